Source: an optimization exercise on an open RTL-to-GDS flow (aim: small area). Production flows keep margins and buffers that such runs may drop.
RTL that was checked went through simulation tests only; none was proved equivalent to the original.
The runs stand in the order in which they began. Some may have run side by side, so a run need not build on the results above it, and the first need not be the original design.
The series may have gaps, and a smaller design here may also do less where the tests do not look.
For runs 3 to 9 and 11, only the layout was checked, not whether the RTL still works.
Power is estimated from default activity; no workload was simulated.

--- design/flow/run.sh ---
#!/bin/bash
# synth_recipe.tcl (not shown) runs the flow's synth.tcl, then flattens the netlist and writes it again
# the make line also repeats each setting of config.mk as NAME=value (left out here)
make -C /OpenROAD-flow-scripts/flow DESIGN_CONFIG=/design/flow/config.mk WORK_HOME=/design/flow/orfs CLKGATE_MAP_FILE= SYNTH_SCRIPT=/design/flow/synth_recipe.tcl finish
--- design/flow/constraint.sdc ---
create_clock -name core_clock -period 10.0 [get_ports {clk}]
set_input_delay 2.0000 -clock core_clock [delete_from_list [all_inputs] [get_ports {clk}]]
set_output_delay 2.0000 -clock core_clock [all_outputs]
set_load 0.01 [all_outputs]
--- design/flow/design.v ---
module disp_7segment(
input [3:0] in,
output reg [6:0] segment);
always @(in)
casex (in)
	4'd0  : segment = 7'b1000000;
	4'd1  : segment = 7'b1111001;
	4'd2  : segment = 7'b0100100;
	4'd3  : segment = 7'b0110000;
	4'd4  : segment = 7'b0011001;
	4'd5  : segment = 7'b0010010;
	4'd6  : segment = 7'b0000010;
	4'd7  : segment = 7'b1111000;
	4'd8  : segment = 7'b0000000;
	4'd9  : segment = 7'b0010000;
	4'd10 : segment = 7'b0001000;
	4'd11 : segment = 7'b0000011;
	4'd12 : segment = 7'b1000110;
	4'd13 : segment = 7'b0100001;
	4'd14 : segment = 7'b0000110;
	4'd15 : segment = 7'b0001110;
	default : segment = 7'b1111111;
endcase
endmodule
module kypd(
input clk, rst, scan_en, sample_en, received,
input [3:0] row, 
output [3:0] col,
output reg new_cycle,
output reg [15:0] number
);
parameter [1:0] col0 = 2'd0, col1 = 2'd1, col2 = 2'd2, col3 = 2'd3;
reg [15:0] button;
reg [15:0] button_nxt;
reg [1:0] state;
reg [2:0] button_pressed_count;
reg [11:0] temp_number;
reg [3:0] temp;
reg [3:0] temp_nxt;
wire button_released;
assign button_released = sample_en & (|button) & ~(|button_nxt);
assign col[0] = (state == col0) ? 1'b0 : 1'b1; 
assign col[1] = (state == col1) ? 1'b0 : 1'b1;
assign col[2] = (state == col2) ? 1'b0 : 1'b1;
assign col[3] = (state == col3) ? 1'b0 : 1'b1;
always@(posedge clk) 
begin
	if(rst) 
		state <= col0;
	else if (scan_en)
		state <= state + 2'd1;
end
always@(*) 
begin
	button_nxt = button;
	case(state)
		col0: 
		begin
			button_nxt[1]  = ~row[0];  
			button_nxt[4]  = ~row[1];  
			button_nxt[7]  = ~row[2];  
			button_nxt[0]  = ~row[3];  
		end
		col1: 
		begin
			button_nxt[2]  = ~row[0];  
			button_nxt[5]  = ~row[1];  
			button_nxt[8]  = ~row[2];  
			button_nxt[15] = ~row[3];  
		end
		col2: 
		begin
			button_nxt[3]  = ~row[0];  
			button_nxt[6]  = ~row[1];  
			button_nxt[9]  = ~row[2];  
			button_nxt[14] = ~row[3];  
		end
		col3: 
		begin
			button_nxt[10] = ~row[0];  
			button_nxt[11] = ~row[1];  
			button_nxt[12] = ~row[2];  
			button_nxt[13] = ~row[3];  
		end
	endcase
end
always@(*) 
begin
	temp_nxt = temp;
	casez(button)
		16'b1???????????????: temp_nxt = 4'hf;
		16'b01??????????????: temp_nxt = 4'he;
		16'b001?????????????: temp_nxt = 4'hd;
		16'b0001????????????: temp_nxt = 4'hc;
		16'b00001???????????: temp_nxt = 4'hb;
		16'b000001??????????: temp_nxt = 4'ha;
		16'b0000001?????????: temp_nxt = 4'h9;
		16'b00000001????????: temp_nxt = 4'h8;
		16'b000000001???????: temp_nxt = 4'h7;
		16'b0000000001??????: temp_nxt = 4'h6;
		16'b00000000001?????: temp_nxt = 4'h5;
		16'b000000000001????: temp_nxt = 4'h4;
		16'b0000000000001???: temp_nxt = 4'h3;
		16'b00000000000001??: temp_nxt = 4'h2;
		16'b000000000000001?: temp_nxt = 4'h1;
		16'b0000000000000001: temp_nxt = 4'h0;
		default: temp_nxt = temp;
	endcase
end
always@(posedge clk) 
begin
	if (rst)
	begin
		button <= 16'd0;
		temp <= 4'd0;
	end
	else if (sample_en)
	begin
		button <= button_nxt;
		temp <= temp_nxt;
	end
end
always@(posedge clk)
begin
	if (rst)
	begin
		button_pressed_count <= 0;
		new_cycle <= 0;
		number <= 0;
		temp_number <= 0;
	end
	else if (button_released)
	begin
		if(received)
		begin
			button_pressed_count <= 0;
			new_cycle <= 0;
			number <= 0;
			temp_number <= 0;
		end
		else if(button_pressed_count == 3'd3)
		begin
			number <= {temp_number,temp_nxt};
			button_pressed_count <= button_pressed_count + 1;
			new_cycle <= 1'b1;
		end
		else if(button_pressed_count == 3'd2)
		begin
			temp_number[3:0] <= temp_nxt;
			button_pressed_count <= button_pressed_count + 1;
			new_cycle <= 1'b0;
		end
		else if(button_pressed_count == 3'd1)
		begin
			temp_number[7:4] <= temp_nxt;
			button_pressed_count <= button_pressed_count + 1;
			new_cycle <= 1'b0;
		end
		else if(button_pressed_count == 3'd0)
		begin
			temp_number[11:8] <= temp_nxt;
			button_pressed_count <= button_pressed_count + 1;
			new_cycle <= 1'b0;
		end
		else if(button_pressed_count == 3'd4)
		begin
			button_pressed_count <= 0;
			new_cycle <= 0;
			number <= 0;
			temp_number <= 0;
		end
	end
end
endmodule
module input_password(
input clk, rst, scan_en, sample_en,
input [3:0] row,
output [3:0] col,
output cycle_complete,
output [15:0] code
);
wire [15:0] number;
wire done;
wire received;
assign received = 1'b0;
kypd u1 (clk, rst, scan_en, sample_en, received, row, col, done, number);
assign cycle_complete = done;
assign code = number;
endmodule
module profiles(
input clk, rst, en, hold, write,
input [15:0] password,
input [3:0] selected_profile,
output valid
);
reg [15:0] profile [15:0];
reg [3:0] t_sel_prof;
reg [15:0] t_pass;
reg t_wr;
integer i;
assign valid = ~rst & ~hold & ~t_wr & (profile[t_sel_prof] == t_pass);
always@ (posedge clk)
begin
	if(rst)
	begin
		t_sel_prof  <= 4'd0;
		t_wr  <= 1'b0;
		t_pass <= 16'd0;
	end
	else if(en & ~hold)
	begin
		t_sel_prof  <= selected_profile;
		t_wr  <= write;
		t_pass <= password;
	end
end
always@ (posedge clk)
begin
	if(rst)
	begin
		for (i = 0; i < 16; i = i + 1)
			profile[i] <= 16'd0;
	end
	else if (en & ~hold & write)
		profile[selected_profile] <= password;
end
endmodule
module digital_lock(
input clk, rst, add_profile, d3_in,
input [3:0] profile_selected,
input [3:0] row,
output [3:0] col,
output [1:0] high, low,
output valid, 
output reg locked,
output [6:0] dis_code0, dis_code1, dis_code2, dis_code3
);
wire [15:0] code;
reg [15:0] pass_code;
wire input_done;
wire [3:0] t_prof_sel;
wire t_add_prof;
wire div_rise, div_fall;
reg [7:0] divcntr;
reg [15:0] d3_fix;
assign t_add_prof = add_profile;
assign t_prof_sel = profile_selected;
assign div_rise = (divcntr == 8'h7f);
assign div_fall = (divcntr == 8'hff);
assign high = 2'b11;
assign low = 2'b00;
input_password in_pass (clk, rst, div_rise, div_fall, row, col, input_done, code);
profiles prof (clk, rst, div_rise, ~input_done, t_add_prof, code, t_prof_sel, valid);
disp_7segment disp1 (pass_code[3:0]  , dis_code0);
disp_7segment disp2 (pass_code[7:4]  , dis_code1);
disp_7segment disp3 (pass_code[11:8] , dis_code2);
disp_7segment disp4 (pass_code[15:12], dis_code3);
always@ (posedge clk)
begin
	if (rst)
		pass_code <= 16'd0;
	else if (div_rise)
	begin
		if (input_done)
			pass_code <= code;
		else
			pass_code <= 16'd0;
	end
end
always@(posedge clk)
begin
	if (rst)
		divcntr <= 8'd0;
	else
		divcntr <= divcntr + 8'd1;
end
always@ (posedge clk)
begin
	if(rst)
	begin
		d3_fix <= {15'h7fff, 1'b0} | {15'd0, d3_in};
		locked <= 1'b0;
	end
	else if (div_rise)
	begin
		if (!locked)
			locked <= ~(&d3_fix);
		d3_fix <= {d3_fix[14:0], d3_in};
	end
end
endmodule
--- design/flow/config.mk ---
export PLATFORM = sky130hd
export DESIGN_NAME = digital_lock
export DESIGN_NICKNAME = digital_lock
export VERILOG_FILES = /design/flow/design.v
export SDC_FILE = /design/flow/constraint.sdc
export NUM_CORES = 4
export LEC_CHECK = 0
export CAP_MARGIN = 20
export CORE_MARGIN = 2
export CORE_UTILIZATION = 40
export SLEW_MARGIN = 20
==> results of run 1 <==
-- layer usage --
metal,share of wire,routed length [µm],track usage,vias up
met5,0.00070,33,0,-
met4,0.024,1130,0.0518,4
met3,0.065,3060,0.0377,78
met2,0.48,22900,0.337,358
met1,0.43,20200,0.272,5995
li1,-,-,-,5570
-- cell usage in the layout (no fill, tap or decap), drive strengths merged, types with 4 or more instances in the layout --
| cell | synthesis | final |
|---|---|---|
| and2 | 261 | 261 |
| edfxtp | 257 | 257 |
| dfxtp | 146 | 146 |
| nand2 | 101 | 101 |
| a21oi | 87 | 87 |
| nor2 | 81 | 81 |
| clkbuf | 79 | 70 |
| mux4 | 63 | 63 |
| o21ai | 61 | 61 |
| buf | 25 | 51 |
| mux2i | 46 | 46 |
| nand3 | 45 | 45 |
| clkdlybuf4s50 | 0 | 44 |
| inv | 39 | 41 |
| ha | 32 | 32 |
| nor3 | 17 | 17 |
| a22o | 16 | 16 |
| a22oi | 16 | 16 |
| o22ai | 13 | 13 |
| nand4 | 12 | 12 |
| xnor2 | 11 | 11 |
| nor2b | 9 | 9 |
| xor2 | 7 | 7 |
| clkinv | 2 | 7 |
| a31oi | 6 | 6 |
| nand2b | 5 | 5 |
| o32ai | 5 | 5 |
| or3 | 5 | 5 |
| a211oi | 5 | 5 |
| nand3b | 5 | 5 |
| and3 | 5 | 5 |
| or4 | 5 | 5 |
| nor4 | 5 | 5 |
| or2 | 4 | 4 |
| conb | 2 | 4 |
-- metrics by stage --
stage / instance area (µm²) / hold WS [ns]
after global placement: 19400 / 0.414
after detailed placement: 19400 / 0.428
final: 20800 / 0.439
after global routing: 20800 / 0.472
after floorplan: 18300 / 0.402
after CTS: 20800 / 0.452
-- layout make-up --
type / instances / share of cell area
multi-input cells: 972 / 0.339
inverters: 41 / 0.00741
clock inverters: 8 / 0.00403
repair buffers: 95 / 0.0395
diodes: 1 / 0.000120
clock buffers: 70 / 0.0610
well taps: 600 / 0.0361
flip-flops and latches: 403 / 0.512
-- state kept, by name (all words and copies together), names as in the netlist, 7 cells and up, named ones only --
| name | cells |
|---|---|
| divcntr | 8 |
| d3_fix | 16 |
| prof.t_pass | 16 |
| in_pass.u1.number | 16 |
| prof.profile | 256 |
| dis_code3 | 7 |
| dis_code1 | 7 |
| dis_code2 | 7 |
| pass_code | 16 |
| dis_code0 | 7 |
| in_pass.u1.temp_number | 12 |
| in_pass.u1.button | 16 |
-- cells by family (layout without fill, tap and decap cells) --
kind of cell,after synthesis,count (layout),synth area share
simple gates,573,573,0.170
other cells,2,5,0.000411
xor+xnor,18,18,0.00863
compound gates,235,235,0.0785
buf+inv,145,214,0.0330
mux,110,110,0.105
flops,403,403,0.583
fa+ha+maj,32,32,0.0219
-- power by group --
part,total (mW),internal [mW],switching [mW],leakage [nW]
Sequential,1.83,1.82,0.0154,3.62
Clock,1.55,0.892,0.655,0.665
Combinational,0.0963,0.0347,0.0616,2.96
Total,3.48,2.74,0.732,7.24
-- how the worst max path moves through the flow --
stage	depth (start not counted)	start	slack, ns	endpoint
floorplan	5	rst	4.74	valid
global placement	8	rst	3.16	valid
detailed placement	8	rst	3.20	valid
CTS	8	rst	3.19	valid
global route	8	rst	2.95	valid
finish	8	rst	3.13	valid
==> impl_summary.log, run 1 <==
INFO  metric run_status = complete, no violations
INFO  metric post-place-ws = 3.20 ns
INFO  metric n_fill_cell = a little over 4000
INFO  metric synthesis.area_per_instance = about 12 µm²
INFO  metric grtUsageTotal = 0.202
INFO  metric fin_ws = about 3.1 ns
INFO  metric layout.area.seq = between 10000 and 15000 µm²
INFO  metric syn-cell-area = 18300 µm²
INFO  metric synthTopCellsByCount = and2_1, edfxtp_1, dfxtp_1
INFO  metric r2r-start = divcntr[0]
INFO  metric initial_antenna_violation_count = 3
INFO  metric grt_pass1_vias = about 12000
INFO  metric min-delay-start = divcntr[0]
INFO  metric cts.root.buffer_cell = clkbuf_16
INFO  metric via_count = 12005
INFO  metric numPortBuffers = 45
INFO  metric start_util = 0.404
INFO  metric worstSkewPairLatency = 0.56 ns
INFO  metric unrepaired_setup_endpoints_after_global_routing = no
INFO  metric library_cell_with_the_highest_instance_count_after_synthesis = and2_1
INFO  metric synth.yosys.seq_area_share = 0.583
INFO  metric synth_async_sr_flop_share = 0
INFO  metric cp_data_required_time = roughly 8 ns
INFO  metric synth_enable_flop_cells = around 260
INFO  metric grt_pass1_wl = ~72000 µm
INFO  metric cp-end-kind = output pin
INFO  metric power.density = 167 nW/µm²
INFO  metric detail_route.drc_violations = 0
INFO  metric cts_num_sinks = roughly 400
INFO  metric crit_fanout = between 80 and 90
INFO  metric num_io_pins = 50
INFO  metric detail_route.first_pass.iterations = 5
INFO  metric ff_latch_count_synth = approximately 400
INFO  metric post_cts_buffers = 0
INFO  metric fmax = 145 MHz
INFO  metric hold_path_depth = 1
INFO  metric timing.critical_path.slowest_stage_cell = clkdlybuf4s50_1
INFO  metric ys_warn_count = 4
INFO  metric tritoncts = done
INFO  metric relSlewSlack = 0.354
INFO  metric postSynth.topFlopCell = edfxtp_1
INFO  metric timing.critical_path.arrival = a little under 5 ns
INFO  metric ant_nets = 0
INFO  metric startpoint_type = primary input
INFO  metric tightestPinTransition = between 0.9 and 1 ns
INFO  metric ir_drop = roughly 0.10 mV
INFO  metric grt_start_max_net_pins = 86
INFO  metric ff2ff_setup_slack = 6.93 ns
INFO  metric path_cells = buf_2, buf_4, nand2b_1, a211oi_1, o31ai_1, or4_1, nor4_2, clkdlybuf4s50_1
INFO  metric die-area = between 40000 and 50000 µm²
INFO  metric cp_slowest_stage_delay = 0.63 ns
INFO  metric final_nets = 1599
INFO  metric max-clock-path-buffers = 3
INFO  metric fin_setup_tns = 0 ns
INFO  metric detailedRoute.firstIterationViolations = between 1000 and 1500
INFO  metric placement_rows = 78
INFO  metric layout_cell_share_with_drive_strength_beyond_1 = 0.118
INFO  metric synth.distinct_cells = 67
INFO  metric drt-vias-per-instance = around 5.5
INFO  metric cts-resized-gates = 0
INFO  metric worstPathBufferInverterCount = 3
INFO  metric grt.overflow.total = 0
INFO  metric synth_area_leaders = edfxtp_1, dfxtp_1, and2_1
INFO  metric ctsHtreeMaxLevel = 2
INFO  metric synthDominantAreaCellType = edfxtp_1
INFO  metric finalSetupViolations = 0
INFO  metric placed_cells_incl_taps = ~2100
INFO  metric fin_total_pwr = around 3.5 mW
INFO  metric worst_hold_path_type = flip-flop to flip-flop
INFO  metric syn_to_final_growth = 13.8%
INFO  metric max_cap_viol_count = 0
INFO  metric worst_path_dominant_cell_family = simple AND/OR/NAND/NOR gates
INFO  metric total_length_of_routed_wires = 47300 µm
INFO  metric layout_cells_excl_fill = about 2200
INFO  metric finalHoldViolations = 0
INFO  metric route.detailed.wl_per_inst = 21.6 µm
INFO  metric static-leakage-power = 7.24 nW
INFO  metric crit_type = primary input to output pin
INFO  metric r2r-end = dis_code1[3]
INFO  metric clkTransAtPathRegs = around 0.060 ns
INFO  metric finalCritPeriodShare = 0.687
INFO  metric yosysTopAreaCellShare = 0.423
INFO  metric clock-skew-final = between 0.01 and 0.015 ns
INFO  metric final_max_slew_viol_count = 0
INFO  metric die-height = 218 µm
INFO  metric final_core_util = 0.460
INFO  metric die_width = ~220 µm
INFO  metric multi_input_area = slightly above 7000 µm²
INFO  metric tritoncts.num_buffers = 42
INFO  metric cts-hold-fix-buffers = 0
INFO  metric core_area = ~45000 µm²
INFO  metric synthesis.instances = between 1500 and 2000
INFO  metric reg2reg_depth = 7
INFO  metric post-dp-hpwl = between 20000 and 30000 µm
INFO  metric min_delay_worst_endpoint = divcntr[0]
INFO  metric place_congestion = around 0.85
INFO  metric post-route-min-period = 6.87 ns
==> inputs of run 2 (changes only) <==
==> design/flow/design.v (replaced) <==
module disp_7segment(
input [3:0] in,
output reg [6:0] segment);
always @(in)
casex (in)
	4'd0  : segment = 7'b1000000;
	4'd1  : segment = 7'b1111001;
	4'd2  : segment = 7'b0100100;
	4'd3  : segment = 7'b0110000;
	4'd4  : segment = 7'b0011001;
	4'd5  : segment = 7'b0010010;
	4'd6  : segment = 7'b0000010;
	4'd7  : segment = 7'b1111000;
	4'd8  : segment = 7'b0000000;
	4'd9  : segment = 7'b0010000;
	4'd10 : segment = 7'b0001000;
	4'd11 : segment = 7'b0000011;
	4'd12 : segment = 7'b1000110;
	4'd13 : segment = 7'b0100001;
	4'd14 : segment = 7'b0000110;
	4'd15 : segment = 7'b0001110;
	default : segment = 7'b1111111;
endcase
endmodule
module kypd(
input clk, rst, sample_en,
input [1:0] state,
input [3:0] row,
output [3:0] col,
output done,
output reg [15:0] number
);
reg [15:0] button;
reg [15:0] button_nxt;
reg [2:0] count;
reg [3:0] key;
wire button_released;
assign col[0] = (state == 2'd0) ? 1'b0 : 1'b1;
assign col[1] = (state == 2'd1) ? 1'b0 : 1'b1;
assign col[2] = (state == 2'd2) ? 1'b0 : 1'b1;
assign col[3] = (state == 2'd3) ? 1'b0 : 1'b1;
always @(*)
begin
	button_nxt = button;
	case (state)
		2'd0: begin
			button_nxt[1]  = ~row[0];
			button_nxt[4]  = ~row[1];
			button_nxt[7]  = ~row[2];
			button_nxt[0]  = ~row[3];
		end
		2'd1: begin
			button_nxt[2]  = ~row[0];
			button_nxt[5]  = ~row[1];
			button_nxt[8]  = ~row[2];
			button_nxt[15] = ~row[3];
		end
		2'd2: begin
			button_nxt[3]  = ~row[0];
			button_nxt[6]  = ~row[1];
			button_nxt[9]  = ~row[2];
			button_nxt[14] = ~row[3];
		end
		2'd3: begin
			button_nxt[10] = ~row[0];
			button_nxt[11] = ~row[1];
			button_nxt[12] = ~row[2];
			button_nxt[13] = ~row[3];
		end
	endcase
end
integer k;
always @(*)
begin
	key = 4'd0;
	for (k = 0; k < 16; k = k + 1)
		if (button[k])
			key = k;
end
assign button_released = sample_en & (|button) & ~(|button_nxt);
assign done = count[2];
always @(posedge clk)
begin
	if (rst)
		button <= 16'd0;
	else if (sample_en)
		button <= button_nxt;
end
always @(posedge clk)
begin
	if (rst)
		count <= 3'd0;
	else if (button_released)
		count <= done ? 3'd0 : count + 3'd1;
end
always @(posedge clk)
begin
	if (button_released & ~done)
		number <= {number[11:0], key};
end
endmodule
module input_password(
input clk, rst, sample_en,
input [1:0] state,
input [3:0] row,
output [3:0] col,
output cycle_complete,
output [15:0] code
);
kypd u1 (clk, rst, sample_en, state, row, col, cycle_complete, code);
endmodule
module profiles(
input clk, rst, en, done, write,
input [15:0] password,
input [3:0] selected_profile,
input [3:0] slot,
output valid
);
reg [255:0] ring;
reg [15:0] match;
reg ok;         
reg wpend;      
reg [3:0] wsel;
reg clr;        
wire wnow = wpend & (slot == wsel);
wire [15:0] head = clr ? 16'd0 : wnow ? password : ring[15:0];
wire [15:0] match_at_rise = {match[0], match[15:1]};
assign valid = ~rst & done & ok;
always @(posedge clk)
begin
	ring <= {head, ring[255:16]};
	match <= {head == password, match[15:1]};
end
always @(posedge clk)
begin
	if (rst)
		clr <= 1'b1;
	else if (&slot)
		clr <= 1'b0;
end
always @(posedge clk)
begin
	if (rst)
	begin
		ok <= 1'b1;
		wpend <= 1'b0;
	end
	else
	begin
		if (en & done)
			ok <= ~write & match_at_rise[selected_profile];
		if (en & done & write)
			wpend <= 1'b1;
		else if (wnow)
			wpend <= 1'b0;
	end
end
always @(posedge clk)
begin
	if (en & done & write)
		wsel <= selected_profile;
end
endmodule
module digital_lock(
input clk, rst, add_profile, d3_in,
input [3:0] profile_selected,
input [3:0] row,
output [3:0] col,
output [1:0] high, low,
output valid,
output reg locked,
output [6:0] dis_code0, dis_code1, dis_code2, dis_code3
);
reg [9:0] cnt;
wire div_rise = &cnt[7:0];
wire div_fall = ~cnt[7] & (&cnt[6:0]);
wire [15:0] code;
wire done;
reg disp_on;    
reg zero_seen;  
assign high = 2'b11;
assign low = 2'b00;
always @(posedge clk)
begin
	if (rst)
		cnt <= 10'h080;
	else
		cnt <= cnt + 10'd1;
end
input_password in_pass (clk, rst, div_fall, cnt[9:8], row, col, done, code);
profiles prof (clk, rst, div_rise, done, add_profile, code, profile_selected, cnt[3:0], valid);
wire [15:0] pass_code = disp_on ? code : 16'd0;
disp_7segment disp1 (pass_code[3:0]  , dis_code0);
disp_7segment disp2 (pass_code[7:4]  , dis_code1);
disp_7segment disp3 (pass_code[11:8] , dis_code2);
disp_7segment disp4 (pass_code[15:12], dis_code3);
always @(posedge clk)
begin
	if (rst)
		disp_on <= 1'b0;
	else if (div_rise)
		disp_on <= done;
end
always @(posedge clk)
begin
	if (rst)
	begin
		zero_seen <= ~d3_in;
		locked <= 1'b0;
	end
	else if (div_rise)
	begin
		zero_seen <= ~d3_in;
		locked <= locked | zero_seen;
	end
end
endmodule
==> run 2 against run 1 <==
Compared with the run above:
- routed wire length shrank 66%
- die area decreased by 46%
- worst setup slack better by 1.8 ns
- non-clock buffer count is 46 lower
- area after synthesis is 47% lower
- synthesized cell count is 49% lower
- final cell count shrank 47%
- design area decreased by 45%
- global-route usage fell by 7.5 points
- clock skew increased by 0.0013 ns
- highest routed layer is now met4
==> impl_summary.log, run 2 <==
INFO  metric postSynth.topFlopCell = dfxtp_1
INFO  metric final_max_slew_viol_count = 0 (unchanged)
INFO  metric layout.cells.most_common = dfxtp_1
INFO  metric grt_pass1_wl = 26400 µm (-63%)
INFO  metric clock-skew-final = 0.0135 ns (+0.00131 ns)
INFO  metric top_signal_layer_used = met4
INFO  metric largest_register_ffs = 256 (unchanged)
INFO  metric grt.overflow.total = 0 (unchanged)
INFO  metric timing.critical_path.slowest_stage_cell = clkdlybuf4s50_1
INFO  metric grt_start_max_net_pins = 39 (-55%)
INFO  metric layout.area.seq = 6760 µm² (-37%)
INFO  metric hold_path_depth = 0 (-1)
INFO  metric via_count = 5409 (-55%)
INFO  metric unrepaired_setup_endpoints_after_global_routing = no
INFO  metric layout_cell_share_with_drive_strength_beyond_1 = 0.0896 (-0.0287)
INFO  metric die_width = 160 µm (-27%)
INFO  metric min-delay-start = prof.ring[162]
INFO  metric synth_area_leaders = dfxtp_1, edfxtp_1, ha_1
INFO  metric die-area = 25500 µm² (-46%)
INFO  metric fmax = 198 MHz (+36%)
INFO  metric syn-cell-area = 9680 µm² (-47%)
INFO  metric post-place-ws = 4.93 ns (+1.73 ns)
INFO  metric r2r-start = cnt[8]
INFO  metric critPathMostFrequentCell = clkdlybuf4s50_1
INFO  metric drt-vias-per-instance = 4.63 (-15%)
INFO  metric cts.root.buffer_cell = clkbuf_16
INFO  metric cp_data_required_time = 8.00 ns (about the same)
INFO  metric numPortBuffers = 45 (unchanged)
INFO  metric largest_register = prof.ring
INFO  metric grt_pass1_vias = 5055 (-58%)
INFO  metric postPlaceCellArea = 10400 µm² (-46%)
INFO  metric worst_path_dominant_cell_family = buffers and inverters
INFO  metric placement_rows = 56 (-28%)
INFO  metric crit_fanout = 2 (-98%)
INFO  metric synth_async_sr_flop_share = 0 (unchanged)
INFO  metric route.detailed.wl_per_inst = 13.9 µm (-36%)
INFO  metric dr_wl_met3 = 745 µm (-76%)
INFO  metric worstPathBufferInverterCount = 2 (-1)
INFO  metric post_cts_buffers = 0 (unchanged)
INFO  metric most-common-layout-cells = dfxtp_1, nor2_1, clkdlybuf4s50_1
INFO  metric path_cells = clkdlybuf4s50_1, nor2_1, clkdlybuf4s50_1
INFO  metric wl_met2 = 6780 µm (-70%)
INFO  metric post-dp-hpwl = 10400 µm (-64%)
INFO  metric min_delay_worst_endpoint = prof.ring[146]
INFO  metric fin_ws = 4.94 ns (+1.82 ns)
INFO  metric detail_route.drc_violations = 0 (unchanged)
INFO  metric detail_route.first_pass.iterations = 4 (-1)
INFO  metric detailedRoute.firstIterationViolations = 260 (-77%)
INFO  metric worstSkewPairLatency = 0.54 ns (-0.02 ns)
INFO  metric max_cap_viol_count = 0 (unchanged)
INFO  metric clkTransAtPathRegs = 0.06 ns (about the same)
INFO  metric ff_latch_count_synth = 327 (-19%)
INFO  metric place_congestion = 0.848 (about the same)
INFO  metric worst_hold_path_type = flip-flop to flip-flop
INFO  metric initial_antenna_violation_count = 0 (-3)
INFO  metric synth_enable_flop_cells = 21 (-92%)
INFO  metric fin_setup_tns = 0 ns (unchanged)
INFO  metric max-clock-path-buffers = 3 (unchanged)
INFO  metric ant_nets = 0 (unchanged)
INFO  metric multi_input_area = 2640 µm² (-63%)
INFO  metric relSlewSlack = 0.468 (+0.114)
INFO  metric yosysTopAreaCellShare = 0.633 (+0.210)
INFO  metric startpoint_type = primary input
INFO  metric cts-resized-gates = 0 (unchanged)
INFO  metric cts-hold-fix-buffers = 0 (unchanged)
INFO  metric run_status = complete, no violations
INFO  metric synth.distinct_cells = 67 (unchanged)
INFO  metric finalCritPeriodShare = 0.506 (-0.182)
INFO  metric grtUsageTotal = 0.127 (-0.0752)
INFO  metric synth.yosys.seq_area_share = 0.698 (+0.115)
INFO  metric cp_slowest_stage_delay = 0.54 ns (-0.09 ns)
INFO  metric final_nets = 862 (-46%)
INFO  metric synthDominantAreaCellType = dfxtp_1
INFO  metric library_cell_with_the_highest_instance_count_after_synthesis = dfxtp_1
INFO  metric worstSetupStartpoint = rst
INFO  metric final_core_util = 0.485 (+0.0254)
INFO  metric synthesis.area_per_instance = 12.5 µm² (+3.7%)
INFO  metric synthesis.instances = 776 (-49%)
INFO  metric finalSetupViolations = 0 (unchanged)
INFO  metric finalHoldViolations = 0 (unchanged)
INFO  metric crit_type = primary input to output pin
INFO  metric tritoncts = done
INFO  metric num_io_pins = 50 (unchanged)
INFO  metric start_util = 0.410 (+0.00573)
INFO  metric final_area = 11500 µm² (-45%)
INFO  metric syn_to_final_growth = 18.4%
INFO  metric synthTopCellsByCount = dfxtp_1, nor2_1, nand2_1
INFO  metric post-route-min-period = 5.06 ns (-1.82 ns)
INFO  metric n_fill_cell = 2096 (-48%)
INFO  metric r2r-end = in_pass.u1.number[13]
INFO  metric antenna_cells = 0 (-1)
INFO  metric cp-end-kind = output pin
INFO  metric reg2reg_depth = 6 (-1)
INFO  metric timing.critical_path.arrival = 3.06 ns (-1.81 ns)
INFO  metric core_area = 23600 µm² (-48%)
INFO  metric ff2ff_setup_slack = 7.39 ns (+0.46 ns)
INFO  metric m1WireLength = 8240 µm (-59%)
INFO  metric tritoncts.num_buffers = 31 (-26%)
INFO  metric cts_num_sinks = 327 (-19%)
INFO  metric ctsHtreeMaxLevel = 1 (-1)
INFO  metric total_length_of_routed_wires = 16200 µm (-66%)
INFO  metric tightestPinTransition = 0.797 ns (-0.171 ns)
INFO  metric ys_warn_count = 4 (unchanged)
INFO  metric die-height = 160 µm (-27%)
[run 2: logic make-up after synthesis]
family | count (synthesis) | synth area share
AND/OR/NAND/NOR | 200 | 0.109
multiplexers | 34 | 0.0424
other | 2 | 0.000776
XOR/XNOR | 10 | 0.00905
adder cells (fa/ha/maj) | 26 | 0.0336
flip-flops | 327 | 0.698
buffers and inverters | 68 | 0.0301
AO/OA/AOI/OAI | 109 | 0.0767
[run 2: layer usage]
layer	up-vias	GRT usage
li1	2737	-
met4	0	0.0450
met1	2547	0.183
met5	-	0
met3	32	0.0300
met2	93	0.185
[run 2: area by class of cell]
| type | instances | area share |
|---|---|---|
| Inverter | 32 | 0.0105 |
| Tap cell | 319 | 0.0348 |
| Timing Repair Buffer | 49 | 0.0419 |
| Clock inverter | 12 | 0.0110 |
| Multi-Input combinational cell | 383 | 0.231 |
| Clock buffer | 45 | 0.0813 |
| Sequential cell | 327 | 0.590 |
[run 2: how the worst max path moves through the flow]
| stage | endpoint | slack (ns) | cells after the start |
|---|---|---|---|
| 4_1_cts | valid | 4.93 | 3 |
| 3_5_place_dp | valid | 4.93 | 3 |
| 5_1_grt | valid | 4.88 | 3 |
| 2_1_floorplan | valid | 5.37 | 3 |
| 6_report | valid | 4.94 | 3 |
| 3_3_place_gp | valid | 4.94 | 3 |
[run 2: worst register-to-register path, cell delays in order, from the launching register on]
cell      delay [ns]
dfxtp_1         0.73
nand2b_1        0.32
mux2i_1         0.27
nand3_1         0.09
or4_1           0.52
nor2_1          0.11
buf_4           0.25
[run 2: per-stage QoR]
stage                     cells  hold slack (ns)
after floorplan             778            0.310
after global placement     1110            0.310
after detailed placement   1110            0.312
after CTS                  1167            0.322
after global routing       1167            0.322
final                      1167            0.320
Power of run 2 is not shown: the default activity estimate is doubtful for this run.
==> inputs of run 3 (changes only) <==
--- a/design/flow/design.v
+++ b/design/flow/design.v
@@ -30,61 +30,66 @@
 output done,
 output reg [15:0] number
 );
-reg [15:0] button;
-reg [15:0] button_nxt;
+reg [2:0] gap;       
+reg [1:0] rank;      
 reg [2:0] count;
+reg [1:0] new_rank;
 reg [3:0] key;
-wire button_released;
+wire [3:0] pressed = ~row;
+wire [3:0] order = (state == 2'd0) ? {pressed[2], pressed[1], pressed[0], pressed[3]} : pressed;
+wire any_new = |pressed;
+wire button_released = sample_en & ~any_new & (gap == 3'd3) ;
 assign col[0] = (state == 2'd0) ? 1'b0 : 1'b1;
 assign col[1] = (state == 2'd1) ? 1'b0 : 1'b1;
 assign col[2] = (state == 2'd2) ? 1'b0 : 1'b1;
 assign col[3] = (state == 2'd3) ? 1'b0 : 1'b1;
 always @(*)
 begin
-	button_nxt = button;
-	case (state)
-		2'd0: begin
-			button_nxt[1]  = ~row[0];
-			button_nxt[4]  = ~row[1];
-			button_nxt[7]  = ~row[2];
-			button_nxt[0]  = ~row[3];
-		end
-		2'd1: begin
-			button_nxt[2]  = ~row[0];
-			button_nxt[5]  = ~row[1];
-			button_nxt[8]  = ~row[2];
-			button_nxt[15] = ~row[3];
-		end
-		2'd2: begin
-			button_nxt[3]  = ~row[0];
-			button_nxt[6]  = ~row[1];
-			button_nxt[9]  = ~row[2];
-			button_nxt[14] = ~row[3];
-		end
-		2'd3: begin
-			button_nxt[10] = ~row[0];
-			button_nxt[11] = ~row[1];
-			button_nxt[12] = ~row[2];
-			button_nxt[13] = ~row[3];
-		end
+	casez (order)
+		4'b1???: new_rank = 2'd3;
+		4'b01??: new_rank = 2'd2;
+		4'b001?: new_rank = 2'd1;
+		default: new_rank = 2'd0;
 	endcase
 end
-integer k;
 always @(*)
 begin
-	key = 4'd0;
-	for (k = 0; k < 16; k = k + 1)
-		if (button[k])
-			key = k;
-end
-assign button_released = sample_en & (|button) & ~(|button_nxt);
+	case ({state, rank})
+		4'h0: key = 4'h0;
+		4'h1: key = 4'h1;
+		4'h2: key = 4'h4;
+		4'h3: key = 4'h7;
+		4'h4: key = 4'h2;
+		4'h5: key = 4'h5;
+		4'h6: key = 4'h8;
+		4'h7: key = 4'hf;
+		4'h8: key = 4'h3;
+		4'h9: key = 4'h6;
+		4'ha: key = 4'h9;
+		4'hb: key = 4'he;
+		4'hc: key = 4'ha;
+		4'hd: key = 4'hb;
+		4'he: key = 4'hc;
+		default: key = 4'hd;
+	endcase
+end
 assign done = count[2];
 always @(posedge clk)
 begin
 	if (rst)
-		button <= 16'd0;
+		gap <= 3'd4;
 	else if (sample_en)
-		button <= button_nxt;
+	begin
+		if (any_new)
+			gap <= 3'd0;
+		else if (~gap[2])
+			gap <= gap + 3'd1;
+	end
+end
+always @(posedge clk)
+begin
+	if (sample_en & any_new)
+		rank <= new_rank;
 end
 always @(posedge clk)
 begin
--- a/design/flow/config.mk
+++ b/design/flow/config.mk
@@ -8,4 +8,5 @@
 export CAP_MARGIN = 20
 export CORE_MARGIN = 2
 export CORE_UTILIZATION = 40
+export CTS_BUF_LIST = sky130_fd_sc_hd__clkbuf_2 sky130_fd_sc_hd__clkbuf_4 sky130_fd_sc_hd__clkbuf_8
 export SLEW_MARGIN = 20
==> run 3 against run 2 <==
Compared with the run above:
- area after synthesis down 6.3%
- count of clock-buffer cells in the layout up 22
- register-to-register slack better by 0.61 ns
- utilization down 0.30 points
- synthesized cell count down 9.3%
- flip-flop and latch count down 11
- maximum frequency down 9.4%
- via count down 6.7%
- critical path type unchanged
- largest cell class unchanged
==> impl_summary.log, run 3 <==
INFO  metric run_status = complete, no violations
INFO  metric die-height = 155 µm (-3.1%)
INFO  metric ys_warn_count = 4 (unchanged)
INFO  metric finalCritPeriodShare = 0.558 (+0.0527)
INFO  metric layout.cells.most_common = dfxtp_1
INFO  metric unrepaired_setup_endpoints_after_global_routing = no
INFO  metric cp_data_required_time = 8.00 ns (about the same)
INFO  metric placement_rows = 55 (-1.8%)
INFO  metric grtUsageTotal = 0.127 (+0.000177)
INFO  metric largest_register_ffs = 256 (unchanged)
INFO  metric library_cell_with_the_highest_instance_count_after_synthesis = dfxtp_1
INFO  metric place_congestion = 0.799 (-5.9%)
INFO  metric detail_route.drc_violations = 0 (unchanged)
INFO  metric most-common-layout-cells = dfxtp_1, clkbuf_8, nor2_1
INFO  metric startpoint_type = primary input
INFO  metric critPathMostFrequentCell = clkdlybuf4s50_1
INFO  metric worst_hold_path_type = flip-flop to flip-flop
INFO  metric synthesis.area_per_instance = 12.9 µm² (+3.3%)
INFO  metric ctsHtreeMaxLevel = 2 (+1)
INFO  metric tritoncts.num_buffers = 46 (+48%)
INFO  metric syn-cell-area = 9070 µm² (-6.3%)
INFO  metric route.detailed.wl_per_inst = 13.5 µm (-2.8%)
INFO  metric final_area = 10800 µm² (-5.6%)
INFO  metric synth.yosys.seq_area_share = 0.723 (+0.0246)
INFO  metric detailedRoute.firstIterationViolations = 155 (-40%)
INFO  metric finalHoldViolations = 0 (unchanged)
INFO  metric detail_route.first_pass.iterations = 4 (unchanged)
INFO  metric crit_fanout = 24 (+22)
INFO  metric via_count = 5045 (-6.7%)
INFO  metric die-area = 23900 µm² (-6.1%)
INFO  metric syn_to_final_growth = 19.3%
INFO  metric cp_slowest_stage_delay = 0.79 ns (+0.25 ns)
INFO  metric tritoncts = done
INFO  metric path_cells = clkdlybuf4s50_1, nor2_1, clkdlybuf4s50_1
INFO  metric synth_enable_flop_cells = 23 (+9.5%)
INFO  metric timing.critical_path.arrival = 3.58 ns (+0.52 ns)
INFO  metric cts.root.buffer_cell = clkbuf_8
INFO  metric worst_path_dominant_cell_family = buffers and inverters
INFO  metric core_area = 22400 µm² (-5.0%)
INFO  metric worstPathBufferInverterCount = 2 (unchanged)
INFO  metric layout_cells_excl_fill = 1092 (-6.4%)
INFO  metric cp-end-kind = output pin
INFO  metric placed_cells_incl_taps = 1010 (-9.0%)
INFO  metric synth_async_sr_flop_share = 0 (unchanged)
INFO  metric num_io_pins = 50 (unchanged)
INFO  metric layout_cell_share_with_drive_strength_beyond_1 = 0.124 (+0.0343)
INFO  metric fmax = 179 MHz (-9.4%)
INFO  metric grt_pass1_vias = 5109 (+1.1%)
INFO  metric tightestPinTransition = 0.789 ns (-0.00859 ns)
INFO  metric worstSkewPairLatency = 0.54 ns (about the same)
INFO  metric worstSetupStartpoint = rst
INFO  metric synth.distinct_cells = 55 (-18%)
INFO  metric r2r-start = in_pass.u1.number[11]
INFO  metric final_max_slew_viol_count = 0 (unchanged)
INFO  metric synthTopCellsByCount = dfxtp_1, nor2_1, nand2_1
INFO  metric cts-hold-fix-buffers = 0 (unchanged)
INFO  metric antenna_cells = 0 (unchanged)
INFO  metric multi_input_area = 2270 µm² (-14%)
INFO  metric drt-vias-per-instance = 4.62 (-0.32%)
INFO  metric numPortBuffers = 45 (unchanged)
INFO  metric layout.area.seq = 6560 µm² (-3.0%)
INFO  metric post_cts_buffers = 0 (unchanged)
INFO  metric ant_nets = 0 (unchanged)
INFO  metric min-delay-start = prof.ring[195]
INFO  metric post-dp-hpwl = 9310 µm (-10%)
INFO  metric clkTransAtPathRegs = 0.06 ns (about the same)
INFO  metric start_util = 0.404 (-0.00552)
INFO  metric clock-skew-final = 0.0148 ns (+0.00125 ns)
INFO  metric post-route-min-period = 5.58 ns (+0.527 ns)
INFO  metric crit_type = primary input to output pin
INFO  metric timing.critical_path.slowest_stage_cell = clkdlybuf4s50_1
INFO  metric grt.overflow.total = 0 (unchanged)
INFO  metric synth_area_leaders = dfxtp_1, edfxtp_1, ha_1
INFO  metric synthDominantAreaCellType = dfxtp_1
INFO  metric grt_pass1_wl = 24700 µm (-6.6%)
INFO  metric cts_num_sinks = 316 (-3.4%)
INFO  metric postSynth.topFlopCell = dfxtp_1
INFO  metric cts-resized-gates = 0 (unchanged)
INFO  metric reg_top3 = prof.ring: 256 flops, in_pass.u1.number: 16 flops, prof.match: 16 flops
INFO  metric largest_register = prof.ring
INFO  metric postPlaceCellArea = 9780 µm² (-5.9%)
INFO  metric max-clock-path-buffers = 3 (unchanged)
INFO  metric ff_latch_count_synth = 316 (-3.4%)
INFO  metric max_cap_viol_count = 0 (unchanged)
INFO  metric finalSetupViolations = 0 (unchanged)
INFO  metric final_nets = 814 (-5.6%)
INFO  metric synthesis.instances = 704 (-9.3%)
INFO  metric n_fill_cell = 1982 (-5.4%)
INFO  metric fin_setup_tns = 0 ns (unchanged)
INFO  metric yosysTopAreaCellShare = 0.647 (+0.0137)
INFO  metric die_width = 155 µm (-3.1%)
INFO  metric initial_antenna_violation_count = 0 (unchanged)
INFO  metric total_length_of_routed_wires = 14700 µm (-9.0%)
INFO  metric relSlewSlack = 0.474 (+0.00573)
INFO  metric grt_start_max_net_pins = 39 (unchanged)
==> run 3: changes by cell type after synthesis, sizes merged, moves of 4 or more <==
cell,delta
clkbuf,-4
nor2,-17
a211oi,-16
or2,-4
dfxtp,-13
o311ai,-4
nor4,-5
o211ai,+4
==> run 3: worst paths after layout <==
path                         end  slack (ns)  depth (start not counted)
hold reg to reg   prof.ring[179]        0.32                          0
setup reg to reg  prof.match[15]        8.00                          5
setup / recovery           valid        4.42                          3
hold / removal    prof.ring[179]        0.32                          0
==> run 3: worst reg2reg max path, stage by stage (launching register included) <==
cell and delay [ns]:
edfxtp_1 0.63, inv_1 0.26, nor2_1 0.10, a2111oi_0 0.39, o2111a_1 0.24, a2bb2oi_1 0.28
==> run 3: area by class of cell <==
cell class,instances,share of cell area
inverters,33,0.0114
flip-flops and latches,316,0.606
clock buffers,67,0.0760
well taps,285,0.0330
multi-input cells,328,0.210
clock inverters,15,0.0199
repair buffers,48,0.0437
==> run 3: kinds of logic after synthesis <==
kind of cell,after synthesis,synth area share
mux,31,0.0400
flops,316,0.723
xor+xnor,12,0.0116
compound gates,90,0.0644
simple gates,162,0.0921
buf+inv,62,0.0283
fa+ha+maj,29,0.0400
other cells,2,0.000828
==> run 3: routing by layer <==
layer / part of all wire / GRT usage / up-vias
li1: - / - / 2501
met1: 0.48 / 0.169 / 2384
met2: 0.45 / 0.202 / 122
met3: 0.045 / 0.0300 / 38
met4: 0.025 / 0.0498 / 0
met5: 0 / 0 / -
==> run 3: through the flow <==
stage               setup slack, ns  hold slack, ns   util
floorplan                      5.63           0.310      -
global placement               4.38           0.311  0.436
detailed placement             4.39           0.312  0.436
CTS                            4.38           0.322  0.482
global route                   4.27           0.326  0.482
finish                         4.42           0.316  0.482
Power of run 3 is not shown: the default activity estimate is doubtful for this run.
==> inputs of run 4 (changes only) <==
--- a/design/flow/design.v
+++ b/design/flow/design.v
@@ -1,26 +1,13 @@
 module disp_7segment(
 input [3:0] in,
-output reg [6:0] segment);
-always @(in)
-casex (in)
-	4'd0  : segment = 7'b1000000;
-	4'd1  : segment = 7'b1111001;
-	4'd2  : segment = 7'b0100100;
-	4'd3  : segment = 7'b0110000;
-	4'd4  : segment = 7'b0011001;
-	4'd5  : segment = 7'b0010010;
-	4'd6  : segment = 7'b0000010;
-	4'd7  : segment = 7'b1111000;
-	4'd8  : segment = 7'b0000000;
-	4'd9  : segment = 7'b0010000;
-	4'd10 : segment = 7'b0001000;
-	4'd11 : segment = 7'b0000011;
-	4'd12 : segment = 7'b1000110;
-	4'd13 : segment = 7'b0100001;
-	4'd14 : segment = 7'b0000110;
-	4'd15 : segment = 7'b0001110;
-	default : segment = 7'b1111111;
-endcase
+output [6:0] segment);
+assign segment[0] = (in[0] & ~in[1] & ~in[2] & ~in[3]) | (~in[0] & ~in[1] & in[2] & ~in[3]) | (in[0] & in[1] & ~in[2] & in[3]) | (in[0] & ~in[1] & in[2] & in[3]);
+assign segment[1] = (in[0] & ~in[1] & in[2] & ~in[3]) | (~in[0] & in[1] & in[2] & ~in[3]) | (in[0] & in[1] & ~in[2] & in[3]) | (~in[0] & ~in[1] & in[2] & in[3]) | (~in[0] & in[1] & in[2] & in[3]) | (in[0] & in[1] & in[2] & in[3]);
+assign segment[2] = (~in[0] & in[1] & ~in[2] & ~in[3]) | (~in[0] & ~in[1] & in[2] & in[3]) | (~in[0] & in[1] & in[2] & in[3]) | (in[0] & in[1] & in[2] & in[3]);
+assign segment[3] = (in[0] & ~in[1] & ~in[2] & ~in[3]) | (~in[0] & ~in[1] & in[2] & ~in[3]) | (in[0] & in[1] & in[2] & ~in[3]) | (~in[0] & in[1] & ~in[2] & in[3]) | (in[0] & in[1] & in[2] & in[3]);
+assign segment[4] = (in[0] & ~in[1] & ~in[2] & ~in[3]) | (in[0] & in[1] & ~in[2] & ~in[3]) | (~in[0] & ~in[1] & in[2] & ~in[3]) | (in[0] & ~in[1] & in[2] & ~in[3]) | (in[0] & in[1] & in[2] & ~in[3]) | (in[0] & ~in[1] & ~in[2] & in[3]);
+assign segment[5] = (in[0] & ~in[1] & ~in[2] & ~in[3]) | (~in[0] & in[1] & ~in[2] & ~in[3]) | (in[0] & in[1] & ~in[2] & ~in[3]) | (in[0] & in[1] & in[2] & ~in[3]) | (in[0] & ~in[1] & in[2] & in[3]);
+assign segment[6] = (~in[0] & ~in[1] & ~in[2] & ~in[3]) | (in[0] & ~in[1] & ~in[2] & ~in[3]) | (in[0] & in[1] & in[2] & ~in[3]) | (~in[0] & ~in[1] & in[2] & in[3]);
 endmodule
 module kypd(
 input clk, rst, sample_en,
==> design/flow/config.mk (replaced) <==
export PLATFORM = sky130hd
export DESIGN_NAME = digital_lock
export DESIGN_NICKNAME = digital_lock
export VERILOG_FILES = /design/flow/design.v
export SDC_FILE = /design/flow/constraint.sdc
export NUM_CORES = 4
export LEC_CHECK = 0
export CAP_MARGIN = 20
export CORE_MARGIN = 2
export CORE_UTILIZATION = 60
export CTS_BUF_LIST = sky130_fd_sc_hd__clkbuf_8
export CTS_CLUSTER_DIAMETER = 50
export CTS_CLUSTER_SIZE = 20
export PLACE_DENSITY = 0.7
export SLEW_MARGIN = 20
==> run 4 against run 3 <==
Compared with the run above:
- die area shrank 35%
- design area shrank 9.9%
- count of clock-buffer cells in the layout shrank 43
- still clean
- sequential share of layout area grew 6.7 points
- register-to-register slack lost 0.25 ns
- via count shrank 6.1%
==> impl_summary.log, run 4 <==
INFO  metric run_status = complete, no violations
INFO  metric detail_route.first_pass.iterations = 4 (unchanged)
INFO  metric synth.distinct_cells = 59 (+7.3%)
INFO  metric antenna_cells = 0 (unchanged)
INFO  metric cts_num_sinks = 316 (unchanged)
INFO  metric synthesized_area_fraction_occupied_by_ao_oa_aoi_and_oai_cells = 0.0712 (+0.00682)
INFO  metric postSynth.topFlopCell = dfxtp_1
INFO  metric synth_area_leaders = dfxtp_1, edfxtp_1, nor2_1
INFO  metric tightestPinTransition = 0.799 ns (+0.0107 ns)
INFO  metric largest_family_of_logic_cells_by_synthesized_area = simple AND/OR/NAND/NOR gates
INFO  metric via_count = 4735 (-6.1%)
INFO  metric num_io_pins = 50 (unchanged)
INFO  metric critPathMostFrequentCell = clkdlybuf4s50_1
INFO  metric layout.cells.most_common = dfxtp_1
INFO  metric place_congestion = 0.815 (+2.0%)
INFO  metric final_max_slew_viol_count = 0 (unchanged)
INFO  metric total_length_of_routed_wires = 13100 µm (-11%)
INFO  metric finalSetupViolations = 0 (unchanged)
INFO  metric grt_pass1_wl = 21900 µm (-11%)
INFO  metric fin_setup_tns = 0 ns (unchanged)
INFO  metric final_nets = 729 (-10%)
INFO  metric path_cells = clkdlybuf4s50_1, nor2_1, clkdlybuf4s50_1
INFO  metric worst_path_dominant_cell_family = buffers and inverters
INFO  metric layout.area.seq = 6560 µm² (unchanged)
INFO  metric post_synth_mux_area_share = 0.0397 (-0.000330)
INFO  metric post-route-min-period = 5.58 ns (-0.00821 ns)
INFO  metric placement_rows = 44 (-20%)
INFO  metric grt_start_max_net_pins = 34 (-13%)
INFO  metric multi_input_area = 2010 µm² (-11%)
INFO  metric ff_latch_count_synth = 316 (unchanged)
INFO  metric finalCritPeriodShare = 0.558 (-0.000821)
INFO  metric crit_fanout = 23 (-4.2%)
INFO  metric largest_register = prof.ring
INFO  metric max-clock-path-buffers = 3 (unchanged)
INFO  metric detail_route.drc_violations = 0 (unchanged)
INFO  metric die_width = 125 µm (-19%)
INFO  metric initial_antenna_violation_count = 0 (unchanged)
INFO  metric synthDominantAreaCellType = dfxtp_1
INFO  metric synth_async_sr_flop_share = 0 (unchanged)
INFO  metric cts.root.buffer_cell = clkbuf_8
INFO  metric worst_hold_path_type = flip-flop to flip-flop
INFO  metric synthTopCellsByCount = dfxtp_1, nor2_1, o21ai_0
INFO  metric ys_warn_count = 3 (-1)
INFO  metric numPortBuffers = 45 (unchanged)
INFO  metric synth_simple_gate_area_share = 0.0903 (-0.00185)
INFO  metric worstSkewPairLatency = 0.53 ns (about the same)
INFO  metric syn-cell-area = 8800 µm² (-3.0%)
INFO  metric clkTransAtPathRegs = 0.11 ns (+0.05 ns)
INFO  metric worstPathBufferInverterCount = 2 (unchanged)
INFO  metric largest_register_ffs = 256 (unchanged)
INFO  metric drt-vias-per-instance = 5.23 (+13%)
INFO  metric clock-skew-final = 0.0163 ns (+0.00155 ns)
INFO  metric ant_nets = 0 (unchanged)
INFO  metric synth_enable_flop_cells = 23 (unchanged)
INFO  metric n_fill_cell = 1043 (-47%)
INFO  metric layout_cell_share_with_drive_strength_beyond_1 = 0.0637 (-0.0602)
INFO  metric library_cell_with_the_highest_instance_count_after_synthesis = dfxtp_1
INFO  metric crit_type = primary input to output pin
INFO  metric grt_pass1_vias = 4529 (-11%)
INFO  metric cts-hold-fix-buffers = 0 (unchanged)
INFO  metric fmax = 179 MHz (+0.15%)
INFO  metric syn_to_final_growth = 10.8%
INFO  metric max_cap_viol_count = 0 (unchanged)
INFO  metric cts-resized-gates = 0 (unchanged)
INFO  metric relSlewSlack = 0.467 (-0.00684)
INFO  metric startpoint_type = primary input
INFO  metric post_cts_buffers = 0 (unchanged)
INFO  metric timing.critical_path.arrival = 3.58 ns (about the same)
INFO  metric post-dp-hpwl = 8290 µm (-11%)
INFO  metric unrepaired_setup_endpoints_after_global_routing = no
INFO  metric cp_slowest_stage_delay = 0.79 ns (about the same)
INFO  metric grt.overflow.total = 0 (unchanged)
INFO  metric die-height = 125 µm (-19%)
INFO  metric synthesis.area_per_instance = 13.1 µm² (+1.3%)
INFO  metric detailedRoute.firstIterationViolations = 288 (+86%)
INFO  metric synth.yosys.seq_area_share = 0.745 (+0.0223)
INFO  metric most-common-layout-cells = dfxtp_1, nor2_1, clkdlybuf4s50_1
INFO  metric cp-end-kind = output pin
INFO  metric yosysTopAreaCellShare = 0.667 (+0.0200)
INFO  metric synth_fa_ha_area_frac = 0.00711 (-0.0329)
INFO  metric grtUsageTotal = 0.169 (+0.0423)
INFO  metric synth_area_in_xor_xnor = 0.0179 (+0.00633)
INFO  metric tritoncts.num_buffers = 22 (-52%)
INFO  metric synthesis.instances = 674 (-4.3%)
INFO  metric timing.critical_path.slowest_stage_cell = clkdlybuf4s50_1
INFO  metric ctsHtreeMaxLevel = 1 (-1)
INFO  metric finalHoldViolations = 0 (unchanged)
INFO  metric core_area = 14400 µm² (-36%)
INFO  metric die-area = 15700 µm² (-35%)
INFO  metric route.detailed.wl_per_inst = 14.4 µm (+6.7%)
INFO  metric start_util = 0.610 (+0.206)
INFO  metric reg_top3 = prof.ring: 256 flops, in_pass.u1.number: 16 flops, prof.match: 16 flops
INFO  metric tritoncts = done
INFO  metric cp_data_required_time = 8.00 ns (about the same)
run 4: changes by cell type after synthesis, sizes merged, moves of 7 or more:
cell    delta
a31oi      +9
buf        +7
ha        -24
inv       -16
nand2     -13
nand2b    -12
nor2      +17
o21ai     +11
xnor2      +9
run 4: final cells by class:
| class | instances | area share |
|---|---|---|
| Clock buffer | 24 | 0.0339 |
| Sequential cell | 316 | 0.673 |
| Multi-Input combinational cell | 307 | 0.207 |
| Inverter | 18 | 0.00693 |
| Tap cell | 184 | 0.0236 |
| Timing Repair Buffer | 47 | 0.0478 |
| Clock inverter | 10 | 0.00847 |
run 4: final timing paths:
kind / start / to / slack, ns / cells past startpoint
hold / removal: prof.ring[77] / prof.ring[61] / 0.32 / 0
setup reg to reg: cnt[0] / in_pass.u1.number[12] / 7.75 / 4
setup / recovery: rst / valid / 4.42 / 3
hold reg to reg: prof.ring[77] / prof.ring[61] / 0.32 / 0
run 4: metal layers:
metal | vias up | track usage | wire, µm
met5 | - | 0 | 0
met2 | 88 | 0.270 | 6020
met1 | 2276 | 0.238 | 6230
met3 | 26 | 0.0342 | 494
met4 | 0 | 0.0490 | 302
li1 | 2345 | - | -
run 4: logic make-up after synthesis:
logic type,Yosys count
flops,316
simple gates,154
compound gates,98
buf+inv,53
mux,28
xor+xnor,18
fa+ha+maj,5
other cells,2
run 4: stage by stage:
step                      utilization  setup WS, ns  cells  cell area [µm²]  hold slack, ns
final                           0.676          4.42    906             9750           0.322
after global routing            0.676          4.31    906             9750           0.324
after CTS                       0.676          4.40    906             9750           0.332
after detailed placement        0.647          4.41    872             9330           0.312
after global placement          0.647          4.44    872             9330           0.310
after floorplan                     -          5.63    676             8810           0.310
Power of run 4 is not shown: the default activity estimate is doubtful for this run.
==> inputs of run 5 (changes only) <==
--- a/design/flow/config.mk
+++ b/design/flow/config.mk
@@ -8,8 +8,8 @@
 export CAP_MARGIN = 20
 export CORE_MARGIN = 2
 export CORE_UTILIZATION = 60
-export CTS_BUF_LIST = sky130_fd_sc_hd__clkbuf_8
-export CTS_CLUSTER_DIAMETER = 50
-export CTS_CLUSTER_SIZE = 20
+export CTS_BUF_LIST = sky130_fd_sc_hd__clkbuf_4
+export CTS_CLUSTER_DIAMETER = 40
+export CTS_CLUSTER_SIZE = 10
 export PLACE_DENSITY = 0.7
 export SLEW_MARGIN = 20
==> run 5 against run 4 <==
Compared with the run above:
- routed wire length up 2.4%
- count of clock-buffer cells in the layout up 22
- utilization about the same
- critical endpoint unchanged
- hold slack worse by 0.0047 ns
- global-route usage up 0.71 points
- flip-flop and latch count unchanged
- critical path depth unchanged
- still clean
==> impl_summary.log, run 5 <==
INFO  metric run_status = complete, no violations
INFO  metric layout.area.seq = 6560 µm² (unchanged)
INFO  metric reg_top3 = prof.ring: 256 flops, in_pass.u1.number: 16 flops, prof.match: 16 flops
INFO  metric tritoncts.num_buffers = 39 (+77%)
INFO  metric start_util = 0.610 (unchanged)
INFO  metric synth_simple_gate_area_share = 0.0903 (unchanged)
INFO  metric multi_input_area = 2010 µm² (unchanged)
INFO  metric clkTransAtPathRegs = 0.10 ns (about the same)
INFO  metric cts-resized-gates = 0 (unchanged)
INFO  metric synth_async_sr_flop_share = 0 (unchanged)
INFO  metric initial_antenna_violation_count = 1 (+1)
INFO  metric finalSetupViolations = 0 (unchanged)
INFO  metric cts-hold-fix-buffers = 0 (unchanged)
INFO  metric worst_hold_path_type = flip-flop to flip-flop
INFO  metric synth.yosys.seq_area_share = 0.745 (unchanged)
INFO  metric finalHoldViolations = 0 (unchanged)
INFO  metric worstSkewPairLatency = 0.62 ns (+0.09 ns)
INFO  metric syn_to_final_growth = 10.8% (about the same)
INFO  metric synth_enable_flop_cells = 23 (unchanged)
INFO  metric ant_nets = 0 (unchanged)
INFO  metric ff_latch_count_synth = 316 (unchanged)
INFO  metric post_cts_buffers = 0 (unchanged)
INFO  metric synthTopCellsByCount = dfxtp_1, nor2_1, o21ai_0
INFO  metric path_cells = clkdlybuf4s50_1, nor2_1, clkdlybuf4s50_1
INFO  metric layout.cells.most_common = dfxtp_1
INFO  metric clock-skew-final = 0.0339 ns (+0.0175 ns)
INFO  metric cp_slowest_stage_delay = 0.79 ns (about the same)
INFO  metric postSynth.topFlopCell = dfxtp_1
INFO  metric library_cell_with_the_highest_instance_count_after_synthesis = dfxtp_1
INFO  metric relSlewSlack = 0.460 (-0.00654)
INFO  metric final_core_util = 0.676 (about the same)
INFO  metric synthesized_area_fraction_occupied_by_ao_oa_aoi_and_oai_cells = 0.0712 (unchanged)
INFO  metric fin_setup_tns = 0 ns (unchanged)
INFO  metric detail_route.first_pass.iterations = 5 (+1)
INFO  metric postPlaceCellArea = 9330 µm² (unchanged)
INFO  metric crit_fanout = 23 (unchanged)
INFO  metric finalCritPeriodShare = 0.559 (+0.00113)
INFO  metric crit_type = primary input to output pin
INFO  metric grt_pass1_wl = 22500 µm (+2.6%)
INFO  metric grt_start_max_net_pins = 34 (unchanged)
INFO  metric yosysTopAreaCellShare = 0.667 (unchanged)
INFO  metric core_area = 14400 µm² (unchanged)
INFO  metric grt_pass1_vias = 4731 (+4.5%)
INFO  metric drt-vias-per-instance = 5.19 (-0.68%)
INFO  metric final_area = 9750 µm² (about the same)
INFO  metric synth_area_in_xor_xnor = 0.0179 (unchanged)
INFO  metric ctsHtreeMaxLevel = 2 (+1)
INFO  metric post_synth_mux_area_share = 0.0397 (unchanged)
INFO  metric grt.overflow.total = 0 (unchanged)
INFO  metric post-place-ws = 4.41 ns (unchanged)
INFO  metric cp-end-kind = output pin
INFO  metric synthesis.area_per_instance = 13.1 µm² (unchanged)
INFO  metric most-common-layout-cells = dfxtp_1, nor2_1, clkbuf_4
INFO  metric timing.critical_path.slowest_stage_cell = clkdlybuf4s50_1
INFO  metric detail_route.drc_violations = 0 (unchanged)
INFO  metric layout_cell_share_with_drive_strength_beyond_1 = 0.0916 (+0.0279)
INFO  metric tritoncts = done
INFO  metric fmax = 179 MHz (-0.20%)
INFO  metric placement_rows = 44 (unchanged)
INFO  metric detailedRoute.firstIterationViolations = 395 (+37%)
INFO  metric timing.critical_path.arrival = 3.59 ns (about the same)
INFO  metric total_length_of_routed_wires = 13400 µm (+2.4%)
INFO  metric post-route-min-period = 5.59 ns (+0.0113 ns)
INFO  metric cts_num_sinks = 316 (unchanged)
INFO  metric max_cap_viol_count = 0 (unchanged)
INFO  metric final_nets = 746 (+2.3%)
INFO  metric die-area = 15700 µm² (unchanged)
INFO  metric synthesis.instances = 674 (unchanged)
INFO  metric syn-cell-area = 8800 µm² (unchanged)
INFO  metric startpoint_type = primary input
INFO  metric n_fill_cell = 1056 (+1.2%)
INFO  metric cts.root.buffer_cell = clkbuf_4
INFO  metric die-height = 125 µm (unchanged)
INFO  metric route.detailed.wl_per_inst = 14.4 µm (about the same)
INFO  metric numPortBuffers = 45 (unchanged)
INFO  metric tightestPinTransition = 0.809 ns (+0.00980 ns)
INFO  metric post-dp-hpwl = 8290 µm (unchanged)
INFO  metric synth.distinct_cells = 59 (unchanged)
INFO  metric critPathMostFrequentCell = clkdlybuf4s50_1
INFO  metric synth_area_leaders = dfxtp_1, edfxtp_1, nor2_1
INFO  metric num_io_pins = 50 (unchanged)
INFO  metric synthDominantAreaCellType = dfxtp_1
INFO  metric largest_register = prof.ring
INFO  metric synth_fa_ha_area_frac = 0.00711 (unchanged)
INFO  metric fin_ws = 4.41 ns (-0.0113 ns)
INFO  metric grtUsageTotal = 0.176 (+0.00714)
INFO  metric max-clock-path-buffers = 3 (unchanged)
INFO  metric final_max_slew_viol_count = 0 (unchanged)
INFO  metric largest_register_ffs = 256 (unchanged)
INFO  metric via_count = 4812 (+1.6%)
INFO  metric die_width = 125 µm (unchanged)
INFO  metric largest_family_of_logic_cells_by_synthesized_area = simple AND/OR/NAND/NOR gates
INFO  metric unrepaired_setup_endpoints_after_global_routing = no
INFO  metric ys_warn_count = 3 (unchanged)
INFO  metric place_congestion = 0.815 (unchanged)
INFO  metric cp_data_required_time = 8.00 ns (about the same)
-- run 5: cell counts after synthesis --
Identical to the previous run, type by type.
-- run 5: layout make-up --
type                       count  area share
tap                          184      0.0236
timing repair buffer          47      0.0477
multi-input combinational    307       0.207
sequential                   316       0.672
inverter                      18     0.00693
clock buffer                  46      0.0354
clock inverter                 8     0.00693
antenna                        1    0.000257
-- run 5: cells by family after synthesis --
group / count (synthesis)
flip-flops: 316
AND/OR/NAND/NOR: 154
AO/OA/AOI/OAI: 98
buffers and inverters: 53
multiplexers: 28
XOR/XNOR: 18
adder cells (fa/ha/maj): 5
other: 2
-- run 5: stage by stage --
step                std cells  hold slack, ns
detailed placement        872           0.312
floorplan                 676           0.310
finish                    927           0.317
global placement          872           0.310
global route              927           0.303
CTS                       926           0.314
-- run 5: critical path, delay by kind of cell --
family                 cells  cell delay [ns]
buffers and inverters      2             1.35
and+or+nand+nor            1             0.23
-- run 5: layer usage --
| metal | vias to the layer above | GRT usage | share of wire |
|---|---|---|---|
| li1 | 2389 | - | - |
| met1 | 2293 | 0.239 | 0.47 |
| met2 | 109 | 0.271 | 0.46 |
| met3 | 21 | 0.0436 | 0.052 |
| met4 | 0 | 0.0791 | 0.021 |
| met5 | - | 0 | 0 |
-- run 5: worst paths after layout --
kind,from,end,slack [ns],cells past startpoint
setup / recovery,rst,valid,4.41,3
hold / removal,prof.ring[174],prof.ring[158],0.32,0
setup reg to reg,cnt[0],in_pass.u1.number[12],7.74,4
hold reg to reg,prof.ring[174],prof.ring[158],0.32,0
Power of run 5 is not shown: the default activity estimate is doubtful for this run.
==> inputs of run 6 (changes only) <==
==> design/flow/config.mk (replaced) <==
export PLATFORM = sky130hd
export DESIGN_NAME = digital_lock
export DESIGN_NICKNAME = digital_lock
export VERILOG_FILES = /design/flow/design.v
export SDC_FILE = /design/flow/constraint.sdc
export NUM_CORES = 4
export LEC_CHECK = 0
export ABC_AREA = 1
export CAP_MARGIN = 20
export CORE_MARGIN = 2
export CORE_UTILIZATION = 60
export CTS_BUF_LIST = sky130_fd_sc_hd__clkbuf_8
export CTS_CLUSTER_DIAMETER = 50
export CTS_CLUSTER_SIZE = 20
export PLACE_DENSITY = 0.7
export SLEW_MARGIN = 20
==> run 6 against run 5 <==
Compared with the run above:
- still clean
- maximum frequency up 3.2%
- clock skew down 0.0025 ns
- design area up 1.1%
- via count up 13%
- sequential share of layout area down 0.76 points
- flip-flop and latch count unchanged
- hold slack better by 0.0053 ns
- first-iteration DRC count up 2.0%
- synthesized cell count up 18%
- critical path type unchanged
==> impl_summary.log, run 6 <==
INFO  metric reg2reg_depth = 12 (+8)
INFO  metric synth.yosys.seq_area_share = 0.735 (-0.0103)
INFO  metric clkTransAtPathRegs = 0.11 ns (about the same)
INFO  metric ys_warn_count = 3 (unchanged)
INFO  metric core_area = 14500 µm² (+0.76%)
INFO  metric synthesis.area_per_instance = 11.2 µm² (-14%)
INFO  metric hold_path_depth = 0 (unchanged)
INFO  metric post_cts_buffers = 0 (unchanged)
INFO  metric post-route-min-period = 5.42 ns (-0.171 ns)
INFO  metric synthTopCellsByCount = dfxtp_1, nand2_1, inv_1
INFO  metric synth_enable_flop_cells = 23 (unchanged)
INFO  metric startpoint_type = primary input
INFO  metric clock-skew-final = 0.0314 ns (-0.00249 ns)
INFO  metric min_delay_worst_endpoint = prof.ring[235]
INFO  metric r2r-end = prof.match[15]
INFO  metric library_cell_with_the_highest_instance_count_after_synthesis = dfxtp_1
INFO  metric fin_setup_tns = 0 ns (unchanged)
INFO  metric timing.critical_path.arrival = 3.42 ns (-0.17 ns)
INFO  metric numPortBuffers = 45 (unchanged)
INFO  metric cp_data_required_time = 8.00 ns (about the same)
INFO  metric ctsHtreeMaxLevel = 1 (-1)
INFO  metric worstSkewPairLatency = 0.53 ns (-0.09 ns)
INFO  metric cts.root.buffer_cell = clkbuf_8
INFO  metric syn_to_final_growth = 10.5%
INFO  metric ant_nets = 0 (unchanged)
INFO  metric unrepaired_setup_endpoints_after_global_routing = no
INFO  metric static-leakage-power = roughly 4.2 nW
INFO  metric synth_async_sr_flop_share = 0 (unchanged)
INFO  metric max-clock-path-buffers = 3 (unchanged)
INFO  metric die_width = 126 µm (+0.68%)
INFO  metric tritoncts = done
INFO  metric place_congestion = 0.913 (+12%)
INFO  metric cp-end-kind = output pin
INFO  metric antenna_cells = 0 (-1)
INFO  metric final_nets = 866 (+16%)
INFO  metric fmax = 185 MHz (+3.2%)
INFO  metric drt-vias-per-instance = 5.22 (+0.54%)
INFO  metric final_max_slew_viol_count = 0 (unchanged)
INFO  metric num_io_pins = 50 (unchanged)
INFO  metric detailedRoute.firstIterationViolations = 403 (+2.0%)
INFO  metric synth.distinct_cells = 40 (-32%)
INFO  metric ir_drop = ~0.15 mV
INFO  metric finalCritPeriodShare = 0.542 (-0.0171)
INFO  metric layout.area.seq = 6560 µm² (unchanged)
INFO  metric route.detailed.wl_per_inst = 14.5 µm (+0.38%)
INFO  metric detail_route.first_pass.iterations = 5 (unchanged)
INFO  metric reg_top3 = prof.ring: 256 flops, in_pass.u1.number: 16 flops, prof.match: 16 flops
INFO  metric ff_latch_count_synth = 316 (unchanged)
INFO  metric die-height = 126 µm (+0.68%)
INFO  metric ff2ff_setup_slack = 7.42 ns (-0.32 ns)
INFO  metric tritoncts.num_buffers = 21 (-46%)
INFO  metric crit_fanout = 14 (-39%)
INFO  metric finalSetupViolations = 0 (unchanged)
INFO  metric run_status = complete, no violations
INFO  metric initial_antenna_violation_count = 0 (-1)
INFO  metric grt_pass1_wl = 24900 µm (+11%)
INFO  metric relSlewSlack = 0.328 (-0.132)
INFO  metric cts-hold-fix-buffers = 0 (unchanged)
INFO  metric cts_num_sinks = 316 (unchanged)
INFO  metric post-dp-hpwl = 10200 µm (+23%)
INFO  metric grt_pass1_vias = 5254 (+11%)
INFO  metric synthDominantAreaCellType = dfxtp_1
INFO  metric total_length_of_routed_wires = 15100 µm (+13%)
INFO  metric detail_route.drc_violations = 0 (unchanged)
INFO  metric fin_total_pwr = roughly 1.9 mW
INFO  metric tightestPinTransition = 1.01 ns (+0.198 ns)
INFO  metric largest_register = prof.ring
INFO  metric max_cap_viol_count = 0 (unchanged)
INFO  metric synth_area_leaders = dfxtp_1, edfxtp_1, nand2_1
INFO  metric final_core_util = 0.678 (+0.00254)
INFO  metric most-common-layout-cells = dfxtp_1, nand2_1, inv_1
INFO  metric cts-resized-gates = 0 (unchanged)
INFO  metric via_count = 5433 (+13%)
INFO  metric layout_cell_share_with_drive_strength_beyond_1 = 0.0665 (-0.0251)
INFO  metric n_fill_cell = 1081 (+2.4%)
INFO  metric power.density = around 190 nW/µm²
INFO  metric worstSetupStartpoint = rst
INFO  metric worst_hold_path_type = flip-flop to flip-flop
INFO  metric multi_input_area = 1900 µm² (-5.8%)
INFO  metric postSynth.topFlopCell = dfxtp_1
INFO  metric yosysTopAreaCellShare = 0.657 (-0.00925)
INFO  metric finalHoldViolations = 0 (unchanged)
INFO  metric crit_type = primary input to output pin
INFO  metric syn-cell-area = 8920 µm² (+1.4%)
INFO  metric grtUsageTotal = 0.190 (+0.0137)
INFO  metric r2r-start = prof.wsel[2]
INFO  metric synthesis.instances = 797 (+18%)
INFO  metric die-area = 15900 µm² (+1.4%)
INFO  metric start_util = 0.614 (+0.00390)
INFO  metric min-delay-start = prof.ring[251]
INFO  metric layout.cells.most_common = dfxtp_1
INFO  metric largest_register_ffs = 256 (unchanged)
INFO  metric grt_start_max_net_pins = 33 (-2.9%)
INFO  metric placement_rows = 44 (unchanged)
INFO  metric grt.overflow.total = 0 (unchanged)
-- run 6: power by group --
| part | total (mW) | internal (mW) | switching (mW) | leakage [nW] |
|---|---|---|---|---|
| logic | 0.0192 | 0.00730 | 0.0119 | 1.40 |
| clock network | 0.569 | 0.205 | 0.364 | 0.198 |
| registers | 1.27 | 1.27 | 0.00129 | 2.57 |
-- run 6: how the worst max path moves through the flow --
stage | to | slack (ns) | cells after the start
after global routing | valid | 4.47 | 3
after global placement | valid | 4.59 | 3
final | valid | 4.58 | 3
after detailed placement | valid | 4.60 | 3
after CTS | valid | 4.58 | 3
after floorplan | valid | 5.63 | 2
-- run 6: kinds of logic (layout without fill, tap and decap cells) --
kind of cell    count (synthesis)  after routing  share of synthesized area
mux                             5              5                    0.00575
xor+xnor                        2              2                    0.00196
other cells                     2              4                   0.000842
buf+inv                       115            173                     0.0534
simple gates                  282            282                      0.150
fa+ha+maj                       5              5                    0.00701
compound gates                 70             70                     0.0460
flops                         316            316                      0.735
-- run 6: routing by layer --
metal	share of wire	wire, µm	track usage	vias up
met1	0.46	6900	0.259	2517
met5	0	0	0	-
met4	0.027	401	0.0562	0
met3	0.058	867	0.0348	37
li1	-	-	-	2689
met2	0.46	6890	0.313	190
-- run 6: area by class of cell --
cell class,instances,area share
Sequential cell,316,0.665
Multi-Input combinational cell,368,0.192
Timing Repair Buffer,46,0.0464
Inverter,96,0.0365
Clock buffer,21,0.0293
Tap cell,184,0.0233
Clock inverter,10,0.00698
-- run 6: stage by stage --
step	hold WS (ns)	std cells	cell area [µm²]	setup slack [ns]
2_1_floorplan	0.310	799	8930	5.63
3_3_place_gp	0.311	1009	9500	4.59
3_5_place_dp	0.312	1009	9500	4.60
4_1_cts	0.329	1040	9850	4.58
5_1_grt	0.330	1041	9860	4.47
6_report	0.323	1041	9860	4.58
-- run 6: critical path, stage by stage --
cell	delay (ns)
clkdlybuf4s50_1	0.67
nor2_1	0.20
clkdlybuf4s50_1	0.55
==> inputs of run 7 (changes only) <==
==> design/flow/flow/run.sh (new file) <==
#!/bin/bash
# The standard layout, with the port buffers made from the smallest buffer cell.
set -euo pipefail
bash standard.sh BUFFER_PORTS_ARGS="-buffer_cell sky130_fd_sc_hd__buf_1" finish > standard.log 2>&1
==> design/flow/standard.sh (new file) <==
#!/bin/bash
# synth_recipe.tcl (not shown) runs the flow's synth.tcl, then flattens the netlist and writes it again
# the make line also repeats each setting of config.mk as NAME=value (left out here)
make -C /OpenROAD-flow-scripts/flow DESIGN_CONFIG=/design/flow/config.mk WORK_HOME=/design/flow/orfs CLKGATE_MAP_FILE= SYNTH_SCRIPT=/design/flow/synth_recipe.tcl "${@:-finish}"
--- a/design/flow/config.mk
+++ b/design/flow/config.mk
@@ -5,7 +5,6 @@
 export SDC_FILE = /design/flow/constraint.sdc
 export NUM_CORES = 4
 export LEC_CHECK = 0
-export ABC_AREA = 1
 export CAP_MARGIN = 20
 export CORE_MARGIN = 2
 export CORE_UTILIZATION = 60
removed: design/flow/run.sh
==> run 7 against run 6 <==
Compared with the run above:
- still clean
- non-clock buffer count is 1 higher
- count of clock-buffer cells in the layout stayed put
- first-iteration DRC count is 13% lower
- hold slack better by 0.0029 ns
- synthesized cell count is 15% lower
- die area is 1.3% lower
- critical path depth stayed put
- clock skew is 0.014 ns lower
- routed wire length is 13% lower
- flip-flop and latch count stayed put
- global-route usage is 2.2 points lower
- maximum frequency is 9.5% higher
- critical endpoint unchanged
- largest cell class unchanged
==> impl_summary.log, run 7 <==
INFO  metric post-route-min-period = 4.95 ns (-0.468 ns)
INFO  metric synth_enable_flop_cells = 23 (unchanged)
INFO  metric finalHoldViolations = 0 (unchanged)
INFO  metric crit_type = primary input to output pin
INFO  metric grt.overflow.total = 0 (unchanged)
INFO  metric ff2ff_setup_slack = 7.72 ns (+0.30 ns)
INFO  metric worst_setup_path_endpoint = valid
INFO  metric max-clock-path-buffers = 3 (unchanged)
INFO  metric ctsHtreeMaxLevel = 1 (unchanged)
INFO  metric yosysTopAreaCellShare = 0.667 (+0.00925)
INFO  metric timing.critical_path.arrival = 2.95 ns (-0.47 ns)
INFO  metric worstSkewPairLatency = 0.52 ns (about the same)
INFO  metric reg_top3 = prof.ring: 256 flops, in_pass.u1.number: 16 flops, prof.match: 16 flops
INFO  metric layout.cells.most_common = dfxtp_1
INFO  metric crit_fanout = 23 (+9)
INFO  metric relSlewSlack = 0.372 (+0.0442)
INFO  metric r2r-end = in_pass.u1.number[12]
INFO  metric postSynth.topFlopCell = dfxtp_1
INFO  metric tritoncts = done
INFO  metric synth_async_sr_flop_share = 0 (unchanged)
INFO  metric final_max_slew_viol_count = 0 (unchanged)
INFO  metric synth_area_leaders = dfxtp_1, edfxtp_1, nor2_1
INFO  metric timing.critical_path.slowest_stage_cell = buf_1
INFO  metric reg2reg_depth = 4 (-8)
INFO  metric die_width = 125 µm (-0.67%)
INFO  metric die-height = 125 µm (-0.67%)
INFO  metric synthesis.area_per_instance = 13.1 µm² (+17%)
INFO  metric die-area = 15700 µm² (-1.3%)
INFO  metric cp_slowest_stage_delay = 0.68 ns (about the same)
INFO  metric synth.yosys.seq_area_share = 0.745 (+0.0103)
INFO  metric critPathMostFrequentCell = buf_1
INFO  metric cts-resized-gates = 0 (unchanged)
INFO  metric syn-cell-area = 8800 µm² (-1.4%)
INFO  metric finalSetupViolations = 0 (unchanged)
INFO  metric largest_register_ffs = 256 (unchanged)
INFO  metric cts_num_sinks = 316 (unchanged)
INFO  metric worst_path_dominant_cell_family = buffers and inverters
INFO  metric clkTransAtPathRegs = 0.11 ns (about the same)
INFO  metric startpoint_type = primary input
INFO  metric post_cts_buffers = 0 (unchanged)
INFO  metric worstSetupStartpoint = rst
INFO  metric post-dp-hpwl = 8210 µm (-19%)
INFO  metric grt_pass1_vias = 4448 (-15%)
INFO  metric via_count = 4640 (-15%)
INFO  metric ff_latch_count_synth = 316 (unchanged)
INFO  metric final_nets = 728 (-16%)
INFO  metric total_length_of_routed_wires = 13000 µm (-13%)
INFO  metric grtUsageTotal = 0.168 (-0.0220)
INFO  metric cp_data_required_time = 8.00 ns (about the same)
INFO  metric grt_pass1_wl = 21800 µm (-13%)
INFO  metric run_status = complete, no violations
INFO  metric ant_nets = 0 (unchanged)
INFO  metric library_cell_with_the_highest_instance_count_after_synthesis = dfxtp_1
INFO  metric cp-end-kind = output pin
INFO  metric r2r-start = cnt[0]
INFO  metric synthDominantAreaCellType = dfxtp_1
INFO  metric cts.root.buffer_cell = clkbuf_8
INFO  metric most-common-layout-cells = dfxtp_1, nor2_1, buf_1
INFO  metric synth.distinct_cells = 59 (+48%)
INFO  metric layout_cell_share_with_drive_strength_beyond_1 = 0.0583 (-0.00818)
INFO  metric syn_to_final_growth = 7.37%
INFO  metric fmax = 202 MHz (+9.5%)
INFO  metric finalCritPeriodShare = 0.495 (-0.0468)
INFO  metric num_io_pins = 50 (unchanged)
INFO  metric placement_rows = 44 (unchanged)
INFO  metric route.detailed.wl_per_inst = 14.4 µm (-0.32%)
INFO  metric synthesis.instances = 674 (-15%)
INFO  metric core_area = 14400 µm² (-0.76%)
INFO  metric worstPathBufferInverterCount = 2 (unchanged)
INFO  metric tritoncts.num_buffers = 21 (unchanged)
INFO  metric worst_hold_path_type = flip-flop to flip-flop
INFO  metric unrepaired_setup_endpoints_after_global_routing = no
INFO  metric worstSetupPathDepth = 3 (unchanged)
INFO  metric numPortBuffers = 45 (unchanged)
INFO  metric place_congestion = 0.779 (-15%)
INFO  metric drt-vias-per-instance = 5.13 (-1.7%)
INFO  metric antenna_cells = 0 (unchanged)
INFO  metric cts-hold-fix-buffers = 0 (unchanged)
INFO  metric detail_route.first_pass.iterations = 5 (unchanged)
INFO  metric initial_antenna_violation_count = 0 (unchanged)
INFO  metric clock-skew-final = 0.0179 ns (-0.0135 ns)
INFO  metric fin_setup_tns = 0 ns (unchanged)
INFO  metric start_util = 0.610 (-0.00390)
INFO  metric largest_register = prof.ring
INFO  metric synthTopCellsByCount = dfxtp_1, nor2_1, o21ai_0
INFO  metric path_cells = buf_1, nor2_1, buf_1
INFO  metric max_cap_viol_count = 0 (unchanged)
INFO  metric ys_warn_count = 3 (unchanged)
INFO  metric tightestPinTransition = 0.942 ns (-0.0652 ns)
INFO  metric grt_start_max_net_pins = 34 (+3.0%)
INFO  metric detailedRoute.firstIterationViolations = 350 (-13%)
INFO  metric detail_route.drc_violations = 0 (unchanged)
==> run 7: changes by cell type after synthesis, moves of 17 or more <==
cell     change
nand4_1     -37
nor2_1      +19
nand3_1     -37
nand2_1     -90
inv_1       -74
mux2i_1     +17
==> run 7: worst reg2reg max path: stages (launching register included) <==
cell	delay (ns)
dfxtp_1	0.42
ha_1	0.26
nand3_4	0.15
nor3_4	0.29
and4b_1	0.76
==> run 7: how the worst min path moves through the flow <==
stage	start	cells past startpoint	endpoint	slack, ns
after global routing	prof.ring[172]	0	prof.ring[156]	0.33
final	prof.ring[172]	0	prof.ring[156]	0.33
after CTS	prof.ring[172]	0	prof.ring[156]	0.33
after global placement	prof.ring[247]	0	prof.ring[231]	0.31
after detailed placement	prof.ring[179]	0	prof.ring[163]	0.31
after floorplan	prof.ring[16]	0	prof.ring[0]	0.31
==> run 7: layer usage <==
metal | up-vias | part of all wire | global-route usage
met5 | - | 0 | 0
met4 | 0 | 0.023 | 0.0451
met3 | 26 | 0.048 | 0.0355
met2 | 91 | 0.45 | 0.272
met1 | 2179 | 0.48 | 0.233
li1 | 2344 | - | -
==> run 7: logic make-up after synthesis <==
family / share of synthesized area
multiplexers: 0.0397
AND/OR/NAND/NOR: 0.0903
other: 0.000853
AO/OA/AOI/OAI: 0.0712
adder cells (fa/ha/maj): 0.00711
flip-flops: 0.745
XOR/XNOR: 0.0179
buffers and inverters: 0.0279
==> run 7: layout make-up <==
type,count,area (µm²)
clock buffers,21,289
clock inverters,11,106
fillers,1078,4980
inverters,18,67.6
multi-input cells,307,2010
flip-flops and latches,316,6560
well taps,184,230
repair buffers,47,184
==> run 7: stage by stage <==
stage	hold slack [ns]	utilization	setup slack (ns)	std cells	area [µm²]
3_5_place_dp	0.312	0.628	5.04	872	9050
5_1_grt	0.332	0.655	4.95	904	9450
3_3_place_gp	0.311	0.628	5.10	872	9050
4_1_cts	0.326	0.655	5.05	904	9450
2_1_floorplan	0.310	-	5.63	676	8810
6_report	0.325	0.655	5.05	904	9450
Power of run 7 is not shown: the default activity estimate is doubtful for this run.
==> inputs of run 8 (changes only) <==
--- a/design/flow/design.v
+++ b/design/flow/design.v
@@ -18,46 +18,22 @@
 output reg [15:0] number
 );
 reg [2:0] gap;       
-reg [1:0] rank;      
 reg [2:0] count;
-reg [1:0] new_rank;
 reg [3:0] key;
 wire [3:0] pressed = ~row;
-wire [3:0] order = (state == 2'd0) ? {pressed[2], pressed[1], pressed[0], pressed[3]} : pressed;
 wire any_new = |pressed;
-wire button_released = sample_en & ~any_new & (gap == 3'd3) ;
+wire button_released = sample_en & ~any_new & (gap == 3'd3);
 assign col[0] = (state == 2'd0) ? 1'b0 : 1'b1;
 assign col[1] = (state == 2'd1) ? 1'b0 : 1'b1;
 assign col[2] = (state == 2'd2) ? 1'b0 : 1'b1;
 assign col[3] = (state == 2'd3) ? 1'b0 : 1'b1;
 always @(*)
 begin
-	casez (order)
-		4'b1???: new_rank = 2'd3;
-		4'b01??: new_rank = 2'd2;
-		4'b001?: new_rank = 2'd1;
-		default: new_rank = 2'd0;
-	endcase
-end
-always @(*)
-begin
-	case ({state, rank})
-		4'h0: key = 4'h0;
-		4'h1: key = 4'h1;
-		4'h2: key = 4'h4;
-		4'h3: key = 4'h7;
-		4'h4: key = 4'h2;
-		4'h5: key = 4'h5;
-		4'h6: key = 4'h8;
-		4'h7: key = 4'hf;
-		4'h8: key = 4'h3;
-		4'h9: key = 4'h6;
-		4'ha: key = 4'h9;
-		4'hb: key = 4'he;
-		4'hc: key = 4'ha;
-		4'hd: key = 4'hb;
-		4'he: key = 4'hc;
-		default: key = 4'hd;
+	case (state)
+		2'd0: key = pressed[2] ? 4'h7 : pressed[1] ? 4'h4 : pressed[0] ? 4'h1 : 4'h0;
+		2'd1: key = pressed[3] ? 4'hf : pressed[2] ? 4'h8 : pressed[1] ? 4'h5 : 4'h2;
+		2'd2: key = pressed[3] ? 4'he : pressed[2] ? 4'h9 : pressed[1] ? 4'h6 : 4'h3;
+		default: key = pressed[3] ? 4'hd : pressed[2] ? 4'hc : pressed[1] ? 4'hb : 4'ha;
 	endcase
 end
 assign done = count[2];
@@ -75,11 +51,6 @@
 end
 always @(posedge clk)
 begin
-	if (sample_en & any_new)
-		rank <= new_rank;
-end
-always @(posedge clk)
-begin
 	if (rst)
 		count <= 3'd0;
 	else if (button_released)
@@ -87,8 +58,13 @@
 end
 always @(posedge clk)
 begin
-	if (button_released & ~done)
-		number <= {number[11:0], key};
+	if (sample_en & any_new & ~done)
+		number[3:0] <= key;
+end
+always @(posedge clk)
+begin
+	if (button_released & ~done & ~(count[1] & count[0]))
+		number[15:4] <= number[11:0];
 end
 endmodule
 module input_password(
==> run 8 against run 7 <==
Compared with the run above:
- non-clock buffer count did not move
- count of clock-buffer cells in the layout rose by 3
- global-route usage rose by 1.2 points
- final cell count rose by 0.44%
- flip-flop and latch count fell by 2
- critical path depth did not move
- maximum frequency barely moved
- hold slack got worse by 0.0085 ns
- highest routed layer unchanged
- worst setup slack barely moved
- largest cell class unchanged
- clock skew rose by 0.014 ns
- critical path type unchanged
- still clean on timing, DRC and antenna
==> impl_summary.log, run 8 <==
INFO  metric detail_route.first_pass.iterations = 4 (-1)
INFO  metric critPathMostFrequentCell = buf_1
INFO  metric syn_to_final_growth = 8.63%
INFO  metric layout_cell_share_with_drive_strength_beyond_1 = 0.0701 (+0.0117)
INFO  metric tritoncts.num_buffers = 23 (+9.5%)
INFO  metric crit_fanout = 23 (unchanged)
INFO  metric tritoncts = done
INFO  metric detail_route.drc_violations = 0 (unchanged)
INFO  metric post_cts_buffers = 0 (unchanged)
INFO  metric r2r-start = cnt[0]
INFO  metric timing.critical_path.slowest_stage_cell = buf_1
INFO  metric synthesized_area_fraction_occupied_by_ao_oa_aoi_and_oai_cells = 0.0722 (+0.00101)
INFO  metric place_congestion = 0.871 (+12%)
INFO  metric yosysTopAreaCellShare = 0.679 (+0.0122)
INFO  metric final_max_slew_viol_count = 0 (unchanged)
INFO  metric min-delay-start = prof.ring[251]
INFO  metric unrepaired_setup_endpoints_after_global_routing = no
INFO  metric grt_start_max_net_pins = 24 (-29%)
INFO  metric ff2ff_setup_slack = 7.88 ns (+0.16 ns)
INFO  metric reg2reg_depth = 5 (+1)
INFO  metric ff_latch_count_synth = 314 (-0.63%)
INFO  metric ctsHtreeMaxLevel = 1 (unchanged)
INFO  metric via_count = 4637 (-0.065%)
INFO  metric numPortBuffers = 45 (unchanged)
INFO  metric clkTransAtPathRegs = 0.10 ns (about the same)
INFO  metric syn-cell-area = 8640 µm² (-1.8%)
INFO  metric cp_slowest_stage_delay = 0.68 ns (about the same)
INFO  metric max-clock-path-buffers = 3 (unchanged)
INFO  metric core_area = 14000 µm² (-3.0%)
INFO  metric cp-end-kind = output pin
INFO  metric worstPathBufferInverterCount = 2 (unchanged)
INFO  metric grt_pass1_vias = 4470 (+0.49%)
INFO  metric largest_register = prof.ring
INFO  metric synthTopCellsByCount = dfxtp_1, nor2_1, nand2_1
INFO  metric cts-hold-fix-buffers = 0 (unchanged)
INFO  metric post-route-min-period = 4.95 ns (-0.000190 ns)
INFO  metric clock-skew-final = 0.0317 ns (+0.0138 ns)
INFO  metric worstSkewPairLatency = 0.55 ns (+0.03 ns)
INFO  metric drt-vias-per-instance = 5.11 (-0.50%)
INFO  metric synth_area_in_xor_xnor = 0.0132 (-0.00474)
INFO  metric synth_async_sr_flop_share = 0 (unchanged)
INFO  metric synthesis.area_per_instance = 12.8 µm² (-2.1%)
INFO  metric ys_warn_count = 3 (unchanged)
INFO  metric start_util = 0.618 (+0.00772)
INFO  metric cts_num_sinks = 314 (-0.63%)
INFO  metric most-common-layout-cells = dfxtp_1, nor2_1, buf_1
INFO  metric max_cap_viol_count = 0 (unchanged)
INFO  metric initial_antenna_violation_count = 0 (unchanged)
INFO  metric reg_top3 = prof.ring: 256 flops, in_pass.u1.number: 16 flops, prof.match: 16 flops
INFO  metric library_cell_with_the_highest_instance_count_after_synthesis = dfxtp_1
INFO  metric post-place-ws = 5.05 ns (+0.00346 ns)
INFO  metric cts-resized-gates = 0 (unchanged)
INFO  metric crit_type = primary input to output pin
INFO  metric postSynth.topFlopCell = dfxtp_1
INFO  metric cp_data_required_time = 8.00 ns (about the same)
INFO  metric post_synth_mux_area_share = 0.0337 (-0.00594)
INFO  metric layout.cells.most_common = dfxtp_1
INFO  metric fin_ws = 5.05 ns (+0.000190 ns)
INFO  metric route.detailed.wl_per_inst = 14.7 µm (+2.0%)
INFO  metric final_nets = 732 (+0.55%)
INFO  metric synth_fa_ha_area_frac = 0.00550 (-0.00161)
INFO  metric multi_input_area = 1920 µm² (-4.6%)
INFO  metric synthDominantAreaCellType = dfxtp_1
INFO  metric path_cells = buf_1, nor2_1, buf_1
INFO  metric n_fill_cell = 1052 (-2.4%)
INFO  metric synth_simple_gate_area_share = 0.0953 (+0.00498)
INFO  metric synth_area_leaders = dfxtp_1, edfxtp_1, nor2_1
INFO  metric antenna_cells = 0 (unchanged)
INFO  metric grtUsageTotal = 0.180 (+0.0115)
INFO  metric fmax = 202 MHz (about the same)
INFO  metric die-height = 124 µm (-0.87%)
INFO  metric cts.root.buffer_cell = clkbuf_8
INFO  metric finalCritPeriodShare = 0.495 (about the same)
INFO  metric synth.yosys.seq_area_share = 0.752 (+0.00664)
INFO  metric num_io_pins = 50 (unchanged)
INFO  metric worstSetupPathDepth = 3 (unchanged)
INFO  metric min_delay_worst_endpoint = prof.ring[235]
INFO  metric post-dp-hpwl = 8640 µm (+5.3%)
INFO  metric worst_hold_path_type = flip-flop to flip-flop
INFO  metric startpoint_type = primary input
INFO  metric relSlewSlack = 0.378 (+0.00595)
INFO  metric hold_path_depth = 0 (unchanged)
INFO  metric synth.distinct_cells = 54 (-8.5%)
INFO  metric largest_register_ffs = 256 (unchanged)
INFO  metric die-area = 15400 µm² (-1.7%)
INFO  metric run_status = complete, no violations
INFO  metric grt.overflow.total = 0 (unchanged)
INFO  metric synthesis.instances = 676 (+0.30%)
INFO  metric tightestPinTransition = 0.933 ns (-0.00893 ns)
INFO  metric fin_setup_tns = 0 ns (unchanged)
INFO  metric worst_path_dominant_cell_family = buffers and inverters
INFO  metric ant_nets = 0 (unchanged)
INFO  metric placed_cells_incl_taps = 872 (unchanged)
INFO  metric layout.area.seq = 6500 µm² (-0.92%)
INFO  metric finalHoldViolations = 0 (unchanged)
INFO  metric detailedRoute.firstIterationViolations = 304 (-13%)
INFO  metric placement_rows = 43 (-2.3%)
INFO  metric finalSetupViolations = 0 (unchanged)
INFO  metric r2r-end = prof.wsel[0]
INFO  metric layout_cells_excl_fill = 908 (+0.44%)
INFO  metric total_length_of_routed_wires = 13400 µm (+2.5%)
INFO  metric timing.critical_path.arrival = 2.95 ns (about the same)
INFO  metric synth_enable_flop_cells = 21 (-8.7%)
INFO  metric die_width = 124 µm (-0.87%)
INFO  metric grt_pass1_wl = 21700 µm (-0.16%)
INFO  metric largest_family_of_logic_cells_by_synthesized_area = simple AND/OR/NAND/NOR gates
[run 8: changes by cell type in the layout (fill, tap and decap cells not counted), moves of 7 or more]
cell,delta
a31oi_1,-8
nand2_1,+9
nand2b_1,+10
o21ai_0,-9
xnor2_1,-7
[run 8: per-stage QoR]
stage	utilization	hold slack, ns	cell area (µm²)
5_1_grt	0.671	0.319	9390
6_report	0.671	0.317	9390
3_3_place_gp	0.637	0.310	8920
3_5_place_dp	0.637	0.312	8920
2_1_floorplan	-	0.310	8650
4_1_cts	0.671	0.318	9390
[run 8: layout make-up]
type	count	share of cell area
multi-input combinational	307	0.205
tap	180	0.0240
timing repair buffer	47	0.0196
sequential	314	0.692
clock buffer	24	0.0352
clock inverter	12	0.0149
inverter	24	0.00960
[run 8: cell families after synthesis]
kind of cell	after synthesis
flops	314
xor+xnor	13
simple gates	167
mux	24
compound gates	95
fa+ha+maj	4
buf+inv	57
other cells	2
[run 8: worst max-delay path by stage]
stage | startpoint | endpoint | slack [ns]
after CTS | rst | valid | 5.03
after floorplan | rst | valid | 5.63
after global placement | rst | valid | 5.11
final | rst | valid | 5.05
after detailed placement | rst | valid | 5.05
after global routing | rst | valid | 4.97
[run 8: per-layer routing]
metal,vias up,GRT usage,share of wire
met3,23,0.0325,0.045
li1,2338,-,-
met4,0,0.0625,0.023
met1,2176,0.253,0.48
met2,100,0.281,0.45
met5,-,0,0
Power of run 8 is not shown: the default activity estimate is doubtful for this run.
==> inputs of run 9 (changes only) <==
==> design/flow/config.mk (replaced) <==
export PLATFORM = sky130hd
export DESIGN_NAME = digital_lock
export DESIGN_NICKNAME = digital_lock
export VERILOG_FILES = /design/flow/design.v
export SDC_FILE = /design/flow/constraint.sdc
export NUM_CORES = 4
export LEC_CHECK = 0
export CAP_MARGIN = 20
export CORE_MARGIN = 2
export CORE_UTILIZATION = 80
export CTS_BUF_LIST = sky130_fd_sc_hd__clkbuf_16
export CTS_CLUSTER_DIAMETER = 60
export CTS_CLUSTER_SIZE = 32
export PLACE_DENSITY = 0.9
export SLEW_MARGIN = 20
==> run 9 against run 8 <==
Compared with the run above:
- design area down 0.61%
- register-to-register slack worse by 0.25 ns
- synthesized cell count unchanged
- count of clock-buffer cells in the layout down 7
- worst setup slack worse by 0.048 ns
- final cell count down 6.4%
- utilization up 22 points
==> impl_summary.log, run 9 <==
INFO  metric run_status = complete, no violations
INFO  metric synth.yosys.seq_area_share = 0.752 (unchanged)
INFO  metric core_area = 10400 µm² (-26%)
INFO  metric timing.critical_path.arrival = 3.00 ns (+0.05 ns)
INFO  metric synthTopCellsByCount = dfxtp_1, nor2_1, nand2_1
INFO  metric total_length_of_routed_wires = 21600 µm (+62%)
INFO  metric most-common-layout-cells = dfxtp_1, nor2_1, buf_1
INFO  metric syn_to_final_growth = 7.96%
INFO  metric internal_power = between 1.5 and 2 mW
INFO  metric power_switching = 0.400 mW
INFO  metric static-leakage-power = between 3 and 4 nW
INFO  metric ff_latch_count_synth = 314 (unchanged)
INFO  metric synthDominantAreaCellType = dfxtp_1
INFO  metric timing.critical_path.slowest_stage_cell = buf_1
INFO  metric syn-cell-area = 8640 µm² (unchanged)
INFO  metric antenna_cells = 0 (unchanged)
INFO  metric ant_nets = 0 (unchanged)
INFO  metric tritoncts = done
INFO  metric drt-vias-per-instance = 6.57 (+29%)
INFO  metric max-clock-path-buffers = 3 (unchanged)
INFO  metric grt.overflow.total = 0 (unchanged)
INFO  metric via_count = 5583 (+20%)
INFO  metric placement_rows = 37 (-14%)
INFO  metric cp-end-kind = output pin
INFO  metric clkTransAtPathRegs = 0.12 ns (+0.02 ns)
INFO  metric min-delay-start = prof.ring[65]
INFO  metric synth.distinct_cells = 54 (unchanged)
INFO  metric post-dp-hpwl = 11300 µm (+31%)
INFO  metric synthesis.instances = 676 (unchanged)
INFO  metric yosysTopAreaCellShare = 0.679 (unchanged)
INFO  metric ff2ff_setup_slack = 7.63 ns (-0.25 ns)
INFO  metric worstSkewPairLatency = 0.50 ns (-0.05 ns)
INFO  metric ir_drop = 0.207 mV
INFO  metric finalCritPeriodShare = 0.500 (+0.00482)
INFO  metric r2r-end = prof.match[15]
INFO  metric die_width = 108 µm (-13%)
INFO  metric largest_register_ffs = 256 (unchanged)
INFO  metric startpoint_type = primary input
INFO  metric path_cells = buf_1, nor2_1, buf_1
INFO  metric fin_total_pwr = between 1.5 and 2 mW
INFO  metric grtUsageTotal = 0.385 (+0.205)
INFO  metric tritoncts.num_buffers = 14 (-39%)
INFO  metric share_clk_of_total_power = 0.355
INFO  metric detail_route.first_pass.iterations = 6 (+2)
INFO  metric fmax = 200 MHz (-0.96%)
INFO  metric largest_register = prof.ring
INFO  metric initial_antenna_violation_count = 0 (unchanged)
INFO  metric ctsHtreeMaxLevel = 1 (unchanged)
INFO  metric tightestPinTransition = 0.953 ns (+0.0200 ns)
INFO  metric synth_area_leaders = dfxtp_1, edfxtp_1, nor2_1
INFO  metric power.density = ~210 nW/µm²
INFO  metric route.detailed.wl_per_inst = 25.4 µm (+73%)
INFO  metric synth_async_sr_flop_share = 0 (unchanged)
INFO  metric detail_route.drc_violations = 0 (unchanged)
INFO  metric library_cell_with_the_highest_instance_count_after_synthesis = dfxtp_1
INFO  metric cts.root.buffer_cell = clkbuf_16
INFO  metric synth_enable_flop_cells = 21 (unchanged)
INFO  metric cts_num_sinks = 314 (unchanged)
INFO  metric layout_cells_excl_fill = 850 (-6.4%)
INFO  metric worst_hold_path_type = flip-flop to flip-flop
INFO  metric final_nets = 723 (-1.2%)
INFO  metric numPortBuffers = 45 (unchanged)
INFO  metric layout_cell_share_with_drive_strength_beyond_1 = 0.0504 (-0.0196)
INFO  metric power.share.switching = 0.202
INFO  metric postSynth.topFlopCell = dfxtp_1
INFO  metric die-height = 108 µm (-13%)
INFO  metric cts-hold-fix-buffers = 0 (unchanged)
INFO  metric grt_start_max_net_pins = 34 (+42%)
INFO  metric detailedRoute.firstIterationViolations = 735 (+140%)
INFO  metric final_max_slew_viol_count = 0 (unchanged)
INFO  metric reg2reg_depth = 5 (unchanged)
INFO  metric post_cts_buffers = 0 (unchanged)
INFO  metric max_cap_viol_count = 0 (unchanged)
INFO  metric reg_top3 = prof.ring: 256 flops, in_pass.u1.number: 16 flops, prof.match: 16 flops
INFO  metric grt_pass1_wl = 33000 µm (+52%)
INFO  metric crit_fanout = 23 (unchanged)
INFO  metric cts-resized-gates = 0 (unchanged)
INFO  metric place_congestion = 0.865 (-0.61%)
INFO  metric die-area = 11700 µm² (-24%)
INFO  metric unrepaired_setup_endpoints_after_global_routing = no
INFO  metric relSlewSlack = 0.365 (-0.0133)
INFO  metric post-route-min-period = 5.00 ns (+0.0482 ns)
INFO  metric layout.cells.most_common = dfxtp_1
INFO  metric start_util = 0.830 (+0.212)
INFO  metric grt_pass1_vias = 5468 (+22%)
INFO  metric cp_slowest_stage_delay = 0.69 ns (about the same)
INFO  metric comb_power_share = 0.007
INFO  metric crit_type = primary input to output pin
INFO  metric cp_data_required_time = 8.00 ns (about the same)
INFO  metric pwr-share-seq = 0.639
INFO  metric r2r-start = in_pass.u1.number[11]
INFO  metric critPathMostFrequentCell = buf_1
INFO  metric min_delay_worst_endpoint = prof.ring[49]
INFO  metric synthesis.area_per_instance = 12.8 µm² (unchanged)
INFO  metric hold_path_depth = 0 (unchanged)
INFO  metric num_io_pins = 50 (unchanged)
INFO  metric finalHoldViolations = 0 (unchanged)
INFO  metric fin_setup_tns = 0 ns (unchanged)
INFO  metric clock-skew-final = 0.0223 ns (-0.00940 ns)
INFO  metric ys_warn_count = 3 (unchanged)
INFO  metric placed_cells_incl_taps = 828 (-5.0%)
INFO  metric finalSetupViolations = 0 (unchanged)
-- run 9: cell types whose count changed in the layout (fill, tap and decap cells not counted), sizes merged --
| cell | before | now |
|---|---|---|
| clkbuf | 24 | 17 |
| bufinv | 1 | 0 |
| clkinvlp | 2 | 1 |
| inv | 31 | 28 |
| clkinv | 2 | 0 |
-- run 9: layout make-up --
type | count | area (µm²)
clock buffers | 17 | 425
clock inverters | 5 | 42.5
fillers | 312 | 1090
inverters | 24 | 90.1
multi-input cells | 307 | 1920
flip-flops and latches | 314 | 6500
well taps | 136 | 170
repair buffers | 47 | 184
-- run 9: cell families after synthesis --
group                    Yosys count  share of synthesized area
AO/OA/AOI/OAI                     95                     0.0722
XOR/XNOR                          13                     0.0132
adder cells (fa/ha/maj)            4                    0.00550
buffers and inverters             57                     0.0275
flip-flops                       314                      0.752
multiplexers                      24                     0.0337
other                              2                   0.000869
AND/OR/NAND/NOR                  167                     0.0953
-- run 9: worst max-delay path: cells and delay by family --
family                 cells  cell delay [ns]
buffers and inverters      2             0.86
AND/OR/NAND/NOR            1             0.13
-- run 9: how the worst max path moves through the flow --
stage,endpoint,start
final,valid,rst
after global routing,valid,rst
after CTS,valid,rst
after detailed placement,valid,rst
after global placement,valid,rst
after floorplan,valid,rst
-- run 9: layer usage --
metal	GRT usage	vias up	part of all wire
met5	0	-	0
met4	0.218	0	0.074
met3	0.0675	147	0.088
met2	0.653	458	0.49
met1	0.466	2658	0.34
li1	-	2320	-
-- run 9: power by group through the flow --
stage | Combinational [mW] | Clock (mW) | Sequential (mW)
5_1_grt | 0.0149 | 0.740 | 1.27
2_1_floorplan | 0.00802 | 0 | 1.29
4_1_cts | 0.0131 | 0.697 | 1.27
3_5_place_dp | 0.0117 | 0 | 1.29
3_3_place_gp | 0.0103 | 0 | 1.29
6_report | 0.0137 | 0.703 | 1.27
-- run 9: stage by stage --
step           hold WS, ns  setup WS [ns]  utilization  area, µm²
2_1_floorplan        0.310           5.63            -       8650
3_3_place_gp         0.310           5.14        0.851       8860
3_5_place_dp         0.312           5.09        0.851       8860
4_1_cts              0.325           5.07        0.896       9330
5_1_grt              0.325           4.96        0.896       9330
6_report             0.319           5.00        0.896       9330
==> inputs of run 10 (changes only) <==
--- a/design/flow/design.v
+++ b/design/flow/design.v
@@ -1,13 +1,13 @@
 module disp_7segment(
 input [3:0] in,
 output [6:0] segment);
-assign segment[0] = (in[0] & ~in[1] & ~in[2] & ~in[3]) | (~in[0] & ~in[1] & in[2] & ~in[3]) | (in[0] & in[1] & ~in[2] & in[3]) | (in[0] & ~in[1] & in[2] & in[3]);
-assign segment[1] = (in[0] & ~in[1] & in[2] & ~in[3]) | (~in[0] & in[1] & in[2] & ~in[3]) | (in[0] & in[1] & ~in[2] & in[3]) | (~in[0] & ~in[1] & in[2] & in[3]) | (~in[0] & in[1] & in[2] & in[3]) | (in[0] & in[1] & in[2] & in[3]);
-assign segment[2] = (~in[0] & in[1] & ~in[2] & ~in[3]) | (~in[0] & ~in[1] & in[2] & in[3]) | (~in[0] & in[1] & in[2] & in[3]) | (in[0] & in[1] & in[2] & in[3]);
-assign segment[3] = (in[0] & ~in[1] & ~in[2] & ~in[3]) | (~in[0] & ~in[1] & in[2] & ~in[3]) | (in[0] & in[1] & in[2] & ~in[3]) | (~in[0] & in[1] & ~in[2] & in[3]) | (in[0] & in[1] & in[2] & in[3]);
-assign segment[4] = (in[0] & ~in[1] & ~in[2] & ~in[3]) | (in[0] & in[1] & ~in[2] & ~in[3]) | (~in[0] & ~in[1] & in[2] & ~in[3]) | (in[0] & ~in[1] & in[2] & ~in[3]) | (in[0] & in[1] & in[2] & ~in[3]) | (in[0] & ~in[1] & ~in[2] & in[3]);
-assign segment[5] = (in[0] & ~in[1] & ~in[2] & ~in[3]) | (~in[0] & in[1] & ~in[2] & ~in[3]) | (in[0] & in[1] & ~in[2] & ~in[3]) | (in[0] & in[1] & in[2] & ~in[3]) | (in[0] & ~in[1] & in[2] & in[3]);
-assign segment[6] = (~in[0] & ~in[1] & ~in[2] & ~in[3]) | (in[0] & ~in[1] & ~in[2] & ~in[3]) | (in[0] & in[1] & in[2] & ~in[3]) | (~in[0] & ~in[1] & in[2] & in[3]);
+assign segment[0] = (~in[0] & ~in[1] & ~in[2] & ~in[3]) | (in[0] & ~in[1] & ~in[2] & ~in[3]) | (in[0] & in[1] & ~in[2] & in[3]) | (in[0] & in[1] & in[2] & in[3]);
+assign segment[1] = (in[0] & ~in[1] & ~in[2] & ~in[3]) | (~in[0] & ~in[1] & in[2] & ~in[3]) | (in[0] & ~in[1] & in[2] & ~in[3]) | (~in[0] & ~in[1] & ~in[2] & in[3]) | (in[0] & ~in[1] & ~in[2] & in[3]) | (~in[0] & ~in[1] & in[2] & in[3]);
+assign segment[2] = (~in[0] & ~in[1] & in[2] & ~in[3]) | (in[0] & ~in[1] & in[2] & ~in[3]) | (~in[0] & ~in[1] & in[2] & in[3]) | (in[0] & ~in[1] & in[2] & in[3]);
+assign segment[3] = (~in[0] & ~in[1] & ~in[2] & ~in[3]) | (in[0] & ~in[1] & in[2] & ~in[3]) | (in[0] & in[1] & in[2] & ~in[3]) | (~in[0] & in[1] & in[2] & in[3]) | (in[0] & in[1] & in[2] & in[3]);
+assign segment[4] = (~in[0] & ~in[1] & ~in[2] & ~in[3]) | (~in[0] & in[1] & ~in[2] & ~in[3]) | (~in[0] & ~in[1] & ~in[2] & in[3]) | (~in[0] & in[1] & ~in[2] & in[3]) | (~in[0] & in[1] & in[2] & in[3]) | (in[0] & in[1] & in[2] & in[3]);
+assign segment[5] = (~in[0] & in[1] & ~in[2] & in[3]) | (in[0] & in[1] & ~in[2] & in[3]) | (in[0] & ~in[1] & in[2] & in[3]) | (~in[0] & in[1] & in[2] & in[3]) | (in[0] & in[1] & in[2] & in[3]);
+assign segment[6] = (~in[0] & ~in[1] & in[2] & ~in[3]) | (~in[0] & in[1] & in[2] & ~in[3]) | (~in[0] & in[1] & in[2] & in[3]) | (in[0] & in[1] & in[2] & in[3]);
 endmodule
 module kypd(
 input clk, rst, sample_en,
@@ -30,10 +30,10 @@
 always @(*)
 begin
 	case (state)
-		2'd0: key = pressed[2] ? 4'h7 : pressed[1] ? 4'h4 : pressed[0] ? 4'h1 : 4'h0;
-		2'd1: key = pressed[3] ? 4'hf : pressed[2] ? 4'h8 : pressed[1] ? 4'h5 : 4'h2;
-		2'd2: key = pressed[3] ? 4'he : pressed[2] ? 4'h9 : pressed[1] ? 4'h6 : 4'h3;
-		default: key = pressed[3] ? 4'hd : pressed[2] ? 4'hc : pressed[1] ? 4'hb : 4'ha;
+		2'd0: key = pressed[2] ? 4'he : pressed[1] ? 4'h0 : pressed[0] ? 4'hf : 4'h6;
+		2'd1: key = pressed[3] ? 4'h5 : pressed[2] ? 4'h3 : pressed[1] ? 4'h8 : 4'hd;
+		2'd2: key = pressed[3] ? 4'hc : pressed[2] ? 4'h2 : pressed[1] ? 4'h9 : 4'ha;
+		default: key = pressed[3] ? 4'hb : pressed[2] ? 4'h4 : pressed[1] ? 4'h1 : 4'h7;
 	endcase
 end
 assign done = count[2];
@@ -90,8 +90,9 @@
 reg wpend;      
 reg [3:0] wsel;
 reg clr;        
+localparam [15:0] ZERO = 16'h6666;
 wire wnow = wpend & (slot == wsel);
-wire [15:0] head = clr ? 16'd0 : wnow ? password : ring[15:0];
+wire [15:0] head = clr ? ZERO : wnow ? password : ring[15:0];
 wire [15:0] match_at_rise = {match[0], match[15:1]};
 assign valid = ~rst & done & ok;
 always @(posedge clk)
@@ -157,7 +158,8 @@
 end
 input_password in_pass (clk, rst, div_fall, cnt[9:8], row, col, done, code);
 profiles prof (clk, rst, div_rise, done, add_profile, code, profile_selected, cnt[3:0], valid);
-wire [15:0] pass_code = disp_on ? code : 16'd0;
+localparam [15:0] ZERO = 16'h6666;
+wire [15:0] pass_code = disp_on ? code : ZERO;
 disp_7segment disp1 (pass_code[3:0]  , dis_code0);
 disp_7segment disp2 (pass_code[7:4]  , dis_code1);
 disp_7segment disp3 (pass_code[11:8] , dis_code2);
==> design/flow/config.mk (replaced) <==
export PLATFORM = sky130hd
export DESIGN_NAME = digital_lock
export DESIGN_NICKNAME = digital_lock
export VERILOG_FILES = /design/flow/design.v
export SDC_FILE = /design/flow/constraint.sdc
export NUM_CORES = 4
export LEC_CHECK = 0
export CAP_MARGIN = 20
export CORE_MARGIN = 2
export CORE_UTILIZATION = 75
export CTS_BUF_LIST = sky130_fd_sc_hd__clkbuf_8
export CTS_CLUSTER_DIAMETER = 50
export CTS_CLUSTER_SIZE = 20
export PLACE_DENSITY = 0.85
export SLEW_MARGIN = 20
==> run 10 against run 9 <==
Compared with the run above:
- count of clock-buffer cells in the layout rose by 3
- sequential share of layout area up 2.9 points
- register-to-register slack gained 0.34 ns
- die area rose by 3.8%
- critical endpoint unchanged
- flip-flop and latch count stayed put
- critical path type unchanged
- still clean on timing, DRC and antenna
- maximum frequency up 0.66%
- clock power down 24%
- worst setup slack better by 0.033 ns
- area after synthesis shrank 2.6%
==> impl_summary.log, run 10 <==
INFO  metric cts_num_sinks = 314 (unchanged)
INFO  metric worstPathBufferInverterCount = 2 (unchanged)
INFO  metric synth_async_sr_flop_share = 0 (unchanged)
INFO  metric final_nets = 689 (-4.7%)
INFO  metric cp_data_required_time = 8.00 ns (about the same)
INFO  metric placement_rows = 38 (+2.7%)
INFO  metric yosysTopAreaCellShare = 0.697 (+0.0180)
INFO  metric synthesis.area_per_instance = 13.2 µm² (+3.4%)
INFO  metric clock-skew-final = 0.0192 ns (-0.00307 ns)
INFO  metric synth_area_in_xor_xnor = 0.0114 (-0.00173)
INFO  metric finalCritPeriodShare = 0.496 (-0.00329)
INFO  metric relSlewSlack = 0.316 (-0.0485)
INFO  metric detail_route.drc_violations = 0 (unchanged)
INFO  metric reg2reg_depth = 5 (unchanged)
INFO  metric syn-cell-area = 8420 µm² (-2.6%)
INFO  metric drt-vias-per-instance = 5.56 (-15%)
INFO  metric m1WireLength = 6030 µm (-19%)
INFO  metric detail_route.first_pass.iterations = 5 (-1)
INFO  metric synthesized_area_fraction_occupied_by_ao_oa_aoi_and_oai_cells = 0.0538 (-0.0184)
INFO  metric ir_drop = 0.169 mV (-19%)
INFO  metric worstSkewPairLatency = 0.53 ns (+0.03 ns)
INFO  metric postSynth.topFlopCell = dfxtp_1
INFO  metric initial_antenna_violation_count = 0 (unchanged)
INFO  metric placed_cells_incl_taps = 793 (-4.2%)
INFO  metric grt_pass1_vias = 4518 (-17%)
INFO  metric ff_latch_count_synth = 314 (unchanged)
INFO  metric tritoncts = done
INFO  metric ff2ff_setup_slack = 7.97 ns (+0.34 ns)
INFO  metric synthesis.instances = 637 (-5.8%)
INFO  metric ctsHtreeMaxLevel = 1 (unchanged)
INFO  metric cp_slowest_stage_delay = 0.67 ns (-0.02 ns)
INFO  metric worst_setup_path_endpoint = valid
INFO  metric detailedRoute.firstIterationViolations = 450 (-39%)
INFO  metric fmax = 201 MHz (+0.66%)
INFO  metric cts.root.buffer_cell = clkbuf_8
INFO  metric synth_enable_flop_cells = 21 (unchanged)
INFO  metric timing.critical_path.slowest_stage_cell = buf_1
INFO  metric grt.overflow.total = 0 (unchanged)
INFO  metric num_io_pins = 50 (unchanged)
INFO  metric die_width = 110 µm (+1.9%)
INFO  metric startpoint_type = primary input
INFO  metric grt_start_max_net_pins = 30 (-12%)
INFO  metric synth_area_leaders = dfxtp_1, edfxtp_1, nand2_1
INFO  metric synth_simple_gate_area_share = 0.103 (+0.00772)
INFO  metric largest_family_of_logic_cells_by_synthesized_area = simple AND/OR/NAND/NOR gates
INFO  metric ys_warn_count = 3 (unchanged)
INFO  metric fin_ws = 5.04 ns (+0.0329 ns)
INFO  metric r2r-end = prof.match[15]
INFO  metric largest_register_ffs = 256 (unchanged)
INFO  metric finalSetupViolations = 0 (unchanged)
INFO  metric layout.cells.most_common = dfxtp_1
INFO  metric reg_top3 = prof.ring: 256 flops, in_pass.u1.number: 16 flops, prof.match: 16 flops
INFO  metric library_cell_with_the_highest_instance_count_after_synthesis = dfxtp_1
INFO  metric grtUsageTotal = 0.241 (-0.144)
INFO  metric top_signal_layer_used = met4
INFO  metric worstSetupStartpoint = rst
INFO  metric layout_cells_excl_fill = 822 (-3.3%)
INFO  metric ant_nets = 0 (unchanged)
INFO  metric numPortBuffers = 45 (unchanged)
INFO  metric finalHoldViolations = 0 (unchanged)
INFO  metric post-dp-hpwl = 9020 µm (-20%)
INFO  metric post-route-min-period = 4.96 ns (-0.0329 ns)
INFO  metric r2r-start = in_pass.u1.number[10]
INFO  metric path_cells = buf_1, nor2_1, buf_1
INFO  metric max-clock-path-buffers = 3 (unchanged)
INFO  metric total_length_of_routed_wires = 14000 µm (-35%)
INFO  metric run_status = complete, no violations
INFO  metric post-place-ws = 5.03 ns (-0.0581 ns)
INFO  metric syn_to_final_growth = 6.38%
INFO  metric crit_type = primary input to output pin
INFO  metric worst_path_dominant_cell_family = buffers and inverters
INFO  metric power.density = 202 nW/µm² (-4.8%)
INFO  metric worstSetupPathDepth = 3 (unchanged)
INFO  metric layout_cell_share_with_drive_strength_beyond_1 = 0.0484 (-0.00203)
INFO  metric cts-hold-fix-buffers = 0 (unchanged)
INFO  metric synth.distinct_cells = 55 (+1.9%)
INFO  metric max_cap_viol_count = 0 (unchanged)
INFO  metric tightestPinTransition = 1.02 ns (+0.0714 ns)
INFO  metric static-leakage-power = 3.44 nW (-1.7%)
INFO  metric synth.yosys.seq_area_share = 0.772 (+0.0199)
INFO  metric wl_met2 = 6670 µm (-37%)
INFO  metric synthTopCellsByCount = dfxtp_1, nand2_1, nor2_1
INFO  metric die-area = 12100 µm² (+3.8%)
INFO  metric clkTransAtPathRegs = 0.12 ns (about the same)
INFO  metric unrepaired_setup_endpoints_after_global_routing = no
INFO  metric synth_fa_ha_area_frac = 0.00446 (-0.00104)
INFO  metric largest_register = prof.ring
INFO  metric crit_fanout = 23 (unchanged)
INFO  metric post_synth_mux_area_share = 0.0270 (-0.00669)
INFO  metric most-common-layout-cells = dfxtp_1, buf_1, nand2_1
INFO  metric cts-resized-gates = 0 (unchanged)
INFO  metric cp-end-kind = output pin
INFO  metric antenna_cells = 0 (unchanged)
INFO  metric tritoncts.num_buffers = 19 (+5)
INFO  metric fin_setup_tns = 0 ns (unchanged)
INFO  metric place_congestion = 0.814 (-5.9%)
INFO  metric final_max_slew_viol_count = 0 (unchanged)
INFO  metric post_cts_buffers = 0 (unchanged)
INFO  metric die-height = 110 µm (+1.9%)
INFO  metric core_area = 10900 µm² (+4.5%)
INFO  metric dr_wl_met3 = 845 µm (-56%)
INFO  metric worst_hold_path_type = flip-flop to flip-flop
INFO  metric critPathMostFrequentCell = buf_1
INFO  metric via_count = 4572 (-18%)
INFO  metric start_util = 0.773 (-0.0564)
INFO  metric grt_pass1_wl = 22200 µm (-33%)
INFO  metric hold_path_depth = 0 (unchanged)
INFO  metric route.detailed.wl_per_inst = 17.0 µm (-33%)
INFO  metric synthDominantAreaCellType = dfxtp_1
INFO  metric timing.critical_path.arrival = 2.96 ns (-0.04 ns)
[run 10: where the power goes]
group / internal, mW / total, mW / leakage, nW / switching, mW
clock: 0.187 / 0.534 / 0.185 / 0.347
sequential: 1.26 / 1.27 / 2.55 / 0.00164
combinational: 0.00462 / 0.0125 / 0.705 / 0.00790
[run 10: kinds of logic after synthesis]
logic type               count (synthesis)
other                                    2
flip-flops                             314
adder cells (fa/ha/maj)                  3
multiplexers                            17
AND/OR/NAND/NOR                        164
AO/OA/AOI/OAI                           69
buffers and inverters                   57
XOR/XNOR                                11
[run 10: how the worst min path moves through the flow]
stage,start,endpoint,slack [ns]
6_report,prof.ring[216],prof.ring[200],0.33
5_1_grt,prof.ring[216],prof.ring[200],0.32
4_1_cts,prof.ring[216],prof.ring[200],0.33
3_5_place_dp,prof.ring[16],prof.ring[0],0.31
3_3_place_gp,prof.ring[16],prof.ring[0],0.31
2_1_floorplan,prof.ring[16],prof.ring[0],0.31
[run 10: layout make-up]
type / count / area, µm²
flip-flops and latches: 314 / 6500
fillers: 583 / 1930
multi-input cells: 268 / 1700
clock buffers: 20 / 275
repair buffers: 47 / 184
well taps: 140 / 175
inverters: 24 / 90.1
clock inverters: 9 / 38.8
[run 10: metrics by stage]
stage / instance area, µm² / power [mW] / hold WS [ns] / utilization
floorplan: 8430 / 1.30 / 0.310 / -
global placement: 8640 / 1.31 / 0.311 / 0.794
detailed placement: 8640 / 1.31 / 0.312 / 0.794
CTS: 8960 / 1.82 / 0.328 / 0.823
global route: 8960 / 1.87 / 0.319 / 0.823
finish: 8960 / 1.81 / 0.326 / 0.823
[run 10: layer usage]
layer / vias to the layer above / GRT usage
li1: 2181 / -
met3: 45 / 0.0409
met1: 2144 / 0.315
met5: - / 0
met4: 0 / 0.0850
met2: 202 / 0.406
==> inputs of run 11 (changes only) <==
--- a/design/flow/design.v
+++ b/design/flow/design.v
@@ -1,13 +1,13 @@
 module disp_7segment(
 input [3:0] in,
 output [6:0] segment);
-assign segment[0] = (~in[0] & ~in[1] & ~in[2] & ~in[3]) | (in[0] & ~in[1] & ~in[2] & ~in[3]) | (in[0] & in[1] & ~in[2] & in[3]) | (in[0] & in[1] & in[2] & in[3]);
-assign segment[1] = (in[0] & ~in[1] & ~in[2] & ~in[3]) | (~in[0] & ~in[1] & in[2] & ~in[3]) | (in[0] & ~in[1] & in[2] & ~in[3]) | (~in[0] & ~in[1] & ~in[2] & in[3]) | (in[0] & ~in[1] & ~in[2] & in[3]) | (~in[0] & ~in[1] & in[2] & in[3]);
+assign segment[0] = (in[0] & ~in[1] & ~in[2] & ~in[3]) | (~in[0] & in[1] & in[2] & ~in[3]) | (in[0] & ~in[1] & ~in[2] & in[3]) | (in[0] & in[1] & in[2] & in[3]);
+assign segment[1] = (~in[0] & ~in[1] & in[2] & ~in[3]) | (in[0] & ~in[1] & in[2] & ~in[3]) | (in[0] & ~in[1] & ~in[2] & in[3]) | (~in[0] & in[1] & ~in[2] & in[3]) | (in[0] & in[1] & ~in[2] & in[3]) | (in[0] & ~in[1] & in[2] & in[3]);
 assign segment[2] = (~in[0] & ~in[1] & in[2] & ~in[3]) | (in[0] & ~in[1] & in[2] & ~in[3]) | (~in[0] & ~in[1] & in[2] & in[3]) | (in[0] & ~in[1] & in[2] & in[3]);
-assign segment[3] = (~in[0] & ~in[1] & ~in[2] & ~in[3]) | (in[0] & ~in[1] & in[2] & ~in[3]) | (in[0] & in[1] & in[2] & ~in[3]) | (~in[0] & in[1] & in[2] & in[3]) | (in[0] & in[1] & in[2] & in[3]);
-assign segment[4] = (~in[0] & ~in[1] & ~in[2] & ~in[3]) | (~in[0] & in[1] & ~in[2] & ~in[3]) | (~in[0] & ~in[1] & ~in[2] & in[3]) | (~in[0] & in[1] & ~in[2] & in[3]) | (~in[0] & in[1] & in[2] & in[3]) | (in[0] & in[1] & in[2] & in[3]);
-assign segment[5] = (~in[0] & in[1] & ~in[2] & in[3]) | (in[0] & in[1] & ~in[2] & in[3]) | (in[0] & ~in[1] & in[2] & in[3]) | (~in[0] & in[1] & in[2] & in[3]) | (in[0] & in[1] & in[2] & in[3]);
-assign segment[6] = (~in[0] & ~in[1] & in[2] & ~in[3]) | (~in[0] & in[1] & in[2] & ~in[3]) | (~in[0] & in[1] & in[2] & in[3]) | (in[0] & in[1] & in[2] & in[3]);
+assign segment[3] = (in[0] & ~in[1] & ~in[2] & ~in[3]) | (~in[0] & in[1] & ~in[2] & ~in[3]) | (in[0] & ~in[1] & in[2] & in[3]) | (~in[0] & in[1] & in[2] & in[3]) | (in[0] & in[1] & in[2] & in[3]);
+assign segment[4] = (in[0] & ~in[1] & ~in[2] & ~in[3]) | (in[0] & in[1] & ~in[2] & ~in[3]) | (in[0] & in[1] & in[2] & ~in[3]) | (in[0] & in[1] & ~in[2] & in[3]) | (~in[0] & in[1] & in[2] & in[3]) | (in[0] & in[1] & in[2] & in[3]);
+assign segment[5] = (~in[0] & in[1] & in[2] & ~in[3]) | (in[0] & in[1] & in[2] & ~in[3]) | (~in[0] & ~in[1] & in[2] & in[3]) | (~in[0] & in[1] & in[2] & in[3]) | (in[0] & in[1] & in[2] & in[3]);
+assign segment[6] = (~in[0] & ~in[1] & ~in[2] & ~in[3]) | (~in[0] & ~in[1] & in[2] & ~in[3]) | (~in[0] & in[1] & in[2] & in[3]) | (in[0] & in[1] & in[2] & in[3]);
 endmodule
 module kypd(
 input clk, rst, sample_en,
@@ -30,10 +30,10 @@
 always @(*)
 begin
 	case (state)
-		2'd0: key = pressed[2] ? 4'he : pressed[1] ? 4'h0 : pressed[0] ? 4'hf : 4'h6;
-		2'd1: key = pressed[3] ? 4'h5 : pressed[2] ? 4'h3 : pressed[1] ? 4'h8 : 4'hd;
-		2'd2: key = pressed[3] ? 4'hc : pressed[2] ? 4'h2 : pressed[1] ? 4'h9 : 4'ha;
-		default: key = pressed[3] ? 4'hb : pressed[2] ? 4'h4 : pressed[1] ? 4'h1 : 4'h7;
+		2'd0: key = pressed[2] ? 4'he : pressed[1] ? 4'h1 : pressed[0] ? 4'hf : 4'h0;
+		2'd1: key = pressed[3] ? 4'hd : pressed[2] ? 4'h8 : pressed[1] ? 4'hb : 4'hc;
+		2'd2: key = pressed[3] ? 4'h5 : pressed[2] ? 4'h3 : pressed[1] ? 4'ha : 4'h7;
+		default: key = pressed[3] ? 4'h6 : pressed[2] ? 4'h4 : pressed[1] ? 4'h9 : 4'h2;
 	endcase
 end
 assign done = count[2];
@@ -90,7 +90,7 @@
 reg wpend;      
 reg [3:0] wsel;
 reg clr;        
-localparam [15:0] ZERO = 16'h6666;
+localparam [15:0] ZERO = 16'h0000;
 wire wnow = wpend & (slot == wsel);
 wire [15:0] head = clr ? ZERO : wnow ? password : ring[15:0];
 wire [15:0] match_at_rise = {match[0], match[15:1]};
@@ -158,7 +158,7 @@
 end
 input_password in_pass (clk, rst, div_fall, cnt[9:8], row, col, done, code);
 profiles prof (clk, rst, div_rise, done, add_profile, code, profile_selected, cnt[3:0], valid);
-localparam [15:0] ZERO = 16'h6666;
+localparam [15:0] ZERO = 16'h0000;
 wire [15:0] pass_code = disp_on ? code : ZERO;
 disp_7segment disp1 (pass_code[3:0]  , dis_code0);
 disp_7segment disp2 (pass_code[7:4]  , dis_code1);
==> design/flow/flow/run.sh (replaced) <==
#!/bin/bash
# The standard layout, with the port buffers made from the smallest buffer cell
# and a clock tree without dummy loads.
set -euo pipefail
bash standard.sh \
  BUFFER_PORTS_ARGS="-buffer_cell sky130_fd_sc_hd__buf_1" \
  CTS_ARGS="-sink_clustering_enable -repair_clock_nets -dont_use_dummy_load -buf_list sky130_fd_sc_hd__clkbuf_8 -sink_clustering_size 20 -sink_clustering_max_diameter 50" \
  finish > standard.log 2>&1
==> run 11 against run 10 <==
Compared with the run above:
- still clean
- synthesized cell count fell by 0.94%
- sequential power about the same
- global-route usage is 0.93 points lower
- critical endpoint unchanged
==> impl_summary.log, run 11 <==
INFO  metric run_status = complete, no violations
INFO  metric worstSkewPairLatency = 0.52 ns (about the same)
INFO  metric syn_to_final_growth = 5.85%
INFO  metric total_length_of_routed_wires = 13600 µm (-2.5%)
INFO  metric synthesis.area_per_instance = 13.3 µm² (+0.35%)
INFO  metric die-area = 12000 µm² (-0.57%)
INFO  metric synth_enable_flop_cells = 21 (unchanged)
INFO  metric ir_drop = 0.180 mV (+7.1%)
INFO  metric most-common-layout-cells = dfxtp_1, nor2_1, buf_1
INFO  metric power.share.switching = 0.192 (-0.00468)
INFO  metric die_width = 110 µm (-0.29%)
INFO  metric synthDominantAreaCellType = dfxtp_1
INFO  metric ant_nets = 0 (unchanged)
INFO  metric worstPathBufferInverterCount = 2 (unchanged)
INFO  metric grtUsageTotal = 0.231 (-0.00931)
INFO  metric post-place-ws = 5.09 ns (+0.0596 ns)
INFO  metric internal_power = 1.44 mW (-0.98%)
INFO  metric synth_async_sr_flop_share = 0 (unchanged)
INFO  metric static-leakage-power = 3.31 nW (-3.9%)
INFO  metric largest_register = prof.ring
INFO  metric post_synth_mux_area_share = 0.0311 (+0.00405)
INFO  metric fin_ws = 5.06 ns (+0.0263 ns)
INFO  metric synthesized_area_fraction_occupied_by_ao_oa_aoi_and_oai_cells = 0.0594 (+0.00555)
INFO  metric grt.overflow.total = 0 (unchanged)
INFO  metric route.detailed.wl_per_inst = 16.9 µm (-0.84%)
INFO  metric cts-resized-gates = 0 (unchanged)
INFO  metric cp_data_required_time = 8.00 ns (about the same)
INFO  metric place_congestion = 0.840 (+3.2%)
INFO  metric detail_route.first_pass.iterations = 5 (unchanged)
INFO  metric finalSetupViolations = 0 (unchanged)
INFO  metric grt_pass1_wl = 21400 µm (-3.7%)
INFO  metric post_cts_buffers = 0 (unchanged)
INFO  metric clock-skew-final = 0.0392 ns (+0.0200 ns)
INFO  metric tritoncts.num_buffers = 19 (unchanged)
INFO  metric detail_route.drc_violations = 0 (unchanged)
INFO  metric initial_antenna_violation_count = 0 (unchanged)
INFO  metric synth.yosys.seq_area_share = 0.776 (+0.00461)
INFO  metric synthesis.instances = 631 (-0.94%)
INFO  metric layout_cell_share_with_drive_strength_beyond_1 = 0.0494 (+0.00101)
INFO  metric share_clk_of_total_power = 0.284 (-0.011)
INFO  metric via_count = 4496 (-1.7%)
INFO  metric clkTransAtPathRegs = 0.12 ns (about the same)
INFO  metric final_core_util = 0.817 (-0.00540)
INFO  metric core_area = 10800 µm² (-0.44%)
INFO  metric worst_hold_path_type = flip-flop to flip-flop
INFO  metric detailedRoute.firstIterationViolations = 336 (-25%)
INFO  metric cts_num_sinks = 314 (unchanged)
INFO  metric postSynth.topFlopCell = dfxtp_1
INFO  metric grt_pass1_vias = 4441 (-1.7%)
INFO  metric power.density = 201 nW/µm² (-0.47%)
INFO  metric synth_simple_gate_area_share = 0.0882 (-0.0148)
INFO  metric finalHoldViolations = 0 (unchanged)
INFO  metric timing.critical_path.slowest_stage_cell = buf_1
INFO  metric fmax = 203 MHz (+0.53%)
INFO  metric cp-end-kind = output pin
INFO  metric post-route-min-period = 4.94 ns (-0.0263 ns)
INFO  metric crit_type = primary input to output pin
INFO  metric timing.critical_path.arrival = 2.94 ns (-0.02 ns)
INFO  metric drt-vias-per-instance = 5.56 (about the same)
INFO  metric yosysTopAreaCellShare = 0.701 (+0.00417)
INFO  metric synth.distinct_cells = 51 (-7.3%)
INFO  metric cp_slowest_stage_delay = 0.67 ns (about the same)
INFO  metric ys_warn_count = 3 (unchanged)
INFO  metric unrepaired_setup_endpoints_after_global_routing = no
INFO  metric die-height = 110 µm (-0.29%)
INFO  metric finalCritPeriodShare = 0.494 (-0.00263)
INFO  metric power_switching = 0.343 mW (-3.9%)
INFO  metric ctsHtreeMaxLevel = 1 (unchanged)
INFO  metric synth_fa_ha_area_frac = 0.00448 (+0.0000267)
INFO  metric library_cell_with_the_highest_instance_count_after_synthesis = dfxtp_1
INFO  metric tightestPinTransition = 0.915 ns (-0.109 ns)
INFO  metric largest_register_ffs = 256 (unchanged)
INFO  metric max_cap_viol_count = 0 (unchanged)
INFO  metric relSlewSlack = 0.390 (+0.0735)
INFO  metric largest_family_of_logic_cells_by_synthesized_area = simple AND/OR/NAND/NOR gates
INFO  metric cts-hold-fix-buffers = 0 (unchanged)
INFO  metric ff_latch_count_synth = 314 (unchanged)
INFO  metric synthTopCellsByCount = dfxtp_1, nor2_1, nand2_1
INFO  metric final_max_slew_viol_count = 0 (unchanged)
INFO  metric crit_fanout = 23 (unchanged)
INFO  metric pwr-share-seq = 0.709 (+0.011)
INFO  metric num_io_pins = 50 (unchanged)
INFO  metric fin_setup_tns = 0 ns (unchanged)
INFO  metric max-clock-path-buffers = 3 (unchanged)
INFO  metric placement_rows = 38 (unchanged)
INFO  metric startpoint_type = primary input
INFO  metric synth_area_leaders = dfxtp_1, edfxtp_1, nor2_1
INFO  metric tritoncts = done
INFO  metric start_util = 0.772 (-0.00123)
INFO  metric synth_area_in_xor_xnor = 0.0126 (+0.00111)
INFO  metric antenna_cells = 0 (unchanged)
INFO  metric grt_start_max_net_pins = 26 (-13%)
INFO  metric post-dp-hpwl = 9010 µm (-0.10%)
INFO  metric comb_power_share = 0.007 (about the same)
INFO  metric numPortBuffers = 45 (unchanged)
INFO  metric cts.root.buffer_cell = clkbuf_8
INFO  metric reg_top3 = prof.ring: 256 flops, in_pass.u1.number: 16 flops, prof.match: 16 flops
INFO  metric critPathMostFrequentCell = buf_1
INFO  metric hold_ws = 0.307 ns (-0.0197 ns)
INFO  metric final_nets = 685 (-0.58%)
INFO  metric layout.cells.most_common = dfxtp_1
INFO  metric syn-cell-area = 8370 µm² (-0.59%)
INFO  metric worst_path_dominant_cell_family = buffers and inverters
INFO  metric fin_total_pwr = 1.78 mW (-1.6%)
INFO  metric path_cells = buf_1, nor2_1, buf_1
==> run 11: changes by cell type in the layout (fill, tap and decap cells not counted), sizes merged, moves of 4 or more <==
cell    previous run  this run
inv               30        22
nor3              15         9
a21oi             18        24
o311ai             0         4
nor2              37        54
nand2             44        30
o21a               6         0
o211ai             6         2
o21ai             11        17
mux2i             13        17
==> run 11: worst reg2reg max path, stage by stage, from the launching register on <==
cell and delay, ns:
dfxtp_1 0.43, ha_1 0.26, nand3_4 0.14, nor3_1 0.62, nand3_1 0.20, inv_1 0.17
==> run 11: final timing paths <==
path	startpoint	to	slack, ns	depth (start not counted)
worst max-delay path	rst	valid	5.06	3
worst min-delay path	prof.ring[50]	prof.ring[34]	0.31	0
worst max register to register	cnt[0]	prof.wsel[3]	7.89	5
worst min register to register	prof.ring[50]	prof.ring[34]	0.31	0
==> run 11: metrics by stage <==
stage | cells | instance area, µm²
2_1_floorplan | 633 | 8380
3_3_place_gp | 789 | 8600
3_5_place_dp | 789 | 8600
4_1_cts | 808 | 8860
5_1_grt | 808 | 8860
6_report | 808 | 8860
==> run 11: cell families after synthesis <==
kind of cell / after synthesis
flops: 314
simple gates: 148
compound gates: 78
buf+inv: 53
mux: 21
xor+xnor: 12
fa+ha+maj: 3
other cells: 2
==> run 11: per-layer routing <==
layer	global-route usage	routed length, µm	vias to the layer above
met5	0	0	-
met4	0.0669	312	0
met3	0.0415	866	34
met2	0.392	6520	183
met1	0.307	5920	2128
li1	-	-	2151
==> run 11: power by group through the flow <==
stage / Combinational [mW] / Clock, mW / Sequential, mW
floorplan: 0.00792 / 0 / 1.29
global placement: 0.0107 / 0 / 1.29
detailed placement: 0.0118 / 0 / 1.29
CTS: 0.0119 / 0.517 / 1.27
global route: 0.0134 / 0.558 / 1.27
finish: 0.0121 / 0.506 / 1.27
==> run 11: final cells by class <==
cell class                 instances  area (µm²)
sequential                       314        6500
fill                             603        1980
multi-input combinational        266        1660
clock buffer                      19         262
timing repair buffer              47         184
tap                              140         175
inverter                          22        82.6
==> inputs of run 12 (changes only) <==
--- a/design/flow/design.v
+++ b/design/flow/design.v
@@ -92,7 +92,8 @@
 reg clr;        
 localparam [15:0] ZERO = 16'h0000;
 wire wnow = wpend & (slot == wsel);
-wire [15:0] head = clr ? ZERO : wnow ? password : ring[15:0];
+wire keep = ~wnow & ~clr;
+wire [15:0] head = ({16{wnow}} & password) | ({16{keep}} & ring[15:0]);
 wire [15:0] match_at_rise = {match[0], match[15:1]};
 assign valid = ~rst & done & ok;
 always @(posedge clk)
==> run 12 against run 11 <==
Compared with the run above:
- still clean
- worst setup slack lost 0.0086 ns
- global-route usage shrank 0.86 points
- utilization shrank 0.39 points
- sequential power is essentially flat
- via count shrank 0.44%
- register-to-register slack lost 0.09 ns
- die area shrank 0.67%
- power shrank 0.44%
- critical path type unchanged
- largest cell class unchanged
==> impl_summary.log, run 12 <==
INFO  metric cp_data_required_time = 8.00 ns (about the same)
INFO  metric final_max_slew_viol_count = 0 (unchanged)
INFO  metric synthesis.area_per_instance = 13.3 µm² (+0.57%)
INFO  metric relSlewSlack = 0.378 (-0.0118)
INFO  metric ctsHtreeMaxLevel = 1 (unchanged)
INFO  metric synth_async_sr_flop_share = 0 (unchanged)
INFO  metric top_signal_layer_used = met4
INFO  metric crit_fanout = 23 (unchanged)
INFO  metric layout_cell_share_with_drive_strength_beyond_1 = 0.0603 (+0.0109)
INFO  metric cts-resized-gates = 0 (unchanged)
INFO  metric grt_pass1_vias = 4257 (-4.1%)
INFO  metric grt_start_max_net_pins = 29 (+12%)
INFO  metric die-height = 109 µm (-0.34%)
INFO  metric max-clock-path-buffers = 3 (unchanged)
INFO  metric n_fill_cell = 612 (+1.5%)
INFO  metric m1WireLength = 5760 µm (-2.7%)
INFO  metric worst_hold_path_type = flip-flop to flip-flop
INFO  metric detailedRoute.firstIterationViolations = 375 (+12%)
INFO  metric total_length_of_routed_wires = 12900 µm (-5.0%)
INFO  metric via_count = 4476 (-0.44%)
INFO  metric die-area = 11900 µm² (-0.67%)
INFO  metric grt_pass1_wl = 20700 µm (-3.4%)
INFO  metric ff_latch_count_synth = 314 (unchanged)
INFO  metric detail_route.first_pass.iterations = 5 (unchanged)
INFO  metric fin_ws = 5.05 ns (-0.00855 ns)
INFO  metric initial_antenna_violation_count = 0 (unchanged)
INFO  metric cts-hold-fix-buffers = 0 (unchanged)
INFO  metric die_width = 109 µm (-0.34%)
INFO  metric run_status = complete, no violations
INFO  metric core_area = 10800 µm² (unchanged)
INFO  metric path_cells = buf_1, nor2_1, buf_1
INFO  metric detail_route.drc_violations = 0 (unchanged)
INFO  metric synthDominantAreaCellType = dfxtp_1
INFO  metric timing.critical_path.slowest_stage_cell = buf_1
INFO  metric tritoncts = done
INFO  metric synth.distinct_cells = 54 (+5.9%)
INFO  metric most-common-layout-cells = dfxtp_1, buf_1, nor2_1
INFO  metric numPortBuffers = 45 (unchanged)
INFO  metric post_cts_buffers = 0 (unchanged)
INFO  metric tightestPinTransition = 0.933 ns (+0.0177 ns)
INFO  metric worstSkewPairLatency = 0.50 ns (-0.02 ns)
INFO  metric fin_setup_tns = 0 ns (unchanged)
INFO  metric tritoncts.num_buffers = 19 (unchanged)
INFO  metric synth_enable_flop_cells = 21 (unchanged)
INFO  metric drt-vias-per-instance = 5.57 (+0.18%)
INFO  metric grtUsageTotal = 0.223 (-0.00863)
INFO  metric place_congestion = 0.933 (+11%)
INFO  metric power.density = 201 nW/µm² (about the same)
INFO  metric critPathMostFrequentCell = buf_1
INFO  metric cts_num_sinks = 314 (unchanged)
INFO  metric yosysTopAreaCellShare = 0.706 (+0.00496)
INFO  metric library_cell_with_the_highest_instance_count_after_synthesis = dfxtp_1
INFO  metric ant_nets = 0 (unchanged)
INFO  metric fmax = 202 MHz (-0.17%)
INFO  metric antenna_cells = 0 (unchanged)
INFO  metric syn-cell-area = 8310 µm² (-0.70%)
INFO  metric finalSetupViolations = 0 (unchanged)
INFO  metric timing.critical_path.arrival = 2.95 ns (about the same)
INFO  metric fin_total_pwr = 1.78 mW (-0.44%)
INFO  metric layout.cells.most_common = dfxtp_1
INFO  metric unrepaired_setup_endpoints_after_global_routing = no
INFO  metric synth.yosys.seq_area_share = 0.782 (+0.00549)
INFO  metric synthTopCellsByCount = dfxtp_1, nor2_1, nand2_1
INFO  metric syn_to_final_growth = 6.08%
INFO  metric clkTransAtPathRegs = 0.11 ns (about the same)
INFO  metric hold_ws = 0.324 ns (+0.0172 ns)
INFO  metric cts.root.buffer_cell = clkbuf_8
INFO  metric largest_register_ffs = 256 (unchanged)
INFO  metric synth_area_leaders = dfxtp_1, edfxtp_1, nor2_1
INFO  metric finalHoldViolations = 0 (unchanged)
INFO  metric num_io_pins = 50 (unchanged)
INFO  metric placement_rows = 38 (unchanged)
INFO  metric final_core_util = 0.813 (-0.00392)
INFO  metric grt.overflow.total = 0 (unchanged)
INFO  metric ys_warn_count = 3 (unchanged)
INFO  metric synthesis.instances = 623 (-1.3%)
INFO  metric finalCritPeriodShare = 0.495 (+0.000855)
INFO  metric postSynth.topFlopCell = dfxtp_1
INFO  metric clock-skew-final = 0.0222 ns (-0.0170 ns)
INFO  metric max_cap_viol_count = 0 (unchanged)
INFO  metric cp_slowest_stage_delay = 0.68 ns (about the same)
INFO  metric wl_met2 = 5910 µm (-9.4%)
INFO  metric reg_top3 = prof.ring: 256 flops, in_pass.u1.number: 16 flops, prof.match: 16 flops
INFO  metric route.detailed.wl_per_inst = 16.1 µm (-4.5%)
INFO  metric startpoint_type = primary input
INFO  metric largest_register = prof.ring
INFO  metric static-leakage-power = 3.31 nW (about the same)
INFO  metric final_nets = 680 (-0.73%)
INFO  metric ir_drop = 0.177 mV (-2.0%)
INFO  metric cp-end-kind = output pin
INFO  metric post-route-min-period = 4.95 ns (+0.00855 ns)
INFO  metric post-place-ws = 5.05 ns (-0.0385 ns)
INFO  metric crit_type = primary input to output pin
INFO  metric start_util = 0.767 (-0.00542)
INFO  metric post-dp-hpwl = 8620 µm (-4.4%)
INFO  metric dr_wl_met3 = 960 µm (+11%)
-- run 12: cell type report --
type	instances	area, µm²	share of cell area
inverter	27	101	0.0115
multi-input combinational	256	1600	0.181
tap	140	175	0.0199
clock buffer	19	262	0.0297
sequential	314	6500	0.737
timing repair buffer	47	184	0.0209
-- run 12: worst paths after layout --
path | cells past startpoint | start | slack (ns) | to
worst max-delay path | 3 | rst | 5.05 | valid
worst min-delay path | 0 | prof.ring[112] | 0.32 | prof.ring[96]
worst max register to register | 5 | cnt[0] | 7.80 | prof.wsel[3]
worst min register to register | 0 | prof.ring[112] | 0.32 | prof.ring[96]
-- run 12: logic make-up after synthesis --
kind of cell | synth area share
buffers and inverters | 0.0270
adder cells (fa/ha/maj) | 0.00452
other | 0.000904
AND/OR/NAND/NOR | 0.0821
multiplexers | 0.0146
AO/OA/AOI/OAI | 0.0787
flip-flops | 0.782
XOR/XNOR | 0.0105
-- run 12: per-layer routing --
| layer | track usage | up-vias |
|---|---|---|
| met5 | 0 | - |
| met4 | 0.0633 | 0 |
| met3 | 0.0353 | 32 |
| met2 | 0.358 | 176 |
| met1 | 0.318 | 2120 |
| li1 | - | 2148 |
-- run 12: report_power, final --
part           total [mW]  internal, mW  switching (mW)
combinational      0.0123       0.00446         0.00783
clock               0.498         0.173           0.325
sequential           1.27          1.26         0.00167
total                1.78          1.44           0.335
-- run 12: worst max-delay path: cells and delay by family --
family / cells / cell delay (ns)
buffers and inverters: 2 / 0.84
AND/OR/NAND/NOR: 1 / 0.11
-- run 12: stage by stage --
step	std cells	instance area, µm²
detailed placement	784	8550
global route	803	8820
CTS	803	8820
global placement	784	8550
floorplan	625	8320
finish	803	8820
==> inputs of run 13 (changes only) <==
==> design/flow/flow/run.sh (replaced) <==
#!/bin/bash
# The standard layout, with the port buffers made from the smallest buffer cell
# and a clock tree without dummy loads.
set -euo pipefail
bash standard.sh \
  BUFFER_PORTS_ARGS="-buffer_cell sky130_fd_sc_hd__buf_1" \
  CTS_ARGS="-sink_clustering_enable -repair_clock_nets -dont_use_dummy_load -buf_list sky130_fd_sc_hd__clkbuf_4 -sink_clustering_size 11 -sink_clustering_max_diameter 40" \
  finish > standard.log 2>&1
==> run 13 against run 12 <==
Compared with the run above:
- critical path depth unchanged
- flip-flop and latch count unchanged
- utilization about the same
- design area about the same
- synthesized cell count unchanged
- final cell count increased by 2.0%
- clock power about the same
- worst setup slack got worse by 0.0030 ns
- first-iteration DRC count decreased by 3.7%
- sequential share of layout area about the same
- maximum frequency about the same
- largest cell class unchanged
- hold slack got worse by 0.015 ns
==> impl_summary.log, run 13 <==
INFO  metric drt-vias-per-instance = 5.59 (+0.21%)
INFO  metric finalSetupViolations = 0 (unchanged)
INFO  metric die_width = 109 µm (unchanged)
INFO  metric worst_hold_path_type = flip-flop to flip-flop
INFO  metric library_cell_with_the_highest_instance_count_after_synthesis = dfxtp_1
INFO  metric yosysTopAreaCellShare = 0.706 (unchanged)
INFO  metric ctsHtreeMaxLevel = 2 (+1)
INFO  metric initial_antenna_violation_count = 0 (unchanged)
INFO  metric post_cts_buffers = 0 (unchanged)
INFO  metric total_length_of_routed_wires = 13100 µm (+1.2%)
INFO  metric synth_async_sr_flop_share = 0 (unchanged)
INFO  metric ff_latch_count_synth = 314 (unchanged)
INFO  metric power.density = 202 nW/µm² (about the same)
INFO  metric layout.cells.most_common = dfxtp_1
INFO  metric crit_type = primary input to output pin
INFO  metric fin_setup_tns = 0 ns (unchanged)
INFO  metric syn-cell-area = 8310 µm² (unchanged)
INFO  metric max_cap_viol_count = 0 (unchanged)
INFO  metric grt_start_max_net_pins = 29 (unchanged)
INFO  metric timing.critical_path.arrival = 2.95 ns (about the same)
INFO  metric synthesis.area_per_instance = 13.3 µm² (unchanged)
INFO  metric postSynth.topFlopCell = dfxtp_1
INFO  metric n_fill_cell = 624 (+2.0%)
INFO  metric via_count = 4575 (+2.2%)
INFO  metric final_area = 8820 µm² (about the same)
INFO  metric cts_num_sinks = 314 (unchanged)
INFO  metric largest_register = prof.ring
INFO  metric ff2ff_setup_slack = 7.82 ns (+0.02 ns)
INFO  metric grt.overflow.total = 0 (unchanged)
INFO  metric detailedRoute.firstIterationViolations = 361 (-3.7%)
INFO  metric detail_route.first_pass.iterations = 5 (unchanged)
INFO  metric cts-resized-gates = 0 (unchanged)
INFO  metric die-height = 109 µm (unchanged)
INFO  metric synthesis.instances = 623 (unchanged)
INFO  metric static-leakage-power = 3.34 nW (+0.74%)
INFO  metric ir_drop = 0.145 mV (-18%)
INFO  metric most-common-layout-cells = dfxtp_1, buf_1, nor2_1
INFO  metric synthDominantAreaCellType = dfxtp_1
INFO  metric place_congestion = 0.933 (unchanged)
INFO  metric final_core_util = 0.813 (about the same)
INFO  metric startpoint_type = primary input
INFO  metric cp-end-kind = output pin
INFO  metric grt_pass1_wl = 21300 µm (+3.2%)
INFO  metric tritoncts = done
INFO  metric tightestPinTransition = 0.936 ns (+0.00313 ns)
INFO  metric largest_register_ffs = 256 (unchanged)
INFO  metric grt_pass1_vias = 4449 (+4.5%)
INFO  metric critPathMostFrequentCell = buf_1
INFO  metric ant_nets = 0 (unchanged)
INFO  metric relSlewSlack = 0.376 (-0.00209)
INFO  metric reg_top3 = prof.ring: 256 flops, in_pass.u1.number: 16 flops, prof.match: 16 flops
INFO  metric cts-hold-fix-buffers = 0 (unchanged)
INFO  metric worst_path_dominant_cell_family = buffers and inverters
INFO  metric max-clock-path-buffers = 3 (unchanged)
INFO  metric antenna_cells = 0 (unchanged)
INFO  metric fmax = 202 MHz (about the same)
INFO  metric finalHoldViolations = 0 (unchanged)
INFO  metric synth.distinct_cells = 54 (unchanged)
INFO  metric synthTopCellsByCount = dfxtp_1, nor2_1, nand2_1
INFO  metric synth_enable_flop_cells = 21 (unchanged)
INFO  metric layout_cell_share_with_drive_strength_beyond_1 = 0.0825 (+0.0221)
INFO  metric worstPathBufferInverterCount = 2 (unchanged)
INFO  metric post-route-min-period = 4.95 ns (+0.00301 ns)
INFO  metric timing.critical_path.slowest_stage_cell = buf_1
INFO  metric unrepaired_setup_endpoints_after_global_routing = no
INFO  metric cp_data_required_time = 8.00 ns (about the same)
INFO  metric core_area = 10800 µm² (unchanged)
INFO  metric cp_slowest_stage_delay = 0.68 ns (about the same)
INFO  metric final_nets = 696 (+2.4%)
INFO  metric tritoncts.num_buffers = 35 (+16)
INFO  metric cts.root.buffer_cell = clkbuf_4
INFO  metric syn_to_final_growth = 6.10% (about the same)
INFO  metric post-dp-hpwl = 8620 µm (unchanged)
INFO  metric worstSkewPairLatency = 0.58 ns (+0.08 ns)
INFO  metric route.detailed.wl_per_inst = 16.0 µm (-0.80%)
INFO  metric num_io_pins = 50 (unchanged)
INFO  metric placement_rows = 38 (unchanged)
INFO  metric detail_route.drc_violations = 0 (unchanged)
INFO  metric synth_area_leaders = dfxtp_1, edfxtp_1, nor2_1
INFO  metric crit_fanout = 23 (unchanged)
INFO  metric clkTransAtPathRegs = 0.10 ns (about the same)
INFO  metric finalCritPeriodShare = 0.495 (about the same)
INFO  metric grtUsageTotal = 0.232 (+0.00939)
INFO  metric die-area = 11900 µm² (unchanged)
INFO  metric ys_warn_count = 3 (unchanged)
INFO  metric final_max_slew_viol_count = 0 (unchanged)
INFO  metric synth.yosys.seq_area_share = 0.782 (unchanged)
INFO  metric postPlaceCellArea = 8550 µm² (unchanged)
INFO  metric clock-skew-final = 0.0472 ns (+0.0250 ns)
INFO  metric path_cells = buf_1, nor2_1, buf_1
INFO  metric numPortBuffers = 45 (unchanged)
INFO  metric run_status = complete, no violations
INFO  metric start_util = 0.767 (unchanged)
==> run 13: cells by family (layout without fill, tap and decap cells) <==
kind of cell	after synthesis	after routing	synth area share
xor+xnor	10	10	0.0105
simple gates	129	129	0.0821
compound gates	103	103	0.0787
buf+inv	55	109	0.0270
flops	314	314	0.782
mux	7	7	0.0146
other cells	2	4	0.000904
fa+ha+maj	3	3	0.00452
==> run 13: cell type report <==
| type | count | area (µm²) | share of cell area |
|---|---|---|---|
| clock buffer | 35 | 263 | 0.0298 |
| multi-input combinational | 256 | 1600 | 0.181 |
| timing repair buffer | 47 | 184 | 0.0209 |
| sequential | 314 | 6500 | 0.737 |
| tap | 140 | 175 | 0.0199 |
| inverter | 27 | 101 | 0.0115 |
==> run 13: worst paths after layout <==
kind,endpoint,depth (start not counted),startpoint
worst max-delay path,valid,3,rst
worst max register to register,prof.wsel[2],5,cnt[0]
worst min-delay path,prof.ring[198],0,prof.ring[214]
worst min register to register,prof.ring[198],0,prof.ring[214]
==> run 13: metal layers <==
layer | vias to the layer above | share of wire | global-route usage
met2 | 185 | 0.46 | 0.367
met3 | 38 | 0.071 | 0.0472
li1 | 2195 | - | -
met5 | - | 0 | 0
met1 | 2157 | 0.44 | 0.322
met4 | 0 | 0.023 | 0.0823
==> run 13: stage by stage <==
stage	hold WS (ns)	setup WS, ns	power, mW	cells
2_1_floorplan	0.310	5.63	1.30	625
3_3_place_gp	0.311	5.10	1.30	784
3_5_place_dp	0.312	5.05	1.31	784
4_1_cts	0.312	5.05	1.79	819
5_1_grt	0.303	4.96	1.85	819
6_report	0.309	5.05	1.78	819
==> run 13: power breakdown <==
part	internal (mW)	switching, mW
combinational	0.00446	0.00781
sequential	1.26	0.00166
clock	0.163	0.337
total	1.43	0.346
==> inputs of run 14 (changes only) <==
==> design/flow/flow/run.sh (replaced) <==
#!/bin/bash
# The standard layout, with the port buffers made from the smallest buffer cell
# and a clock tree without dummy loads.
set -euo pipefail
bash standard.sh \
  BUFFER_PORTS_ARGS="-buffer_cell sky130_fd_sc_hd__buf_1" \
  CTS_ARGS="-sink_clustering_enable -repair_clock_nets -dont_use_dummy_load -buf_list sky130_fd_sc_hd__clkbuf_4 -sink_clustering_size 12 -sink_clustering_max_diameter 45" \
  finish > standard.log 2>&1
==> run 14 against run 13 <==
Compared with the run above:
- critical path depth did not move
- sequential share of layout area up 0.32 points
- utilization shrank 0.35 points
- largest cell class unchanged
- highest routed layer unchanged
- global-route usage fell by 0.54 points
- register-to-register slack hardly changed
- still clean on timing, DRC and antenna
- clock skew rose by 0.056 ns
- area after synthesis unchanged
- synthesized cell count is the same
==> impl_summary.log, run 14 <==
INFO  metric cp-end-kind = output pin
INFO  metric crit_fanout = 23 (unchanged)
INFO  metric cp_data_required_time = 8.00 ns (about the same)
INFO  metric cts-hold-fix-buffers = 0 (unchanged)
INFO  metric ys_warn_count = 3 (unchanged)
INFO  metric finalHoldViolations = 0 (unchanged)
INFO  metric cts.root.buffer_cell = clkbuf_4
INFO  metric startpoint_type = primary input
INFO  metric die_width = 109 µm (unchanged)
INFO  metric cp_slowest_stage_delay = 0.68 ns (about the same)
INFO  metric synthesis.area_per_instance = 13.3 µm² (unchanged)
INFO  metric most-common-layout-cells = dfxtp_1, buf_1, nor2_1
INFO  metric static-leakage-power = 3.31 nW (-0.69%)
INFO  metric library_cell_with_the_highest_instance_count_after_synthesis = dfxtp_1
INFO  metric syn_to_final_growth = 5.65%
INFO  metric synthTopCellsByCount = dfxtp_1, nor2_1, nand2_1
INFO  metric grt_pass1_vias = 4345 (-2.3%)
INFO  metric timing.critical_path.arrival = 2.94 ns (about the same)
INFO  metric ant_nets = 0 (unchanged)
INFO  metric die-height = 109 µm (unchanged)
INFO  metric tritoncts.num_buffers = 30 (-14%)
INFO  metric postPlaceCellArea = 8550 µm² (unchanged)
INFO  metric power.density = 198 nW/µm² (-1.6%)
INFO  metric worstPathBufferInverterCount = 2 (unchanged)
INFO  metric run_status = complete, no violations
INFO  metric final_nets = 691 (-0.72%)
INFO  metric detail_route.drc_violations = 0 (unchanged)
INFO  metric ff_latch_count_synth = 314 (unchanged)
INFO  metric synthesis.instances = 623 (unchanged)
INFO  metric drt-vias-per-instance = 5.61 (+0.37%)
INFO  metric core_area = 10800 µm² (unchanged)
INFO  metric syn-cell-area = 8310 µm² (unchanged)
INFO  metric post_cts_buffers = 0 (unchanged)
INFO  metric timing.critical_path.slowest_stage_cell = buf_1
INFO  metric die-area = 11900 µm² (unchanged)
INFO  metric clock-skew-final = 0.104 ns (+0.0565 ns)
INFO  metric fmax = 202 MHz (+0.11%)
INFO  metric postSynth.topFlopCell = dfxtp_1
INFO  metric fin_total_pwr = 1.74 mW (-2.1%)
INFO  metric max-clock-path-buffers = 3 (unchanged)
INFO  metric start_util = 0.767 (unchanged)
INFO  metric largest_register_ffs = 256 (unchanged)
INFO  metric cts-resized-gates = 0 (unchanged)
INFO  metric tightestPinTransition = 0.930 ns (-0.00666 ns)
INFO  metric fin_setup_tns = 0 ns (unchanged)
INFO  metric placement_rows = 38 (unchanged)
INFO  metric n_fill_cell = 629 (+0.80%)
INFO  metric worst_hold_path_type = flip-flop to flip-flop
INFO  metric crit_type = primary input to output pin
INFO  metric worstSkewPairLatency = 0.64 ns (+0.06 ns)
INFO  metric cts_num_sinks = 314 (unchanged)
INFO  metric synth_async_sr_flop_share = 0 (unchanged)
INFO  metric synthDominantAreaCellType = dfxtp_1
INFO  metric critPathMostFrequentCell = buf_1
INFO  metric tritoncts = done
INFO  metric relSlewSlack = 0.380 (+0.00444)
INFO  metric grt.overflow.total = 0 (unchanged)
INFO  metric route.detailed.wl_per_inst = 15.9 µm (-0.59%)
INFO  metric final_area = 8780 µm² (-0.43%)
INFO  metric clkTransAtPathRegs = 0.11 ns (about the same)
INFO  metric layout.cells.most_common = dfxtp_1
INFO  metric grt_pass1_wl = 21000 µm (-1.4%)
INFO  metric max_cap_viol_count = 0 (unchanged)
INFO  metric layout_cell_share_with_drive_strength_beyond_1 = 0.0757 (-0.00681)
INFO  metric place_congestion = 0.933 (unchanged)
INFO  metric synth.yosys.seq_area_share = 0.782 (unchanged)
INFO  metric synth_enable_flop_cells = 21 (unchanged)
INFO  metric finalCritPeriodShare = 0.494 (-0.000549)
INFO  metric initial_antenna_violation_count = 0 (unchanged)
INFO  metric final_max_slew_viol_count = 0 (unchanged)
INFO  metric numPortBuffers = 45 (unchanged)
INFO  metric reg_top3 = prof.ring: 256 flops, in_pass.u1.number: 16 flops, prof.match: 16 flops
INFO  metric worst_path_dominant_cell_family = buffers and inverters
INFO  metric synth_area_leaders = dfxtp_1, edfxtp_1, nor2_1
INFO  metric grtUsageTotal = 0.227 (-0.00538)
INFO  metric path_cells = buf_1, nor2_1, buf_1
INFO  metric via_count = 4564 (-0.24%)
INFO  metric post-route-min-period = 4.94 ns (-0.00549 ns)
INFO  metric unrepaired_setup_endpoints_after_global_routing = no
INFO  metric grt_start_max_net_pins = 29 (unchanged)
INFO  metric detail_route.first_pass.iterations = 6 (+1)
INFO  metric num_io_pins = 50 (unchanged)
INFO  metric finalSetupViolations = 0 (unchanged)
INFO  metric ctsHtreeMaxLevel = 1 (-1)
INFO  metric largest_register = prof.ring
INFO  metric detailedRoute.firstIterationViolations = 470 (+30%)
INFO  metric synth.distinct_cells = 54 (unchanged)
INFO  metric yosysTopAreaCellShare = 0.706 (unchanged)
INFO  metric post-dp-hpwl = 8620 µm (unchanged)
INFO  metric total_length_of_routed_wires = 12900 µm (-1.2%)
INFO  metric ir_drop = 0.139 mV (-4.5%)
INFO  metric antenna_cells = 0 (unchanged)
-- run 14: stage by stage --
step	util	setup WS (ns)	hold WS, ns	cells
final	0.810	5.06	0.272	814
after global routing	0.810	4.96	0.262	814
after CTS	0.810	5.05	0.274	814
after detailed placement	0.789	5.05	0.312	784
after global placement	0.789	5.10	0.311	784
after floorplan	-	5.63	0.310	625
-- run 14: worst reg2reg max path, delay by kind of cell (launching register included) --
family        cells  cell delay (ns)
fa+ha+maj         1             0.26
buf+inv           1             0.18
flops             1             0.44
simple gates      3             1.03
-- run 14: logic make-up (layout without fill, tap and decap cells) --
kind of cell    count (synthesis)  after routing  share of synthesized area
compound gates                103            103                     0.0787
xor+xnor                       10             10                     0.0105
fa+ha+maj                       3              3                    0.00452
buf+inv                        55            104                     0.0270
flops                         314            314                      0.782
mux                             7              7                     0.0146
other cells                     2              4                   0.000904
simple gates                  129            129                     0.0821
-- run 14: cell type report --
class / count / area, µm² / share of cell area
repair buffers: 47 / 184 / 0.0209
inverters: 27 / 101 / 0.0115
clock buffers: 30 / 225 / 0.0257
well taps: 140 / 175 / 0.0200
multi-input cells: 256 / 1600 / 0.182
flip-flops and latches: 314 / 6500 / 0.740
-- run 14: power breakdown --
| group | internal (mW) | leakage (nW) | total (mW) | switching (mW) |
|---|---|---|---|---|
| Sequential | 1.26 | 2.55 | 1.27 | 0.00165 |
| Combinational | 0.00446 | 0.626 | 0.0123 | 0.00783 |
| Clock | 0.138 | 0.138 | 0.463 | 0.325 |
-- run 14: worst paths after layout --
check                 start              to  slack, ns  depth (start not counted)
max                     rst           valid       5.06                          3
min          prof.match[12]  prof.match[11]       0.27                          0
max reg2reg          cnt[0]    prof.wsel[2]       7.81                          5
min reg2reg  prof.match[12]  prof.match[11]       0.27                          0
-- run 14: per-layer routing --
layer	share of wire	global-route usage	vias up	wire, µm
li1	-	-	2180	-
met1	0.44	0.317	2134	5700
met2	0.47	0.367	231	6050
met3	0.076	0.0406	19	986
met4	0.015	0.0669	0	193
met5	0	0	-	0
==> inputs of run 15 (changes only) <==
--- a/design/flow/flow/run.sh
+++ b/design/flow/flow/run.sh
@@ -1,6 +1,6 @@
 #!/bin/bash
 # The standard layout, with the port buffers made from the smallest buffer cell
-# and a clock tree without dummy loads.
+# and a clock tree of small buffers (clkbuf_4, at most 12 sinks each) without dummy loads.
 set -euo pipefail
 bash standard.sh \
   BUFFER_PORTS_ARGS="-buffer_cell sky130_fd_sc_hd__buf_1" \
==> run 15 against run 14 <==
Compared with the run above:
- via count did not move
- critical path type unchanged
- sequential share of layout area stayed put
- still clean
- largest cell class unchanged
- final cell count is the same
- register-to-register slack is essentially flat
- sequential power is essentially flat
- design area unchanged
- die area is the same
- non-clock buffer count is the same
- power stayed put
- routed wire length did not move
==> impl_summary.log, run 15 <==
INFO  metric worst_hold_path_type = flip-flop to flip-flop
INFO  metric cts-hold-fix-buffers = 0 (unchanged)
INFO  metric tightestPinTransition = 0.930 ns (unchanged)
INFO  metric final_nets = 691 (unchanged)
INFO  metric power_switching = 0.334 mW (unchanged)
INFO  metric die-height = 109 µm (unchanged)
INFO  metric ys_warn_count = 3 (unchanged)
INFO  metric power.share.switching = 0.192 (unchanged)
INFO  metric worst_path_dominant_cell_family = buffers and inverters
INFO  metric relSlewSlack = 0.380 (unchanged)
INFO  metric internal_power = 1.41 mW (unchanged)
INFO  metric grt_start_max_net_pins = 29 (unchanged)
INFO  metric detailedRoute.firstIterationViolations = 470 (unchanged)
INFO  metric timing.critical_path.slowest_stage_cell = buf_1
INFO  metric unrepaired_setup_endpoints_after_global_routing = no
INFO  metric postSynth.topFlopCell = dfxtp_1
INFO  metric fin_setup_tns = 0 ns (unchanged)
INFO  metric run_status = complete, no violations
INFO  metric synth_area_leaders = dfxtp_1, edfxtp_1, nor2_1
INFO  metric crit_type = primary input to output pin
INFO  metric ant_nets = 0 (unchanged)
INFO  metric comb_power_share = 0.007 (about the same)
INFO  metric clock-skew-final = 0.104 ns (unchanged)
INFO  metric largest_register_ffs = 256 (unchanged)
INFO  metric library_cell_with_the_highest_instance_count_after_synthesis = dfxtp_1
INFO  metric ctsHtreeMaxLevel = 1 (unchanged)
INFO  metric ff_latch_count_synth = 314 (unchanged)
INFO  metric grt_pass1_wl = 21000 µm (unchanged)
INFO  metric cp-end-kind = output pin
INFO  metric post_cts_buffers = 0 (unchanged)
INFO  metric syn-cell-area = 8310 µm² (unchanged)
INFO  metric placement_rows = 38 (unchanged)
INFO  metric synthTopCellsByCount = dfxtp_1, nor2_1, nand2_1
INFO  metric via_count = 4564 (unchanged)
INFO  metric route.detailed.wl_per_inst = 15.9 µm (unchanged)
INFO  metric fin_total_pwr = 1.74 mW (unchanged)
INFO  metric final_core_util = 0.810 (unchanged)
INFO  metric timing.critical_path.arrival = 2.94 ns (about the same)
INFO  metric static-leakage-power = 3.31 nW (unchanged)
INFO  metric power.density = 198 nW/µm² (unchanged)
INFO  metric syn_to_final_growth = 5.65% (unchanged)
INFO  metric cts_num_sinks = 314 (unchanged)
INFO  metric clkTransAtPathRegs = 0.11 ns (about the same)
INFO  metric detail_route.first_pass.iterations = 6 (unchanged)
INFO  metric critPathMostFrequentCell = buf_1
INFO  metric reg_top3 = prof.ring: 256 flops, in_pass.u1.number: 16 flops, prof.match: 16 flops
INFO  metric layout.cells.most_common = dfxtp_1
INFO  metric pwr-share-seq = 0.727 (about the same)
INFO  metric finalHoldViolations = 0 (unchanged)
INFO  metric grtUsageTotal = 0.227 (unchanged)
INFO  metric crit_fanout = 23 (unchanged)
INFO  metric final_max_slew_viol_count = 0 (unchanged)
INFO  metric die_width = 109 µm (unchanged)
INFO  metric initial_antenna_violation_count = 0 (unchanged)
INFO  metric synth_async_sr_flop_share = 0 (unchanged)
INFO  metric layout_cell_share_with_drive_strength_beyond_1 = 0.0757 (unchanged)
INFO  metric die-area = 11900 µm² (unchanged)
INFO  metric most-common-layout-cells = dfxtp_1, buf_1, nor2_1
INFO  metric tritoncts = done
INFO  metric synthDominantAreaCellType = dfxtp_1
INFO  metric finalCritPeriodShare = 0.494 (unchanged)
INFO  metric ir_drop = 0.139 mV (unchanged)
INFO  metric drt-vias-per-instance = 5.61 (unchanged)
INFO  metric post-dp-hpwl = 8620 µm (unchanged)
INFO  metric num_io_pins = 50 (unchanged)
INFO  metric post-route-min-period = 4.94 ns (unchanged)
INFO  metric place_congestion = 0.933 (unchanged)
INFO  metric tritoncts.num_buffers = 30 (unchanged)
INFO  metric worstSkewPairLatency = 0.64 ns (about the same)
INFO  metric synth_enable_flop_cells = 21 (unchanged)
INFO  metric synth.distinct_cells = 54 (unchanged)
INFO  metric max-clock-path-buffers = 3 (unchanged)
INFO  metric synth.yosys.seq_area_share = 0.782 (unchanged)
INFO  metric grt_pass1_vias = 4345 (unchanged)
INFO  metric grt.overflow.total = 0 (unchanged)
INFO  metric startpoint_type = primary input
INFO  metric cp_data_required_time = 8.00 ns (about the same)
INFO  metric cp_slowest_stage_delay = 0.68 ns (about the same)
INFO  metric total_length_of_routed_wires = 12900 µm (unchanged)
INFO  metric finalSetupViolations = 0 (unchanged)
INFO  metric path_cells = buf_1, nor2_1, buf_1
INFO  metric antenna_cells = 0 (unchanged)
INFO  metric final_area = 8780 µm² (unchanged)
INFO  metric detail_route.drc_violations = 0 (unchanged)
INFO  metric worstPathBufferInverterCount = 2 (unchanged)
INFO  metric share_clk_of_total_power = 0.266 (about the same)
INFO  metric synthesis.instances = 623 (unchanged)
INFO  metric yosysTopAreaCellShare = 0.706 (unchanged)
INFO  metric numPortBuffers = 45 (unchanged)
INFO  metric synthesis.area_per_instance = 13.3 µm² (unchanged)
INFO  metric cts.root.buffer_cell = clkbuf_4
INFO  metric cts-resized-gates = 0 (unchanged)
INFO  metric postPlaceCellArea = 8550 µm² (unchanged)
INFO  metric largest_register = prof.ring
INFO  metric hold_ws = 0.272 ns (unchanged)
INFO  metric start_util = 0.767 (unchanged)
INFO  metric fmax = 202 MHz (unchanged)
INFO  metric max_cap_viol_count = 0 (unchanged)
INFO  metric core_area = 10800 µm² (unchanged)
[run 15: cell counts in the layout (fill, tap and decap cells not counted)]
No cell type changed its count.
[run 15: worst register-to-register path, cell delays in order (launching register included)]
cell and delay (ns):
dfxtp_1 0.44, ha_1 0.26, nand3_4 0.14, nor3_1 0.66, nand3_1 0.23, inv_1 0.18
[run 15: cell type report]
cell class,instances,area [µm²]
repair buffers,47,184
well taps,140,175
clock buffers,30,225
fillers,629,2060
flip-flops and latches,314,6500
inverters,27,101
multi-input cells,256,1600
[run 15: metal layers]
layer | wire length, µm | global-route usage
met3 | 986 | 0.0406
met2 | 6050 | 0.367
met4 | 193 | 0.0669
met5 | 0 | 0
met1 | 5700 | 0.317
[run 15: through the flow]
step                      worst slack (ns)  instances
after global routing                  4.96        814
after CTS                             5.05        814
after global placement                5.10        784
after detailed placement              5.05        784
final                                 5.06        814
after floorplan                       5.63        625
[run 15: cell families after synthesis]
| kind of cell | count (synthesis) | synth area share |
|---|---|---|
| other | 2 | 0.000904 |
| adder cells (fa/ha/maj) | 3 | 0.00452 |
| AO/OA/AOI/OAI | 103 | 0.0787 |
| XOR/XNOR | 10 | 0.0105 |
| flip-flops | 314 | 0.782 |
| buffers and inverters | 55 | 0.0270 |
| AND/OR/NAND/NOR | 129 | 0.0821 |
| multiplexers | 7 | 0.0146 |
[run 15: power by group through the flow]
stage               logic [mW]  registers [mW]  clock network [mW]
floorplan              0.00860            1.29                   0
global placement        0.0112            1.29                   0
detailed placement      0.0122            1.29                   0
CTS                     0.0122            1.27               0.479
global route            0.0138            1.27               0.527
finish                  0.0123            1.27               0.463
[run 15: path summary, 6_finish.rpt]
check,from,endpoint,slack [ns],cells past startpoint
worst min-delay path,prof.match[12],prof.match[11],0.27,0
worst max register to register,cnt[0],prof.wsel[2],7.81,5
worst max-delay path,rst,valid,5.06,3
worst min register to register,prof.match[12],prof.match[11],0.27,0
==> inputs of run 16 (changes only) <==
--- a/design/flow/design.v
+++ b/design/flow/design.v
@@ -90,9 +90,11 @@
 reg wpend;      
 reg [3:0] wsel;
 reg clr;        
+reg wnow;       
+reg keep;       
 localparam [15:0] ZERO = 16'h0000;
-wire wnow = wpend & (slot == wsel);
-wire keep = ~wnow & ~clr;
+wire wnow_nxt = ~rst & wpend & ~wnow & ((slot + 4'd1) == wsel);
+wire clr_nxt = rst | (clr & ~(&slot));
 wire [15:0] head = ({16{wnow}} & password) | ({16{keep}} & ring[15:0]);
 wire [15:0] match_at_rise = {match[0], match[15:1]};
 assign valid = ~rst & done & ok;
@@ -103,10 +105,9 @@
 end
 always @(posedge clk)
 begin
-	if (rst)
-		clr <= 1'b1;
-	else if (&slot)
-		clr <= 1'b0;
+	clr <= clr_nxt;
+	wnow <= wnow_nxt;
+	keep <= ~wnow_nxt & ~clr_nxt;
 end
 always @(posedge clk)
 begin
==> run 16 against run 15 <==
Compared with the run above:
- clock power is 1% higher
- die area rose by 0.52%
- critical path depth did not move
- register-to-register slack improved by 0.11 ns
- power is 0.99% higher
- via count shrank 2.2%
- sequential share of layout area rose by 0.28 points
- count of clock-buffer cells in the layout is the same
- sequential power about the same
- design area up 0.24%
- final cell count fell by 0.25%
- largest cell class unchanged
- largest power group unchanged
==> impl_summary.log, run 16 <==
INFO  metric total_length_of_routed_wires = 13300 µm (+2.8%)
INFO  metric most-common-layout-cells = dfxtp_1, buf_1, nor2_1
INFO  metric numPortBuffers = 45 (unchanged)
INFO  metric final_nets = 689 (-0.29%)
INFO  metric ff_latch_count_synth = 316 (+0.64%)
INFO  metric timing.critical_path.arrival = 3.00 ns (+0.06 ns)
INFO  metric run_status = complete, no violations
INFO  metric startpoint_type = primary input
INFO  metric fmax = 200 MHz (-1.2%)
INFO  metric die-height = 110 µm (+0.26%)
INFO  metric tightestPinTransition = 0.980 ns (+0.0499 ns)
INFO  metric r2r-start = cnt[0]
INFO  metric syn_to_final_growth = 5.33%
INFO  metric final_max_slew_viol_count = 0 (unchanged)
INFO  metric synth.yosys.seq_area_share = 0.782 (about the same)
INFO  metric finalHoldViolations = 0 (unchanged)
INFO  metric placement_rows = 38 (unchanged)
INFO  metric synthesis.area_per_instance = 13.3 µm² (about the same)
INFO  metric cts-resized-gates = 0 (unchanged)
INFO  metric layout_cells_excl_fill = 812 (-0.25%)
INFO  metric finalCritPeriodShare = 0.500 (+0.00590)
INFO  metric cp-end-kind = output pin
INFO  metric clkTransAtPathRegs = 0.12 ns (about the same)
INFO  metric synth_area_leaders = dfxtp_1, edfxtp_1, a21oi_1
INFO  metric place_congestion = 0.868 (-7.0%)
INFO  metric max_cap_viol_count = 0 (unchanged)
INFO  metric grt_pass1_wl = 21000 µm (-0.20%)
INFO  metric route.detailed.wl_per_inst = 16.4 µm (+3.0%)
INFO  metric final_core_util = 0.812 (+0.00196)
INFO  metric post-dp-hpwl = 8820 µm (+2.3%)
INFO  metric relSlewSlack = 0.347 (-0.0333)
INFO  metric die_width = 110 µm (+0.26%)
INFO  metric via_count = 4463 (-2.2%)
INFO  metric worst_hold_path_type = flip-flop to flip-flop
INFO  metric layout.cells.most_common = dfxtp_1
INFO  metric synth.distinct_cells = 52 (-3.7%)
INFO  metric cts.root.buffer_cell = clkbuf_4
INFO  metric synth_enable_flop_cells = 21 (unchanged)
INFO  metric synthDominantAreaCellType = dfxtp_1
INFO  metric detail_route.first_pass.iterations = 5 (-1)
INFO  metric min-delay-start = prof.match[6]
INFO  metric cts-hold-fix-buffers = 0 (unchanged)
INFO  metric synth_async_sr_flop_share = 0 (unchanged)
INFO  metric ant_nets = 0 (unchanged)
INFO  metric largest_register = prof.ring
INFO  metric ys_warn_count = 3 (unchanged)
INFO  metric layout_cell_share_with_drive_strength_beyond_1 = 0.0625 (-0.0132)
INFO  metric detail_route.drc_violations = 0 (unchanged)
INFO  metric static-leakage-power = 3.35 nW (+1.2%)
INFO  metric detailedRoute.firstIterationViolations = 254 (-46%)
INFO  metric library_cell_with_the_highest_instance_count_after_synthesis = dfxtp_1
INFO  metric crit_type = primary input to output pin
INFO  metric die-area = 12000 µm² (+0.52%)
INFO  metric worstSetupStartpoint = rst
INFO  metric power.density = 200 nW/µm² (+0.74%)
INFO  metric post_cts_buffers = 0 (unchanged)
INFO  metric grt_start_max_net_pins = 26 (-10%)
INFO  metric largest_register_ffs = 256 (unchanged)
INFO  metric synthesis.instances = 626 (+0.48%)
INFO  metric unrepaired_setup_endpoints_after_global_routing = no
INFO  metric placed_cells_incl_taps = 782 (-0.26%)
INFO  metric worstSkewPairLatency = 0.62 ns (-0.02 ns)
INFO  metric grt.overflow.total = 0 (unchanged)
INFO  metric antenna_cells = 0 (unchanged)
INFO  metric num_io_pins = 50 (unchanged)
INFO  metric grtUsageTotal = 0.227 (about the same)
INFO  metric max-clock-path-buffers = 3 (unchanged)
INFO  metric finalSetupViolations = 0 (unchanged)
INFO  metric ctsHtreeMaxLevel = 1 (unchanged)
INFO  metric core_area = 10800 µm² (unchanged)
INFO  metric ir_drop = 0.138 mV (-0.15%)
INFO  metric synthTopCellsByCount = dfxtp_1, nor2_1, a21oi_1
INFO  metric reg_top3 = prof.ring: 256 flops, in_pass.u1.number: 16 flops, prof.match: 16 flops
INFO  metric fin_setup_tns = 0 ns (unchanged)
INFO  metric cts_num_sinks = 316 (+0.64%)
INFO  metric start_util = 0.771 (+0.00416)
INFO  metric grt_pass1_vias = 4408 (+1.4%)
INFO  metric clock-skew-final = 0.0650 ns (-0.0387 ns)
INFO  metric syn-cell-area = 8360 µm² (+0.54%)
INFO  metric n_fill_cell = 619 (-1.6%)
INFO  metric postSynth.topFlopCell = dfxtp_1
INFO  metric crit_fanout = 24 (+4.3%)
INFO  metric tritoncts = done
INFO  metric cp_data_required_time = 8.00 ns (about the same)
INFO  metric tritoncts.num_buffers = 30 (unchanged)
INFO  metric post-route-min-period = 5.00 ns (+0.0590 ns)
INFO  metric drt-vias-per-instance = 5.50 (-2.0%)
INFO  metric yosysTopAreaCellShare = 0.707 (+0.000987)
INFO  metric initial_antenna_violation_count = 0 (unchanged)
-- run 16: changes by cell type after synthesis, moves of 4 or more --
cell      delta
o21ai_0      -5
nand2_1     -12
nor2b_1     +17
o31ai_1      -9
a21oi_1      +4
nand2b_1     -6
a22o_1      +14
nor3_1       +4
inv_1        -7
or3b_2       -6
-- run 16: path summary, 6_finish.rpt --
kind	to	slack (ns)	cells past startpoint
hold reg to reg	prof.match[5]	0.28	0
setup / recovery	valid	5.00	3
hold / removal	prof.match[5]	0.28	0
setup reg to reg	in_pass.u1.number[6]	7.92	6
-- run 16: power by group --
group / switching [mW] / internal (mW) / leakage [nW]
clock network: 0.331 / 0.138 / 0.138
registers: 0.00135 / 1.27 / 2.56
logic: 0.00950 / 0.00565 / 0.649
total: 0.342 / 1.42 / 3.35
-- run 16: worst max-delay path: stages --
cell and delay, ns:
buf_1 0.71, nor2_1 0.12, buf_1 0.16
-- run 16: cells by family (layout without fill, tap and decap cells) --
family | after synthesis | count (layout) | share of synthesized area
xor+xnor | 13 | 13 | 0.0136
flops | 316 | 316 | 0.782
other cells | 2 | 4 | 0.000899
buf+inv | 52 | 96 | 0.0256
compound gates | 108 | 108 | 0.0854
mux | 5 | 5 | 0.00913
simple gates | 127 | 127 | 0.0786
fa+ha+maj | 3 | 3 | 0.00449
-- run 16: area by class of cell --
cell class / instances / area (µm²) / area share
Timing Repair Buffer: 46 / 176 / 0.0200
Clock buffer: 30 / 225 / 0.0256
Multi-Input combinational cell: 260 / 1610 / 0.183
Sequential cell: 316 / 6540 / 0.743
Inverter: 20 / 75.1 / 0.00853
Tap cell: 140 / 175 / 0.0199
-- run 16: metrics by stage --
stage,total power [mW],worst slack [ns],hold WS (ns),area (µm²)
2_1_floorplan,1.31,5.63,0.310,8360
3_3_place_gp,1.32,5.06,0.312,8580
3_5_place_dp,1.32,5.01,0.312,8580
4_1_cts,1.77,5.02,0.284,8800
5_1_grt,1.82,4.90,0.291,8800
6_report,1.76,5.00,0.281,8800
-- run 16: metal layers --
metal  up-vias  global-route usage  part of all wire
li1       2182                   -                 -
met1      2104               0.299              0.45
met2       147               0.378              0.48
met3        30              0.0451             0.049
met4         0              0.0778             0.021
met5         -                   0                 0
==> inputs of run 17 (changes only) <==
--- a/design/flow/config.mk
+++ b/design/flow/config.mk
@@ -7,9 +7,9 @@
 export LEC_CHECK = 0
 export CAP_MARGIN = 20
 export CORE_MARGIN = 2
-export CORE_UTILIZATION = 75
+export CORE_UTILIZATION = 65
 export CTS_BUF_LIST = sky130_fd_sc_hd__clkbuf_8
 export CTS_CLUSTER_DIAMETER = 50
 export CTS_CLUSTER_SIZE = 20
-export PLACE_DENSITY = 0.85
+export PLACE_DENSITY = 0.75
 export SLEW_MARGIN = 20
==> run 17 against run 16 <==
Compared with the run above:
- clock skew is 0.017 ns lower
- register-to-register slack worse by 0.06 ns
- power is 0.32% higher
- utilization is 11 points lower
- hold slack better by 0.029 ns
- design area is 0.54% higher
- synthesized cell count stayed put
- critical path depth stayed put
- flip-flop and latch count stayed put
- largest power group unchanged
- highest routed layer is now met5
==> impl_summary.log, run 17 <==
INFO  metric run_status = complete, no violations
INFO  metric post_cts_buffers = 0 (unchanged)
INFO  metric grt_pass1_wl = 20500 µm (-2.1%)
INFO  metric clock-skew-final = 0.0484 ns (-0.0166 ns)
INFO  metric reg_top3 = prof.ring: 256 flops, in_pass.u1.number: 16 flops, prof.match: 16 flops
INFO  metric crit_type = primary input to output pin
INFO  metric cts.root.buffer_cell = clkbuf_4
INFO  metric path_cells = buf_1, nor2_1, buf_1
INFO  metric n_fill_cell = 889 (+44%)
INFO  metric min-delay-start = prof.match[1]
INFO  metric largest_register_ffs = 256 (unchanged)
INFO  metric finalCritPeriodShare = 0.498 (-0.00235)
INFO  metric fmax = 201 MHz (+0.47%)
INFO  metric post-dp-hpwl = 8120 µm (-7.9%)
INFO  metric via_count = 4436 (-0.60%)
INFO  metric die-height = 117 µm (+7.1%)
INFO  metric detailedRoute.firstIterationViolations = 325 (+28%)
INFO  metric layout.cells.most_common = dfxtp_1
INFO  metric layout_cell_share_with_drive_strength_beyond_1 = 0.0639 (+0.00139)
INFO  metric ir_drop = 0.133 mV (-3.8%)
INFO  metric cts-hold-fix-buffers = 0 (unchanged)
INFO  metric postSynth.topFlopCell = dfxtp_1
INFO  metric grt_pass1_vias = 4401 (-0.16%)
INFO  metric detail_route.drc_violations = 0 (unchanged)
INFO  metric m1_gr_usage = 0.245 (-0.0542)
INFO  metric ff_latch_count_synth = 316 (unchanged)
INFO  metric hold_path_depth = 0 (unchanged)
INFO  metric die_width = 117 µm (+7.1%)
INFO  metric initial_antenna_violation_count = 1 (+1)
INFO  metric hold_ws = 0.310 ns (+0.0288 ns)
INFO  metric cp_data_required_time = 8.00 ns (about the same)
INFO  metric startpoint_type = primary input
INFO  metric post-place-ws = 5.02 ns (+0.00997 ns)
INFO  metric synth.yosys.seq_area_share = 0.782 (unchanged)
INFO  metric most-common-layout-cells = dfxtp_1, buf_1, nor2_1
INFO  metric antenna_cells = 0 (unchanged)
INFO  metric finalSetupViolations = 0 (unchanged)
INFO  metric synthesis.area_per_instance = 13.3 µm² (unchanged)
INFO  metric syn-cell-area = 8360 µm² (unchanged)
INFO  metric post-route-min-period = 4.98 ns (-0.0235 ns)
INFO  metric finalHoldViolations = 0 (unchanged)
INFO  metric synth_async_sr_flop_share = 0 (unchanged)
INFO  metric cp-end-kind = output pin
INFO  metric tritoncts = done
INFO  metric worstSkewPairLatency = 0.66 ns (+0.04 ns)
INFO  metric syn_to_final_growth = 5.90%
INFO  metric grt_start_max_net_pins = 26 (unchanged)
INFO  metric clkTransAtPathRegs = 0.12 ns (about the same)
INFO  metric power.density = 199 nW/µm² (-0.22%)
INFO  metric total_length_of_routed_wires = 12500 µm (-5.7%)
INFO  metric final_nets = 690 (+0.15%)
INFO  metric synth_area_leaders = dfxtp_1, edfxtp_1, a21oi_1
INFO  metric final_max_slew_viol_count = 0 (unchanged)
INFO  metric r2r-end = in_pass.u1.number[8]
INFO  metric grt_busiest_layer = met2
INFO  metric detail_route.first_pass.iterations = 5 (unchanged)
INFO  metric cts_num_sinks = 316 (unchanged)
INFO  metric synthesis.instances = 626 (unchanged)
INFO  metric max-clock-path-buffers = 3 (unchanged)
INFO  metric ctsHtreeMaxLevel = 1 (unchanged)
INFO  metric cts-resized-gates = 0 (unchanged)
INFO  metric largest_register = prof.ring
INFO  metric synthTopCellsByCount = dfxtp_1, nor2_1, a21oi_1
INFO  metric drt-vias-per-instance = 5.25 (-4.5%)
INFO  metric static-leakage-power = 3.36 nW (+0.14%)
INFO  metric grtUsageTotal = 0.184 (-0.0432)
INFO  metric fin_setup_tns = 0 ns (unchanged)
INFO  metric cp_slowest_stage_delay = 0.70 ns (about the same)
INFO  metric reg2reg_depth = 6 (unchanged)
INFO  metric die-area = 13800 µm² (+15%)
INFO  metric max_cap_viol_count = 0 (unchanged)
INFO  metric r2r-start = cnt[0]
INFO  metric critPathMostFrequentCell = buf_1
INFO  metric place_congestion = 0.834 (-3.9%)
INFO  metric unrepaired_setup_endpoints_after_global_routing = no
INFO  metric numPortBuffers = 45 (unchanged)
INFO  metric groute.layer.met3.usage = 0.0409 (-0.00419)
INFO  metric ant_nets = 0 (unchanged)
INFO  metric synth.distinct_cells = 52 (unchanged)
INFO  metric ys_warn_count = 3 (unchanged)
INFO  metric timing.critical_path.arrival = 2.98 ns (-0.02 ns)
INFO  metric synthDominantAreaCellType = dfxtp_1
INFO  metric num_io_pins = 50 (unchanged)
INFO  metric worstPathBufferInverterCount = 2 (unchanged)
INFO  metric start_util = 0.665 (-0.106)
INFO  metric yosysTopAreaCellShare = 0.707 (unchanged)
INFO  metric grtUsageMet2 = 0.295 (-0.0829)
INFO  metric ff2ff_setup_slack = 7.86 ns (-0.06 ns)
INFO  metric fin_ws = 5.02 ns (+0.0235 ns)
INFO  metric timing.critical_path.slowest_stage_cell = buf_1
INFO  metric worst_path_dominant_cell_family = buffers and inverters
INFO  metric relSlewSlack = 0.358 (+0.0113)
INFO  metric worst_hold_path_type = flip-flop to flip-flop
INFO  metric tightestPinTransition = 0.963 ns (-0.0169 ns)
INFO  metric synth_enable_flop_cells = 21 (unchanged)
INFO  metric min_delay_worst_endpoint = prof.match[0]
INFO  metric placement_rows = 41 (+7.9%)
INFO  metric route.detailed.wl_per_inst = 14.8 µm (-9.4%)
INFO  metric library_cell_with_the_highest_instance_count_after_synthesis = dfxtp_1
INFO  metric tritoncts.num_buffers = 31 (+3.3%)
INFO  metric core_area = 12600 µm² (+16%)
INFO  metric crit_fanout = 24 (unchanged)
INFO  metric grt.overflow.total = 0 (unchanged)
[run 17: cell counts after synthesis]
Identical to the previous run, type by type.
[run 17: worst register-to-register path: cells and delay by family (launching register included)]
family                   cells  cell delay (ns)
AND/OR/NAND/NOR              4             0.87
buffers and inverters        1             0.23
adder cells (fa/ha/maj)      1             0.28
flip-flops                   1             0.43
[run 17: per-layer routing]
layer / share of wire / up-vias / wire [µm]
met2: 0.46 / 120 / 5770
met4: 0.027 / 2 / 338
li1: - / 2194 / -
met3: 0.046 / 37 / 581
met5: 0.0012 / - / 15
met1: 0.47 / 2083 / 5830
[run 17: stage by stage]
stage	power [mW]	cell area, µm²	util	std cells
after CTS	1.79	8850	0.704	845
after global routing	1.84	8850	0.704	845
after detailed placement	1.32	8620	0.686	814
after floorplan	1.31	8360	-	628
final	1.76	8850	0.704	845
after global placement	1.32	8620	0.686	814
[run 17: where the power goes]
part           internal [mW]  switching [mW]  leakage [nW]  total, mW
Clock                  0.143           0.333         0.143      0.475
Sequential              1.27         0.00135          2.56       1.27
Combinational        0.00564         0.00926         0.649     0.0149
Total                   1.42           0.344          3.36       1.76
[run 17: logic make-up after synthesis]
logic type	after synthesis	share of synthesized area
AOI/OAI and AO/OA	108	0.0854
DFF	316	0.782
buffers and inverters	52	0.0256
and+or+nand+nor	127	0.0786
other	2	0.000899
xor gates and xnor gates	13	0.0136
adders and majority gates	3	0.00449
muxes	5	0.00913
[run 17: worst max-delay path by stage]
| stage | startpoint | endpoint | slack (ns) | depth (start not counted) |
|---|---|---|---|---|
| after floorplan | rst | valid | 5.63 | 2 |
| after global placement | rst | valid | 5.07 | 3 |
| after detailed placement | rst | valid | 5.02 | 3 |
| after CTS | rst | valid | 5.01 | 3 |
| after global routing | rst | valid | 4.88 | 3 |
| final | rst | valid | 5.02 | 3 |
[run 17: final cells by class]
class                   count  area (µm²)  share of cell area
flip-flops and latches    316        6540               0.739
multi-input cells         260        1610               0.182
repair buffers             46         176              0.0199
clock buffers              31         233              0.0263
inverters                  20        75.1             0.00848
well taps                 172         215              0.0243
==> inputs of run 18 (changes only) <==
--- a/design/flow/design.v
+++ b/design/flow/design.v
@@ -90,11 +90,9 @@
 reg wpend;      
 reg [3:0] wsel;
 reg clr;        
-reg wnow;       
-reg keep;       
 localparam [15:0] ZERO = 16'h0000;
-wire wnow_nxt = ~rst & wpend & ~wnow & ((slot + 4'd1) == wsel);
-wire clr_nxt = rst | (clr & ~(&slot));
+wire wnow = wpend & (slot == wsel);
+wire keep = ~wnow & ~clr;
 wire [15:0] head = ({16{wnow}} & password) | ({16{keep}} & ring[15:0]);
 wire [15:0] match_at_rise = {match[0], match[15:1]};
 assign valid = ~rst & done & ok;
@@ -105,9 +103,10 @@
 end
 always @(posedge clk)
 begin
-	clr <= clr_nxt;
-	wnow <= wnow_nxt;
-	keep <= ~wnow_nxt & ~clr_nxt;
+	if (rst)
+		clr <= 1'b1;
+	else if (&slot)
+		clr <= 1'b0;
 end
 always @(posedge clk)
 begin
--- a/design/flow/config.mk
+++ b/design/flow/config.mk
@@ -7,9 +7,9 @@
 export LEC_CHECK = 0
 export CAP_MARGIN = 20
 export CORE_MARGIN = 2
-export CORE_UTILIZATION = 65
+export CORE_UTILIZATION = 70
 export CTS_BUF_LIST = sky130_fd_sc_hd__clkbuf_8
 export CTS_CLUSTER_DIAMETER = 50
 export CTS_CLUSTER_SIZE = 20
-export PLACE_DENSITY = 0.75
+export PLACE_DENSITY = 0.8
 export SLEW_MARGIN = 20
==> run 18 against run 17 <==
Compared with the run above:
- still clean on timing, DRC and antenna
- final cell count decreased by 3.3%
- sequential share of layout area increased by 0.091 points
- maximum frequency increased by 0.64%
- register-to-register slack improved by 0.05 ns
- count of clock-buffer cells in the layout decreased by 1
- critical path type unchanged
- critical endpoint unchanged
- largest cell class unchanged
==> impl_summary.log, run 18 <==
INFO  metric placement_rows = 39 (-4.9%)
INFO  metric max-clock-path-buffers = 3 (unchanged)
INFO  metric tightestPinTransition = 0.916 ns (-0.0467 ns)
INFO  metric yosysTopAreaCellShare = 0.706 (-0.000987)
INFO  metric tritoncts = done
INFO  metric largest_register = prof.ring
INFO  metric synthTopCellsByCount = dfxtp_1, nor2_1, nand2_1
INFO  metric synth_enable_flop_cells = 21 (unchanged)
INFO  metric min_delay_worst_endpoint = prof.ring[172]
INFO  metric num_io_pins = 50 (unchanged)
INFO  metric n_fill_cell = 730 (-18%)
INFO  metric grt.overflow.total = 0 (unchanged)
INFO  metric start_util = 0.722 (+0.0568)
INFO  metric fin_total_pwr = 1.75 mW (-0.96%)
INFO  metric r2r-start = cnt[0]
INFO  metric ys_warn_count = 3 (unchanged)
INFO  metric ff2ff_setup_slack = 7.91 ns (+0.05 ns)
INFO  metric most-common-layout-cells = dfxtp_1, buf_1, nor2_1
INFO  metric crit_type = primary input to output pin
INFO  metric startpoint_type = primary input
INFO  metric numPortBuffers = 45 (unchanged)
INFO  metric run_status = complete, no violations
INFO  metric synthesis.instances = 623 (-0.48%)
INFO  metric hold_path_depth = 0 (unchanged)
INFO  metric grt_pass1_wl = 21300 µm (+3.8%)
INFO  metric cts-hold-fix-buffers = 0 (unchanged)
INFO  metric ant_nets = 0 (unchanged)
INFO  metric grt_pass1_vias = 4334 (-1.5%)
INFO  metric route.detailed.wl_per_inst = 15.7 µm (+6.2%)
INFO  metric detail_route.drc_violations = 0 (unchanged)
INFO  metric finalSetupViolations = 0 (unchanged)
INFO  metric via_count = 4525 (+2.0%)
INFO  metric ir_drop = 0.171 mV (+28%)
INFO  metric fin_setup_tns = 0 ns (unchanged)
INFO  metric clkTransAtPathRegs = 0.12 ns (about the same)
INFO  metric die-height = 113 µm (-3.8%)
INFO  metric grt_start_max_net_pins = 29 (+12%)
INFO  metric ctsHtreeMaxLevel = 1 (unchanged)
INFO  metric finalHoldViolations = 0 (unchanged)
INFO  metric layout_cell_share_with_drive_strength_beyond_1 = 0.0757 (+0.0118)
INFO  metric finalCritPeriodShare = 0.495 (-0.00319)
INFO  metric synthDominantAreaCellType = dfxtp_1
INFO  metric min-delay-start = prof.ring[188]
INFO  metric detailedRoute.firstIterationViolations = 326 (+0.31%)
INFO  metric cts-resized-gates = 0 (unchanged)
INFO  metric crit_fanout = 23 (-4.2%)
INFO  metric clock-skew-final = 0.0279 ns (-0.0204 ns)
INFO  metric layout.area.seq = 6500 µm² (-0.61%)
INFO  metric postPlaceCellArea = 8560 µm² (-0.67%)
INFO  metric core_area = 11500 µm² (-8.4%)
INFO  metric place_congestion = 0.843 (+1.1%)
INFO  metric postSynth.topFlopCell = dfxtp_1
INFO  metric power.density = 199 nW/µm² (-0.22%)
INFO  metric ff_latch_count_synth = 314 (-0.63%)
INFO  metric drt-vias-per-instance = 5.54 (+5.5%)
INFO  metric synth_area_leaders = dfxtp_1, edfxtp_1, nor2_1
INFO  metric unrepaired_setup_endpoints_after_global_routing = no
INFO  metric die-area = 12800 µm² (-7.4%)
INFO  metric hold_ws = 0.308 ns (-0.00199 ns)
INFO  metric syn-cell-area = 8310 µm² (-0.54%)
INFO  metric timing.critical_path.slowest_stage_cell = buf_1
INFO  metric initial_antenna_violation_count = 1 (unchanged)
INFO  metric largest_register_ffs = 256 (unchanged)
INFO  metric cp_data_required_time = 8.00 ns (about the same)
INFO  metric tritoncts.num_buffers = 30 (-3.2%)
INFO  metric antenna_cells = 0 (unchanged)
INFO  metric final_nets = 691 (+0.14%)
INFO  metric die_width = 113 µm (-3.8%)
INFO  metric cts_num_sinks = 314 (-0.63%)
INFO  metric synthesis.area_per_instance = 13.3 µm² (about the same)
INFO  metric layout.cells.most_common = dfxtp_1
INFO  metric reg_top3 = prof.ring: 256 flops, in_pass.u1.number: 16 flops, prof.match: 16 flops
INFO  metric static-leakage-power = 3.31 nW (-1.3%)
INFO  metric r2r-end = prof.wsel[1]
INFO  metric post-dp-hpwl = 8390 µm (+3.4%)
INFO  metric cp_slowest_stage_delay = 0.67 ns (-0.03 ns)
INFO  metric post_cts_buffers = 0 (unchanged)
INFO  metric final_core_util = 0.763 (+0.0587)
INFO  metric path_cells = buf_1, nor2_1, buf_1
INFO  metric fmax = 202 MHz (+0.64%)
INFO  metric cp-end-kind = output pin
INFO  metric worst_hold_path_type = flip-flop to flip-flop
INFO  metric cts.root.buffer_cell = clkbuf_4
INFO  metric syn_to_final_growth = 5.69%
INFO  metric multi_input_area = 1600 µm² (-0.93%)
INFO  metric synth_async_sr_flop_share = 0 (unchanged)
INFO  metric grtUsageTotal = 0.207 (+0.0236)
INFO  metric worstSetupStartpoint = rst
INFO  metric timing.critical_path.arrival = 2.95 ns (-0.03 ns)
INFO  metric post-route-min-period = 4.95 ns (-0.0319 ns)
INFO  metric reg2reg_depth = 5 (-1)
INFO  metric synth.distinct_cells = 54 (+3.8%)
INFO  metric max_cap_viol_count = 0 (unchanged)
INFO  metric worstSkewPairLatency = 0.63 ns (-0.03 ns)
INFO  metric library_cell_with_the_highest_instance_count_after_synthesis = dfxtp_1
INFO  metric relSlewSlack = 0.389 (+0.0311)
INFO  metric synth.yosys.seq_area_share = 0.782 (about the same)
INFO  metric total_length_of_routed_wires = 12900 µm (+2.7%)
INFO  metric final_max_slew_viol_count = 0 (unchanged)
INFO  metric final_area = 8780 µm² (-0.74%)
INFO  metric detail_route.first_pass.iterations = 16 (+11)
INFO  metric critPathMostFrequentCell = buf_1
run 18: changes by cell type after synthesis, sizes merged, moves of 7 or more:
cell   previous run  this run
inv              20        27
nand2            23        34
a22o             16         2
o31ai             2        11
or3b              0         8
nor2b            22         5
run 18: kinds of logic (layout without fill, tap and decap cells):
logic type / count (synthesis) / in the layout / share of synthesized area
other: 2 / 4 / 0.000904
buffers and inverters: 55 / 104 / 0.0270
DFF: 314 / 314 / 0.782
xor gates and xnor gates: 10 / 10 / 0.0105
adders and majority gates: 3 / 3 / 0.00452
AOI/OAI and AO/OA: 103 / 103 / 0.0787
and+or+nand+nor: 129 / 129 / 0.0821
muxes: 7 / 7 / 0.0146
run 18: critical path: cells and delay by family:
family / cells / cell delay [ns]
buffers and inverters: 2 / 0.83
and+or+nand+nor: 1 / 0.12
run 18: metal layers:
metal,vias to the layer above,track usage,routed length (µm)
met1,2117,0.296,5730
met4,0,0.0699,292
met2,193,0.317,5720
met3,28,0.0509,1130
met5,-,0,0
li1,2187,-,-
run 18: how the worst max path moves through the flow:
stage | end | slack, ns | depth (start not counted)
2_1_floorplan | valid | 5.63 | 2
3_3_place_gp | valid | 5.09 | 3
3_5_place_dp | valid | 5.07 | 3
4_1_cts | valid | 5.06 | 3
5_1_grt | valid | 4.97 | 3
6_report | valid | 5.05 | 3
run 18: final cells by class:
type,instances,share of cell area
multi-input combinational,256,0.182
tap,143,0.0204
inverter,27,0.0115
timing repair buffer,47,0.0209
clock buffer,30,0.0256
sequential,314,0.740
run 18: through the flow:
| stage | setup WS [ns] | cells |
|---|---|---|
| global route | 4.97 | 817 |
| finish | 5.05 | 817 |
| floorplan | 5.63 | 625 |
| global placement | 5.09 | 787 |
| CTS | 5.06 | 817 |
| detailed placement | 5.07 | 787 |
run 18: power by group:
part | internal, mW | total, mW | leakage, nW | switching, mW
sequential | 1.26 | 1.27 | 2.55 | 0.00163
combinational | 0.00444 | 0.0122 | 0.626 | 0.00780
clock | 0.138 | 0.469 | 0.138 | 0.331
total | 1.41 | 1.75 | 3.31 | 0.340

afterwards: timing with drivers on the ports:
The flow's constraints put no driver on any port. The routed layouts listed below were extracted and timed again, unchanged, in two steps. Step 1: set_driving_cell puts a clkbuf_16 on clk and a buf_2 on each other input, an assumption about the parent block. Step 2 times the ports against the registers' clock, not the clock port: input delays grow and output delays shrink by t, the midpoint of the rising clock arrivals with the driver on. a / b / c = ideal ports / drivers / drivers and shift; a / b = the first two.
run | shift t [ns] | slack for setup (ns) | clock arrival spread, ns | worst slew at a driven data input, ns | cell pins on the clock port's net
run 1 | 0.605 | 3.125 / 3.106 / 3.106 | 0.019 / 0.019 | 0.07 | 1
run 2 | 0.583 | 4.943 / 4.922 / 4.922 | 0.017 / 0.017 | 0.03 | 1
run 3 | 0.568 | 4.415 / 4.395 / 4.395 | 0.018 / 0.018 | 0.03 | 1
run 4 | 0.556 | 4.424 / 4.397 / 4.397 | 0.022 / 0.023 | 0.04 | 1
run 5 | 0.641 | 4.412 / 4.386 / 4.386 | 0.041 / 0.041 | 0.04 | 1
run 6 | 0.557 | 4.583 / 4.563 / 4.563 | 0.032 / 0.032 | 0.03 | 1
run 7 | 0.547 | 5.052 / 5.026 / 5.026 | 0.020 / 0.020 | 0.03 | 1
run 8 | 0.572 | 5.052 / 5.026 / 5.026 | 0.038 / 0.038 | 0.03 | 1
run 9 | 0.534 | 5.004 / 4.946 / 4.946 | 0.023 / 0.023 | 0.05 | 1
run 10 | 0.550 | 5.037 / 5.006 / 5.006 | 0.020 / 0.020 | 0.03 | 1
run 11 | 0.542 | 5.063 / 5.035 / 5.035 | 0.039 / 0.040 | 0.03 | 1
run 12 | 0.528 | 5.054 / 5.029 / 5.029 | 0.022 / 0.023 | 0.03 | 1
run 13 | 0.587 | 5.051 / 5.026 / 5.026 | 0.048 / 0.047 | 0.03 | 1
run 14 | 0.621 | 5.057 / 5.031 / 5.031 | 0.111 / 0.111 | 0.03 | 1
run 15 | 0.621 | 5.057 / 5.031 / 5.031 | 0.111 / 0.111 | 0.03 | 1
run 16 | 0.621 | 4.998 / 4.962 / 4.962 | 0.065 / 0.065 | 0.04 | 1
run 17 | 0.672 | 5.021 / 4.995 / 4.995 | 0.049 / 0.050 | 0.03 | 1
run 18 | 0.653 | 5.053 / 5.026 / 5.026 | 0.028 / 0.028 | 0.03 | 1
After both steps every run listed still meets setup and hold. For run 9, which loses most, drivers alone change the setup slack by -0.058 ns; drivers and shift together by -0.058 ns.
